What follows belongs to an exercise in optimizing a design on an open flow for small area and a short achievable clock period; a production flow would make more cautious choices.
Where RTL was checked, it was by simulation tests only, not by an equivalence proof against the original.
Runs are listed by start time; runs that overlapped did not see each other's results, and the first one shown may already differ from the original design.
Not every run is shown, and edits may drop behaviour that the tests do not exercise.
No functional check of the RTL was part of runs 2 to 6, 21 and 24.
The clock port is modelled as an ideal driver, which makes a skipped or thinned clock tree look cheaper than it is; a real chip needs a root buffer or a tree.
Power and IR drop assume default switching activity.

<file path="design/flow/config.mk">
export PLATFORM = sky130hd
export DESIGN_NAME = alu128_top
export DESIGN_NICKNAME = alu128_top
export VERILOG_FILES = /design/flow/design.v
export SDC_FILE = /design/flow/constraint.sdc
export NUM_CORES = 8
export LEC_CHECK = 0
export CAP_MARGIN = 20
export CORE_MARGIN = 2
export CORE_UTILIZATION = 40
export SLEW_MARGIN = 20
</file>
<file path="design/flow/constraint.sdc">
create_clock -name core_clock -period 80.0 [get_ports {clk}]
set_input_delay 16.0000 -clock core_clock [delete_from_list [all_inputs] [get_ports {clk}]]
set_output_delay 16.0000 -clock core_clock [all_outputs]
set_load 0.01 [all_outputs]
</file>
<file path="design/flow/design.v">
`timescale 1ns / 1ps
module alu128_top(
    input  logic         clk,
    input  logic [127:0] op1,
    input  logic [127:0] op2,
    input  logic [2:0]   opsel,
    input  logic         mode,
    output logic [127:0] result
    );
    logic [127:0] op1_q;
    logic [127:0] op2_q;
    logic [2:0]   opsel_q;
    logic         mode_q;
    logic [127:0] result_d;
    always_ff @(posedge clk) begin
        op1_q   <= op1;
        op2_q   <= op2;
        opsel_q <= opsel;
        mode_q  <= mode;
        result  <= result_d;
    end
    midterm128bit ALU (
        .op1(op1_q),
        .op2(op2_q),
        .opsel(opsel_q),
        .mode(mode_q),
        .result(result_d)
    );
endmodule

`timescale 1ns / 1ps
module complementer(
    input A,
    output Y
    );
    assign Y = ~A;  
endmodule
`timescale 1ns / 1ps    
module mux2to1(  
    input logic A,
    input logic B,
    input logic sel,
    output Y
    );   
    assign Y = (sel == 1'b0)? A : B;
endmodule
`timescale 1ns / 1ps
module fulladder (
		input logic thing_a, thing_b, thing_cin,
		output logic arith_result, arith_Cout);
	assign arith_result = thing_a^thing_b^thing_cin;
	assign arith_Cout = (thing_a&thing_b)|(thing_cin&(thing_a^thing_b));
endmodule
`timescale 1ns / 1ps
module c_selector(
    input logic [2:0]opsel,
    input logic mode,
    output logic Cin_initial
    );
    wire net1;
    wire net2;
    wire comp_opsel2;
    wire comp_mode;
    complementer comp_two(
        .A(opsel[2]),
        .Y(comp_opsel2)
    );
    complementer comp_Mode(
        .A(mode),
        .Y(comp_mode)
    );
    mux2to1 OneLevel1(
        .A(opsel[1]),
        .B(opsel[0]),
        .sel(opsel[1]),
        .Y(net1)
    );
    mux2to1 OneLevel2(
        .A(net1),
        .B(comp_opsel2),
        .sel(opsel[2]),
        .Y(net2)
    );
    mux2to1 OneLevel3(
        .A(net2),
        .B(comp_mode),
        .sel(mode),
        .Y(Cin_initial)
    );
endmodule
`timescale 1ns / 1ps
module arth_unit(
    input logic op1,
    input logic op2,
    input logic Cin_final,
    input logic [2:0]opsel,
    output logic arith_result,
    output logic arith_Cout
    );
    wire net1;
    wire net2;
    wire net3;
    wire net4;
    wire net5;
    wire comp_op2;
    complementer comp_one(
        .A(op2),
        .Y(comp_op2)
    );   
    mux2to1 OneLevel1(
        .A(op2),
        .B(comp_op2),
        .sel(opsel[0]),
        .Y(net1)
    );
    mux2to1 TwoLevel1(
        .A(opsel[0]),
        .B(net1),
        .sel(opsel[0]),
        .Y(net2)
    );
    mux2to1 OneLevel2(
        .A(net1),
        .B(net2),
        .sel(opsel[1]),
        .Y(net3)
    );
    mux2to1 TwoLevel2(
        .A(opsel[0]),
        .B(op2),
        .sel(opsel[1]),
        .Y(net4)
    );
    mux2to1 OneLevel3(
        .A(net3),
        .B(net4),
        .sel(opsel[2]),
        .Y(net5)
    );
    fulladder FA(
        .thing_a(op1),
        .thing_b(net5),
        .thing_cin(Cin_final),
        .arith_result(arith_result),
        .arith_Cout(arith_Cout)
    );
endmodule
`timescale 1ns / 1ps
module logic_unit(
    input logic op1,
    input logic op2,
    input logic [2:0] opsel,
    input logic Cin_final,
    output logic logic_result,
    output logic logic_Cout
    );
    wire logic_net1;
    wire logic_net2;
    wire logic_net3;
    wire op1_op2_AND;
    wire op1_op2_OR;
    wire op1_op2_XOR;
    assign op1_op2_AND = op1 && op2;
    assign op1_op2_OR = op1 || op2;
    assign op1_op2_XOR = op1 ^ op2;
    wire comp_op1;
    mux2to1 logic_OneLevel1(
        .A(op1_op2_AND),
        .B(op1_op2_OR),
        .sel(opsel[0]),
        .Y(logic_net1)
    );
    complementer comp_one(
        .A(op1),
        .Y(comp_op1)
    );
    mux2to1 logic_TwoLevel1(
        .A(op1_op2_XOR),
        .B(comp_op1),
        .sel(opsel[0]),
        .Y(logic_net2)
    );
    mux2to1 logic_OneLevel2(
        .A(logic_net1),
        .B(logic_net2),
        .sel(opsel[1]),
        .Y(logic_net3)
    );
    mux2to1 logic_OneLevel3(
        .A(logic_net3),
        .B(Cin_final),
        .sel(opsel[2]),
        .Y(logic_result)
    );
    assign logic_Cout = (op1 && opsel[2]);
endmodule
`timescale 1ns / 1ps
module mode_mux(
    input logic arith_result_mux,
    input logic arith_Cout_mux,
    input logic logic_result_mux,
    input logic logic_Cout_mux,
    input logic mode_mux,
    output logic result_final,
    output logic Cout_final
    );
    mux2to1 OneLevel1(
        .A(arith_result_mux),
        .B(logic_result_mux),
        .sel(mode_mux),
        .Y(result_final)
    );
    mux2to1 TwoLevel1(
        .A(arith_Cout_mux),
        .B(logic_Cout_mux),
        .sel(mode_mux),
        .Y(Cout_final)
    );
endmodule
`timescale 1ns / 1ps
module midterm1bit(
    input logic op1,
    input logic op2,
    input logic mode,
    input logic [2:0]opsel,
    input logic Cin_final,
    output logic result_final,
    output logic Cout_final
    );
    logic arith_result;
    logic arith_Cout;
    logic logic_result;
    logic logic_Cout;
    arth_unit AU(
        .op1(op1),
        .op2(op2),
        .Cin_final(Cin_final),
        .opsel(opsel),
        .arith_result(arith_result),
        .arith_Cout(arith_Cout)
    );
    logic_unit LU(
        .op1(op1),
        .op2(op2),
        .opsel(opsel),
        .Cin_final(Cin_final),
        .logic_result(logic_result),
        .logic_Cout(logic_Cout)
    );
    mode_mux ModeMux(
        .arith_result_mux(arith_result),
        .arith_Cout_mux(arith_Cout),
        .logic_result_mux(logic_result),
        .logic_Cout_mux(logic_Cout),
        .mode_mux(mode),
        .result_final(result_final),
        .Cout_final(Cout_final)
    );
endmodule
`timescale 1ns / 1ps
module midterm128bit(
    input logic [127:0] op1,
    input logic [127:0] op2,
    input logic [2:0] opsel,
    input logic mode,
    output logic [127:0] result
    );
    logic Cin_initial;
    logic [128:0]Cin_final;  
    c_selector InitialC(
        .opsel(opsel),
        .mode(mode),
        .Cin_initial(Cin_initial)
    );
    assign Cin_final[0] = Cin_initial;
    genvar i;
    generate
        for (i = 0; i < 128; i++) begin: inst
            midterm1bit M1Bit(op1[i], op2[i], mode, opsel, Cin_final[i], result[i], Cin_final[i+1]);
        end
    endgenerate
endmodule
</file>
<file path="design/flow/run.sh">
#!/bin/bash
# synth_recipe.tcl (not shown) runs the flow's synth.tcl, then flattens the netlist and writes it again
# the make line also repeats each setting of config.mk as NAME=value (left out here)
make -C /OpenROAD-flow-scripts/flow DESIGN_CONFIG=/design/flow/config.mk WORK_HOME=/design/flow/orfs CLKGATE_MAP_FILE= SYNTH_SCRIPT=/design/flow/synth_recipe.tcl finish
</file>
==> flow_summary.toml, run 1 <==
[run_status]
status = "timing/DRC/antenna clean"

[worst_setup_path]
critPathBufInv = 0
cp-start-kind = "flop"
cpMostUsedCell = "fa_1"
arrival_ns = 74.67
crit_path_end = "result[127]"
critPathRequiredTime_ns = 80.44
r2r_cells = 384
critPathLaunch = "opsel_q[0]"
cp.depth = 384
path_class = "flop to flop"
end_kind = "flop"
rr_endpoint = "result[127]"
rr_startpoint = "opsel_q[0]"
worstPathMaxFanout = 18
max_stage_delay_ns = 0.57
cp_top_family = "adder cells"
crit_slowest_cell = "dfxtp_4"
reg2reg_slack_ns = 5.77

[yosys]
async_reset_ff_frac = 0
synth_edf_count = 0
yosysSeqAreaShare = 0.289
yosys_warnings = 1
synth_common_cells = "dfxtp_1 (388), ha_1 (384), inv_1 (326), o21ai_0 (292), mux2i_1 (247)"
syn-num-nets = 3606
synth_top_area_frac = 0.289
post_synth.cell_area_avg_sq_um = 9.47
syn_inst = 2834
synth.distinct_cells = 27
synth-seq-cells = 388
yosys-top-cells-area = "dfxtp_1 (29%), ha_1 (18%), fa_1 (9.5%), mux2i_1 (9.2%), mux4_2 (5.8%)"
yosys.cell_count.top_type = "dfxtp_1"
synthFlopType = "dfxtp_1"
syn-cell-area_sq_um = 26800
synth.largest_area_cell = "dfxtp_1"

[clock_tree]
clk_root_buffer_cell = "clkbuf_16"
cts_buffers = 48
path_clk_slew_ns = 0.05
clockBufferDepth = 3
clk_latency_ns = 0.60
hold_buffers = 0
cts_tree = "built"
numClockSinks = 388
h-tree-depth = 2

[hold_path]
hold_path_depth = 2
hp-class = "flop to flop"

[timing]
tightestPinTransition_ns = 0.998
relSlewSlack = 0.335
worst_clock_skew_ns = 0.0260
fin_crit_ns = 74.23
setup_violations = 0
fin_setup_tns_ns = 0
timing.fmax_mhz = 13.5
finalHoldViolCount = 0
rsz0062_at_grt = "no"
final.period_utilization = 0.928
slew_viol_final = 0

[place]
port_buffers = 388
dp.final_hpwl_microns = 51100
placedCellCount = 3910
gp_congestion = 0.815
dpl_cell_area_sq_um = 31100

[grt]
grt_pass1_vias = 22300
grt_use_total = 0.209
grt_start_max_net_pins = 184
gr-total-overflow = 0
grt_first_pass_wirelength_microns = 118000
antenna_found_initial = 9

[drt]
drtAntennaViolNets = 0
vias = 21400
drt_wl_total_microns = 74700
drtPass1Iterations = 5
viasPerCell = 5.35
drtIter0Drc = 1129
drc = 0
routedWlPerCell_microns = 18.7

[power]
powerDensity_nw_per_um2 = 18.7
totalPowerFinal_mw = 0.615
peakVddDrop_mv = 0.0152
power_leakage_nw = 14.9

[layout]
fill_cells = 6035
drive_gt1_frac = 0.0596
final_core_util = 0.497
final_area_sq_um = 32900
final_cell_count_no_fill = 4002
final_nets = 3872
area_delta_synth_final_pct = 22.4

[die]
die_y_microns = 263
core_sq_um = 66100
start_util = 0.406
die_w_microns = 263
fp.dieArea_sq_um = 69200
pin_count = 389
fp-row-count = 94

[run]
maxCapViolations = 0
==> per-layer routing <==
| layer | part of all wire | GRT usage |
|---|---|---|
| met5 | 0.0011 | 0 |
| met4 | 0.029 | 0.0701 |
| met3 | 0.054 | 0.0387 |
| met2 | 0.49 | 0.365 |
| met1 | 0.42 | 0.259 |
==> kinds of logic (layout without fill, tap and decap cells) <==
| logic type | count (synthesis) | in the layout | synth area share |
|---|---|---|---|
| flip-flops | 388 | 388 | 0.289 |
| AO/OA/AOI/OAI | 688 | 688 | 0.146 |
| multiplexers | 316 | 316 | 0.150 |
| XOR/XNOR | 2 | 2 | 0.000653 |
| adder cells (fa/ha/maj) | 511 | 511 | 0.274 |
| other | 0 | 3 | 0 |
| buffers and inverters | 531 | 831 | 0.0835 |
| AND/OR/NAND/NOR | 398 | 399 | 0.0572 |
==> where the power goes <==
| group | internal, mW | total, mW | switching [mW] | leakage, nW |
|---|---|---|---|---|
| clock | 0.148 | 0.237 | 0.0893 | 0.843 |
| combinational | 0.0756 | 0.151 | 0.0753 | 10.7 |
| sequential | 0.213 | 0.227 | 0.0137 | 3.28 |
==> tightest hold or removal path: cells and delay by family (launching register included) <==
family           cells  cell delay, ns
flip-flops           1            0.34
AND/OR/NAND/NOR      1            0.08
AO/OA/AOI/OAI        1            0.07
==> stage by stage <==
stage	hold WS [ns]	worst slack, ns
5_1_grt	0.561	0.00846
3_3_place_gp	0.535	5.65
2_1_floorplan	0.487	11.73
6_report	0.536	5.77
4_1_cts	0.537	5.16
3_5_place_dp	0.523	5.55
==> registers in the layout, indices dropped and copies added, names as in the netlist <==
signal / count
op1_q: 128
result: 128
op2_q: 128
mode_q: 1
opsel_q: 3
==> timing repair <==
item                                    4_1_cts  5_1_grt
endpoints found under the setup margin        0        2
setup buffers                                 0        3
resized for setup                             0        1
==> final cells by class <==
class | count | area [sq um] | area share
repair buffers | 419 | 4190 | 0.128
clock inverters | 23 | 360 | 0.0110
inverters | 327 | 1230 | 0.0375
clock buffers | 62 | 1360 | 0.0413
well taps | 864 | 1080 | 0.0329
diodes | 3 | 7.51 | 0.000228
multi-input cells | 1916 | 16900 | 0.513
flip-flops and latches | 388 | 7780 | 0.237
==> worst min path at each step <==
stage,start,endpoint,slack (ns)
final,op1_q[42],result[43],0.54
after global routing,op1_q[42],result[43],0.56
after CTS,op1_q[37],result[38],0.54
after detailed placement,op1_q[42],result[43],0.52
after global placement,op1_q[42],result[43],0.53
after floorplan,op1_q[124],result[125],0.49
==> cell usage in the layout (no fill, tap or decap), types with 60 or more instances in the layout <==
cell type	n
clkdlybuf4s50_1	388
a211oi_1	120
fa_1	127
mux4_2	69
a21oi_1	122
o22ai_1	60
ha_1	384
nand2_1	139
dfxtp_1	384
a31oi_1	72
mux2i_1	247
inv_1	326
nor2_1	245
o21ai_0	292
==> run 2, diff against run 1 <==
==> design/flow/design.v (replaced) <==
`timescale 1ns / 1ps
module alu128_top(
    input  logic         clk,
    input  logic [127:0] op1,
    input  logic [127:0] op2,
    input  logic [2:0]   opsel,
    input  logic         mode,
    output logic [127:0] result
    );
    logic [127:0] op1_q;
    logic [127:0] op2_q;
    logic [2:0]   opsel_q;
    logic         mode_q;
    logic [127:0] result_d;
    always_ff @(posedge clk) begin
        op1_q   <= op1;
        op2_q   <= op2;
        opsel_q <= opsel;
        mode_q  <= mode;
        result  <= result_d;
    end
    midterm128bit ALU (
        .op1(op1_q),
        .op2(op2_q),
        .opsel(opsel_q),
        .mode(mode_q),
        .result(result_d)
    );
endmodule

module complementer(input A, output Y);
    assign Y = ~A;
endmodule
module mux2to1(input logic A, input logic B, input logic sel, output Y);
    assign Y = sel ? B : A;
endmodule
module fulladder(input logic thing_a, thing_b, thing_cin, output logic arith_result, arith_Cout);
    assign arith_result = thing_a ^ thing_b ^ thing_cin;
    assign arith_Cout = (thing_a & thing_b) | (thing_cin & (thing_a ^ thing_b));
endmodule
module alu_ysel(input logic b, input logic y0n, input logic y1n, output logic y);
    assign y = ~(b ? y1n : y0n);
endmodule
module alu_pg(input logic a, input logic y, output logic p, output logic g);
    assign p = a ^ y;
    assign g = a & y;
endmodule
module alu_pgn(input logic a, input logic y, output logic pn, output logic gn);
    assign pn = ~(a ^ y);
    assign gn = ~(a & y);
endmodule
module alu_ce(input logic p, input logic g, input logic c, input logic kp, output logic cn);
    assign cn = ~((p & kp & c) | g);
endmodule
module alu_co(input logic pn, input logic gn, input logic cn, input logic kpn, output logic c);
    assign c = ~((pn | kpn | cn) & gn);
endmodule
module alu_re(input logic p, input logic g, input logic c, input logic kp, input logic kg,
              input logic kc, output logic r);
    assign r = (p & kp) ^ ((g & kg) | (c & kc));
endmodule
module alu_ro(input logic pn, input logic gn, input logic cn, input logic kpn, input logic kgn,
              input logic kcn, output logic r);
    assign r = ~(pn | kpn) ^ ~((gn | kgn) & (cn | kcn));
endmodule
module midterm1bit #(parameter bit ODD = 0) (
    input  logic a, b, cin, y0n, y1n, kp, kg, kc,
    output logic r, cout, pk, gk
    );
    logic y, p, g;
    alu_ysel ys(.b(b), .y0n(y0n), .y1n(y1n), .y(y));
    if (!ODD) begin : e
        alu_pg pg(.a(a), .y(y), .p(p), .g(g));
        alu_ce ch(.p(p), .g(g), .c(cin), .kp(kp), .cn(cout));
        alu_re rs(.p(p), .g(g), .c(cin), .kp(kp), .kg(kg), .kc(kc), .r(r));
        assign pk = p;
        assign gk = g;
    end else begin : o
        alu_pgn pg(.a(a), .y(y), .pn(p), .gn(g));
        alu_co ch(.pn(p), .gn(g), .cn(cin), .kpn(kp), .c(cout));
        alu_ro rs(.pn(p), .gn(g), .cn(cin), .kpn(kp), .kgn(kg), .kcn(kc), .r(r));
        assign pk = p;
        assign gk = g;
    end
endmodule
module midterm128bit(
    input  logic [127:0] op1,
    input  logic [127:0] op2,
    input  logic [2:0]   opsel,
    input  logic         mode,
    output logic [127:0] result
    );
    logic y0n, y1n, cin, kp, kg, kc;
    always_comb begin
        kp = 1'b1; kg = 1'b0; kc = 1'b1; cin = 1'b0;
        y0n = 1'b1; y1n = 1'b0;
        if (!mode) begin
            case (opsel)
                3'b001: begin y0n = 1'b0; y1n = 1'b1; end
                3'b011: begin y0n = 1'b0; y1n = 1'b1; cin = 1'b1; end
                3'b010, 3'b100: begin y0n = 1'b1; y1n = 1'b1; end
                3'b101: begin y0n = 1'b0; y1n = 1'b0; end
                default: ;
            endcase
        end else begin
            kc = 1'b0;
            case (opsel)
                3'b000: begin kp = 1'b0; kg = 1'b1; end
                3'b001: kg = 1'b1;
                3'b010: ;
                3'b011: begin y0n = 1'b0; y1n = 1'b0; end
                default: begin kp = 1'b0; kc = 1'b1; y0n = 1'b0; y1n = 1'b0; end
            endcase
        end
    end
    wire kpn = ~kp, kgn = ~kg, kcn = ~kc;
    localparam int NB = 3;
    localparam logic [8*(NB+1)-1:0] BS = {8'd128, 8'd88, 8'd48, 8'd0};
    logic [127:0] pk;     
    logic [127:0] gk;     
    logic [NB:0] cb;      
    assign cb[0] = cin;
    genvar i, k;
    for (k = 0; k < NB; k++) begin : blk
        localparam int S = BS[8*k +: 8], E = BS[8*(k+1) +: 8];
        logic [E:S] c;    
        assign c[S] = cb[k];
        for (i = S; i < E; i++) begin : bit_
            midterm1bit #(.ODD(i % 2)) M(
                .a(op1[i]), .b(op2[i]), .cin(c[i]),
                .y0n(y0n), .y1n(y1n),
                .kp((i % 2) ? kpn : kp), .kg((i % 2) ? kgn : kg), .kc((i % 2) ? kcn : kc),
                .r(result[i]), .cout(c[i+1]), .pk(pk[i]), .gk(gk[i]));
        end
        if (k == 0) begin : rip
            assign cb[k+1] = c[E];
        end else begin : skp
            logic [E:S] z;
            assign z[S] = 1'b0;
            for (i = S; i < E; i++) begin : zc
                if (i % 2 == 0) begin : e
                    alu_ce ch(.p(pk[i]), .g(gk[i]), .c(z[i]), .kp(kp), .cn(z[i+1]));
                end else begin : o
                    alu_co ch(.pn(pk[i]), .gn(gk[i]), .cn(z[i]), .kpn(kpn), .c(z[i+1]));
                end
            end
            logic allp;
            always_comb begin
                allp = kp;
                for (int j = S; j < E; j++) allp &= (j % 2) ? ~pk[j] : pk[j];
            end
            assign cb[k+1] = z[E] | (allp & cb[k]);
        end
    end
endmodule
--- a/design/flow/config.mk
+++ b/design/flow/config.mk
@@ -5,7 +5,9 @@
 export SDC_FILE = /design/flow/constraint.sdc
 export NUM_CORES = 8
 export LEC_CHECK = 0
+export ABC_AREA = 1
 export CAP_MARGIN = 20
 export CORE_MARGIN = 2
 export CORE_UTILIZATION = 40
+export CTS_BUF_LIST = sky130_fd_sc_hd__clkbuf_4
 export SLEW_MARGIN = 20
==> run 2 against run 1 <==
Clock skew up 0.016 ns. Utilization up 5.3 points. Sequential power about the same. Design area down 35%. Flip-flop and latch count unchanged. Die area down 41%. Critical endpoint is now result[68]. Largest cell class is now registers.
==> flow_summary.toml, run 2 <==
[drt]
drtIter0Drc = 527
drc = 0
viasPerCell = 4.58
met2_length_microns = 21400
vias = 13000
met1_length_microns = 18300
top_layer_used = "met5"
wl_met3_microns = 2830
drtAntennaViolNets = 0
drt_wl_total_microns = 43700
drtPass1Iterations = 5
routedWlPerCell_microns = 15.4

[worst_setup_path]
critPathRequiredTime_ns = 64.00
end_kind = "output pin"
arrival_ns = 1.72
path_class = "flop to output pin"
critPathBufInv = 1
cp-start-kind = "flop"
crit_slowest_cell = "clkdlybuf4s50_1"
worstPathMaxFanout = 1
crit_chain = "clkdlybuf4s50_1"
max_stage_delay_ns = 0.56
cp_top_family = "buffers and inverters"

[timing]
timing.hold.ws_ns = 0.706
fin_crit_ns = 17.72
setup_violations = 0
rsz0062_at_grt = "no"
finalHoldViolCount = 0
fin_setup_tns_ns = 0
layout_setup_ws_ns = 62.28
slew_viol_final = 0
relSlewSlack = 0.288
final.period_utilization = 0.222
tightestPinTransition_ns = 1.07
timing.fmax_mhz = 56.4
worst_clock_skew_ns = 0.0421

[die]
pin_count = 389
start_util = 0.405
die_w_microns = 202
core_sq_um = 38600
fp-row-count = 72
die_y_microns = 202
fp.dieArea_sq_um = 40700

[clock_tree]
clk_latency_ns = 0.80
cts_buffers = 103
clockBufferDepth = 3
numClockSinks = 388
cts-resized-gates = 0
path_clk_slew_ns = 0.06
clk_root_buffer_cell = "clkbuf_4"
h-tree-depth = 3
post-cts-setup-buffers = 0
hold_buffers = 0
cts_tree = "built"

[yosys]
yosys-mux-area-fraction = 0
synth_top_family_by_area = "simple AND/OR/NAND/NOR gates"
synth_top_area_frac = 0.496
synth-compound-area-share = 0.119
synth_xor_area_frac = 0.0694
yosysSeqAreaShare = 0.496
yosys-top-cells-area = "dfxtp_1 (50%), ha_1 (10%), xnor2_1 (6.8%), nand2_1 (6.5%), inv_1 (6.3%)"
async_reset_ff_frac = 0
post_synth.cell_area_avg_sq_um = 8.61
synth.distinct_cells = 22
synthFlopType = "dfxtp_1"
syn-num-nets = 2208
synth_edf_count = 0
yosys_warnings = 2
syn_inst = 1819
yosys.cell_count.top_type = "dfxtp_1"
syn-cell-area_sq_um = 15700
synth-seq-cells = 388
synth.largest_area_cell = "dfxtp_1"
yosys.area_share.simple = 0.134
synth_fa_ha_area_frac = 0.102
synth_common_cells = "dfxtp_1 (388), nand2_1 (272), inv_1 (261), nor2_1 (254), a21oi_1 (133)"

[layout]
final_core_util = 0.550
top_regs = "op1_q (128), op2_q (128), result (128)"
drive_gt1_frac = 0.0721
final_area_sq_um = 21300
area_delta_synth_final_pct = 35.9
final_cell_count_no_fill = 2845
layout_common_cells = "clkdlybuf4s50_1 (388), dfxtp_1 (388), nand2_1 (271), inv_1 (260), nor2_1 (252)"
final_nets = 2641

[grt]
antenna_found_initial = 12
grt_pass1_vias = 13000
grt_first_pass_wirelength_microns = 68400
grt_start_max_net_pins = 92
gr-total-overflow = 0
grt_use_total = 0.214

[place]
port_buffers = 388
pre_cts_slack_ns = 63.07
dp.final_hpwl_microns = 30800
placedCellCount = 2665
dpl_cell_area_sq_um = 20000
gp_congestion = 0.839

[run_status]
status = "timing/DRC/antenna clean"

[power]
totalPowerFinal_mw = 0.523
peakVddDrop_mv = 0.0140
powerDensity_nw_per_um2 = 24.6
power_leakage_nw = 9.83

[run]
maxCapViolations = 0

[hold_path]
hp-class = "flop to flop"
[run 2: path summary, 6_finish.rpt]
check	startpoint	endpoint	slack, ns	depth (start not counted)
worst min register to register	op1_q[37]	result[37]	0.71	3
worst max register to register	mode_q	result[126]	64.64	186
worst min-delay path	op1_q[37]	result[37]	0.71	3
worst max-delay path	result[68]	result[68]	62.28	1
[run 2: cell type report]
cell class	count	area [sq um]
Antenna cell	11	27.5
Fill cell	3546	17400
Clock buffer	147	1100
Inverter	261	982
Timing Repair Buffer	396	3950
Tap cell	518	648
Sequential cell	388	7770
Clock inverter	22	114
Multi-Input combinational cell	1102	6680
[run 2: metal layers]
metal  global-route usage  vias up
met1                0.251     5843
li1                     -     6728
met2                0.366      378
met4               0.0840        6
met3               0.0639       88
met5                    0        -
[run 2: report_power, final]
part           internal [mW]  total (mW)  switching (mW)
clock network         0.0863       0.165          0.0784
logic                 0.0693       0.132          0.0631
registers              0.218       0.226         0.00780
[run 2: logic make-up (layout without fill, tap and decap cells)]
| kind of cell | count (synthesis) | in the layout |
|---|---|---|
| compound gates | 301 | 301 |
| simple gates | 549 | 549 |
| other cells | 0 | 11 |
| flops | 388 | 388 |
| buf+inv | 329 | 826 |
| fa+ha+maj | 128 | 128 |
| xor+xnor | 124 | 124 |
==> run 3, diff against run 2 <==
--- a/design/flow/config.mk
+++ b/design/flow/config.mk
@@ -9,5 +9,4 @@
 export CAP_MARGIN = 20
 export CORE_MARGIN = 2
 export CORE_UTILIZATION = 40
-export CTS_BUF_LIST = sky130_fd_sc_hd__clkbuf_4
 export SLEW_MARGIN = 20
==> run 3 against run 2 <==
Fmax grew 1.3%. Synthesized area is the same. Cell count is 3.2% lower. Total power rose by 6.4%. Largest power group unchanged.
==> flow_summary.toml, run 3 <==
[die]
fp.dieArea_sq_um = 40700
die_y_microns = 202
start_util = 0.405
fp-row-count = 72
core_sq_um = 38600
pin_count = 389
die_w_microns = 202

[timing]
rsz0062_at_grt = "no"
final.period_utilization = 0.219
fin_crit_ns = 17.50
relSlewSlack = 0.290
worst_clock_skew_ns = 0.0219
timing.fmax_mhz = 57.1
fin_setup_tns_ns = 0
timing.hold.ws_ns = 0.707
slew_viol_final = 0
tightestPinTransition_ns = 1.06
setup_violations = 0
finalHoldViolCount = 0

[grt]
grt_first_pass_wirelength_microns = 67600
grt_pass1_vias = 12500
grt_start_max_net_pins = 92
gr-total-overflow = 0
grt_use_total = 0.212
antenna_found_initial = 15

[drt]
routedWlPerCell_microns = 15.8
drt_wl_total_microns = 43400
drtIter0Drc = 580
drc = 0
vias = 12700
drtPass1Iterations = 5
drtAntennaViolNets = 0
viasPerCell = 4.62

[layout]
final_nets = 2582
drive_gt1_frac = 0.0378
area_delta_synth_final_pct = 37.2
fill_cells = 3440
final_area_sq_um = 21500
top_regs = "op1_q (128), op2_q (128), result (128)"
layout_common_cells = "clkdlybuf4s50_1 (388), dfxtp_1 (388), nand2_1 (271), inv_1 (260), nor2_1 (252)"

[worst_setup_path]
critPathRequiredTime_ns = 64.00
cp-start-kind = "flop"
crit_slowest_cell = "clkdlybuf4s50_1"
cp_top_family = "buffers and inverters"
path_class = "flop to output pin"
reg2reg_slack_ns = 64.64
max_stage_delay_ns = 0.56
worstPathMaxFanout = 1
crit_chain = "clkdlybuf4s50_1"
rr_endpoint = "result[126]"
end_kind = "output pin"
arrival_ns = 1.50
critPathBufInv = 1
rr_startpoint = "mode_q"
r2r_cells = 186

[run_status]
status = "timing/DRC/antenna clean"

[yosys]
yosys.cell_count.top_type = "dfxtp_1"
syn_inst = 1819
synth.distinct_cells = 22
post_synth.cell_area_avg_sq_um = 8.61
synth-seq-cells = 388
synth.largest_area_cell = "dfxtp_1"
synthFlopType = "dfxtp_1"
syn-cell-area_sq_um = 15700
synth_top_area_frac = 0.496
synth_common_cells = "dfxtp_1 (388), nand2_1 (272), inv_1 (261), nor2_1 (254), a21oi_1 (133)"
async_reset_ff_frac = 0
synth_edf_count = 0
syn-num-nets = 2208
yosys-top-cells-area = "dfxtp_1 (50%), ha_1 (10%), xnor2_1 (6.8%), nand2_1 (6.5%), inv_1 (6.3%)"
yosysSeqAreaShare = 0.496
yosys_warnings = 2

[clock_tree]
post-cts-setup-buffers = 0
cts-resized-gates = 0
clk_root_buffer_cell = "clkbuf_16"
hold_buffers = 0
clk_latency_ns = 0.56
h-tree-depth = 2
clockBufferDepth = 3
cts_tree = "built"
numClockSinks = 388
cts_buffers = 44
path_clk_slew_ns = 0.06

[place]
dpl_cell_area_sq_um = 20000
dp.final_hpwl_microns = 30800
gp_congestion = 0.839
port_buffers = 388

[hold_path]
hold_path_depth = 4
min_from = "op1_q[126]"
min_to = "result[126]"
hp-class = "flop to flop"

[power]
peakVddDrop_mv = 0.0177
power_leakage_nw = 9.79
powerDensity_nw_per_um2 = 25.9

[run]
maxCapViolations = 0
run 3: cell counts after synthesis:
No cell type changed its count.
run 3: logic make-up (layout without fill, tap and decap cells):
group	after synthesis	count (layout)	synth area share
other	0	11	0
buffers and inverters	329	734	0.0790
AND/OR/NAND/NOR	549	549	0.134
AO/OA/AOI/OAI	301	301	0.119
flip-flops	388	388	0.496
adder cells (fa/ha/maj)	128	128	0.102
XOR/XNOR	124	124	0.0694
run 3: worst max path at each step:
stage                     from           to  slack [ns]  depth (start not counted)
floorplan            result[0]    result[0]       63.67                          0
global placement    result[68]   result[68]       63.09                          1
detailed placement  result[68]   result[68]       63.07                          1
CTS                 result[68]   result[68]       62.47                          1
global route            mode_q  result[127]       62.08                        187
finish              result[68]   result[68]       62.50                          1
run 3: routing by layer:
metal	vias up	part of all wire	global-route usage
li1	6550	-	-
met1	5759	0.42	0.256
met2	335	0.49	0.362
met3	66	0.067	0.0587
met4	6	0.023	0.0738
met5	-	0.00088	0
run 3: layout make-up:
cell class / count / area (sq um) / share of cell area
flip-flops and latches: 388 / 7770 / 0.362
multi-input cells: 1102 / 6680 / 0.311
repair buffers: 396 / 3950 / 0.184
clock buffers: 58 / 1230 / 0.0575
inverters: 261 / 982 / 0.0457
well taps: 518 / 648 / 0.0302
clock inverters: 19 / 181 / 0.00845
diodes: 11 / 27.5 / 0.00128
run 3: where the power goes:
group	internal, mW	total [mW]	switching [mW]
logic	0.0693	0.132	0.0632
clock network	0.118	0.198	0.0798
registers	0.218	0.226	0.00781
total	0.406	0.556	0.151
run 3: worst register-to-register path: cells and delay by family (launching register included):
| kind | cells | cell delay (ns) |
|---|---|---|
| AND/OR/NAND/NOR | 180 | 13.35 |
| flip-flops | 1 | 0.44 |
| AO/OA/AOI/OAI | 2 | 0.19 |
| buffers and inverters | 3 | 0.91 |
| adder cells (fa/ha/maj) | 1 | 0.33 |
run 3: stage by stage:
stage                     cells  setup slack, ns  power, mW   util
after floorplan            1819            63.67      0.298      -
after global placement     2665            63.09      0.361  0.518
after detailed placement   2665            63.07      0.363  0.518
after CTS                  2742            62.47      0.563  0.555
after global routing       2752            62.08      0.587  0.556
final                      2753            62.50      0.556  0.556
==> run 4, diff against run 3 <==
==> design/flow/design.v (replaced) <==
`timescale 1ns / 1ps
module alu128_top(
    input  logic         clk,
    input  logic [127:0] op1,
    input  logic [127:0] op2,
    input  logic [2:0]   opsel,
    input  logic         mode,
    output logic [127:0] result
    );
    logic [127:0] op1_q;
    logic [127:0] op2_q;
    logic [2:0]   opsel_q;
    logic         mode_q;
    logic [127:0] result_d;
    always_ff @(posedge clk) begin
        op1_q   <= op1;
        op2_q   <= op2;
        opsel_q <= opsel;
        mode_q  <= mode;
        result  <= result_d;
    end
    midterm128bit ALU (
        .op1(op1_q),
        .op2(op2_q),
        .opsel(opsel_q),
        .mode(mode_q),
        .result(result_d)
    );
endmodule

module complementer(input A, output Y);
    assign Y = ~A;
endmodule
module mux2to1(input logic A, input logic B, input logic sel, output Y);
    assign Y = sel ? B : A;
endmodule
module fulladder(input logic thing_a, thing_b, thing_cin, output logic arith_result, arith_Cout);
    assign arith_result = thing_a ^ thing_b ^ thing_cin;
    assign arith_Cout = (thing_a & thing_b) | (thing_cin & (thing_a ^ thing_b));
endmodule
module alu_mux2i(input logic s, input logic a0, input logic a1, output logic y);
    assign y = ~(s ? a1 : a0);
endmodule
module alu_xnor2(input logic a, input logic b, output logic y);
    assign y = ~(a ^ b);
endmodule
module alu_nand2(input logic a, input logic b, output logic y);
    assign y = ~(a & b);
endmodule
module alu_nor2(input logic a, input logic b, output logic y);
    assign y = ~(a | b);
endmodule
module alu_o22ai(input logic a1, input logic a2, input logic b1, input logic b2, output logic y);
    assign y = ~((a1 | a2) & (b1 | b2));
endmodule
module midterm1bit(
    input  logic a, b, cin, y0n, y1n, kp, kpn, kgn, kc,
    output logic r, cout
    );
    logic y, pn, gn, pk, x, u, vn;
    alu_mux2i ys(.s(b), .a0(y0n), .a1(y1n), .y(y));           
    alu_xnor2 pp(.a(a), .b(y), .y(pn));                        
    alu_nand2 gg(.a(a), .b(y), .y(gn));                        
    alu_nor2  pq(.a(pn), .b(kpn), .y(pk));                     
    alu_nand2 cx(.a(pk), .b(cin), .y(x));                      
    alu_nand2 co(.a(x), .b(gn), .y(cout));                     
    alu_o22ai uu(.a1(pn), .a2(kpn), .b1(gn), .b2(kgn), .y(u));  
    alu_nand2 vv(.a(cin), .b(kc), .y(vn));                     
    alu_xnor2 rs(.a(u), .b(vn), .y(r));                        
endmodule
module midterm128bit(
    input  logic [127:0] op1,
    input  logic [127:0] op2,
    input  logic [2:0]   opsel,
    input  logic         mode,
    output logic [127:0] result
    );
    logic y0n, y1n, cin, kp, kg, kc;
    always_comb begin
        kp = 1'b1; kg = 1'b0; kc = 1'b1; cin = 1'b0;
        y0n = 1'b1; y1n = 1'b0;
        if (!mode) begin
            case (opsel)
                3'b001: begin y0n = 1'b0; y1n = 1'b1; end                     
                3'b011: begin y0n = 1'b0; y1n = 1'b1; cin = 1'b1; end         
                3'b010, 3'b100: begin y0n = 1'b1; y1n = 1'b1; end             
                3'b101: begin y0n = 1'b0; y1n = 1'b0; end                     
                default: ;                                                     
            endcase
        end else begin
            kc = 1'b0;
            case (opsel)
                3'b000: begin kp = 1'b0; kg = 1'b1; end                       
                3'b001: kg = 1'b1;                                             
                3'b010: ;                                                      
                3'b011: begin y0n = 1'b0; y1n = 1'b0; end                     
                default: begin kp = 1'b0; kc = 1'b1; y0n = 1'b0; y1n = 1'b0; end  
            endcase
        end
    end
    logic [128:0] c;    
    assign c[0] = cin;
    genvar i;
    for (i = 0; i < 128; i++) begin : bit_
        midterm1bit M(
            .a(op1[i]), .b(op2[i]), .cin(c[i]), .y0n(y0n), .y1n(y1n),
            .kp(kp), .kpn(~kp), .kgn(~kg), .kc(kc), .r(result[i]), .cout(c[i+1]));
    end
endmodule
--- a/design/flow/config.mk
+++ b/design/flow/config.mk
@@ -5,8 +5,8 @@
 export SDC_FILE = /design/flow/constraint.sdc
 export NUM_CORES = 8
 export LEC_CHECK = 0
-export ABC_AREA = 1
 export CAP_MARGIN = 20
 export CORE_MARGIN = 2
 export CORE_UTILIZATION = 40
 export SLEW_MARGIN = 20
+export SYNTH_HIERARCHICAL = 1
==> run 4 against run 3 <==
Still clean on timing, DRC and antenna. Combinational power grew 4%. Synthesized area fell by 7.0%. Die area decreased by 6.8%. Critical path depth increased by 260. Fmax is 8.2% lower. Sequential power about the same. Critical path type is now flop to flop.
==> flow_summary.toml, run 4 <==
[run_status]
status = "timing/DRC/antenna clean"

[worst_setup_path]
cpMostUsedCell = "nand2_1"
path_class = "flop to flop"
r2r_cells = 261
critPathBufInv = 0
crit_slowest_cell = "dfxtp_1"
worstPathMaxFanout = 6
reg2reg_slack_ns = 60.94
max_stage_delay_ns = 0.55
end_kind = "flop"
arrival_ns = 19.50
rr_endpoint = "result[127]"
cp_top_family = "simple AND/OR/NAND/NOR gates"
rr_startpoint = "mode_q"
critPathLaunch = "mode_q"
critPathRequiredTime_ns = 80.44
cp-start-kind = "flop"

[layout]
final_area_sq_um = 20500
area_delta_synth_final_pct = 41.1
top_regs = "op1_q (128), op2_q (128), result (128)"
final_cell_count_no_fill = 2490
drive_gt1_frac = 0.0376
final_nets = 2253
final_common_cell = "nand2_1"
layout_common_cells = "nand2_1 (511), clkdlybuf4s50_1 (388), dfxtp_1 (388), xnor2_1 (256), nor2_1 (129)"

[grt]
grt_start_max_net_pins = 109
grt_first_pass_wirelength_microns = 59100
grt_use_total = 0.198
gr-total-overflow = 0
grt_pass1_vias = 11200
antenna_found_initial = 9

[yosys]
syn-num-nets = 1810
syn-cell-area_sq_um = 14600
post_synth.cell_area_avg_sq_um = 9.40
yosys_warnings = 8
syn_inst = 1549

[timing]
setup_violations = 0
slew_viol_final = 0
finalHoldViolCount = 0
fin_crit_ns = 19.06
worst_clock_skew_ns = 0.0146
timing.fmax_mhz = 52.5
relSlewSlack = 0.332
fin_setup_tns_ns = 0
final.period_utilization = 0.238
tightestPinTransition_ns = 1.00
rsz0062_at_grt = "no"

[hold_path]
min_to = "result[127]"
min_from = "op1_q[127]"
hp-class = "flop to flop"
hold_path_depth = 3

[clock_tree]
post-cts-setup-buffers = 0
numClockSinks = 388
cts-resized-gates = 0
path_clk_slew_ns = 0.06
h-tree-depth = 2
cts_buffers = 43
cts_tree = "built"
clockBufferDepth = 3
clk_latency_ns = 0.55
hold_buffers = 0
clk_root_buffer_cell = "clkbuf_16"

[power]
powerDensity_nw_per_um2 = 27.1
power_leakage_nw = 8.68
peakVddDrop_mv = 0.0143

[drt]
drtPass1Iterations = 5
vias = 11700
drt_wl_total_microns = 38500
drtIter0Drc = 394
drtAntennaViolNets = 0
routedWlPerCell_microns = 15.5
drc = 0
viasPerCell = 4.70

[run]
maxCapViolations = 0

[place]
placedCellCount = 2407
gp_congestion = 0.804
dp.final_hpwl_microns = 26000
port_buffers = 388
dpl_cell_area_sq_um = 19100

[die]
fp.dieArea_sq_um = 37900
die_y_microns = 195
core_sq_um = 35700
start_util = 0.407
pin_count = 389
die_w_microns = 195
fp-row-count = 69
-- run 4: cell count changes in the layout (fill, tap and decap cells not counted), sizes merged, moves of 10 or more --
| cell | change |
|---|---|
| xnor2 | +135 |
| mux2i | +128 |
| inv | -262 |
| nor2 | -125 |
| a21oi | -134 |
| a21boi | -16 |
| nand2 | +239 |
| nand3 | -12 |
| o21ai | -22 |
| ha | -128 |
| a22oi | -123 |
| clkbuf | +10 |
| o22ai | +125 |
-- run 4: through the flow --
step                      total power [mW]  utilization  worst slack [ns]  hold slack [ns]
after global routing                 0.585        0.575             57.39            0.642
after floorplan                      0.305            -             53.82            0.561
after detailed placement             0.369        0.535             60.33            0.596
after global placement               0.368        0.535             60.51            0.583
final                                0.557        0.575             60.94            0.603
after CTS                            0.565        0.574             60.20            0.603
-- run 4: worst reg2reg max path: cells and delay by family (launching register included) --
family	cells	cell delay (ns)
AO/OA/AOI/OAI	1	0.46
AND/OR/NAND/NOR	257	17.37
flip-flops	1	0.55
multiplexers	1	0.18
XOR/XNOR	2	0.35
-- run 4: how the worst max path moves through the flow --
stage / depth (start not counted) / to / slack [ns]
global route: 261 / result[127] / 57.39
global placement: 261 / result[127] / 60.51
finish: 261 / result[127] / 60.94
floorplan: 261 / result[127] / 53.82
detailed placement: 261 / result[127] / 60.33
CTS: 261 / result[127] / 60.20
-- run 4: final cells by class --
type | count | area (sq um)
well taps | 461 | 577
clock buffers | 68 | 1290
fillers | 3188 | 15200
multi-input cells | 1161 | 6830
clock inverters | 8 | 90.1
flip-flops and latches | 388 | 7770
diodes | 6 | 15.0
repair buffers | 398 | 3980
-- run 4: routing by layer --
metal,share of wire,wire length (microns),track usage,vias to the layer above
met5,0.00070,27,0,-
met4,0.035,1360,0.0868,4
met3,0.074,2860,0.0569,77
met2,0.47,17900,0.328,304
met1,0.42,16300,0.238,5310
li1,-,-,-,6018
-- run 4: report_power, final --
group	total (mW)	leakage, nW	internal [mW]	switching (mW)
clock	0.193	0.682	0.117	0.0758
combinational	0.137	4.73	0.0741	0.0624
sequential	0.228	3.27	0.219	0.00902
total	0.557	8.68	0.410	0.147
==> run 5, diff against run 4 <==
==> design/flow/flow/run.sh (new file) <==
#!/bin/bash
# Layout flow: the standard ORFS flow (standard.sh) with the I/O port
# buffers made the smallest buffer, sky130_fd_sc_hd__buf_1.
set -euo pipefail
cd "$(dirname "$0")/.."
export BUFFER_PORTS_ARGS="-buffer_cell sky130_fd_sc_hd__buf_1"
bash standard.sh > orfs_make.log 2>&1
==> design/flow/standard.sh (new file) <==
#!/bin/bash
# synth_recipe.tcl (not shown) runs the flow's synth.tcl, then flattens the netlist and writes it again
# the make line also repeats each setting of config.mk as NAME=value (left out here)
make -C /OpenROAD-flow-scripts/flow DESIGN_CONFIG=/design/flow/config.mk WORK_HOME=/design/flow/orfs CLKGATE_MAP_FILE= SYNTH_SCRIPT=/design/flow/synth_recipe.tcl "${@:-finish}"
removed: design/flow/run.sh
==> run 5 against run 4 <==
Still clean. Die area stayed put. Via count is 0.37% higher. Wire length decreased by 4.0%. Cell count down 0.24%. Combinational power is 23% lower. Clock-buffer cell count down 12. Utilization down 6.8 points. Clock power about the same. Design area fell by 12%. Critical endpoint unchanged.
==> flow_summary.toml, run 5 <==
[run_status]
status = "timing/DRC/antenna clean"

[timing]
relSlewSlack = 0.340
finalHoldViolCount = 0
slew_viol_final = 0
worst_clock_skew_ns = 0.0194
fin_crit_ns = 19.30
timing.hold.ws_ns = 0.609
timing.fmax_mhz = 51.8
rsz0062_at_grt = "no"
tightestPinTransition_ns = 0.990
fin_setup_tns_ns = 0
final.period_utilization = 0.241
setup_violations = 0

[die]
core_sq_um = 35700
pin_count = 389
start_util = 0.407
fp-row-count = 69
die_y_microns = 195
fp.dieArea_sq_um = 37900
die_w_microns = 195

[yosys]
syn_inst = 1549
syn-num-nets = 1810
yosys_warnings = 8
syn-cell-area_sq_um = 14600
post_synth.cell_area_avg_sq_um = 9.40

[layout]
final_nets = 2249
final_common_cell = "nand2_1"
top_regs = "op1_q (128), op2_q (128), result (128)"
layout_common_cells = "nand2_1 (511), buf_1 (388), dfxtp_1 (388), xnor2_1 (256), nor2_1 (129)"
area_delta_synth_final_pct = 24.4
drive_gt1_frac = 0.0387
final_core_util = 0.507

[worst_setup_path]
path_class = "flop to flop"
critPathLaunch = "mode_q"
arrival_ns = 19.73
critPathRequiredTime_ns = 80.43
end_kind = "flop"
worstPathMaxFanout = 12
cpMostUsedCell = "nand2_1"
rr_startpoint = "mode_q"
max_stage_delay_ns = 0.59
cp-start-kind = "flop"
crit_slowest_cell = "a221oi_4"

[drt]
viasPerCell = 4.73
drtAntennaViolNets = 0
routedWlPerCell_microns = 14.9
vias = 11800
drtIter0Drc = 455
drc = 0
drt_wl_total_microns = 36900
drtPass1Iterations = 5

[power]
totalPowerFinal_mw = 0.528
power_leakage_nw = 7.61
peakVddDrop_mv = 0.0188
powerDensity_nw_per_um2 = 29.2

[run]
maxCapViolations = 0

[place]
dp.final_hpwl_microns = 25100
port_buffers = 388
gp_congestion = 0.821

[clock_tree]
clk_root_buffer_cell = "clkbuf_16"
cts-resized-gates = 0
cts_buffers = 41
h-tree-depth = 2
clk_latency_ns = 0.56
clockBufferDepth = 3
numClockSinks = 388
hold_buffers = 0
cts_tree = "built"
path_clk_slew_ns = 0.06
post-cts-setup-buffers = 0

[grt]
grt_start_max_net_pins = 118
antenna_found_initial = 6
grt_pass1_vias = 11600
grt_first_pass_wirelength_microns = 57500
grt_use_total = 0.189
gr-total-overflow = 0

[hold_path]
hp-class = "flop to flop"
min_from = "op1_q[127]"
[run 5: routing by layer]
layer	global-route usage	wire length, microns	up-vias	part of all wire
met5	0	12	-	0.00032
met4	0.0927	1370	2	0.037
met3	0.0500	2730	81	0.074
met2	0.320	17500	360	0.47
met1	0.222	15400	5324	0.42
li1	-	-	5989	-
[run 5: critical path: cells and delay by family, from the launching register on]
kind | cells | cell delay [ns]
AND/OR/NAND/NOR | 257 | 17.37
AO/OA/AOI/OAI | 1 | 0.59
flip-flops | 1 | 0.55
XOR/XNOR | 2 | 0.37
multiplexers | 1 | 0.21
[run 5: path summary, 6_finish.rpt]
kind | end | slack (ns) | cells past startpoint
max | result[127] | 60.70 | 261
min reg2reg | result[127] | 0.61 | 3
min | result[127] | 0.61 | 3
max reg2reg | result[127] | 60.70 | 261
[run 5: layout make-up]
cell class                      count  area, sq um
Multi-Input combinational cell   1161         6830
Fill cell                        3396        17600
Sequential cell                   388         7770
Clock buffer                       56         1180
Timing Repair Buffer              396         1540
Antenna cell                        6         15.0
Clock inverter                     16          200
Tap cell                          461          577
[run 5: power breakdown]
group | total [mW] | switching, mW | internal, mW
Sequential | 0.229 | 0.00964 | 0.219
Clock | 0.194 | 0.0771 | 0.117
Combinational | 0.105 | 0.0621 | 0.0434
Total | 0.528 | 0.149 | 0.379
[run 5: stage by stage]
| stage | setup WS, ns | instances | cell area (sq um) |
|---|---|---|---|
| 5_1_grt | 57.31 | 2483 | 18100 |
| 3_5_place_dp | 60.73 | 2406 | 16700 |
| 3_3_place_gp | 60.89 | 2406 | 16700 |
| 2_1_floorplan | 53.82 | 1549 | 14600 |
| 6_report | 60.70 | 2484 | 18100 |
| 4_1_cts | 60.61 | 2478 | 18100 |
==> run 6, diff against run 5 <==
--- a/design/flow/design.v
+++ b/design/flow/design.v
@@ -55,9 +55,9 @@
 endmodule
 module midterm1bit(
     input  logic a, b, cin, y0n, y1n, kp, kpn, kgn, kc,
-    output logic r, cout
+    output logic r, cout, pk, gn
     );
-    logic y, pn, gn, pk, x, u, vn;
+    logic y, pn, x, u, vn;
     alu_mux2i ys(.s(b), .a0(y0n), .a1(y1n), .y(y));           
     alu_xnor2 pp(.a(a), .b(y), .y(pn));                        
     alu_nand2 gg(.a(a), .b(y), .y(gn));                        
@@ -67,6 +67,20 @@
     alu_o22ai uu(.a1(pn), .a2(kpn), .b1(gn), .b2(kgn), .y(u));  
     alu_nand2 vv(.a(cin), .b(kc), .y(vn));                     
     alu_xnor2 rs(.a(u), .b(vn), .y(r));                        
+endmodule
+module alu_carry(input logic pk, input logic gn, input logic c, output logic cout);
+    logic x;
+    alu_nand2 cx(.a(pk), .b(c), .y(x));
+    alu_nand2 co(.a(x), .b(gn), .y(cout));
+endmodule
+module alu_inv(input logic a, output logic y);
+    assign y = ~a;
+endmodule
+module alu_skip(input logic z, input logic allp, input logic c, output logic cout);
+    assign cout = z | (allp & c);
+endmodule
+module alu_and_reduce #(parameter int N = 2) (input logic [N-1:0] a, output logic y);
+    assign y = &a;
 endmodule
 module midterm128bit(
     input  logic [127:0] op1,
@@ -98,12 +112,29 @@
             endcase
         end
     end
+    localparam int SK = 52, SE = 76;
     logic [128:0] c;    
+    logic [127:0] pk, gn;
+    logic allp, cs;
     assign c[0] = cin;
     genvar i;
     for (i = 0; i < 128; i++) begin : bit_
+        logic ci;
+        if (i == SE) begin : sk
+            assign ci = cs;
+        end else begin : rp
+            assign ci = c[i];
+        end
         midterm1bit M(
-            .a(op1[i]), .b(op2[i]), .cin(c[i]), .y0n(y0n), .y1n(y1n),
-            .kp(kp), .kpn(~kp), .kgn(~kg), .kc(kc), .r(result[i]), .cout(c[i+1]));
+            .a(op1[i]), .b(op2[i]), .cin(ci), .y0n(y0n), .y1n(y1n),
+            .kp(kp), .kpn(~kp), .kgn(~kg), .kc(kc), .r(result[i]), .cout(c[i+1]),
+            .pk(pk[i]), .gn(gn[i]));
     end
+    logic [SE:SK+1] z;
+    alu_inv z0(.a(gn[SK]), .y(z[SK+1]));
+    for (i = SK + 1; i < SE; i++) begin : zc
+        alu_carry zk(.pk(pk[i]), .gn(gn[i]), .c(z[i]), .cout(z[i+1]));
+    end
+    alu_and_reduce #(.N(SE - SK)) ap(.a(pk[SE-1:SK]), .y(allp));
+    alu_skip sk(.z(z[SE]), .allp(allp), .c(c[SK]), .cout(cs));
 endmodule
==> run 6 against run 5 <==
Sequential power about the same. Synthesized area increased by 1.6%. Total power rose by 2.8%. Clock skew fell by 0.0061 ns. Highest routed layer unchanged.
==> flow_summary.toml, run 6 <==
[drt]
drc = 0
vias = 12100
viasPerCell = 4.75
routedWlPerCell_microns = 15.0
drtIter0Drc = 476
drtPass1Iterations = 5
drtAntennaViolNets = 0
drt_wl_total_microns = 38300

[die]
die_w_microns = 196
fp-row-count = 70
pin_count = 389
fp.dieArea_sq_um = 38500
core_sq_um = 36500
start_util = 0.405
die_y_microns = 196

[hold_path]
min_from = "op1_q[6]"
hold_path_depth = 3
hp-class = "flop to flop"
min_to = "result[6]"

[clock_tree]
h-tree-depth = 2
numClockSinks = 388
path_clk_slew_ns = 0.06
clk_root_buffer_cell = "clkbuf_16"
clk_latency_ns = 0.55
hold_buffers = 0
clockBufferDepth = 3
post-cts-setup-buffers = 0
cts_buffers = 42
cts-resized-gates = 0
cts_tree = "built"

[timing]
fin_crit_ns = 17.05
fin_setup_tns_ns = 0
rsz0062_at_grt = "no"
timing.hold.ws_ns = 0.617
finalHoldViolCount = 0
timing.fmax_mhz = 58.7
worst_clock_skew_ns = 0.0133
relSlewSlack = 0.242
tightestPinTransition_ns = 1.14
setup_violations = 0
slew_viol_final = 0
final.period_utilization = 0.213

[worst_setup_path]
cp_top_family = "flip-flops"
worstPathMaxFanout = 1
rr_endpoint = "result[127]"
crit_slowest_cell = "dfxtp_1"
reg2reg_slack_ns = 63.03
arrival_ns = 1.05
crit_chain = "buf_1"
cp-start-kind = "flop"
rr_startpoint = "mode_q"
max_stage_delay_ns = 0.34
critPathRequiredTime_ns = 64.00
path_class = "flop to output pin"
critPathBufInv = 1
end_kind = "output pin"
critPathLaunch = "result[35]"
r2r_cells = 210

[layout]
top_regs = "op1_q (128), op2_q (128), result (128)"
final_cell_count_no_fill = 2548
final_nets = 2307
fill_cells = 3464
drive_gt1_frac = 0.0424
final_common_cell = "nand2_1"
seq_area_sq_um = 7770
layout_common_cells = "nand2_1 (555), buf_1 (388), dfxtp_1 (388), xnor2_1 (256), nor2_1 (129)"
multi_input_area_sq_um = 7050
area_delta_synth_final_pct = 24.8

[grt]
grt_first_pass_wirelength_microns = 59500
grt_pass1_vias = 11800
grt_use_total = 0.194
gr-total-overflow = 0
antenna_found_initial = 6
grt_start_max_net_pins = 83

[power]
power_leakage_nw = 7.84
power_switching_mw = 0.152
totalPowerFinal_mw = 0.543
peakVddDrop_mv = 0.0199
pwr-share-seq = 0.420
p_clk_frac = 0.380
p_int_mw = 0.391
powerDensity_nw_per_um2 = 29.4
pwr-share-comb = 0.200
swShare = 0.280

[yosys]
syn_inst = 1603
syn-cell-area_sq_um = 14800
post_synth.cell_area_avg_sq_um = 9.23
syn-num-nets = 1864
yosys_warnings = 8

[place]
port_buffers = 388
dp.final_hpwl_microns = 26500
placedCellCount = 2470
gp_congestion = 0.821

[run]
maxCapViolations = 0

[run_status]
status = "timing/DRC/antenna clean"
-- run 6: cell count changes in the layout (fill, tap and decap cells not counted), sizes merged --
| cell | change |
|---|---|
| or4 | +1 |
| buf | +3 |
| a21o | +1 |
| nand4 | +6 |
| diode | -3 |
| clkinvlp | -4 |
| clkinv | +2 |
| nand2 | +44 |
| nor3 | +1 |
| clkbuf | +3 |
| bufinv | +1 |
| inv | +2 |
-- run 6: worst register-to-register path, delay by kind of cell (launching register included) --
family,cells,cell delay (ns)
AND/OR/NAND/NOR,203,13.92
buffers and inverters,2,0.78
AO/OA/AOI/OAI,2,0.76
XOR/XNOR,2,0.58
flip-flops,1,0.54
multiplexers,1,0.22
-- run 6: stage by stage --
stage | instance area [sq um] | utilization | worst slack (ns)
global placement | 16900 | 0.464 | 62.98
finish | 18500 | 0.506 | 62.95
CTS | 18500 | 0.505 | 62.87
floorplan | 14800 | - | 57.04
global route | 18500 | 0.505 | 59.97
detailed placement | 17000 | 0.464 | 62.96
-- run 6: how the worst max path moves through the flow --
stage / end / slack, ns / depth (start not counted)
finish: result[35] / 62.95 / 1
global route: result[127] / 59.97 / 210
CTS: result[127] / 62.87 / 210
detailed placement: result[127] / 62.96 / 210
global placement: result[127] / 62.98 / 209
floorplan: result[127] / 57.04 / 214
-- run 6: area by class of cell --
class                      instances  area share
sequential                       388       0.421
multi-input combinational       1214       0.382
timing repair buffer             399      0.0836
clock buffer                      59      0.0693
tap                              468      0.0317
clock inverter                    16      0.0121
antenna                            3    0.000407
inverter                           1    0.000203
-- run 6: power groups by stage --
stage	registers (mW)	clock network (mW)	logic, mW
detailed placement	0.232	0	0.109
global placement	0.232	0	0.107
finish	0.228	0.206	0.109
CTS	0.228	0.211	0.110
global route	0.230	0.219	0.121
floorplan	0.241	0	0.0663
-- run 6: metal layers --
layer  global-route usage  vias to the layer above  part of all wire
li1                     -                     6196                 -
met1                0.247                     5496              0.45
met2                0.320                      326              0.47
met3               0.0407                       76             0.056
met4               0.0822                        8             0.030
met5                    0                        -            0.0015
==> run 7, diff against run 6 <==
--- a/design/flow/design.v
+++ b/design/flow/design.v
@@ -82,14 +82,12 @@
 module alu_and_reduce #(parameter int N = 2) (input logic [N-1:0] a, output logic y);
     assign y = &a;
 endmodule
-module midterm128bit(
-    input  logic [127:0] op1,
-    input  logic [127:0] op2,
-    input  logic [2:0]   opsel,
-    input  logic         mode,
-    output logic [127:0] result
+module alu_ctrl(
+    input  logic [2:0] opsel,
+    input  logic       mode,
+    output logic       y0n, y1n, cin, kp, kpn, kgn, kc
     );
-    logic y0n, y1n, cin, kp, kg, kc;
+    logic kg;
     always_comb begin
         kp = 1'b1; kg = 1'b0; kc = 1'b1; cin = 1'b0;
         y0n = 1'b1; y1n = 1'b0;
@@ -112,11 +110,27 @@
             endcase
         end
     end
+    assign kpn = ~kp;
+    assign kgn = ~kg;
+endmodule
+module midterm128bit(
+    input  logic [127:0] op1,
+    input  logic [127:0] op2,
+    input  logic [2:0]   opsel,
+    input  logic         mode,
+    output logic [127:0] result
+    );
+    localparam int NF = 16;
+    logic [1:0] y0n, y1n, cin, kp, kpn, kgn, kc;
+    for (genvar j = 0; j < 2; j++) begin : ctl
+        alu_ctrl C(.opsel(opsel), .mode(mode), .y0n(y0n[j]), .y1n(y1n[j]), .cin(cin[j]),
+                   .kp(kp[j]), .kpn(kpn[j]), .kgn(kgn[j]), .kc(kc[j]));
+    end
     localparam int SK = 52, SE = 76;
     logic [128:0] c;    
     logic [127:0] pk, gn;
     logic allp, cs;
-    assign c[0] = cin;
+    assign c[0] = cin[0];
     genvar i;
     for (i = 0; i < 128; i++) begin : bit_
         logic ci;
@@ -125,9 +139,10 @@
         end else begin : rp
             assign ci = c[i];
         end
+        localparam int H = (i < NF) ? 0 : 1;
         midterm1bit M(
-            .a(op1[i]), .b(op2[i]), .cin(ci), .y0n(y0n), .y1n(y1n),
-            .kp(kp), .kpn(~kp), .kgn(~kg), .kc(kc), .r(result[i]), .cout(c[i+1]),
+            .a(op1[i]), .b(op2[i]), .cin(ci), .y0n(y0n[H]), .y1n(y1n[H]),
+            .kp(kp[H]), .kpn(kpn[H]), .kgn(kgn[H]), .kc(kc[H]), .r(result[i]), .cout(c[i+1]),
             .pk(pk[i]), .gn(gn[i]));
     end
     logic [SE:SK+1] z;
==> run 7 against run 6 <==
Total power fell by 1.4%. Synthesized area grew 0.47%. Critical path depth is the same. Combinational power barely moved. First-iteration DRC count is the same. Largest power group unchanged.
==> flow_summary.toml, run 7 <==
[run_status]
status = "timing/DRC/antenna clean"

[drt]
drtPass1Iterations = 5
drtIter0Drc = 476
vias = 12400
routedWlPerCell_microns = 15.1
drtAntennaViolNets = 0
drc = 0
viasPerCell = 4.82
drt_wl_total_microns = 38700

[clock_tree]
path_clk_slew_ns = 0.06
h-tree-depth = 2
post-cts-setup-buffers = 0
cts-resized-gates = 0
clockBufferDepth = 3
cts_tree = "built"
cts_buffers = 42
hold_buffers = 0
clk_latency_ns = 0.55
clk_root_buffer_cell = "clkbuf_16"
numClockSinks = 388

[timing]
rsz0062_at_grt = "no"
relSlewSlack = 0.303
worst_clock_skew_ns = 0.0123
tightestPinTransition_ns = 1.05
fin_setup_tns_ns = 0
finalHoldViolCount = 0
fin_crit_ns = 17.03
final.period_utilization = 0.213
timing.fmax_mhz = 58.7
setup_violations = 0
slew_viol_final = 0

[layout]
top_regs = "op1_q (128), op2_q (128), result (128)"
area_delta_synth_final_pct = 24.4
final_cell_count_no_fill = 2565
fill_cells = 3420
final_nets = 2318
final_common_cell = "nand2_1"
layout_common_cells = "nand2_1 (555), buf_1 (388), dfxtp_1 (388), xnor2_1 (256), nor2_1 (131)"
drive_gt1_frac = 0.0455

[die]
core_sq_um = 36600
die_w_microns = 197
die_y_microns = 197
pin_count = 389
fp-row-count = 70
fp.dieArea_sq_um = 38700
start_util = 0.406

[yosys]
syn-num-nets = 1874
yosys_warnings = 8
syn_inst = 1613
post_synth.cell_area_avg_sq_um = 9.21
syn-cell-area_sq_um = 14900

[worst_setup_path]
cp_top_family = "flip-flops"
cp.depth = 1
crit_chain = "buf_1"
end_kind = "output pin"
r2r_cells = 215
crit_slowest_cell = "dfxtp_1"
cp-start-kind = "flop"
path_class = "flop to output pin"
critPathBufInv = 1
arrival_ns = 1.03
reg2reg_slack_ns = 63.35
crit_path_end = "result[5]"
critPathRequiredTime_ns = 64.00
rr_endpoint = "result[127]"
worstPathMaxFanout = 1
critPathLaunch = "result[5]"
max_stage_delay_ns = 0.33
rr_startpoint = "opsel_q[2]"

[power]
totalPowerFinal_mw = 0.535
pwr-share-comb = 0.205
powerDensity_nw_per_um2 = 28.9
power_leakage_nw = 7.83
peakVddDrop_mv = 0.0187
p_int_mw = 0.381
power_switching_mw = 0.154
p_clk_frac = 0.369
pwr-share-seq = 0.426
swShare = 0.287

[place]
gp_congestion = 0.831
port_buffers = 388
dp.final_hpwl_microns = 26900
placedCellCount = 2481

[grt]
grt_start_max_net_pins = 84
grt_use_total = 0.195
antenna_found_initial = 6
grt_first_pass_wirelength_microns = 60000
gr-total-overflow = 0
grt_pass1_vias = 11800

[hold_path]
hp-class = "flop to flop"

[run]
maxCapViolations = 0
run 7: metrics by stage:
step / util / worst slack (ns) / hold WS, ns / cell area (sq um)
final: 0.505 / 62.97 / 0.621 / 18500
after global routing: 0.505 / 60.20 / 0.651 / 18500
after CTS: 0.505 / 62.92 / 0.624 / 18500
after detailed placement: 0.465 / 63.32 / 0.588 / 17000
after global placement: 0.465 / 63.12 / 0.589 / 17000
after floorplan: - / 60.33 / 0.561 / 14900
run 7: metal layers:
metal	part of all wire	vias up	global-route usage
met5	0	-	0
met4	0.035	0	0.0941
met3	0.062	83	0.0361
met2	0.47	403	0.321
met1	0.44	5631	0.246
li1	-	6236	-
run 7: power groups by stage:
stage | Clock (mW) | Sequential, mW | Combinational [mW]
after floorplan | 0 | 0.241 | 0.0659
after global placement | 0 | 0.232 | 0.108
after detailed placement | 0 | 0.232 | 0.110
after CTS | 0.203 | 0.228 | 0.110
after global routing | 0.211 | 0.230 | 0.121
final | 0.198 | 0.228 | 0.110
run 7: cell type report:
type / count / area (sq um) / share of cell area
multi-input cells: 1224 / 7120 / 0.385
well taps: 468 / 586 / 0.0317
clock buffers: 55 / 1220 / 0.0660
clock inverters: 22 / 226 / 0.0122
flip-flops and latches: 388 / 7770 / 0.420
diodes: 7 / 17.5 / 0.000947
inverters: 1 / 3.75 / 0.000203
repair buffers: 400 / 1550 / 0.0836
run 7: worst min path at each step:
| stage | start | end | slack [ns] | depth (start not counted) |
|---|---|---|---|---|
| final | op1_q[107] | result[107] | 0.62 | 3 |
| after CTS | op1_q[107] | result[107] | 0.62 | 3 |
| after global placement | op1_q[127] | result[127] | 0.59 | 3 |
| after detailed placement | op1_q[127] | result[127] | 0.59 | 3 |
| after floorplan | op1_q[127] | result[127] | 0.56 | 3 |
| after global routing | op1_q[83] | result[83] | 0.65 | 3 |
run 7: worst register-to-register path, delay by kind of cell, from the launching register on:
kind            cells  cell delay (ns)
buf+inv             1             0.24
mux                 1             0.10
compound gates      2             0.59
simple gates      209            14.62
flops               1             0.64
xor+xnor            2             0.33
==> run 8, diff against run 7 <==
--- a/design/flow/design.v
+++ b/design/flow/design.v
@@ -126,7 +126,7 @@
         alu_ctrl C(.opsel(opsel), .mode(mode), .y0n(y0n[j]), .y1n(y1n[j]), .cin(cin[j]),
                    .kp(kp[j]), .kpn(kpn[j]), .kgn(kgn[j]), .kc(kc[j]));
     end
-    localparam int SK = 52, SE = 76;
+    localparam int SK = 50, SE = 78;
     logic [128:0] c;    
     logic [127:0] pk, gn;
     logic allp, cs;
==> design/flow/flow/run.sh (replaced) <==
#!/bin/bash
# Layout flow: the standard ORFS flow (standard.sh) with the I/O port
# buffers made the smallest buffer, sky130_fd_sc_hd__buf_1, and a clock tree
# without dummy loads.
set -euo pipefail
cd "$(dirname "$0")/.."
export BUFFER_PORTS_ARGS="-buffer_cell sky130_fd_sc_hd__buf_1"
export CTS_ARGS="-sink_clustering_enable -repair_clock_nets -dont_use_dummy_load -sink_clustering_size 24 -buf_list sky130_fd_sc_hd__clkbuf_8"
bash standard.sh > orfs_make.log 2>&1
==> run 8 against run 7 <==
Still clean on timing, DRC and antenna. Flip-flop and latch count unchanged. Fmax down 0.68%. Sequential share of layout area up 1.1 points. Global-route usage up 0.60 points. Synthesized area up 0.26%. Die area up 0.25%. Critical path type unchanged.
==> flow_summary.toml, run 8 <==
[yosys]
syn-cell-area_sq_um = 14900
yosys_warnings = 8
syn-num-nets = 1883
post_synth.cell_area_avg_sq_um = 9.19
syn_inst = 1622

[clock_tree]
numClockSinks = 388
cts_buffers = 67
h-tree-depth = 3
path_clk_slew_ns = 0.06
post-cts-setup-buffers = 0
cts-resized-gates = 0
clockBufferDepth = 3
clk_latency_ns = 0.61
clk_root_buffer_cell = "clkbuf_8"
hold_buffers = 0
cts_tree = "built"

[grt]
gr-total-overflow = 0
antenna_found_initial = 10
grt_use_total = 0.201
grt_pass1_vias = 12100
grt_first_pass_wirelength_microns = 61000
grt_start_max_net_pins = 135

[run]
maxCapViolations = 0

[die]
core_sq_um = 36600
die_y_microns = 197
start_util = 0.407
fp.dieArea_sq_um = 38800
die_w_microns = 197
pin_count = 389
fp-row-count = 70

[layout]
fill_cells = 3573
area_delta_synth_final_pct = 21.0
drive_gt1_frac = 0.0412
final_nets = 2350
top_regs = "op1_q (128), op2_q (128), result (128)"
final_core_util = 0.493
seq_area_sq_um = 7770
final_common_cell = "nand2_1"
layout_common_cells = "nand2_1 (563), buf_1 (388), dfxtp_1 (388), xnor2_1 (256), nor2_1 (131)"
multi_input_area_sq_um = 7170

[timing]
fin_setup_tns_ns = 0
tightestPinTransition_ns = 1.07
rsz0062_at_grt = "no"
slew_viol_final = 0
fin_crit_ns = 17.15
worst_clock_skew_ns = 0.0544
timing.fmax_mhz = 58.3
final.period_utilization = 0.214
relSlewSlack = 0.289
setup_violations = 0
finalHoldViolCount = 0

[worst_setup_path]
critPathBufInv = 1
crit_slowest_cell = "dfxtp_1"
max_stage_delay_ns = 0.38
crit_chain = "buf_1"
arrival_ns = 1.15
critPathRequiredTime_ns = 64.00
cp_top_family = "flip-flops"
worstPathMaxFanout = 1
cp-start-kind = "flop"
end_kind = "output pin"
path_class = "flop to output pin"

[drt]
drtIter0Drc = 449
vias = 12300
viasPerCell = 4.79
drtAntennaViolNets = 0
drt_wl_total_microns = 39200
routedWlPerCell_microns = 15.3
drc = 0
drtPass1Iterations = 4

[power]
power_leakage_nw = 7.64
p_int_mw = 0.337
powerDensity_nw_per_um2 = 26.7
p_clk_frac = 0.298
pwr-share-comb = 0.226
swShare = 0.298
peakVddDrop_mv = 0.0147
pwr-share-seq = 0.475
power_switching_mw = 0.144

[place]
dp.final_hpwl_microns = 26700
port_buffers = 388
gp_congestion = 0.799

[run_status]
status = "timing/DRC/antenna clean"

[hold_path]
hp-class = "flop to flop"
==> run 8: final timing paths <==
kind	from	to	slack, ns	cells after the start
setup / recovery	result[103]	result[103]	62.85	1
hold reg to reg	op1_q[116]	result[116]	0.59	3
hold / removal	op1_q[116]	result[116]	0.59	3
setup reg to reg	mode_q	result[127]	64.30	207
==> run 8: area by class of cell <==
cell class | count | area share
timing repair buffer | 398 | 0.0863
multi-input combinational | 1233 | 0.398
tap | 468 | 0.0325
antenna | 10 | 0.00139
inverter | 1 | 0.000208
sequential | 388 | 0.431
clock buffer | 67 | 0.0511
==> run 8: per-layer routing <==
metal	vias to the layer above	wire (microns)	GRT usage
li1	6273	-	-
met1	5583	16300	0.236
met2	327	18700	0.337
met3	90	2750	0.0532
met4	2	1460	0.105
met5	-	12	0
==> run 8: metrics by stage <==
step / hold slack [ns] / area, sq um / std cells / power (mW) / setup WS, ns
floorplan: 0.561 / 14900 / 1622 / 0.307 / 60.88
global placement: 0.587 / 17100 / 2488 / 0.340 / 63.47
detailed placement: 0.596 / 17100 / 2488 / 0.342 / 63.47
CTS: 0.602 / 18000 / 2555 / 0.488 / 62.79
global route: 0.647 / 18000 / 2561 / 0.509 / 61.11
finish: 0.595 / 18000 / 2565 / 0.481 / 62.85
==> run 8: power by group through the flow <==
stage	combinational (mW)	clock, mW	sequential (mW)
floorplan	0.0663	0	0.241
global placement	0.108	0	0.232
detailed placement	0.110	0	0.232
CTS	0.110	0.149	0.229
global route	0.122	0.156	0.231
finish	0.109	0.144	0.229
==> run 8: worst min-delay path, cell delays in order, from the launching register on <==
cell and delay [ns]:
dfxtp_1 0.31, nand2_1 0.08, o22ai_1 0.08, xnor2_1 0.12
==> run 9, diff against run 8 <==
==> design/flow/flow/run.sh (replaced) <==
#!/bin/bash
# Layout flow: the standard ORFS flow (standard.sh) with the I/O port
# buffers made the smallest buffer, sky130_fd_sc_hd__buf_1, and a clock tree
# without dummy loads.
set -euo pipefail
cd "$(dirname "$0")/.."
export BUFFER_PORTS_ARGS="-buffer_cell sky130_fd_sc_hd__buf_1"
export CTS_ARGS="-sink_clustering_enable -repair_clock_nets -dont_use_dummy_load -sink_clustering_size 30 -sink_clustering_max_diameter 60"
bash standard.sh > orfs_make.log 2>&1
==> run 9 against run 8 <==
Non-clock buffer count unchanged. Total power decreased by 2.5%. Global-route usage decreased by 0.57 points. Register-to-register slack about the same. Synthesized cell count unchanged. Clock skew decreased by 0.0032 ns. Flip-flop and latch count unchanged. Clock power decreased by 8%. First-iteration DRC count increased by 3.6%. Utilization decreased by 0.39 points. Critical path depth unchanged. Fmax about the same.
==> flow_summary.toml, run 9 <==
[clock_tree]
numClockSinks = 388
h-tree-depth = 1
clk_root_buffer_cell = "clkbuf_16"
hold_buffers = 0
cts_tree = "built"
clk_latency_ns = 0.59
clockBufferDepth = 3
cts-resized-gates = 0
cts_buffers = 31
post-cts-setup-buffers = 0
path_clk_slew_ns = 0.08

[die]
fp-row-count = 70
die_w_microns = 197
die_y_microns = 197
fp.dieArea_sq_um = 38800
core_sq_um = 36600
start_util = 0.407
pin_count = 389

[worst_setup_path]
worstPathMaxFanout = 1
crit_chain = "buf_1"
arrival_ns = 1.14
cp_top_family = "flip-flops"
critPathRequiredTime_ns = 64.00
end_kind = "output pin"
critPathBufInv = 1
path_class = "flop to output pin"
cp-start-kind = "flop"
crit_slowest_cell = "dfxtp_1"
max_stage_delay_ns = 0.37

[power]
power_leakage_nw = 7.54
powerDensity_nw_per_um2 = 26.2
peakVddDrop_mv = 0.0176
totalPowerFinal_mw = 0.469

[drt]
met1_length_microns = 16100
top_layer_used = "met5"
wl_met3_microns = 2700
viasPerCell = 4.80
drt_wl_total_microns = 38600
drtAntennaViolNets = 0
drtIter0Drc = 465
routedWlPerCell_microns = 15.2
vias = 12100
drtPass1Iterations = 5
drc = 0
met2_length_microns = 18600

[grt]
grt_start_max_net_pins = 135
gr-total-overflow = 0
grt_use_total = 0.195
grt_first_pass_wirelength_microns = 60200
grt_pass1_vias = 11900
antenna_found_initial = 10

[yosys]
syn-num-nets = 1883
syn_inst = 1622
yosys_warnings = 8
post_synth.cell_area_avg_sq_um = 9.19
syn-cell-area_sq_um = 14900

[place]
port_buffers = 388
pre_cts_slack_ns = 63.47
gp_congestion = 0.799
dpl_cell_area_sq_um = 17100
dp.final_hpwl_microns = 26700

[timing]
worst_clock_skew_ns = 0.0512
slew_viol_final = 0
timing.fmax_mhz = 58.3
setup_violations = 0
finalHoldViolCount = 0
rsz0062_at_grt = "no"
fin_setup_tns_ns = 0
layout_setup_ws_ns = 62.86
final.period_utilization = 0.214
relSlewSlack = 0.295
tightestPinTransition_ns = 1.06
fin_crit_ns = 17.14

[layout]
layout_common_cells = "nand2_1 (563), buf_1 (388), dfxtp_1 (388), xnor2_1 (256), nor2_1 (131)"
final_core_util = 0.489
final_area_sq_um = 17900
area_delta_synth_final_pct = 20.1
final_common_cell = "nand2_1"
final_nets = 2314
drive_gt1_frac = 0.0244
top_regs = "op1_q (128), op2_q (128), result (128)"

[run_status]
status = "timing/DRC/antenna clean"

[run]
maxCapViolations = 0

[hold_path]
hp-class = "flop to flop"
[run 9: layout make-up]
| type | count | area (sq um) |
|---|---|---|
| antenna | 12 | 30.0 |
| inverter | 1 | 3.75 |
| timing repair buffer | 398 | 1560 |
| multi-input combinational | 1233 | 7170 |
| tap | 468 | 586 |
| sequential | 388 | 7770 |
| clock buffer | 31 | 776 |
| fill | 3568 | 18700 |
[run 9: layer usage]
metal | vias to the layer above | GRT usage
li1 | 6220 | -
met1 | 5546 | 0.237
met2 | 311 | 0.334
met3 | 59 | 0.0424
met4 | 2 | 0.0824
met5 | - | 0
[run 9: final timing paths]
kind | startpoint | to | slack [ns] | cells after the start
setup / recovery | result[70] | result[70] | 62.86 | 1
hold reg to reg | op1_q[127] | result[127] | 0.62 | 3
hold / removal | op1_q[127] | result[127] | 0.62 | 3
setup reg to reg | mode_q | result[127] | 64.30 | 207
[run 9: report_power, final]
part	switching [mW]	internal [mW]	leakage, nW
clock network	0.0642	0.0675	0.382
logic	0.0645	0.0445	3.88
registers	0.00923	0.219	3.27
[run 9: worst register-to-register path: cells and delay by family, from the launching register on]
kind                   cells  cell delay (ns)
AND/OR/NAND/NOR          201            13.68
flip-flops                 1             0.71
AO/OA/AOI/OAI              2             0.42
XOR/XNOR                   2             0.33
buffers and inverters      1             0.26
multiplexers               1             0.14
[run 9: metrics by stage]
stage | instances | hold WS (ns)
finish | 2531 | 0.618
global route | 2526 | 0.656
CTS | 2519 | 0.615
detailed placement | 2488 | 0.596
global placement | 2488 | 0.587
floorplan | 1622 | 0.561
==> run 10, diff against run 9 <==
==> design/flow/flow/run.sh (replaced) <==
#!/bin/bash
# Layout flow: the standard ORFS flow (standard.sh) with the I/O port
# buffers made the smallest buffer, sky130_fd_sc_hd__buf_1, and a clock tree
# without dummy loads.
set -euo pipefail
cd "$(dirname "$0")/.."
export BUFFER_PORTS_ARGS="-buffer_cell sky130_fd_sc_hd__buf_1"
export CTS_ARGS="-sink_clustering_enable -repair_clock_nets -dont_use_dummy_load -sink_clustering_size 32 -sink_clustering_max_diameter 80"
bash standard.sh > orfs_make.log 2>&1
==> run 10 against run 9 <==
Global-route usage shrank 0.16 points. Cell count decreased by 0.47%. Clock skew rose by 0.012 ns. Largest power group unchanged. Register-to-register slack about the same. Clock power shrank 17%. Sequential power hardly changed. Largest cell class unchanged. Synthesized cell count is the same. Critical endpoint is now result[103]. Total power down 4.9%. Still clean.
==> flow_summary.toml, run 10 <==
[run_status]
status = "timing/DRC/antenna clean"

[timing]
finalHoldViolCount = 0
final.period_utilization = 0.214
fin_setup_tns_ns = 0
tightestPinTransition_ns = 1.07
fin_crit_ns = 17.08
worst_clock_skew_ns = 0.0631
timing.fmax_mhz = 58.5
timing.hold.ws_ns = 0.596
setup_violations = 0
rsz0062_at_grt = "no"
slew_viol_final = 0
relSlewSlack = 0.287

[drt]
vias = 12100
routedWlPerCell_microns = 15.3
viasPerCell = 4.81
drtAntennaViolNets = 0
drtIter0Drc = 401
drt_wl_total_microns = 38400
drc = 0
drtPass1Iterations = 4

[yosys]
syn-num-nets = 1883
post_synth.cell_area_avg_sq_um = 9.19
yosys_warnings = 8
syn_inst = 1622
syn-cell-area_sq_um = 14900

[clock_tree]
numClockSinks = 388
hold_buffers = 0
path_clk_slew_ns = 0.12
h-tree-depth = 1
cts-resized-gates = 0
cts_buffers = 22
post-cts-setup-buffers = 0
clk_root_buffer_cell = "clkbuf_16"
cts_tree = "built"
clockBufferDepth = 3
clk_latency_ns = 0.57

[grt]
grt_use_total = 0.193
antenna_found_initial = 8
grt_pass1_vias = 11800
grt_start_max_net_pins = 135
gr-total-overflow = 0
grt_first_pass_wirelength_microns = 59900

[layout]
fill_cells = 3596
final_area_sq_um = 17700
area_delta_synth_final_pct = 18.5
final_nets = 2305
final_core_util = 0.482
top_regs = "op1_q (128), op2_q (128), result (128)"
layout_common_cells = "nand2_1 (563), buf_1 (388), dfxtp_1 (388), xnor2_1 (256), nor2_1 (131)"
final_common_cell = "nand2_1"
drive_gt1_frac = 0.0201

[place]
dp.final_hpwl_microns = 26700
gp_congestion = 0.799
port_buffers = 388
dpl_cell_area_sq_um = 17100

[worst_setup_path]
cp-start-kind = "flop"
path_class = "flop to output pin"
critPathRequiredTime_ns = 64.00
arrival_ns = 1.08
cp_top_family = "flip-flops"
crit_chain = "buf_1"
critPathBufInv = 1
crit_slowest_cell = "dfxtp_1"
end_kind = "output pin"
worstPathMaxFanout = 1
max_stage_delay_ns = 0.38

[die]
die_w_microns = 197
core_sq_um = 36600
die_y_microns = 197
pin_count = 389
fp.dieArea_sq_um = 38800
start_util = 0.407
fp-row-count = 70

[power]
peakVddDrop_mv = 0.0175
powerDensity_nw_per_um2 = 25.2
totalPowerFinal_mw = 0.446
power_leakage_nw = 7.43

[run]
maxCapViolations = 0

[hold_path]
hp-class = "flop to flop"
## run 10: report_power, final
part           leakage [nW]  switching (mW)  internal (mW)
logic                  3.88          0.0644         0.0445
clock network         0.271          0.0598         0.0490
registers              3.27         0.00917          0.219
## run 10: worst paths after layout
path / cells after the start / to / slack, ns / from
min: 3 / result[39] / 0.60 / op1_q[39]
max reg2reg: 207 / result[127] / 64.31 / mode_q
min reg2reg: 3 / result[39] / 0.60 / op1_q[39]
max: 1 / result[103] / 62.92 / result[103]
## run 10: area by class of cell
type,count,area (sq um),share of cell area
antenna,9,22.5,0.00128
clock buffer,22,551,0.0312
sequential,388,7770,0.440
tap,468,586,0.0332
timing repair buffer,398,1560,0.0881
multi-input combinational,1233,7170,0.406
inverter,1,3.75,0.000213
## run 10: per-layer routing
layer	global-route usage	part of all wire	up-vias
met2	0.339	0.48	312
met4	0.0654	0.029	2
met1	0.234	0.42	5555
li1	-	-	6186
met5	0	0.00029	-
met3	0.0431	0.066	56
## run 10: metrics by stage
| step | worst slack [ns] | std cells |
|---|---|---|
| final | 62.92 | 2519 |
| after global routing | 61.10 | 2515 |
| after CTS | 62.88 | 2510 |
| after detailed placement | 63.47 | 2488 |
| after global placement | 63.47 | 2488 |
| after floorplan | 60.88 | 1622 |
==> run 11, diff against run 10 <==
--- a/design/flow/design.v
+++ b/design/flow/design.v
@@ -126,7 +126,7 @@
         alu_ctrl C(.opsel(opsel), .mode(mode), .y0n(y0n[j]), .y1n(y1n[j]), .cin(cin[j]),
                    .kp(kp[j]), .kpn(kpn[j]), .kgn(kgn[j]), .kc(kc[j]));
     end
-    localparam int SK = 50, SE = 78;
+    localparam int SK = 52, SE = 76;
     logic [128:0] c;    
     logic [127:0] pk, gn;
     logic allp, cs;
==> design/flow/flow/run.sh (replaced) <==
#!/bin/bash
# Layout flow: the standard ORFS flow (standard.sh) with the I/O port
# buffers made the smallest buffer, sky130_fd_sc_hd__buf_1, and a clock tree
# without dummy loads.
set -euo pipefail
cd "$(dirname "$0")/.."
export BUFFER_PORTS_ARGS="-buffer_cell sky130_fd_sc_hd__buf_1"
export CTS_ARGS="-sink_clustering_enable -repair_clock_nets -dont_use_dummy_load -sink_clustering_size 24"
bash standard.sh > orfs_make.log 2>&1
==> run 11 against run 10 <==
Still clean. Design area up 2.5%. Flip-flop and latch count unchanged. Die area down 0.25%. Clock-buffer cell count up 20. Worst hold slack better by 0.013 ns. Cell count up 0.52%. Combinational power about the same. Critical path depth unchanged. Critical endpoint is now result[83]. Largest cell class unchanged.
==> flow_summary.toml, run 11 <==
[drt]
drtAntennaViolNets = 0
drtIter0Drc = 507
vias = 12300
drt_wl_total_microns = 38300
drc = 0
drtPass1Iterations = 5
viasPerCell = 4.85
routedWlPerCell_microns = 15.1

[die]
die_y_microns = 197
fp-row-count = 70
core_sq_um = 36600
fp.dieArea_sq_um = 38700
pin_count = 389
die_w_microns = 197
start_util = 0.406

[clock_tree]
cts_tree = "built"
post-cts-setup-buffers = 0
clk_latency_ns = 0.55
numClockSinks = 388
path_clk_slew_ns = 0.06
clk_root_buffer_cell = "clkbuf_16"
cts_buffers = 42
hold_buffers = 0
h-tree-depth = 2
cts-resized-gates = 0
clockBufferDepth = 3

[power]
totalPowerFinal_mw = 0.498
power_leakage_nw = 7.65
peakVddDrop_mv = 0.0173
powerDensity_nw_per_um2 = 27.5

[grt]
grt_first_pass_wirelength_microns = 59200
gr-total-overflow = 0
grt_use_total = 0.193
grtUsageMet1 = 0.244
grt_busiest_layer = "met2"
antenna_found_initial = 10
met3_usage = 0.0387
grt_pass1_vias = 11800
met2_usage = 0.309
grt_start_max_net_pins = 84

[yosys]
syn-cell-area_sq_um = 14900
syn-num-nets = 1874
post_synth.cell_area_avg_sq_um = 9.21
yosys_warnings = 8
syn_inst = 1613

[hold_path]
hold_path_depth = 3
min_from = "op1_q[127]"
hp-class = "flop to flop"
min_to = "result[127]"

[worst_setup_path]
path_class = "flop to output pin"
critPathBufInv = 1
reg2reg_slack_ns = 63.41
max_stage_delay_ns = 0.33
rr_startpoint = "opsel_q[2]"
rr_endpoint = "result[127]"
crit_chain = "buf_1"
cp-start-kind = "flop"
end_kind = "output pin"
arrival_ns = 1.03
critPathRequiredTime_ns = 64.00
worstPathMaxFanout = 1
crit_slowest_cell = "dfxtp_1"
cp_top_family = "flip-flops"
r2r_cells = 215

[layout]
drive_gt1_frac = 0.0302
final_common_cell = "nand2_1"
layout_common_cells = "nand2_1 (555), buf_1 (388), dfxtp_1 (388), xnor2_1 (256), nor2_1 (131)"
area_delta_synth_final_pct = 21.8
top_regs = "op1_q (128), op2_q (128), result (128)"
final_nets = 2318
fill_cells = 3443

[timing]
setup_violations = 0
fin_crit_ns = 17.03
fin_setup_tns_ns = 0
worst_clock_skew_ns = 0.0336
final.period_utilization = 0.213
tightestPinTransition_ns = 1.06
timing.fmax_mhz = 58.7
finalHoldViolCount = 0
relSlewSlack = 0.295
slew_viol_final = 0
rsz0062_at_grt = "no"

[run]
maxCapViolations = 0

[run_status]
status = "timing/DRC/antenna clean"

[place]
gp_congestion = 0.831
dp.final_hpwl_microns = 26900
port_buffers = 388
-- run 11: layout make-up --
cell class / count / area (sq um) / area share
Antenna cell: 9 / 22.5 / 0.00124
Clock buffer: 42 / 1050 / 0.0581
Inverter: 1 / 3.75 / 0.000207
Multi-Input combinational cell: 1224 / 7120 / 0.394
Sequential cell: 388 / 7770 / 0.429
Tap cell: 468 / 586 / 0.0324
Timing Repair Buffer: 400 / 1550 / 0.0854
-- run 11: report_power, final --
| part | switching, mW | leakage [nW] | total, mW | internal [mW] |
|---|---|---|---|---|
| sequential | 0.00887 | 3.27 | 0.228 | 0.219 |
| clock | 0.0689 | 0.518 | 0.161 | 0.0918 |
| combinational | 0.0651 | 3.86 | 0.109 | 0.0442 |
| total | 0.143 | 7.65 | 0.498 | 0.355 |
-- run 11: worst max-delay path by stage --
stage,from,end,depth (start not counted)
2_1_floorplan,opsel_q[2],result[127],182
3_3_place_gp,opsel_q[2],result[127],214
3_5_place_dp,opsel_q[2],result[127],215
4_1_cts,result[5],result[5],1
5_1_grt,opsel_q[2],result[127],215
6_report,result[83],result[83],1
-- run 11: metrics by stage --
stage	util	hold WS, ns	worst slack, ns	instances	instance area [sq um]
floorplan	-	0.561	60.33	1613	14900
CTS	0.494	0.609	62.93	2523	18100
detailed placement	0.465	0.588	63.32	2481	17000
finish	0.494	0.608	62.97	2532	18100
global placement	0.465	0.589	63.12	2479	17000
global route	0.494	0.645	60.20	2531	18100
-- run 11: per-layer routing --
metal  routed length (microns)  share of wire  vias up
met5                         9        0.00024        -
met1                     16700           0.44     5593
met4                      1510          0.039        2
met3                      2490          0.065       87
li1                          -              -     6201
met2                     17600           0.46      391
==> run 12, diff against run 11 <==
--- a/design/flow/design.v
+++ b/design/flow/design.v
@@ -126,7 +126,7 @@
         alu_ctrl C(.opsel(opsel), .mode(mode), .y0n(y0n[j]), .y1n(y1n[j]), .cin(cin[j]),
                    .kp(kp[j]), .kpn(kpn[j]), .kgn(kgn[j]), .kc(kc[j]));
     end
-    localparam int SK = 52, SE = 76;
+    localparam int SK = 50, SE = 78;
     logic [128:0] c;    
     logic [127:0] pk, gn;
     logic allp, cs;
==> design/flow/flow/run.sh (replaced) <==
#!/bin/bash
# Layout flow: the standard ORFS flow (standard.sh) with the I/O port
# buffers made the smallest buffer, sky130_fd_sc_hd__buf_1, and a clock tree
# without dummy loads.
set -euo pipefail
cd "$(dirname "$0")/.."
export BUFFER_PORTS_ARGS="-buffer_cell sky130_fd_sc_hd__buf_1"
export CTS_ARGS="-sink_clustering_enable -repair_clock_nets -dont_use_dummy_load -sink_clustering_size 36 -sink_clustering_max_diameter 70"
bash standard.sh > orfs_make.log 2>&1
==> run 12 against run 11 <==
Highest routed layer unchanged. Global-route usage hardly changed. Utilization down 0.91 points. Critical path type unchanged. Sequential share of layout area increased by 0.80 points. Via count is 1.5% lower. Non-clock buffer count fell by 2. Synthesized area rose by 0.26%. First-iteration DRC count down 25%. Setup slack got worse by 0.056 ns.
==> flow_summary.toml, run 12 <==
[run_status]
status = "timing/DRC/antenna clean"

[clock_tree]
h-tree-depth = 1
post-cts-setup-buffers = 0
cts_tree = "built"
numClockSinks = 388
cts_buffers = 26
hold_buffers = 0
clk_latency_ns = 0.58
clk_root_buffer_cell = "clkbuf_16"
cts-resized-gates = 0
path_clk_slew_ns = 0.11
clockBufferDepth = 3

[die]
core_sq_um = 36600
die_y_microns = 197
pin_count = 389
fp-row-count = 70
die_w_microns = 197
start_util = 0.407
fp.dieArea_sq_um = 38800

[timing]
fin_crit_ns = 17.08
worst_clock_skew_ns = 0.0718
setup_violations = 0
relSlewSlack = 0.297
layout_setup_ws_ns = 62.92
slew_viol_final = 0
rsz0062_at_grt = "no"
finalHoldViolCount = 0
tightestPinTransition_ns = 1.05
final.period_utilization = 0.214
fin_setup_tns_ns = 0
timing.fmax_mhz = 58.5

[worst_setup_path]
arrival_ns = 1.08
worstPathMaxFanout = 1
max_stage_delay_ns = 0.37
crit_chain = "buf_1"
path_class = "flop to output pin"
cp_top_family = "flip-flops"
critPathBufInv = 1
end_kind = "output pin"
crit_slowest_cell = "dfxtp_1"
cp-start-kind = "flop"
critPathRequiredTime_ns = 64.00

[place]
port_buffers = 388
placedCellCount = 2488
pre_cts_slack_ns = 63.47
gp_congestion = 0.799
dp.final_hpwl_microns = 26700

[grt]
grt_start_max_net_pins = 135
grt_first_pass_wirelength_microns = 59800
grt_use_total = 0.193
gr-total-overflow = 0
antenna_found_initial = 12
grt_pass1_vias = 11800

[power]
totalPowerFinal_mw = 0.455
power_leakage_nw = 7.48
peakVddDrop_mv = 0.0165
powerDensity_nw_per_um2 = 25.6

[yosys]
syn_inst = 1622
post_synth.cell_area_avg_sq_um = 9.19
syn-num-nets = 1883
syn-cell-area_sq_um = 14900
yosys_warnings = 8

[hold_path]
hp-class = "flop to flop"

[layout]
drive_gt1_frac = 0.0220
layout_common_cells = "nand2_1 (563), buf_1 (388), dfxtp_1 (388), xnor2_1 (256), nor2_1 (131)"
final_common_cell = "nand2_1"
final_cell_count_no_fill = 2526
area_delta_synth_final_pct = 19.2
final_nets = 2309
top_regs = "op1_q (128), op2_q (128), result (128)"

[drt]
drtIter0Drc = 378
viasPerCell = 4.79
vias = 12100
drt_wl_total_microns = 38300
drtAntennaViolNets = 0
drtPass1Iterations = 4
drc = 0
routedWlPerCell_microns = 15.2

[run]
maxCapViolations = 0
## run 12: routing by layer
metal  wire length, microns  GRT usage  vias up  share of wire
met5                     11          0        -        0.00029
li1                       -          -     6206              -
met1                  16300      0.235     5513           0.42
met3                   2470     0.0407       68          0.064
met4                   1260     0.0838        2          0.033
met2                  18300      0.331      301           0.48
## run 12: layout make-up
cell class                 instances  area (sq um)
fill                            3583         18800
timing repair buffer             398          1560
clock buffer                      26           651
multi-input combinational       1233          7170
tap                              468           586
sequential                       388          7770
inverter                           1          3.75
antenna                           12          30.0
## run 12: path summary, 6_finish.rpt
kind / startpoint / to / slack (ns) / cells past startpoint
worst min register to register: op1_q[83] / result[83] / 0.59 / 3
worst min-delay path: op1_q[83] / result[83] / 0.59 / 3
worst max register to register: mode_q / result[127] / 64.33 / 207
worst max-delay path: result[58] / result[58] / 62.92 / 1
## run 12: power by group
group          switching, mW  internal, mW
clock                 0.0613        0.0572
combinational         0.0644        0.0445
sequential           0.00916         0.219
## run 12: metrics by stage
step	utilization	area (sq um)	hold WS (ns)
6_report	0.485	17800	0.593
5_1_grt	0.485	17800	0.652
4_1_cts	0.484	17700	0.606
3_5_place_dp	0.467	17100	0.596
3_3_place_gp	0.467	17100	0.587
2_1_floorplan	-	14900	0.561
==> run 13, diff against run 12 <==
==> design/flow/flow/run.sh (replaced) <==
#!/bin/bash
# Layout flow: the standard ORFS flow (standard.sh) with the I/O port
# buffers made the smallest buffer, sky130_fd_sc_hd__buf_1, and a clock tree
# without dummy loads.
set -euo pipefail
cd "$(dirname "$0")/.."
export BUFFER_PORTS_ARGS="-buffer_cell sky130_fd_sc_hd__buf_1"
export CTS_ARGS="-sink_clustering_enable -repair_clock_nets -dont_use_dummy_load -sink_clustering_size 32 -sink_clustering_max_diameter 80"
bash standard.sh > orfs_make.log 2>&1
--- a/design/flow/config.mk
+++ b/design/flow/config.mk
@@ -7,6 +7,7 @@
 export LEC_CHECK = 0
 export CAP_MARGIN = 20
 export CORE_MARGIN = 2
-export CORE_UTILIZATION = 40
+export CORE_UTILIZATION = 50
+export PLACE_DENSITY = 0.65
 export SLEW_MARGIN = 20
 export SYNTH_HIERARCHICAL = 1
==> run 13 against run 12 <==
Still clean. Fmax grew 0.20%. Flip-flop and latch count unchanged. Die area is 20% lower. Clock power decreased by 21%. Critical endpoint is now result[98]. Largest power group unchanged.
==> flow_summary.toml, run 13 <==
[run_status]
status = "timing/DRC/antenna clean"

[layout]
final_cell_count_no_fill = 2434
area_delta_synth_final_pct = 16.9
drive_gt1_frac = 0.0177
final_common_cell = "nand2_1"
top_regs = "op1_q (128), op2_q (128), result (128)"
final_nets = 2300
layout_common_cells = "nand2_1 (563), buf_1 (388), dfxtp_1 (388), xnor2_1 (256), nor2_1 (131)"

[clock_tree]
path_clk_slew_ns = 0.11
numClockSinks = 388
clockBufferDepth = 3
cts_tree = "built"
cts-resized-gates = 0
clk_latency_ns = 0.53
cts_buffers = 17
post-cts-setup-buffers = 0
h-tree-depth = 1
clk_root_buffer_cell = "clkbuf_16"
hold_buffers = 0

[power]
peakVddDrop_mv = 0.0213
powerDensity_nw_per_um2 = 24.7
power_leakage_nw = 7.36

[worst_setup_path]
cp-start-kind = "flop"
reg2reg_slack_ns = 64.24
critPathBufInv = 1
worstPathMaxFanout = 1
critPathRequiredTime_ns = 64.00
crit_slowest_cell = "dfxtp_1"
end_kind = "output pin"
arrival_ns = 1.05
cp_top_family = "flip-flops"
crit_chain = "buf_1"
max_stage_delay_ns = 0.36
path_class = "flop to output pin"

[timing]
final.period_utilization = 0.213
timing.fmax_mhz = 58.7
rsz0062_at_grt = "no"
tightestPinTransition_ns = 0.940
fin_setup_tns_ns = 0
fin_crit_ns = 17.05
worst_clock_skew_ns = 0.0389
finalHoldViolCount = 0
slew_viol_final = 0
setup_violations = 0
relSlewSlack = 0.370

[drt]
drc = 0
drt_wl_total_microns = 36700
viasPerCell = 5.02
drtIter0Drc = 727
drtAntennaViolNets = 0
vias = 12200
routedWlPerCell_microns = 15.1
drtPass1Iterations = 5

[grt]
antenna_found_initial = 7
grt_pass1_vias = 11400
grt_start_max_net_pins = 164
grt_use_total = 0.224
gr-total-overflow = 0
grt_first_pass_wirelength_microns = 55900

[place]
placedCellCount = 2410
dp.final_hpwl_microns = 25700
port_buffers = 388
gp_congestion = 0.797

[die]
die_w_microns = 177
die_y_microns = 177
start_util = 0.505
fp.dieArea_sq_um = 31200
core_sq_um = 29500
pin_count = 389
fp-row-count = 63

[yosys]
syn_inst = 1622
post_synth.cell_area_avg_sq_um = 9.19
syn-num-nets = 1883
syn-cell-area_sq_um = 14900
yosys_warnings = 8

[run]
maxCapViolations = 0

[hold_path]
hp-class = "flop to flop"
## run 13: cell count changes in the layout (fill, tap and decap cells not counted), sizes merged
cell,delta
clkbuf,-9
diode,-5
## run 13: per-stage QoR
| stage | hold slack [ns] | worst slack [ns] | utilization | power, mW | instance area [sq um] |
|---|---|---|---|---|---|
| 2_1_floorplan | 0.561 | 60.88 | - | 0.307 | 14900 |
| 3_3_place_gp | 0.590 | 63.48 | 0.576 | 0.339 | 17000 |
| 3_5_place_dp | 0.595 | 63.48 | 0.576 | 0.341 | 17000 |
| 4_1_cts | 0.611 | 62.92 | 0.590 | 0.435 | 17400 |
| 5_1_grt | 0.658 | 61.53 | 0.590 | 0.455 | 17400 |
| 6_report | 0.609 | 62.95 | 0.591 | 0.431 | 17400 |
## run 13: final cells by class
type | count | area [sq um]
repair buffers | 398 | 1540
fillers | 2695 | 12100
inverters | 1 | 3.75
multi-input cells | 1233 | 7170
flip-flops and latches | 388 | 7770
diodes | 7 | 17.5
clock buffers | 17 | 425
well taps | 390 | 488
## run 13: per-layer routing
layer / GRT usage / vias up / share of wire
met5: 0 / - / 0.0014
met2: 0.392 / 338 / 0.49
met1: 0.271 / 5641 / 0.41
met3: 0.0438 / 68 / 0.068
met4: 0.0844 / 8 / 0.034
li1: - / 6169 / -
## run 13: worst paths after layout
kind | startpoint | to | cells past startpoint
worst max-delay path | result[98] | result[98] | 1
worst min-delay path | op1_q[127] | result[127] | 3
worst max register to register | mode_q | result[127] | 207
worst min register to register | op1_q[127] | result[127] | 3
## run 13: power by group
| group | leakage [nW] | internal [mW] | switching, mW |
|---|---|---|---|
| logic | 3.88 | 0.0443 | 0.0635 |
| clock network | 0.210 | 0.0385 | 0.0557 |
| registers | 3.27 | 0.219 | 0.00979 |
==> run 14, diff against run 13 <==
--- a/design/flow/config.mk
+++ b/design/flow/config.mk
@@ -7,7 +7,7 @@
 export LEC_CHECK = 0
 export CAP_MARGIN = 20
 export CORE_MARGIN = 2
-export CORE_UTILIZATION = 50
-export PLACE_DENSITY = 0.65
+export CORE_UTILIZATION = 60
+export PLACE_DENSITY = 0.7
 export SLEW_MARGIN = 20
 export SYNTH_HIERARCHICAL = 1
==> run 14 against run 13 <==
First-iteration DRC count shrank 3.2%. Fmax is essentially flat. Flip-flop and latch count is the same. Via count grew 0.37%. Wire length grew 0.21%. Cell count shrank 2.4%. Critical path depth is the same. Largest power group unchanged. Synthesized area is the same. Design area shrank 0.52%. Clock-buffer cell count shrank 1. Sequential share of layout area grew 0.23 points. Highest routed layer unchanged.
==> flow_summary.toml, run 14 <==
[yosys]
syn-cell-area_sq_um = 14900
post_synth.cell_area_avg_sq_um = 9.19
syn-num-nets = 1883
syn_inst = 1622
yosys_warnings = 8

[grt]
grt_first_pass_wirelength_microns = 56400
antenna_found_initial = 14
grt_start_max_net_pins = 170
grt_use_total = 0.269
gr-total-overflow = 0
grt_pass1_vias = 11400

[worst_setup_path]
crit_slowest_cell = "dfxtp_1"
r2r_cells = 207
max_stage_delay_ns = 0.39
critPathBufInv = 1
arrival_ns = 1.06
path_class = "flop to output pin"
cp_top_family = "flip-flops"
cp-start-kind = "flop"
rr_startpoint = "mode_q"
worstPathMaxFanout = 1
critPathRequiredTime_ns = 64.00
end_kind = "output pin"
reg2reg_slack_ns = 64.10
rr_endpoint = "result[127]"
crit_chain = "buf_1"

[clock_tree]
hold_buffers = 0
h-tree-depth = 1
post-cts-setup-buffers = 0
clk_latency_ns = 0.52
path_clk_slew_ns = 0.11
clk_root_buffer_cell = "clkbuf_16"
cts_buffers = 16
cts-resized-gates = 0
clockBufferDepth = 3
numClockSinks = 388
cts_tree = "built"

[timing]
setup_violations = 0
final.period_utilization = 0.213
relSlewSlack = 0.237
slew_viol_final = 0
fin_crit_ns = 17.06
tightestPinTransition_ns = 1.14
fin_setup_tns_ns = 0
rsz0062_at_grt = "no"
finalHoldViolCount = 0
worst_clock_skew_ns = 0.0297
layout_setup_ws_ns = 62.94
timing.fmax_mhz = 58.6

[drt]
vias = 12300
viasPerCell = 5.16
drc = 0
drt_wl_total_microns = 36800
drtAntennaViolNets = 0
drtPass1Iterations = 5
drtIter0Drc = 704
routedWlPerCell_microns = 15.5

[layout]
final_common_cell = "nand2_1"
final_nets = 2299
seq_area_sq_um = 7770
fill_cells = 2015
drive_gt1_frac = 0.0167
final_core_util = 0.712
area_delta_synth_final_pct = 16.3
multi_input_area_sq_um = 7160
top_regs = "op1_q (128), op2_q (128), result (128)"
final_area_sq_um = 17300
layout_common_cells = "nand2_1 (563), buf_1 (388), dfxtp_1 (388), xnor2_1 (256), nor2_1 (131)"

[hold_path]
hp-class = "flop to flop"
min_to = "result[17]"
min_from = "op1_q[17]"
hold_path_depth = 3

[die]
die_y_microns = 162
pin_count = 389
start_util = 0.613
fp.dieArea_sq_um = 26100
die_w_microns = 162
core_sq_um = 24300
fp-row-count = 57

[run]
maxCapViolations = 0

[place]
gp_congestion = 0.830
dp.final_hpwl_microns = 25800
port_buffers = 388
dpl_cell_area_sq_um = 16900
pre_cts_slack_ns = 63.48

[power]
totalPowerFinal_mw = 0.429
peakVddDrop_mv = 0.0215
power_leakage_nw = 7.35
powerDensity_nw_per_um2 = 24.8

[run_status]
status = "timing/DRC/antenna clean"
-- run 14: cell types whose count changed in the layout (fill, tap and decap cells not counted), sizes merged --
| cell | delta |
|---|---|
| diode | +9 |
| clkbuf | -1 |
-- run 14: through the flow --
stage / hold slack (ns) / cells
finish: 0.631 / 2376
global route: 0.661 / 2369
CTS: 0.631 / 2360
detailed placement: 0.607 / 2344
global placement: 0.595 / 2344
floorplan: 0.561 / 1622
-- run 14: per-layer routing --
| layer | vias to the layer above | routed length [microns] | GRT usage | share of wire |
|---|---|---|---|---|
| met5 | - | 13 | 0 | 0.00035 |
| met4 | 2 | 1240 | 0.114 | 0.034 |
| met3 | 65 | 2530 | 0.0547 | 0.069 |
| met2 | 378 | 17800 | 0.463 | 0.48 |
| met1 | 5626 | 15200 | 0.329 | 0.41 |
| li1 | 6198 | - | - | - |
-- run 14: layout make-up --
type,count,area share
flip-flops and latches,388,0.448
multi-input cells,1233,0.413
inverters,1,0.000217
repair buffers,398,0.0891
clock buffers,16,0.0231
diodes,16,0.00231
well taps,324,0.0234
-- run 14: worst max-delay path by stage --
stage / cells past startpoint / start / slack [ns] / end
after CTS: 1 / result[72] / 62.93 / result[72]
after floorplan: 174 / opsel_q[2] / 60.88 / result[127]
after global placement: 1 / result[72] / 63.48 / result[72]
after global routing: 207 / mode_q / 61.60 / result[127]
after detailed placement: 1 / result[72] / 63.48 / result[72]
final: 1 / result[72] / 62.94 / result[72]
-- run 14: worst register-to-register path, delay by kind of cell (launching register included) --
| family | cells | cell delay, ns |
|---|---|---|
| buf+inv | 1 | 0.26 |
| simple gates | 201 | 13.91 |
| compound gates | 2 | 0.42 |
| xor+xnor | 2 | 0.35 |
| flops | 1 | 0.68 |
| mux | 1 | 0.15 |
-- run 14: power by group --
| part | leakage [nW] | switching [mW] | internal [mW] |
|---|---|---|---|
| clock network | 0.197 | 0.0558 | 0.0364 |
| logic | 3.88 | 0.0641 | 0.0443 |
| registers | 3.27 | 0.00976 | 0.219 |
==> run 15, diff against run 14 <==
==> design/flow/flow/run.sh (replaced) <==
#!/bin/bash
# Layout flow: the standard ORFS flow (standard.sh) with
#  - the I/O port buffers made the smallest buffer, sky130_fd_sc_hd__buf_1;
#  - a clock tree of larger clusters and without dummy loads;
#  - after clock tree synthesis, the tree's root buffer taken out when it
#    drives only a few clock buffers, so that the clock port drives them.
set -euo pipefail
cd "$(dirname "$0")/.."
export BUFFER_PORTS_ARGS="-buffer_cell sky130_fd_sc_hd__buf_1"
export CTS_ARGS="-sink_clustering_enable -repair_clock_nets -dont_use_dummy_load -sink_clustering_size 32 -sink_clustering_max_diameter 80"
export POST_CTS_TCL="$PWD/flow/clock_root.tcl"
bash standard.sh > orfs_make.log 2>&1
==> design/flow/flow/clock_root.tcl (new file) <==
proc remove_clock_root {} {
  set block [ord::get_db_block]
  set clk_net [$block findNet clk]
  set loads {}
  foreach it [$clk_net getITerms] {
    if {[$it isInputSignal]} { lappend loads [$it getInst] }
  }
  if {[llength $loads] != 1} { puts "remove_clock_root: clock port has [llength $loads] loads, left as is"; return }
  set root [lindex $loads 0]
  if {![string match "*clkbuf*" [[$root getMaster] getName]]} { return }
  set rnet [[$root findITerm X] getNet]
  set below {}
  foreach it [$rnet getITerms] {
    if {[$it isInputSignal]} { lappend below $it }
  }
  if {[llength $below] > 4} { puts "remove_clock_root: root drives [llength $below] cells, left as is"; return }
  foreach it $below {
    if {![string match "*clkbuf*" [[[$it getInst] getMaster] getName]]} { puts "remove_clock_root: root drives a non-buffer, left as is"; return }
  }
  foreach it $below { $it disconnect; $it connect $clk_net }
  [$root findITerm A] disconnect
  [$root findITerm X] disconnect
  odb::dbInst_destroy $root
  odb::dbNet_destroy $rnet
  puts "remove_clock_root: clock port now drives [llength $below] clock buffers"
}
remove_clock_root
==> run 15 against run 14 <==
Clock skew grew 0.0036 ns. Synthesized area is the same. Worst hold slack is essentially flat. Sequential power is essentially flat. Cell count shrank 0.13%. Combinational power is essentially flat. Global-route usage shrank 0.066 points. Synthesized cell count is the same. Total power shrank 0.67%. Critical path depth is the same. Design area shrank 0.17%. Via count is essentially flat. Critical path type unchanged. Critical endpoint unchanged.
==> flow_summary.toml, run 15 <==
[run_status]
status = "timing/DRC/antenna clean"

[power]
p_int_mw = 0.297
totalPowerFinal_mw = 0.426
power_leakage_nw = 7.33
swShare = 0.303
peakVddDrop_mv = 0.0215
p_clk_frac = 0.209
powerDensity_nw_per_um2 = 24.7
power_switching_mw = 0.129
pwr-share-seq = 0.536
pwr-share-comb = 0.254

[worst_setup_path]
crit_slowest_cell = "dfxtp_1"
rr_startpoint = "mode_q"
critPathRequiredTime_ns = 64.00
max_stage_delay_ns = 0.39
cp_top_family = "flip-flops"
worstPathMaxFanout = 1
crit_chain = "buf_1"
arrival_ns = 0.93
critPathBufInv = 1
reg2reg_slack_ns = 64.07
end_kind = "output pin"
path_class = "flop to output pin"
r2r_cells = 207
rr_endpoint = "result[127]"
cp.depth = 1
cp-start-kind = "flop"

[clock_tree]
clk_latency_ns = 0.39
path_clk_slew_ns = 0.11
numClockSinks = 388

[timing]
relSlewSlack = 0.233
final.period_utilization = 0.212
fin_crit_ns = 16.94
tightestPinTransition_ns = 1.15
timing.fmax_mhz = 59.0
slew_viol_final = 0
finalHoldViolCount = 0
timing.hold.ws_ns = 0.631
fin_setup_tns_ns = 0
setup_violations = 0
worst_clock_skew_ns = 0.0333
rsz0062_at_grt = "no"

[die]
die_y_microns = 162
core_sq_um = 24300
die_w_microns = 162
start_util = 0.613
fp.dieArea_sq_um = 26100
pin_count = 389
fp-row-count = 57

[layout]
final_core_util = 0.711
layout_common_cells = "nand2_1 (563), buf_1 (388), dfxtp_1 (388), xnor2_1 (256), nor2_1 (131)"
top_regs = "op1_q (128), op2_q (128), result (128)"
final_nets = 2298
fill_cells = 2018
drive_gt1_frac = 0.0162
area_delta_synth_final_pct = 16.1
final_cell_count_no_fill = 2373
final_common_cell = "nand2_1"

[grt]
grt_start_max_net_pins = 170
gr-total-overflow = 0
grt_use_total = 0.269
grt_first_pass_wirelength_microns = 56300
grt_pass1_vias = 11400
antenna_found_initial = 14

[hold_path]
hp-class = "flop to flop"
min_from = "op1_q[17]"
min_to = "result[17]"
hold_path_depth = 3

[place]
dp.final_hpwl_microns = 25800
port_buffers = 388
placedCellCount = 2344
gp_congestion = 0.830

[drt]
drtPass1Iterations = 5
drtAntennaViolNets = 0
viasPerCell = 5.17
drt_wl_total_microns = 36800
vias = 12300
routedWlPerCell_microns = 15.5
drtIter0Drc = 819
drc = 0

[run]
maxCapViolations = 0

[yosys]
syn-cell-area_sq_um = 14900
post_synth.cell_area_avg_sq_um = 9.19
yosys_warnings = 8
syn_inst = 1622
syn-num-nets = 1883
==> run 15: layout make-up <==
class / instances / area [sq um] / area share
diodes: 14 / 35.0 / 0.00203
well taps: 324 / 405 / 0.0234
multi-input cells: 1233 / 7160 / 0.414
flip-flops and latches: 388 / 7770 / 0.449
clock buffers: 15 / 375 / 0.0217
repair buffers: 398 / 1540 / 0.0893
inverters: 1 / 3.75 / 0.000217
==> run 15: metrics by stage <==
stage,setup WS (ns),cell area [sq um]
after detailed placement,63.48,16900
final,63.07,17300
after floorplan,60.88,14900
after global routing,61.60,17300
after global placement,63.48,16900
==> run 15: routing by layer <==
layer  share of wire  GRT usage
met5         0.00035          0
met4           0.033      0.111
met3           0.069     0.0539
met2            0.49      0.463
met1            0.41      0.329
==> run 15: power groups by stage <==
stage | Clock [mW] | Sequential (mW) | Combinational [mW]
floorplan | 0 | 0.241 | 0.0663
global placement | 0 | 0.232 | 0.106
detailed placement | 0 | 0.233 | 0.108
global route | 0.0983 | 0.231 | 0.119
finish | 0.0893 | 0.229 | 0.108
==> run 15: worst max-delay path by stage <==
stage          startpoint     endpoint  slack (ns)
6_report       result[72]   result[72]       63.07
5_1_grt            mode_q  result[127]       61.60
3_5_place_dp   result[72]   result[72]       63.48
3_3_place_gp   result[72]   result[72]       63.48
2_1_floorplan  opsel_q[2]  result[127]       60.88
==> run 15: worst register-to-register path: cells and delay by family (launching register included) <==
family / cells / cell delay (ns)
AOI/OAI and AO/OA: 2 / 0.42
xor gates and xnor gates: 2 / 0.35
buffers and inverters: 1 / 0.26
DFF: 1 / 0.68
muxes: 1 / 0.15
and+or+nand+nor: 201 / 13.92
==> run 16, diff against run 15 <==
--- a/design/flow/flow/run.sh
+++ b/design/flow/flow/run.sh
@@ -7,6 +7,6 @@
 set -euo pipefail
 cd "$(dirname "$0")/.."
 export BUFFER_PORTS_ARGS="-buffer_cell sky130_fd_sc_hd__buf_1"
-export CTS_ARGS="-sink_clustering_enable -repair_clock_nets -dont_use_dummy_load -sink_clustering_size 32 -sink_clustering_max_diameter 80"
+export CTS_ARGS="-sink_clustering_enable -repair_clock_nets -dont_use_dummy_load -sink_clustering_size 20 -sink_clustering_max_diameter 60 -root_buf sky130_fd_sc_hd__clkbuf_16 -buf_list sky130_fd_sc_hd__clkbuf_8"
 export POST_CTS_TCL="$PWD/flow/clock_root.tcl"
 bash standard.sh > orfs_make.log 2>&1
==> run 16 against run 15 <==
Synthesized cell count unchanged. Worst hold slack worse by 0.026 ns. Combinational power hardly changed. Via count rose by 0.81%. Die area unchanged. Utilization rose by 0.24 points. Global-route usage increased by 0.13 points. Wire length decreased by 0.17%. Setup slack got worse by 0.0054 ns. Critical path type unchanged. Critical endpoint unchanged. Highest routed layer unchanged.
==> flow_summary.toml, run 16 <==
[run_status]
status = "timing/DRC/antenna clean"

[grt]
grt_first_pass_wirelength_microns = 56500
antenna_found_initial = 13
grt_use_total = 0.270
grt_start_max_net_pins = 170
grt_pass1_vias = 11500
gr-total-overflow = 0

[yosys]
syn-num-nets = 1883
post_synth.cell_area_avg_sq_um = 9.19
syn_inst = 1622
yosys_warnings = 8
syn-cell-area_sq_um = 14900

[worst_setup_path]
reg2reg_slack_ns = 64.09
critPathLaunch = "result[72]"
cp-start-kind = "flop"
path_class = "flop to output pin"
critPathBufInv = 1
rr_endpoint = "result[127]"
crit_chain = "buf_1"
crit_slowest_cell = "dfxtp_1"
end_kind = "output pin"
arrival_ns = 0.94
cp_top_family = "flip-flops"
critPathRequiredTime_ns = 64.00
rr_startpoint = "opsel_q[2]"
r2r_cells = 207
max_stage_delay_ns = 0.38
worstPathMaxFanout = 1

[drt]
met1_length_microns = 15000
met2_length_microns = 17600
vias = 12400
drt_wl_total_microns = 36700
wl_met3_microns = 2740
top_layer_used = "met5"
drtAntennaViolNets = 0
drtPass1Iterations = 5
routedWlPerCell_microns = 15.4
drc = 0
viasPerCell = 5.19
drtIter0Drc = 801

[place]
dpl_cell_area_sq_um = 16900
gp_congestion = 0.830
dp.final_hpwl_microns = 25800
port_buffers = 388
pre_cts_slack_ns = 63.48

[timing]
tightestPinTransition_ns = 1.13
timing.fmax_mhz = 59.0
fin_crit_ns = 16.94
slew_viol_final = 0
layout_setup_ws_ns = 63.06
fin_setup_tns_ns = 0
final.period_utilization = 0.212
timing.hold.ws_ns = 0.605
relSlewSlack = 0.246
finalHoldViolCount = 0
setup_violations = 0
worst_clock_skew_ns = 0.0660
rsz0062_at_grt = "no"

[clock_tree]
path_clk_slew_ns = 0.11
numClockSinks = 388
clk_latency_ns = 0.41

[die]
die_y_microns = 162
start_util = 0.613
fp-row-count = 57
core_sq_um = 24300
fp.dieArea_sq_um = 26100
pin_count = 389
die_w_microns = 162

[power]
power_switching_mw = 0.130
p_clk_frac = 0.215
p_int_mw = 0.299
pwr-share-seq = 0.533
totalPowerFinal_mw = 0.429
pwr-share-comb = 0.252
swShare = 0.303
peakVddDrop_mv = 0.0182
powerDensity_nw_per_um2 = 24.7
power_leakage_nw = 7.38

[layout]
drive_gt1_frac = 0.0234
top_regs = "op1_q (128), op2_q (128), result (128)"
final_nets = 2313
fill_cells = 2012
layout_common_cells = "nand2_1 (563), buf_1 (388), dfxtp_1 (388), xnor2_1 (256), nor2_1 (131)"
area_delta_synth_final_pct = 16.5
final_area_sq_um = 17400
final_common_cell = "nand2_1"

[hold_path]
min_from = "op1_q[127]"
min_to = "result[127]"
hp-class = "flop to flop"
hold_path_depth = 3

[run]
maxCapViolations = 0
## run 16: cell types whose count changed in the layout (fill, tap and decap cells not counted), sizes merged
cell and change:
diode -1, clkbuf +15
## run 16: metrics by stage
| stage | util | cells |
|---|---|---|
| 2_1_floorplan | - | 1622 |
| 3_3_place_gp | 0.694 | 2344 |
| 3_5_place_dp | 0.694 | 2344 |
| 5_1_grt | 0.713 | 2381 |
| 6_report | 0.713 | 2387 |
## run 16: per-layer routing
layer	GRT usage	up-vias
met2	0.461	413
li1	-	6213
met1	0.330	5664
met5	0	-
met4	0.116	2
met3	0.0580	85
## run 16: area by class of cell
cell class | instances | area, sq um | area share
sequential | 388 | 7770 | 0.448
multi-input combinational | 1233 | 7160 | 0.413
timing repair buffer | 398 | 1540 | 0.0890
clock buffer | 30 | 435 | 0.0251
tap | 324 | 405 | 0.0234
antenna | 13 | 32.5 | 0.00187
inverter | 1 | 3.75 | 0.000216
## run 16: power groups by stage
| stage | Sequential (mW) | Combinational (mW) | Clock [mW] |
|---|---|---|---|
| floorplan | 0.241 | 0.0663 | 0 |
| global placement | 0.232 | 0.106 | 0 |
| detailed placement | 0.233 | 0.108 | 0 |
| global route | 0.231 | 0.119 | 0.103 |
| finish | 0.229 | 0.108 | 0.0923 |
## run 16: worst register-to-register path, delay by kind of cell, from the launching register on
family / cells / cell delay, ns
xor+xnor: 2 / 0.35
simple gates: 201 / 13.98
mux: 1 / 0.15
compound gates: 2 / 0.32
flops: 1 / 0.66
buf+inv: 1 / 0.27
## run 16: worst max path at each step
| stage | to | slack (ns) | cells past startpoint |
|---|---|---|---|
| 6_report | result[72] | 63.06 | 1 |
| 5_1_grt | result[127] | 61.62 | 207 |
| 3_5_place_dp | result[72] | 63.48 | 1 |
| 3_3_place_gp | result[72] | 63.48 | 1 |
| 2_1_floorplan | result[127] | 60.88 | 174 |
==> run 17, diff against run 16 <==
--- a/design/flow/flow/run.sh
+++ b/design/flow/flow/run.sh
@@ -7,6 +7,6 @@
 set -euo pipefail
 cd "$(dirname "$0")/.."
 export BUFFER_PORTS_ARGS="-buffer_cell sky130_fd_sc_hd__buf_1"
-export CTS_ARGS="-sink_clustering_enable -repair_clock_nets -dont_use_dummy_load -sink_clustering_size 20 -sink_clustering_max_diameter 60 -root_buf sky130_fd_sc_hd__clkbuf_16 -buf_list sky130_fd_sc_hd__clkbuf_8"
+export CTS_ARGS="-sink_clustering_enable -repair_clock_nets -dont_use_dummy_load -sink_clustering_size 32 -sink_clustering_max_diameter 80"
 export POST_CTS_TCL="$PWD/flow/clock_root.tcl"
 bash standard.sh > orfs_make.log 2>&1
--- a/design/flow/config.mk
+++ b/design/flow/config.mk
@@ -7,7 +7,7 @@
 export LEC_CHECK = 0
 export CAP_MARGIN = 20
 export CORE_MARGIN = 2
-export CORE_UTILIZATION = 60
-export PLACE_DENSITY = 0.7
+export CORE_UTILIZATION = 72
+export PLACE_DENSITY = 0.8
 export SLEW_MARGIN = 20
 export SYNTH_HIERARCHICAL = 1
==> run 17 against run 16 <==
Still clean on timing, DRC and antenna. Clock-buffer cell count decreased by 15. Global-route usage rose by 6.9 points. Clock skew down 0.0029 ns. Fmax about the same. Design area fell by 0.87%. Clock power shrank 3.8%. Register-to-register slack got worse by 0.37 ns. Flip-flop and latch count is the same. Largest cell class unchanged. Largest power group unchanged.
==> flow_summary.toml, run 17 <==
[run_status]
status = "timing/DRC/antenna clean"

[grt]
grt_first_pass_wirelength_microns = 59700
grt_pass1_vias = 12300
grt_use_total = 0.339
grt_start_max_net_pins = 172
gr-total-overflow = 0
antenna_found_initial = 8

[die]
die_y_microns = 148
core_sq_um = 20300
die_w_microns = 148
fp-row-count = 52
fp.dieArea_sq_um = 21900
pin_count = 389
start_util = 0.734

[worst_setup_path]
arrival_ns = 0.93
cp_top_family = "flip-flops"
max_stage_delay_ns = 0.37
crit_chain = "buf_1"
crit_slowest_cell = "dfxtp_1"
end_kind = "output pin"
worstPathMaxFanout = 1
rr_startpoint = "mode_q"
critPathRequiredTime_ns = 64.00
critPathLaunch = "result[98]"
path_class = "flop to output pin"
cp-start-kind = "flop"
reg2reg_slack_ns = 63.72
critPathBufInv = 1

[power]
totalPowerFinal_mw = 0.428
power_leakage_nw = 7.33
peakVddDrop_mv = 0.0260
powerDensity_nw_per_um2 = 24.9

[layout]
fill_cells = 1186
final_common_cell = "nand2_1"
area_delta_synth_final_pct = 15.4
drive_gt1_frac = 0.0162
top_regs = "op1_q (128), op2_q (128), result (128)"
layout_common_cells = "nand2_1 (563), buf_1 (388), dfxtp_1 (388), xnor2_1 (256), nor2_1 (131)"
final_core_util = 0.847
final_nets = 2298

[timing]
final.period_utilization = 0.212
timing.hold.ws_ns = 0.625
tightestPinTransition_ns = 0.973
rsz0062_at_grt = "no"
slew_viol_final = 0
layout_setup_ws_ns = 63.07
finalHoldViolCount = 0
setup_violations = 0
fin_setup_tns_ns = 0
fin_crit_ns = 16.93
relSlewSlack = 0.351
timing.fmax_mhz = 59.1
worst_clock_skew_ns = 0.0631

[drt]
met1_length_microns = 14100
drc = 0
top_layer_used = "met5"
routedWlPerCell_microns = 16.7
drt_wl_total_microns = 38500
drtAntennaViolNets = 0
wl_met3_microns = 3000
vias = 12700
drtPass1Iterations = 6
viasPerCell = 5.50
drtIter0Drc = 830
met2_length_microns = 19300

[hold_path]
hp-class = "flop to flop"
min_from = "op1_q[98]"

[clock_tree]
path_clk_slew_ns = 0.12
numClockSinks = 388
clk_latency_ns = 0.40

[yosys]
post_synth.cell_area_avg_sq_um = 9.19
syn-num-nets = 1883
syn_inst = 1622
syn-cell-area_sq_um = 14900
yosys_warnings = 8

[place]
port_buffers = 388
dp.final_hpwl_microns = 27000
gp_congestion = 0.857
pre_cts_slack_ns = 63.49

[run]
maxCapViolations = 0
==> run 17: cell type report <==
cell class              count  area [sq um]  share of cell area
well taps                 270           338              0.0196
flip-flops and latches    388          7770               0.452
repair buffers            398          1540              0.0898
multi-input cells        1233          7160               0.416
clock buffers              15           375              0.0218
diodes                      4          10.0            0.000582
inverters                   1          3.75            0.000218
==> run 17: worst paths after layout <==
kind / to / cells after the start
min reg2reg: result[98] / 3
max reg2reg: result[127] / 207
max: result[98] / 1
min: result[98] / 3
==> run 17: power breakdown <==
group | internal, mW | switching, mW
clock | 0.0342 | 0.0546
sequential | 0.219 | 0.00976
combinational | 0.0443 | 0.0668
total | 0.297 | 0.131
==> run 17: metrics by stage <==
| step | std cells | area, sq um |
|---|---|---|
| after floorplan | 1622 | 14900 |
| after global placement | 2290 | 16800 |
| after detailed placement | 2290 | 16800 |
| after global routing | 2309 | 17200 |
| final | 2309 | 17200 |
==> run 17: layer usage <==
layer  global-route usage  vias to the layer above
li1                     -                     6170
met1                0.393                     5819
met2                0.601                      559
met3               0.0571                      135
met4                0.179                        8
met5                    0                        -
==> run 18, diff against run 17 <==
--- a/design/flow/config.mk
+++ b/design/flow/config.mk
@@ -6,8 +6,9 @@
 export NUM_CORES = 8
 export LEC_CHECK = 0
 export CAP_MARGIN = 20
+export CORE_ASPECT_RATIO = 0.5
 export CORE_MARGIN = 2
-export CORE_UTILIZATION = 72
-export PLACE_DENSITY = 0.8
+export CORE_UTILIZATION = 60
+export PLACE_DENSITY = 0.7
 export SLEW_MARGIN = 20
 export SYNTH_HIERARCHICAL = 1
==> run 18 against run 17 <==
Still clean on timing, DRC and antenna. Critical endpoint is now result[60]. Flip-flop and latch count did not move. Critical path type unchanged. Setup slack got worse by 0.020 ns. Clock-buffer cell count did not move.
==> flow_summary.toml, run 18 <==
[worst_setup_path]
end_kind = "output pin"
rr_startpoint = "opsel_q[2]"
r2r_cells = 206
arrival_ns = 0.95
cp-start-kind = "flop"
worstPathMaxFanout = 1
cp_top_family = "flip-flops"
critPathRequiredTime_ns = 64.00
crit_slowest_cell = "dfxtp_1"
path_class = "flop to output pin"
cp.depth = 1
critPathBufInv = 1
crit_chain = "buf_1"
max_stage_delay_ns = 0.39
reg2reg_slack_ns = 63.96
rr_endpoint = "result[127]"

[clock_tree]
numClockSinks = 388
clk_latency_ns = 0.39
path_clk_slew_ns = 0.12

[yosys]
yosys_warnings = 8
syn-cell-area_sq_um = 14900
syn_inst = 1622
syn-num-nets = 1883
post_synth.cell_area_avg_sq_um = 9.19

[timing]
fin_crit_ns = 16.95
setup_violations = 0
worst_clock_skew_ns = 0.0786
final.period_utilization = 0.212
tightestPinTransition_ns = 1.11
timing.fmax_mhz = 59.0
finalHoldViolCount = 0
relSlewSlack = 0.263
fin_setup_tns_ns = 0
timing.hold.ws_ns = 0.628
rsz0062_at_grt = "no"
slew_viol_final = 0

[layout]
layout_common_cells = "nand2_1 (563), buf_1 (388), dfxtp_1 (388), xnor2_1 (256), nor2_1 (131)"
final_core_util = 0.717
top_regs = "op1_q (128), op2_q (128), result (128)"
area_delta_synth_final_pct = 16.3
fill_cells = 1979
final_common_cell = "nand2_1"
final_nets = 2301
drive_gt1_frac = 0.0177

[drt]
drc = 0
drtPass1Iterations = 7
routedWlPerCell_microns = 15.8
drt_wl_total_microns = 37600
drtAntennaViolNets = 0
drtIter0Drc = 803
vias = 12500
viasPerCell = 5.25

[hold_path]
hp-class = "flop to flop"
min_from = "op1_q[127]"
min_to = "result[127]"
hold_path_depth = 3

[die]
die_w_microns = 227
core_sq_um = 24200
fp-row-count = 40
die_y_microns = 115
fp.dieArea_sq_um = 26200
start_util = 0.616
pin_count = 389

[power]
peakVddDrop_mv = 0.0201
totalPowerFinal_mw = 0.428
power_leakage_nw = 7.36
powerDensity_nw_per_um2 = 24.7

[place]
port_buffers = 388
dp.final_hpwl_microns = 27200
gp_congestion = 0.911

[grt]
grt_use_total = 0.274
grt_first_pass_wirelength_microns = 56900
gr-total-overflow = 0
antenna_found_initial = 9
grt_start_max_net_pins = 96
grt_pass1_vias = 11700

[run]
maxCapViolations = 0

[run_status]
status = "timing/DRC/antenna clean"
-- run 18: area by class of cell --
type | count | area [sq um] | share of cell area
inverters | 1 | 3.75 | 0.000217
clock buffers | 15 | 375 | 0.0217
repair buffers | 401 | 1580 | 0.0910
diodes | 11 | 27.5 | 0.00159
flip-flops and latches | 388 | 7770 | 0.448
well taps | 336 | 420 | 0.0243
multi-input cells | 1233 | 7160 | 0.413
-- run 18: stage by stage --
stage	std cells	setup WS [ns]	cell area (sq um)
floorplan	1622	60.88	14900
global placement	2357	63.48	16900
detailed placement	2358	63.48	16900
global route	2377	61.65	17300
finish	2385	63.05	17300
-- run 18: per-layer routing --
layer,share of wire,vias to the layer above,GRT usage
met3,0.066,71,0.0558
li1,-,6190,-
met2,0.48,361,0.479
met1,0.42,5890,0.345
met5,0.00066,-,0
met4,0.028,4,0.0851
-- run 18: how the worst max path moves through the flow --
stage / startpoint / endpoint
3_3_place_gp: result[75] / result[75]
3_5_place_dp: result[60] / result[60]
6_report: result[60] / result[60]
2_1_floorplan: opsel_q[2] / result[127]
5_1_grt: opsel_q[2] / result[127]
-- run 18: report_power, final --
group / internal [mW] / total (mW) / switching, mW
logic: 0.0444 / 0.109 / 0.0646
clock network: 0.0342 / 0.0895 / 0.0553
registers: 0.219 / 0.229 / 0.0104
==> run 19, diff against run 18 <==
--- a/design/flow/flow/run.sh
+++ b/design/flow/flow/run.sh
@@ -7,6 +7,6 @@
 set -euo pipefail
 cd "$(dirname "$0")/.."
 export BUFFER_PORTS_ARGS="-buffer_cell sky130_fd_sc_hd__buf_1"
-export CTS_ARGS="-sink_clustering_enable -repair_clock_nets -dont_use_dummy_load -sink_clustering_size 32 -sink_clustering_max_diameter 80"
+export CTS_ARGS="-sink_clustering_enable -repair_clock_nets -dont_use_dummy_load -sink_clustering_size 36 -sink_clustering_max_diameter 60"
 export POST_CTS_TCL="$PWD/flow/clock_root.tcl"
 bash standard.sh > orfs_make.log 2>&1
--- a/design/flow/config.mk
+++ b/design/flow/config.mk
@@ -6,9 +6,8 @@
 export NUM_CORES = 8
 export LEC_CHECK = 0
 export CAP_MARGIN = 20
-export CORE_ASPECT_RATIO = 0.5
 export CORE_MARGIN = 2
-export CORE_UTILIZATION = 60
-export PLACE_DENSITY = 0.7
+export CORE_UTILIZATION = 72
+export PLACE_DENSITY = 0.8
 export SLEW_MARGIN = 20
 export SYNTH_HIERARCHICAL = 1
==> run 19 against run 18 <==
Wire length rose by 2.9%. Flip-flop and latch count unchanged. Total power grew 3.8%. Setup slack gained 0.021 ns. Clock power rose by 16%. Die area decreased by 17%. Synthesized cell count did not move. Sequential share of layout area barely moved. Critical path depth stayed put. Synthesized area unchanged. Clock-buffer cell count is 6 higher. Via count grew 1.6%. Critical path type unchanged. Critical endpoint is now result[98]. Largest cell class unchanged.
==> flow_summary.toml, run 19 <==
[run_status]
status = "timing/DRC/antenna clean"

[worst_setup_path]
cp_top_family = "flip-flops"
r2r_cells = 207
max_stage_delay_ns = 0.36
crit_chain = "buf_1"
arrival_ns = 0.93
critPathRequiredTime_ns = 64.00
worstPathMaxFanout = 1
cp.depth = 1
path_class = "flop to output pin"
critPathBufInv = 1
crit_slowest_cell = "dfxtp_1"
end_kind = "output pin"
cp-start-kind = "flop"

[die]
fp-row-count = 52
core_sq_um = 20300
die_w_microns = 148
die_y_microns = 148
fp.dieArea_sq_um = 21900
pin_count = 389
start_util = 0.734

[clock_tree]
path_clk_slew_ns = 0.08
clk_latency_ns = 0.43
numClockSinks = 388

[yosys]
syn-num-nets = 1883
syn_inst = 1622
post_synth.cell_area_avg_sq_um = 9.19
syn-cell-area_sq_um = 14900
yosys_warnings = 8

[drt]
vias = 12700
drtPass1Iterations = 5
drtIter0Drc = 777
drc = 0
drt_wl_total_microns = 38700
drtAntennaViolNets = 0
routedWlPerCell_microns = 16.7
viasPerCell = 5.49

[run]
maxCapViolations = 0

[place]
gp_congestion = 0.857
dp.final_hpwl_microns = 27000
port_buffers = 388

[grt]
grt_start_max_net_pins = 172
antenna_found_initial = 8
grt_first_pass_wirelength_microns = 60100
grt_use_total = 0.342
grt_pass1_vias = 12400
gr-total-overflow = 0

[power]
powerDensity_nw_per_um2 = 25.6
p_clk_frac = 0.234
peakVddDrop_mv = 0.0233
swShare = 0.302
power_switching_mw = 0.134
p_int_mw = 0.310
pwr-share-comb = 0.251
pwr-share-seq = 0.515
power_leakage_nw = 7.41

[layout]
drive_gt1_frac = 0.0191
fill_cells = 1181
final_common_cell = "nand2_1"
multi_input_area_sq_um = 7160
area_delta_synth_final_pct = 16.5
layout_common_cells = "nand2_1 (563), buf_1 (388), dfxtp_1 (388), xnor2_1 (256), nor2_1 (131)"
top_regs = "op1_q (128), op2_q (128), result (128)"
seq_area_sq_um = 7770
final_nets = 2304
final_core_util = 0.855

[timing]
finalHoldViolCount = 0
setup_violations = 0
timing.hold.ws_ns = 0.624
timing.fmax_mhz = 59.1
tightestPinTransition_ns = 0.962
worst_clock_skew_ns = 0.0641
rsz0062_at_grt = "no"
fin_crit_ns = 16.93
final.period_utilization = 0.212
relSlewSlack = 0.359
fin_setup_tns_ns = 0
slew_viol_final = 0

[hold_path]
hold_path_depth = 3
hp-class = "flop to flop"
[run 19: cell type report]
cell class              instances  share of cell area
repair buffers                398              0.0890
inverters                       1            0.000216
multi-input cells            1233               0.413
flip-flops and latches        388               0.448
diodes                          4            0.000577
clock buffers                  21              0.0303
well taps                     270              0.0195
[run 19: power by group through the flow]
stage | combinational [mW] | sequential, mW | clock, mW
2_1_floorplan | 0.0663 | 0.241 | 0
3_3_place_gp | 0.105 | 0.232 | 0
3_5_place_dp | 0.109 | 0.233 | 0
5_1_grt | 0.121 | 0.231 | 0.111
6_report | 0.111 | 0.229 | 0.104
[run 19: stage by stage]
stage	setup slack (ns)	area [sq um]	cells	total power, mW
finish	63.07	17400	2315	0.444
global route	61.48	17400	2315	0.463
detailed placement	63.49	16800	2290	0.342
global placement	63.49	16800	2290	0.337
floorplan	60.88	14900	1622	0.307
[run 19: worst paths after layout]
| kind | startpoint | end | slack (ns) |
|---|---|---|---|
| worst max register to register | opsel_q[2] | result[127] | 63.76 |
| worst min-delay path | op1_q[102] | result[102] | 0.62 |
| worst max-delay path | result[98] | result[98] | 63.07 |
| worst min register to register | op1_q[102] | result[102] | 0.62 |
[run 19: routing by layer]
metal / part of all wire / up-vias / GRT usage / wire length [microns]
met2: 0.49 / 542 / 0.602 / 19100
met1: 0.36 / 5840 / 0.392 / 13900
met5: 0.0015 / - / 0 / 57
li1: - / 6178 / - / -
met3: 0.081 / 152 / 0.0602 / 3120
met4: 0.064 / 8 / 0.194 / 2470
==> run 20, diff against run 19 <==
==> design/flow/flow/run.sh (replaced) <==
#!/bin/bash
# Layout flow: the standard ORFS flow (standard.sh) with
#  - logic cells that synthesis sized up set back to drive strength 1 after
#    floorplanning (repair_design buffers what needs it);
#  - the I/O port buffers made the smallest buffer, sky130_fd_sc_hd__buf_1;
#  - a clock tree of larger clusters and without dummy loads;
#  - after clock tree synthesis, the tree's root buffer taken out when it
#    drives only a few clock buffers, so that the clock port drives them.
set -euo pipefail
cd "$(dirname "$0")/.."
export POST_FLOORPLAN_TCL="$PWD/flow/downsize.tcl"
export BUFFER_PORTS_ARGS="-buffer_cell sky130_fd_sc_hd__buf_1"
export CTS_ARGS="-sink_clustering_enable -repair_clock_nets -dont_use_dummy_load -sink_clustering_size 32 -sink_clustering_max_diameter 80"
export POST_CTS_TCL="$PWD/flow/clock_root.tcl"
bash standard.sh > orfs_make.log 2>&1
==> design/flow/flow/downsize.tcl (new file) <==
# Logic cells that synthesis sized up (drive strength 2 or more) go back to
# drive strength 1; repair_design buffers any net that then needs it.
proc downsize_logic {} {
  set db [ord::get_db]
  set block [ord::get_db_block]
  set n 0
  foreach inst [$block getInsts] {
    set m [[$inst getMaster] getName]
    if {![regexp {^(sky130_fd_sc_hd__(a|o|nand|nor|and|or|xor|xnor|mux|inv|maj)[0-9a-z]*)_([2-9]|1[0-9])$} $m -> base]} { continue }
    if {[regexp {dfxtp|clkbuf|buf_|dly} $m]} { continue }
    set small [$db findMaster ${base}_1]
    if {$small eq "NULL"} { continue }
    $inst swapMaster $small
    incr n
  }
  puts "downsize_logic: $n cells set to drive strength 1"
}
downsize_logic
--- a/design/flow/config.mk
+++ b/design/flow/config.mk
@@ -7,7 +7,7 @@
 export LEC_CHECK = 0
 export CAP_MARGIN = 20
 export CORE_MARGIN = 2
-export CORE_UTILIZATION = 72
-export PLACE_DENSITY = 0.8
+export CORE_UTILIZATION = 60
+export PLACE_DENSITY = 0.7
 export SLEW_MARGIN = 20
 export SYNTH_HIERARCHICAL = 1
==> run 20 against run 19 <==
Setup slack worse by 0.034 ns. Global-route usage down 7.5 points. Still clean on timing, DRC and antenna. Synthesized cell count stayed put. Die area rose by 19%. Fmax down 0.20%. Critical endpoint is now result[38]. First-iteration DRC count is 15% lower. Via count down 3.9%. Largest cell class unchanged. Utilization fell by 14 points. Critical path depth unchanged.
==> flow_summary.toml, run 20 <==
[hold_path]
hp-class = "flop to flop"

[place]
port_buffers = 388
pre_cts_slack_ns = 63.47
dp.final_hpwl_microns = 25800
gp_congestion = 0.852

[layout]
area_delta_synth_final_pct = 16.0
final_common_cell = "nand2_1"
drive_gt1_frac = 0.0152
layout_common_cells = "nand2_1 (563), buf_1 (388), dfxtp_1 (388), xnor2_1 (256), nor2_1 (131)"
top_regs = "op1_q (128), op2_q (128), result (128)"
final_core_util = 0.711
final_nets = 2299

[die]
die_w_microns = 162
fp.dieArea_sq_um = 26100
core_sq_um = 24300
pin_count = 389
die_y_microns = 162
start_util = 0.613
fp-row-count = 57

[drt]
drtIter0Drc = 660
viasPerCell = 5.14
drc = 0
drt_wl_total_microns = 36600
drtAntennaViolNets = 0
vias = 12200
routedWlPerCell_microns = 15.4
drtPass1Iterations = 5

[grt]
gr-total-overflow = 0
grt_pass1_vias = 11500
grt_first_pass_wirelength_microns = 56000
grt_use_total = 0.267
antenna_found_initial = 14
grt_start_max_net_pins = 91

[timing]
slew_viol_final = 0
relSlewSlack = 0.311
final.period_utilization = 0.212
fin_crit_ns = 16.96
tightestPinTransition_ns = 1.03
timing.hold.ws_ns = 0.631
setup_violations = 0
fin_setup_tns_ns = 0
worst_clock_skew_ns = 0.0442
timing.fmax_mhz = 59.0
rsz0062_at_grt = "no"
finalHoldViolCount = 0
layout_setup_ws_ns = 63.04

[power]
p_int_mw = 0.297
power_leakage_nw = 7.33
p_clk_frac = 0.208
pwr-share-seq = 0.536
power_switching_mw = 0.128
peakVddDrop_mv = 0.0232
totalPowerFinal_mw = 0.425
powerDensity_nw_per_um2 = 24.6
pwr-share-comb = 0.256
swShare = 0.301

[worst_setup_path]
cp_top_family = "flip-flops"
max_stage_delay_ns = 0.40
crit_slowest_cell = "dfxtp_1"
cp-start-kind = "flop"
crit_chain = "buf_1"
arrival_ns = 0.96
path_class = "flop to output pin"
worstPathMaxFanout = 1
critPathRequiredTime_ns = 64.00
critPathBufInv = 1
end_kind = "output pin"

[run]
maxCapViolations = 0

[clock_tree]
numClockSinks = 388
clk_latency_ns = 0.39
path_clk_slew_ns = 0.11

[yosys]
syn-cell-area_sq_um = 14900
syn-num-nets = 1883
post_synth.cell_area_avg_sq_um = 9.19
syn_inst = 1622
yosys_warnings = 8

[run_status]
status = "timing/DRC/antenna clean"
-- run 20: final timing paths --
path | start | cells past startpoint | to | slack (ns)
hold reg to reg | op1_q[46] | 3 | result[46] | 0.63
setup reg to reg | opsel_q[2] | 207 | result[127] | 64.17
setup / recovery | result[38] | 1 | result[38] | 63.04
hold / removal | op1_q[46] | 3 | result[46] | 0.63
-- run 20: stage by stage --
stage	area (sq um)	instances
2_1_floorplan	14900	1622
3_3_place_gp	16900	2345
3_5_place_dp	16900	2345
5_1_grt	17300	2371
6_report	17300	2377
-- run 20: per-layer routing --
metal	GRT usage	routed length [microns]	vias to the layer above
met4	0.118	1260	4
met5	0	29	-
met3	0.0609	2590	66
met1	0.317	15000	5641
met2	0.462	17700	344
li1	-	-	6172
-- run 20: cell type report --
class                      count  area [sq um]
fill                        2022          7040
antenna                       17          42.5
tap                          324           405
clock buffer                  15           375
multi-input combinational   1233          7150
sequential                   388          7770
inverter                       1          3.75
timing repair buffer         399          1540
-- run 20: worst register-to-register path: cells and delay by family (launching register included) --
family / cells / cell delay [ns]
AOI/OAI and AO/OA: 2 / 0.35
xor gates and xnor gates: 2 / 0.36
buffers and inverters: 1 / 0.27
DFF: 1 / 0.63
muxes: 1 / 0.14
and+or+nand+nor: 201 / 13.93
-- run 20: power by group through the flow --
| stage | clock (mW) | sequential (mW) | combinational (mW) |
|---|---|---|---|
| floorplan | 0 | 0.241 | 0.0663 |
| global placement | 0 | 0.232 | 0.106 |
| detailed placement | 0 | 0.232 | 0.108 |
| global route | 0.0972 | 0.230 | 0.120 |
| finish | 0.0882 | 0.228 | 0.109 |
==> run 21, diff against run 20 <==
==> design/flow/design.v (replaced) <==
`timescale 1ns / 1ps
module alu128_top(
    input  logic         clk,
    input  logic [127:0] op1,
    input  logic [127:0] op2,
    input  logic [2:0]   opsel,
    input  logic         mode,
    output logic [127:0] result
    );
    logic [127:0] op1_q;
    logic [127:0] op2_q;
    logic [2:0]   opsel_q;
    logic         mode_q;
    logic [127:0] result_d;
    always_ff @(posedge clk) begin
        op1_q   <= op1;
        op2_q   <= op2;
        opsel_q <= opsel;
        mode_q  <= mode;
        result  <= result_d;
    end
    midterm128bit ALU (
        .op1(op1_q),
        .op2(op2_q),
        .opsel(opsel_q),
        .mode(mode_q),
        .result(result_d)
    );
endmodule

module complementer(input A, output Y);
    assign Y = ~A;
endmodule
module mux2to1(input logic A, input logic B, input logic sel, output Y);
    assign Y = sel ? B : A;
endmodule
module fulladder(input logic thing_a, thing_b, thing_cin, output logic arith_result, arith_Cout);
    assign arith_result = thing_a ^ thing_b ^ thing_cin;
    assign arith_Cout = (thing_a & thing_b) | (thing_cin & (thing_a ^ thing_b));
endmodule
module alu_mux4(input logic s1, input logic s0, input logic a0, input logic a1,
                input logic a2, input logic a3, output logic y);
    assign y = s1 ? (s0 ? a3 : a2) : (s0 ? a1 : a0);
endmodule
module alu_mux2i(input logic s, input logic a0, input logic a1, output logic y);
    assign y = ~(s ? a1 : a0);
endmodule
module alu_inv(input logic a, output logic y);
    assign y = ~a;
endmodule
module alu_nand2(input logic a, input logic b, output logic y);
    assign y = ~(a & b);
endmodule
module alu_nor2(input logic a, input logic b, output logic y);
    assign y = ~(a | b);
endmodule
module alu_xor2(input logic a, input logic b, output logic y);
    assign y = a ^ b;
endmodule
module alu_xnor2(input logic a, input logic b, output logic y);
    assign y = ~(a ^ b);
endmodule
module alu_zstart(input logic p, input logic a, output logic yn);
    assign yn = ~(~p & a);
endmodule
module alu_skip(input logic z, input logic allp, input logic c, output logic cout);
    assign cout = z | (allp & c);
endmodule
module alu_and_reduce #(parameter int N = 2) (input logic [N-1:0] a, output logic y);
    assign y = &a;
endmodule
module midterm1bit #(parameter int ODD = 0) (
    input  logic a, b, cin, t0, t1, t2, t3, kc,
    output logic r, cout, p, ad
    );
    alu_mux4 pm(.s1(a), .s0(b), .a0(t0), .a1(t1), .a2(t2), .a3(t3), .y(p));
    if (ODD == 0) begin : e
        logic vn;
        alu_mux2i ch(.s(p), .a0(a), .a1(cin), .y(cout));          
        alu_nand2 vv(.a(cin), .b(kc), .y(vn));                     
        alu_xnor2 rs(.a(p), .b(vn), .y(r));                        
    end else begin : o
        logic v;
        alu_inv   ai(.a(a), .y(ad));                               
        alu_mux2i ch(.s(p), .a0(ad), .a1(cin), .y(cout));         
        alu_nor2  vv(.a(cin), .b(kc), .y(v));                      
        alu_xor2  rs(.a(p), .b(v), .y(r));                         
    end
endmodule
module alu_ctrl(
    input  logic [2:0] opsel,
    input  logic       mode,
    output logic [3:0] t,
    output logic       kc, kcn, cin
    );
    always_comb begin
        kc = 1'b1; cin = 1'b0;
        if (!mode) begin
            case (opsel)
                3'b001: t = 4'b1001;                        
                3'b011: begin t = 4'b1001; cin = 1'b1; end  
                3'b010, 3'b100: t = 4'b1100;                
                3'b101: t = 4'b0011;                        
                default: t = 4'b0110;                       
            endcase
        end else begin
            kc = 1'b0;
            case (opsel)
                3'b000: t = 4'b1000;                        
                3'b001: t = 4'b1110;                        
                3'b010: t = 4'b0110;                        
                3'b011: t = 4'b0011;                        
                default: begin t = 4'b0000; kc = 1'b1; end  
            endcase
        end
    end
    assign kcn = ~kc;
endmodule
module midterm128bit(
    input  logic [127:0] op1,
    input  logic [127:0] op2,
    input  logic [2:0]   opsel,
    input  logic         mode,
    output logic [127:0] result
    );
    localparam int NF = 16;
    logic [3:0] t [2];
    logic [1:0] kc, kcn, cin;
    for (genvar j = 0; j < 2; j++) begin : ctl
        alu_ctrl C(.opsel(opsel), .mode(mode), .t(t[j]), .kc(kc[j]), .kcn(kcn[j]), .cin(cin[j]));
    end
    localparam int SK = 44, SE = 86;
    logic [128:0] c;      
    logic [127:0] p, ad;
    logic allp, cs;
    assign c[0] = cin[0];
    genvar i;
    for (i = 0; i < 128; i++) begin : bit_
        localparam int H = (i < NF) ? 0 : 1;
        logic ci;
        if (i == SE) begin : sk
            assign ci = cs;
        end else begin : rp
            assign ci = c[i];
        end
        midterm1bit #(.ODD(i % 2)) M(
            .a(op1[i]), .b(op2[i]), .cin(ci),
            .t0(t[H][0]), .t1(t[H][1]), .t2(t[H][2]), .t3(t[H][3]),
            .kc((i % 2) ? kcn[H] : kc[H]),
            .r(result[i]), .cout(c[i+1]), .p(p[i]), .ad(ad[i]));
    end
    logic [SE:SK+1] z;
    alu_zstart z0(.p(p[SK]), .a(op1[SK]), .yn(z[SK+1]));
    for (i = SK + 1; i < SE; i++) begin : zc
        alu_mux2i zk(.s(p[i]), .a0((i % 2) ? ad[i] : op1[i]), .a1(z[i]), .y(z[i+1]));
    end
    alu_and_reduce #(.N(SE - SK)) ap(.a(p[SE-1:SK]), .y(allp));
    alu_skip sk(.z(z[SE]), .allp(allp), .c(c[SK]), .cout(cs));
endmodule
==> design/flow/flow/run.sh (replaced) <==
#!/bin/bash
# Layout flow: the standard ORFS flow (standard.sh) with
#  - the I/O port buffers made the smallest buffer, sky130_fd_sc_hd__buf_1;
#  - a clock tree of larger clusters and without dummy loads;
#  - after clock tree synthesis, the tree's root buffer taken out when it
#    drives only a few clock buffers, so that the clock port drives them.
set -euo pipefail
cd "$(dirname "$0")/.."
export BUFFER_PORTS_ARGS="-buffer_cell sky130_fd_sc_hd__buf_1"
export CTS_ARGS="-sink_clustering_enable -repair_clock_nets -dont_use_dummy_load -sink_clustering_size 32 -sink_clustering_max_diameter 80"
export POST_CTS_TCL="$PWD/flow/clock_root.tcl"
bash standard.sh > orfs_make.log 2>&1
removed: design/flow/flow/downsize.tcl
==> run 21 against run 20 <==
Via count shrank 21%. Clock-buffer cell count did not move. Combinational power shrank 6%. Total power decreased by 1.2%. Non-clock buffer count decreased by 4. Still clean. Largest power group unchanged. Critical path type unchanged. Wire length down 5.8%. Die area decreased by 2.4%. Design area down 2.5%. Sequential power about the same. Synthesized cell count decreased by 35%. Global-route usage fell by 0.089 points.
==> flow_summary.toml, run 21 <==
[run_status]
status = "timing/DRC/antenna clean"

[layout]
layout_common_cells = "buf_1 (388), dfxtp_1 (388), mux2i_1 (169), mux4_2 (128), nand2_1 (69)"
area_delta_synth_final_pct = 15.9
top_regs = "op1_q (128), op2_q (128), result (128)"
final_nets = 1727
drive_gt1_frac = 0.109
final_core_util = 0.714
fill_cells = 1764

[die]
start_util = 0.616
pin_count = 389
core_sq_um = 23600
fp.dieArea_sq_um = 25500
die_w_microns = 160
fp-row-count = 56
die_y_microns = 160

[worst_setup_path]
reg2reg_slack_ns = 63.04
crit_slowest_cell = "dfxtp_1"
cp_top_family = "flip-flops"
critPathRequiredTime_ns = 64.00
max_stage_delay_ns = 0.41
critPathBufInv = 1
end_kind = "output pin"
arrival_ns = 0.97
worstPathMaxFanout = 1
cp-start-kind = "flop"
path_class = "flop to output pin"
crit_chain = "buf_1"

[timing]
worst_clock_skew_ns = 0.0443
timing.fmax_mhz = 58.9
layout_setup_ws_ns = 63.03
fin_setup_tns_ns = 0
slew_viol_final = 0
tightestPinTransition_ns = 0.909
fin_crit_ns = 16.97
setup_violations = 0
final.period_utilization = 0.212
finalHoldViolCount = 0
relSlewSlack = 0.392
rsz0062_at_grt = "no"

[place]
port_buffers = 388
dp.final_hpwl_microns = 24800
gp_congestion = 0.824
pre_cts_slack_ns = 62.95

[drt]
drc = 0
vias = 9642
drtPass1Iterations = 4
viasPerCell = 5.36
drtIter0Drc = 553
drt_wl_total_microns = 34500
routedWlPerCell_microns = 19.2
drtAntennaViolNets = 0

[yosys]
yosys_warnings = 12
syn-cell-area_sq_um = 14500
syn-num-nets = 1321
syn_inst = 1060
post_synth.cell_area_avg_sq_um = 13.7

[grt]
grt_first_pass_wirelength_microns = 52600
grt_use_total = 0.266
gr-total-overflow = 0
grt_start_max_net_pins = 77
grtUsageMet1 = 0.325
met3_usage = 0.0623
antenna_found_initial = 16
grt_busiest_layer = "met2"
met2_usage = 0.456
grt_pass1_vias = 9558

[power]
powerDensity_nw_per_um2 = 24.9
peakVddDrop_mv = 0.0250
power_leakage_nw = 6.86

[clock_tree]
clk_latency_ns = 0.39
path_clk_slew_ns = 0.11
numClockSinks = 388

[hold_path]
hp-class = "flop to flop"

[run]
maxCapViolations = 0
[run 21: layer usage]
layer | part of all wire | vias up
met2 | 0.50 | 345
met1 | 0.39 | 4654
met5 | 0.0014 | -
met3 | 0.074 | 73
met4 | 0.038 | 8
li1 | - | 4562
[run 21: power breakdown]
group          switching (mW)  internal [mW]  total, mW
combinational          0.0562         0.0459      0.102
clock                  0.0542         0.0342     0.0884
sequential            0.00983          0.220      0.229
total                   0.120          0.300      0.420
[run 21: layout make-up]
class	instances	area (sq um)	share of cell area
flip-flops and latches	388	7770	0.461
multi-input cells	601	6520	0.387
repair buffers	395	1510	0.0895
well taps	319	399	0.0237
clock buffers	15	375	0.0223
inverters	65	244	0.0145
diodes	15	37.5	0.00223
[run 21: final timing paths]
kind	depth (start not counted)	from	to
worst max register to register	91	mode_q	result[127]
worst max-delay path	1	result[41]	result[41]
worst min-delay path	2	op1_q[127]	result[127]
worst min register to register	2	op1_q[127]	result[127]
[run 21: tightest hold or removal path, stage by stage (launching register included)]
cell	delay, ns
dfxtp_1	0.33
mux4_2	0.18
xor2_1	0.06
[run 21: stage by stage]
step           total power [mW]  cell area, sq um  hold WS [ns]  instances
3_3_place_gp              0.334             16400         0.590       1768
2_1_floorplan             0.302             14500         0.572       1060
3_5_place_dp              0.336             16400         0.586       1768
5_1_grt                   0.440             16800         0.614       1791
6_report                  0.420             16900         0.598       1798
==> run 22, diff against run 21 <==
--- a/design/flow/design.v
+++ b/design/flow/design.v
@@ -123,37 +123,45 @@
     input  logic         mode,
     output logic [127:0] result
     );
-    localparam int NF = 16;
-    logic [3:0] t [2];
+    localparam int NF = 12;
+    logic [3:0] t0, t1;
     logic [1:0] kc, kcn, cin;
-    for (genvar j = 0; j < 2; j++) begin : ctl
-        alu_ctrl C(.opsel(opsel), .mode(mode), .t(t[j]), .kc(kc[j]), .kcn(kcn[j]), .cin(cin[j]));
-    end
-    localparam int SK = 44, SE = 86;
+    alu_ctrl C0(.opsel(opsel), .mode(mode), .t(t0), .kc(kc[0]), .kcn(kcn[0]), .cin(cin[0]));
+    alu_ctrl C1(.opsel(opsel), .mode(mode), .t(t1), .kc(kc[1]), .kcn(kcn[1]), .cin(cin[1]));
+    localparam int NB = 2;
+    localparam logic [8*NB-1:0] BS = {8'd66, 8'd28};
+    localparam logic [8*NB-1:0] BE = {8'd92, 8'd52};
     logic [128:0] c;      
+    logic [127:0] ci;     
     logic [127:0] p, ad;
-    logic allp, cs;
+    logic [NB-1:0] cs;    
     assign c[0] = cin[0];
-    genvar i;
+    genvar i, k;
     for (i = 0; i < 128; i++) begin : bit_
-        localparam int H = (i < NF) ? 0 : 1;
-        logic ci;
-        if (i == SE) begin : sk
-            assign ci = cs;
+        logic [3:0] t;
+        assign t = (i < NF) ? t0 : t1;
+        if (i == BE[7:0]) begin : sk0
+            assign ci[i] = cs[0];
+        end else if (i == BE[15:8]) begin : sk1
+            assign ci[i] = cs[1];
         end else begin : rp
-            assign ci = c[i];
+            assign ci[i] = c[i];
         end
         midterm1bit #(.ODD(i % 2)) M(
-            .a(op1[i]), .b(op2[i]), .cin(ci),
-            .t0(t[H][0]), .t1(t[H][1]), .t2(t[H][2]), .t3(t[H][3]),
-            .kc((i % 2) ? kcn[H] : kc[H]),
+            .a(op1[i]), .b(op2[i]), .cin(ci[i]),
+            .t0(t[0]), .t1(t[1]), .t2(t[2]), .t3(t[3]),
+            .kc((i % 2) ? kcn[i < NF ? 0 : 1] : kc[i < NF ? 0 : 1]),
             .r(result[i]), .cout(c[i+1]), .p(p[i]), .ad(ad[i]));
     end
-    logic [SE:SK+1] z;
-    alu_zstart z0(.p(p[SK]), .a(op1[SK]), .yn(z[SK+1]));
-    for (i = SK + 1; i < SE; i++) begin : zc
-        alu_mux2i zk(.s(p[i]), .a0((i % 2) ? ad[i] : op1[i]), .a1(z[i]), .y(z[i+1]));
+    for (k = 0; k < NB; k++) begin : blk
+        localparam int S = BS[8*k +: 8], E = BE[8*k +: 8];
+        logic [E:S+1] z;
+        logic allp;
+        alu_zstart z0(.p(p[S]), .a(op1[S]), .yn(z[S+1]));
+        for (i = S + 1; i < E; i++) begin : zc
+            alu_mux2i zk(.s(p[i]), .a0((i % 2) ? ad[i] : op1[i]), .a1(z[i]), .y(z[i+1]));
+        end
+        alu_and_reduce #(.N(E - S)) ap(.a(p[E-1:S]), .y(allp));
+        alu_skip sk(.z(z[E]), .allp(allp), .c(ci[S]), .cout(cs[k]));
     end
-    alu_and_reduce #(.N(SE - SK)) ap(.a(p[SE-1:SK]), .y(allp));
-    alu_skip sk(.z(z[SE]), .allp(allp), .c(c[SK]), .cout(cs));
 endmodule
==> run 22 against run 21 <==
Via count is essentially flat. Die area grew 0.67%. Cell count up 0.33%. First-iteration DRC count up 15%. Register-to-register slack better by 0.87 ns. Still clean on timing, DRC and antenna. Wire length shrank 1.0%. Critical endpoint is now result[26]. Utilization shrank 1.1 points. Sequential power about the same. Sequential share of layout area down 0.23 points.
==> flow_summary.toml, run 22 <==
[die]
core_sq_um = 24100
die_w_microns = 160
pin_count = 389
die_y_microns = 160
start_util = 0.607
fp-row-count = 57
fp.dieArea_sq_um = 25700

[layout]
layout_common_cells = "buf_1 (388), dfxtp_1 (388), mux2i_1 (175), mux4_2 (128), nand2_1 (69)"
final_cell_count_no_fill = 1804
area_delta_synth_final_pct = 15.7
top_regs = "op1_q (128), op2_q (128), result (128)"
final_nets = 1736
drive_gt1_frac = 0.109

[place]
gp_congestion = 0.807
port_buffers = 388
placedCellCount = 1782
pre_cts_slack_ns = 63.48
dp.final_hpwl_microns = 24000

[power]
totalPowerFinal_mw = 0.421
powerDensity_nw_per_um2 = 24.9
peakVddDrop_mv = 0.0239
power_leakage_nw = 6.90

[drt]
drtIter0Drc = 634
vias = 9649
drtAntennaViolNets = 0
drc = 0
drtPass1Iterations = 5
routedWlPerCell_microns = 18.9
drt_wl_total_microns = 34100
viasPerCell = 5.35

[timing]
setup_violations = 0
rsz0062_at_grt = "no"
fin_crit_ns = 16.95
final.period_utilization = 0.212
finalHoldViolCount = 0
timing.fmax_mhz = 59.0
tightestPinTransition_ns = 1.06
fin_setup_tns_ns = 0
worst_clock_skew_ns = 0.0581
relSlewSlack = 0.288
layout_setup_ws_ns = 63.05
slew_viol_final = 0

[worst_setup_path]
crit_slowest_cell = "dfxtp_1"
crit_chain = "buf_1"
path_class = "flop to output pin"
max_stage_delay_ns = 0.39
cp-start-kind = "flop"
worstPathMaxFanout = 1
cp_top_family = "flip-flops"
critPathBufInv = 1
end_kind = "output pin"
critPathRequiredTime_ns = 64.00
r2r_cells = 84
cp.depth = 1
arrival_ns = 0.95

[yosys]
yosys_warnings = 10
syn_inst = 1070
syn-cell-area_sq_um = 14600
post_synth.cell_area_avg_sq_um = 13.7
syn-num-nets = 1331

[hold_path]
hold_path_depth = 4
hp-class = "flop to flop"

[grt]
grt_first_pass_wirelength_microns = 51600
grt_start_max_net_pins = 78
grt_pass1_vias = 9617
grt_use_total = 0.259
gr-total-overflow = 0
antenna_found_initial = 7

[clock_tree]
clk_latency_ns = 0.40
numClockSinks = 388
path_clk_slew_ns = 0.11

[run_status]
status = "timing/DRC/antenna clean"

[run]
maxCapViolations = 0
[run 22: worst paths after layout]
kind	from	end	slack (ns)
worst max-delay path	result[26]	result[26]	63.05
worst min-delay path	op1_q[57]	result[58]	0.62
worst max register to register	mode_q	result[127]	63.91
worst min register to register	op1_q[57]	result[58]	0.62
[run 22: layout make-up]
class	count	area (sq um)
Antenna cell	7	17.5
Clock buffer	15	375
Fill cell	1871	7170
Inverter	65	244
Multi-Input combinational cell	611	6620
Sequential cell	388	7770
Tap cell	324	405
Timing Repair Buffer	394	1500
[run 22: stage by stage]
stage,hold WS (ns),util,cell area [sq um]
6_report,0.619,0.703,16900
5_1_grt,0.631,0.702,16900
2_1_floorplan,0.572,-,14600
3_5_place_dp,0.612,0.686,16500
3_3_place_gp,0.583,0.686,16500
[run 22: layer usage]
layer / track usage / vias up / wire length [microns]
met5: 0 / - / 13
met4: 0.0790 / 2 / 929
met3: 0.0647 / 52 / 2670
met2: 0.448 / 338 / 17200
met1: 0.322 / 4657 / 13300
li1: - / 4600 / -
[run 22: power breakdown]
| part | internal [mW] | switching (mW) | total (mW) | leakage, nW |
|---|---|---|---|---|
| logic | 0.0463 | 0.0572 | 0.103 | 3.44 |
| clock network | 0.0342 | 0.0541 | 0.0883 | 0.185 |
| registers | 0.220 | 0.00963 | 0.229 | 3.27 |
| total | 0.300 | 0.121 | 0.421 | 6.90 |
==> run 23, diff against run 22 <==
==> design/flow/flow/run.sh (replaced) <==
#!/bin/bash
# Layout flow: the standard ORFS flow (standard.sh) with
#  - logic cells that synthesis sized up set back to drive strength 1 after
#    floorplanning (repair_design buffers what needs it);
#  - the I/O port buffers made the smallest buffer, sky130_fd_sc_hd__buf_1;
#  - a clock tree of larger clusters and without dummy loads;
#  - after clock tree synthesis, the tree's root buffer taken out when it
#    drives only a few clock buffers, so that the clock port drives them.
set -euo pipefail
cd "$(dirname "$0")/.."
export POST_FLOORPLAN_TCL="$PWD/flow/downsize.tcl"
export BUFFER_PORTS_ARGS="-buffer_cell sky130_fd_sc_hd__buf_1"
export CTS_ARGS="-sink_clustering_enable -repair_clock_nets -dont_use_dummy_load -sink_clustering_size 32 -sink_clustering_max_diameter 80"
export POST_CTS_TCL="$PWD/flow/clock_root.tcl"
bash standard.sh > orfs_make.log 2>&1
==> design/flow/flow/downsize.tcl (new file) <==
# Logic cells that synthesis sized up (drive strength 2 or more) go back to
# drive strength 1; repair_design buffers any net that then needs it.
proc downsize_logic {} {
  set db [ord::get_db]
  set block [ord::get_db_block]
  set n 0
  foreach inst [$block getInsts] {
    set m [[$inst getMaster] getName]
    if {![regexp {^(sky130_fd_sc_hd__(a|o|nand|nor|and|or|xor|xnor|mux2|inv|maj)[0-9a-z]*)_([2-9]|1[0-9])$} $m -> base]} { continue }
    if {[regexp {dfxtp|clkbuf|buf_|dly} $m]} { continue }
    set small [$db findMaster ${base}_1]
    if {$small eq "NULL"} { continue }
    $inst swapMaster $small
    incr n
  }
  puts "downsize_logic: $n cells set to drive strength 1"
}
downsize_logic
==> run 23 against run 22 <==
Synthesized cell count stayed put. Critical endpoint is now result[21]. Sequential share of layout area about the same. First-iteration DRC count is 4.4% lower. Register-to-register slack better by 0.18 ns. Via count grew 0.25%.
==> flow_summary.toml, run 23 <==
[die]
start_util = 0.607
fp-row-count = 57
die_w_microns = 160
pin_count = 389
fp.dieArea_sq_um = 25700
die_y_microns = 160
core_sq_um = 24100

[drt]
vias = 9673
drc = 0
drtAntennaViolNets = 0
routedWlPerCell_microns = 19.2
viasPerCell = 5.34
drt_wl_total_microns = 34800
drtPass1Iterations = 4
drtIter0Drc = 606

[power]
power_switching_mw = 0.121
peakVddDrop_mv = 0.0228
powerDensity_nw_per_um2 = 24.9
p_int_mw = 0.300
swShare = 0.287
pwr-share-comb = 0.247
power_leakage_nw = 6.90
p_clk_frac = 0.209
pwr-share-seq = 0.544
totalPowerFinal_mw = 0.421

[worst_setup_path]
path_class = "flop to output pin"
crit_slowest_cell = "dfxtp_1"
crit_path_end = "result[21]"
critPathBufInv = 1
r2r_cells = 84
max_stage_delay_ns = 0.39
end_kind = "output pin"
cp_top_family = "flip-flops"
cp.depth = 1
critPathLaunch = "result[21]"
reg2reg_slack_ns = 64.09
rr_startpoint = "mode_q"
worstPathMaxFanout = 1
arrival_ns = 0.96
crit_chain = "buf_1"
cp-start-kind = "flop"
rr_endpoint = "result[127]"
critPathRequiredTime_ns = 64.00

[layout]
final_nets = 1738
layout_common_cells = "buf_1 (388), dfxtp_1 (388), mux2i_1 (175), mux4_2 (128), nand2_1 (69)"
final_cell_count_no_fill = 1810
area_delta_synth_final_pct = 15.7
fill_cells = 1865
drive_gt1_frac = 0.106
top_regs = "op1_q (128), op2_q (128), result (128)"

[yosys]
post_synth.cell_area_avg_sq_um = 13.7
syn-num-nets = 1331
yosys_warnings = 10
syn-cell-area_sq_um = 14600
syn_inst = 1070

[grt]
grt_first_pass_wirelength_microns = 52900
grt_use_total = 0.266
grt_pass1_vias = 9872
gr-total-overflow = 0
grt_start_max_net_pins = 74
antenna_found_initial = 13

[clock_tree]
numClockSinks = 388
clk_latency_ns = 0.39
path_clk_slew_ns = 0.11

[run_status]
status = "timing/DRC/antenna clean"

[run]
maxCapViolations = 0

[timing]
timing.fmax_mhz = 59.0
rsz0062_at_grt = "no"
relSlewSlack = 0.468
setup_violations = 0
worst_clock_skew_ns = 0.0326
slew_viol_final = 0
tightestPinTransition_ns = 0.798
fin_setup_tns_ns = 0
finalHoldViolCount = 0
timing.hold.ws_ns = 0.610
final.period_utilization = 0.212
fin_crit_ns = 16.96

[place]
dp.final_hpwl_microns = 24500
placedCellCount = 1784
gp_congestion = 0.800
port_buffers = 388

[hold_path]
hp-class = "flop to flop"
-- run 23: how the worst min path moves through the flow --
stage,cells past startpoint,slack [ns],end,from
floorplan,2,0.57,result[127],op1_q[127]
global placement,2,0.59,result[127],op1_q[127]
detailed placement,2,0.59,result[127],op1_q[127]
global route,2,0.63,result[127],op1_q[127]
finish,2,0.61,result[127],op1_q[127]
-- run 23: worst min-delay path, stage by stage (launching register included) --
cell and delay, ns:
dfxtp_1 0.33, mux4_2 0.18, xor2_1 0.06
-- run 23: layout make-up --
type	instances	area, sq um	share of cell area
diodes	11	27.5	0.00162
clock buffers	15	375	0.0222
inverters	65	244	0.0144
multi-input cells	611	6610	0.390
flip-flops and latches	388	7770	0.458
well taps	324	405	0.0239
repair buffers	396	1520	0.0895
-- run 23: through the flow --
step | instance area, sq um | util | setup slack [ns]
floorplan | 14600 | - | 63.67
detailed placement | 16500 | 0.686 | 63.48
global placement | 16500 | 0.686 | 63.48
global route | 16900 | 0.703 | 61.85
finish | 16900 | 0.703 | 63.04
-- run 23: per-layer routing --
| layer | vias to the layer above | global-route usage | wire length (microns) |
|---|---|---|---|
| li1 | 4603 | - | - |
| met1 | 4669 | 0.322 | 13600 |
| met2 | 336 | 0.462 | 17500 |
| met3 | 61 | 0.0670 | 2650 |
| met4 | 4 | 0.0954 | 992 |
| met5 | - | 0 | 27 |
-- run 23: power by group through the flow --
stage | Sequential (mW) | Combinational [mW] | Clock (mW)
floorplan | 0.243 | 0.0603 | 0
global placement | 0.233 | 0.103 | 0
detailed placement | 0.234 | 0.104 | 0
global route | 0.232 | 0.112 | 0.0968
finish | 0.229 | 0.104 | 0.0878
==> run 24, diff against run 23 <==
--- a/design/flow/design.v
+++ b/design/flow/design.v
@@ -69,32 +69,32 @@
 module alu_and_reduce #(parameter int N = 2) (input logic [N-1:0] a, output logic y);
     assign y = &a;
 endmodule
+module alu_and2(input logic a, input logic b, output logic y);
+    assign y = a & b;
+endmodule
 module midterm1bit #(parameter int ODD = 0) (
-    input  logic a, b, cin, t0, t1, t2, t3, kc,
-    output logic r, cout, p, ad
+    input  logic a, b, cin, t0, t1, t2, t3, kg,
+    output logic r, cout, p, ag
     );
     alu_mux4 pm(.s1(a), .s0(b), .a0(t0), .a1(t1), .a2(t2), .a3(t3), .y(p));
     if (ODD == 0) begin : e
-        logic vn;
-        alu_mux2i ch(.s(p), .a0(a), .a1(cin), .y(cout));          
-        alu_nand2 vv(.a(cin), .b(kc), .y(vn));                     
-        alu_xnor2 rs(.a(p), .b(vn), .y(r));                        
+        alu_and2  gg(.a(a), .b(kg), .y(ag));                       
+        alu_mux2i ch(.s(p), .a0(ag), .a1(cin), .y(cout));         
+        alu_xor2  rs(.a(p), .b(cin), .y(r));                       
     end else begin : o
-        logic v;
-        alu_inv   ai(.a(a), .y(ad));                               
-        alu_mux2i ch(.s(p), .a0(ad), .a1(cin), .y(cout));         
-        alu_nor2  vv(.a(cin), .b(kc), .y(v));                      
-        alu_xor2  rs(.a(p), .b(v), .y(r));                         
+        alu_nand2 gg(.a(a), .b(kg), .y(ag));                       
+        alu_mux2i ch(.s(p), .a0(ag), .a1(cin), .y(cout));         
+        alu_xnor2 rs(.a(p), .b(cin), .y(r));                       
     end
 endmodule
 module alu_ctrl(
     input  logic [2:0] opsel,
     input  logic       mode,
     output logic [3:0] t,
-    output logic       kc, kcn, cin
+    output logic       kg, cin
     );
     always_comb begin
-        kc = 1'b1; cin = 1'b0;
+        kg = 1'b1; cin = 1'b0;
         if (!mode) begin
             case (opsel)
                 3'b001: t = 4'b1001;                        
@@ -104,17 +104,16 @@
                 default: t = 4'b0110;                       
             endcase
         end else begin
-            kc = 1'b0;
+            kg = 1'b0;
             case (opsel)
                 3'b000: t = 4'b1000;                        
                 3'b001: t = 4'b1110;                        
                 3'b010: t = 4'b0110;                        
                 3'b011: t = 4'b0011;                        
-                default: begin t = 4'b0000; kc = 1'b1; end  
+                default: begin t = 4'b0000; kg = 1'b1; end  
             endcase
         end
     end
-    assign kcn = ~kc;
 endmodule
 module midterm128bit(
     input  logic [127:0] op1,
@@ -125,15 +124,15 @@
     );
     localparam int NF = 12;
     logic [3:0] t0, t1;
-    logic [1:0] kc, kcn, cin;
-    alu_ctrl C0(.opsel(opsel), .mode(mode), .t(t0), .kc(kc[0]), .kcn(kcn[0]), .cin(cin[0]));
-    alu_ctrl C1(.opsel(opsel), .mode(mode), .t(t1), .kc(kc[1]), .kcn(kcn[1]), .cin(cin[1]));
+    logic [1:0] kg, cin;
+    alu_ctrl C0(.opsel(opsel), .mode(mode), .t(t0), .kg(kg[0]), .cin(cin[0]));
+    alu_ctrl C1(.opsel(opsel), .mode(mode), .t(t1), .kg(kg[1]), .cin(cin[1]));
     localparam int NB = 2;
     localparam logic [8*NB-1:0] BS = {8'd66, 8'd28};
     localparam logic [8*NB-1:0] BE = {8'd92, 8'd52};
     logic [128:0] c;      
     logic [127:0] ci;     
-    logic [127:0] p, ad;
+    logic [127:0] p, ag;
     logic [NB-1:0] cs;    
     assign c[0] = cin[0];
     genvar i, k;
@@ -150,16 +149,16 @@
         midterm1bit #(.ODD(i % 2)) M(
             .a(op1[i]), .b(op2[i]), .cin(ci[i]),
             .t0(t[0]), .t1(t[1]), .t2(t[2]), .t3(t[3]),
-            .kc((i % 2) ? kcn[i < NF ? 0 : 1] : kc[i < NF ? 0 : 1]),
-            .r(result[i]), .cout(c[i+1]), .p(p[i]), .ad(ad[i]));
+            .kg(kg[i < NF ? 0 : 1]),
+            .r(result[i]), .cout(c[i+1]), .p(p[i]), .ag(ag[i]));
     end
     for (k = 0; k < NB; k++) begin : blk
         localparam int S = BS[8*k +: 8], E = BE[8*k +: 8];
         logic [E:S+1] z;
         logic allp;
-        alu_zstart z0(.p(p[S]), .a(op1[S]), .yn(z[S+1]));
+        alu_zstart z0(.p(p[S]), .a(ag[S]), .yn(z[S+1]));
         for (i = S + 1; i < E; i++) begin : zc
-            alu_mux2i zk(.s(p[i]), .a0((i % 2) ? ad[i] : op1[i]), .a1(z[i]), .y(z[i+1]));
+            alu_mux2i zk(.s(p[i]), .a0(ag[i]), .a1(z[i]), .y(z[i+1]));
         end
         alu_and_reduce #(.N(E - S)) ap(.a(p[E-1:S]), .y(allp));
         alu_skip sk(.z(z[E]), .allp(allp), .c(ci[S]), .cout(cs[k]));
==> design/flow/flow/run.sh (replaced) <==
#!/bin/bash
# Layout flow: the standard ORFS flow (standard.sh) with
#  - the I/O port buffers made the smallest buffer, sky130_fd_sc_hd__buf_1;
#  - a clock tree of larger clusters and without dummy loads;
#  - after clock tree synthesis, the tree's root buffer taken out when it
#    drives only a few clock buffers, so that the clock port drives them.
set -euo pipefail
cd "$(dirname "$0")/.."
export BUFFER_PORTS_ARGS="-buffer_cell sky130_fd_sc_hd__buf_1"
export CTS_ARGS="-sink_clustering_enable -repair_clock_nets -dont_use_dummy_load -sink_clustering_size 32 -sink_clustering_max_diameter 80"
export POST_CTS_TCL="$PWD/flow/clock_root.tcl"
bash standard.sh > orfs_make.log 2>&1
removed: design/flow/flow/downsize.tcl
==> run 24 against run 23 <==
Global-route usage is 1.8 points lower. First-iteration DRC count shrank 21%. Sequential power barely moved. Non-clock buffer count shrank 1. Critical path depth is 81 higher. Die area decreased by 0.82%. Clock skew rose by 0.027 ns. Clock power down 2%. Synthesized area fell by 0.84%. Largest cell class unchanged.
==> flow_summary.toml, run 24 <==
[worst_setup_path]
critPathRequiredTime_ns = 80.33
end_kind = "flop"
r2r_cells = 82
max_stage_delay_ns = 0.84
reg2reg_slack_ns = 62.29
cp_top_family = "multiplexers"
arrival_ns = 18.04
rr_endpoint = "result[127]"
path_class = "flop to flop"
crit_path_end = "result[127]"
worstPathMaxFanout = 17
critPathBufInv = 0
cp-start-kind = "flop"
critPathLaunch = "mode_q"
cpMostUsedCell = "mux2i_1"
cp.depth = 82
rr_startpoint = "mode_q"
crit_slowest_cell = "dfxtp_1"

[drt]
drt_wl_total_microns = 32200
drc = 0
drtAntennaViolNets = 0
drtIter0Drc = 477
routedWlPerCell_microns = 18.5
vias = 9293
drtPass1Iterations = 4
viasPerCell = 5.35

[layout]
final_cell_count_no_fill = 1737
fill_cells = 1741
final_core_util = 0.714
area_delta_synth_final_pct = 16.1
top_regs = "op1_q (128), op2_q (128), result (128)"
layout_common_cells = "buf_1 (388), dfxtp_1 (388), mux2i_1 (175), mux4_2 (128), xor2_1 (66)"
drive_gt1_frac = 0.115
final_nets = 1669

[power]
swShare = 0.282
pwr-share-seq = 0.550
pwr-share-comb = 0.244
power_leakage_nw = 6.60
totalPowerFinal_mw = 0.419
p_clk_frac = 0.206
power_switching_mw = 0.118
p_int_mw = 0.301
powerDensity_nw_per_um2 = 24.9
peakVddDrop_mv = 0.0214

[die]
die_w_microns = 160
fp-row-count = 56
core_sq_um = 23600
start_util = 0.615
fp.dieArea_sq_um = 25500
pin_count = 389
die_y_microns = 160

[grt]
grt_pass1_vias = 9446
met3_usage = 0.0610
met2_usage = 0.424
antenna_found_initial = 12
grt_first_pass_wirelength_microns = 50000
grt_start_max_net_pins = 92
grt_busiest_layer = "met2"
grt_use_total = 0.248
grtUsageMet1 = 0.302
gr-total-overflow = 0

[yosys]
yosys_warnings = 8
syn-num-nets = 1261
post_synth.cell_area_avg_sq_um = 14.5
syn-cell-area_sq_um = 14500
syn_inst = 1000

[timing]
slew_viol_final = 0
final.period_utilization = 0.221
relSlewSlack = 0.381
tightestPinTransition_ns = 0.926
worst_clock_skew_ns = 0.0599
setup_violations = 0
rsz0062_at_grt = "no"
fin_crit_ns = 17.71
timing.fmax_mhz = 56.5
finalHoldViolCount = 0
fin_setup_tns_ns = 0

[clock_tree]
path_clk_slew_ns = 0.11
clk_latency_ns = 0.40
numClockSinks = 388

[place]
port_buffers = 388
placedCellCount = 1710
dp.final_hpwl_microns = 22900
gp_congestion = 0.852

[hold_path]
hp-class = "flop to flop"
min_from = "op1_q[120]"

[run_status]
status = "timing/DRC/antenna clean"

[run]
maxCapViolations = 0
-- run 24: worst min-delay path by stage --
stage | to | slack, ns | cells after the start
finish | result[120] | 0.59 | 2
global route | result[120] | 0.63 | 2
detailed placement | result[127] | 0.60 | 2
global placement | result[127] | 0.59 | 2
floorplan | result[127] | 0.57 | 2
-- run 24: worst min-delay path: stages, from the launching register on --
cell and delay [ns]:
dfxtp_1 0.32, mux4_2 0.21, xor2_1 0.06
-- run 24: metrics by stage --
step | hold slack (ns) | worst slack, ns | instance area [sq um]
after global routing | 0.627 | 60.03 | 16800
after detailed placement | 0.602 | 61.96 | 16500
after floorplan | 0.570 | 61.88 | 14500
after global placement | 0.586 | 62.79 | 16500
final | 0.587 | 62.29 | 16900
-- run 24: layout make-up --
cell class | count | area (sq um) | share of cell area
multi-input cells | 606 | 6770 | 0.402
well taps | 319 | 399 | 0.0237
repair buffers | 395 | 1510 | 0.0895
diodes | 12 | 30.0 | 0.00178
flip-flops and latches | 388 | 7770 | 0.461
inverters | 2 | 7.51 | 0.000445
clock buffers | 15 | 375 | 0.0223
-- run 24: power by group through the flow --
| stage | clock network [mW] | logic [mW] | registers (mW) |
|---|---|---|---|
| after floorplan | 0 | 0.0589 | 0.244 |
| after global placement | 0 | 0.101 | 0.235 |
| after detailed placement | 0 | 0.102 | 0.235 |
| after global routing | 0.0957 | 0.110 | 0.233 |
| final | 0.0864 | 0.102 | 0.231 |
-- run 24: layer usage --
metal  vias up  routed length, microns
met5         -                      29
met2       325                   15800
met1      4430                   12600
met3        71                    2430
li1       4463                       -
met4         4                    1320

-- port drivers added, routing unchanged --
No port has a modelled driver above. Below, the same layouts with a new extraction and two added sets of constraints.
Step 1: set_driving_cell puts a clkbuf_16 on clk and a buf_2 on each other input, an assumption about the parent block.
Step 2 times the ports against the registers' clock, not the clock port: input delays grow and output delays shrink by t, the midpoint of the rising clock arrivals with the driver on.
a / b / c = no drivers / after step 1 / after step 2; a / b = the first two.
| run | t (ns) | setup WS [ns] | worst hold slack (ns) | worst setup path after step 2 | worst register clock-pin slew, ns |
|---|---|---|---|---|---|
| run 1 | 0.647 | 5.768 / 5.768 / 5.768 | 0.535 / 0.535 / 0.535 | register to register | 0.06 / 0.06 |
| run 2 | 0.829 | 62.275 / 62.228 / 63.057 | 0.706 / 0.706 / 0.706 | register to output | 0.07 / 0.07 |
| run 3 | 0.609 | 62.496 / 62.441 / 63.050 | 0.707 / 0.707 / 0.707 | register to output | 0.06 / 0.06 |
| run 4 | 0.592 | 60.937 / 60.937 / 60.937 | 0.603 / 0.603 / 0.603 | register to register | 0.06 / 0.06 |
| run 5 | 0.597 | 60.702 / 60.702 / 60.702 | 0.609 / 0.609 / 0.609 | register to register | 0.06 / 0.06 |
| run 6 | 0.601 | 62.951 / 62.898 / 63.027 | 0.617 / 0.617 / 0.617 | register to register | 0.06 / 0.06 |
| run 7 | 0.592 | 62.966 / 62.917 / 63.347 | 0.621 / 0.621 / 0.621 | register to register | 0.06 / 0.06 |
| run 8 | 0.633 | 62.850 / 62.804 / 63.437 | 0.595 / 0.595 / 0.595 | register to output | 0.06 / 0.06 |
| run 9 | 0.617 | 62.861 / 62.807 / 63.425 | 0.618 / 0.618 / 0.618 | register to output | 0.08 / 0.08 |
| run 10 | 0.587 | 62.916 / 62.863 / 63.450 | 0.596 / 0.596 / 0.596 | register to output | 0.12 / 0.12 |
| run 11 | 0.580 | 62.973 / 62.924 / 63.410 | 0.608 / 0.608 / 0.608 | register to register | 0.06 / 0.06 |
| run 12 | 0.597 | 62.916 / 62.863 / 63.460 | 0.593 / 0.593 / 0.593 | register to output | 0.11 / 0.11 |
| run 13 | 0.558 | 62.950 / 62.900 / 63.458 | 0.609 / 0.609 / 0.609 | register to output | 0.11 / 0.11 |
| run 14 | 0.555 | 62.940 / 62.890 / 63.445 | 0.631 / 0.631 / 0.631 | register to output | 0.11 / 0.11 |
| run 15 | 0.440 | 63.065 / 63.003 / 63.443 | 0.631 / 0.631 / 0.631 | register to output | 0.11 / 0.11 |
| run 16 | 0.439 | 63.060 / 62.993 / 63.432 | 0.605 / 0.605 / 0.605 | register to output | 0.11 / 0.11 |
| run 17 | 0.432 | 63.069 / 63.004 / 63.436 | 0.625 / 0.625 / 0.625 | register to output | 0.12 / 0.12 |
| run 18 | 0.424 | 63.049 / 62.980 / 63.404 | 0.628 / 0.628 / 0.628 | register to output | 0.12 / 0.12 |
| run 19 | 0.458 | 63.070 / 63.009 / 63.467 | 0.624 / 0.624 / 0.624 | register to output | 0.11 / 0.11 |
| run 20 | 0.436 | 63.037 / 62.971 / 63.408 | 0.631 / 0.631 / 0.631 | register to output | 0.12 / 0.12 |
| run 21 | 0.434 | 63.030 / 62.968 / 63.035 | 0.598 / 0.598 / 0.598 | register to register | 0.11 / 0.11 |
| run 22 | 0.427 | 63.051 / 62.991 / 63.418 | 0.619 / 0.619 / 0.619 | register to output | 0.12 / 0.12 |
| run 23 | 0.438 | 63.043 / 62.981 / 63.418 | 0.610 / 0.610 / 0.610 | register to output | 0.12 / 0.12 |
| run 24 | 0.428 | 62.288 / 62.288 / 62.288 | 0.587 / 0.587 / 0.587 | register to register | 0.12 / 0.12 |
After both steps every run listed still meets setup and hold.
